From an optimization exercise on the open Yosys and OpenROAD flow, aimed at small area, a short achievable clock period and few clock cycles per item; shortcuts taken in it are not production practice. Where RTL was checked, it was by simulation tests only, not by an equivalence proof against the original. Runs are listed by start time; runs that overlapped did not see each other's results, and the first one shown may already differ from the original design. Not every run is shown, and edits may drop behaviour that the tests do not exercise. Function not checked in run 6: the RTL went through the layout flow alone. Power and IR drop assume default switching activity.

[flow/run.sh]
#!/bin/bash
# synth_recipe.tcl (not shown) runs the flow's synth.tcl, then flattens the netlist and writes it again
# the make line also repeats each setting of config.mk as NAME=value (left out here)
make -C /OpenROAD-flow-scripts/flow DESIGN_CONFIG=/design/flow/config.mk WORK_HOME=/design/flow/orfs CLKGATE_MAP_FILE= SYNTH_SCRIPT=/design/flow/synth_recipe.tcl finish
[flow/config.mk]
export PLATFORM = sky130hd
export DESIGN_NAME = md5
export DESIGN_NICKNAME = md5
export VERILOG_FILES = /design/flow/design.v
export SDC_FILE = /design/flow/constraint.sdc
export NUM_CORES = 4
export LEC_CHECK = 0
export CAP_MARGIN = 20
export CORE_MARGIN = 2
export CORE_UTILIZATION = 40
export SLEW_MARGIN = 20
[flow/constraint.sdc]
create_clock -name core_clock -period 11.0 [get_ports {clk}]
set_input_delay 2.2000 -clock core_clock [delete_from_list [all_inputs] [get_ports {clk}]]
set_output_delay 2.2000 -clock core_clock [all_outputs]
set_load 0.01 [all_outputs]
[flow/design.v]
`timescale 1ns / 1ps
module md5(
      input clk,
      input reset_n,
      input start,
      input [63:0] password,
      output reg done,
      output reg [127:0] passwd_hash
      );
reg [31:0] w [0:15];
reg [6:0] i;
reg [31:0] h0;
reg [31:0] h1;
reg [31:0] h2;
reg [31:0] h3;
reg [31:0] a,b,c,d,f,g;
function [31:0] r_rom;
  input [5:0] idx;
  case (idx)
    6'd0: r_rom = 32'd7;
    6'd1: r_rom = 32'd12;
    6'd2: r_rom = 32'd17;
    6'd3: r_rom = 32'd22;
    6'd4: r_rom = 32'd7;
    6'd5: r_rom = 32'd12;
    6'd6: r_rom = 32'd17;
    6'd7: r_rom = 32'd22;
    6'd8: r_rom = 32'd7;
    6'd9: r_rom = 32'd12;
    6'd10: r_rom = 32'd17;
    6'd11: r_rom = 32'd22;
    6'd12: r_rom = 32'd7;
    6'd13: r_rom = 32'd12;
    6'd14: r_rom = 32'd17;
    6'd15: r_rom = 32'd22;
    6'd16: r_rom = 32'd5;
    6'd17: r_rom = 32'd9;
    6'd18: r_rom = 32'd14;
    6'd19: r_rom = 32'd20;
    6'd20: r_rom = 32'd5;
    6'd21: r_rom = 32'd9;
    6'd22: r_rom = 32'd14;
    6'd23: r_rom = 32'd20;
    6'd24: r_rom = 32'd5;
    6'd25: r_rom = 32'd9;
    6'd26: r_rom = 32'd14;
    6'd27: r_rom = 32'd20;
    6'd28: r_rom = 32'd5;
    6'd29: r_rom = 32'd9;
    6'd30: r_rom = 32'd14;
    6'd31: r_rom = 32'd20;
    6'd32: r_rom = 32'd4;
    6'd33: r_rom = 32'd11;
    6'd34: r_rom = 32'd16;
    6'd35: r_rom = 32'd23;
    6'd36: r_rom = 32'd4;
    6'd37: r_rom = 32'd11;
    6'd38: r_rom = 32'd16;
    6'd39: r_rom = 32'd23;
    6'd40: r_rom = 32'd4;
    6'd41: r_rom = 32'd11;
    6'd42: r_rom = 32'd16;
    6'd43: r_rom = 32'd23;
    6'd44: r_rom = 32'd4;
    6'd45: r_rom = 32'd11;
    6'd46: r_rom = 32'd16;
    6'd47: r_rom = 32'd23;
    6'd48: r_rom = 32'd6;
    6'd49: r_rom = 32'd10;
    6'd50: r_rom = 32'd15;
    6'd51: r_rom = 32'd21;
    6'd52: r_rom = 32'd6;
    6'd53: r_rom = 32'd10;
    6'd54: r_rom = 32'd15;
    6'd55: r_rom = 32'd21;
    6'd56: r_rom = 32'd6;
    6'd57: r_rom = 32'd10;
    6'd58: r_rom = 32'd15;
    6'd59: r_rom = 32'd21;
    6'd60: r_rom = 32'd6;
    6'd61: r_rom = 32'd10;
    6'd62: r_rom = 32'd15;
    6'd63: r_rom = 32'd21;
    default: r_rom = 32'd0;
  endcase
endfunction
function [31:0] k_rom;
  input [5:0] idx;
  case (idx)
    6'd0: k_rom = 32'hd76aa478;
    6'd1: k_rom = 32'he8c7b756;
    6'd2: k_rom = 32'h242070db;
    6'd3: k_rom = 32'hc1bdceee;
    6'd4: k_rom = 32'hf57c0faf;
    6'd5: k_rom = 32'h4787c62a;
    6'd6: k_rom = 32'ha8304613;
    6'd7: k_rom = 32'hfd469501;
    6'd8: k_rom = 32'h698098d8;
    6'd9: k_rom = 32'h8b44f7af;
    6'd10: k_rom = 32'hffff5bb1;
    6'd11: k_rom = 32'h895cd7be;
    6'd12: k_rom = 32'h6b901122;
    6'd13: k_rom = 32'hfd987193;
    6'd14: k_rom = 32'ha679438e;
    6'd15: k_rom = 32'h49b40821;
    6'd16: k_rom = 32'hf61e2562;
    6'd17: k_rom = 32'hc040b340;
    6'd18: k_rom = 32'h265e5a51;
    6'd19: k_rom = 32'he9b6c7aa;
    6'd20: k_rom = 32'hd62f105d;
    6'd21: k_rom = 32'h02441453;
    6'd22: k_rom = 32'hd8a1e681;
    6'd23: k_rom = 32'he7d3fbc8;
    6'd24: k_rom = 32'h21e1cde6;
    6'd25: k_rom = 32'hc33707d6;
    6'd26: k_rom = 32'hf4d50d87;
    6'd27: k_rom = 32'h455a14ed;
    6'd28: k_rom = 32'ha9e3e905;
    6'd29: k_rom = 32'hfcefa3f8;
    6'd30: k_rom = 32'h676f02d9;
    6'd31: k_rom = 32'h8d2a4c8a;
    6'd32: k_rom = 32'hfffa3942;
    6'd33: k_rom = 32'h8771f681;
    6'd34: k_rom = 32'h6d9d6122;
    6'd35: k_rom = 32'hfde5380c;
    6'd36: k_rom = 32'ha4beea44;
    6'd37: k_rom = 32'h4bdecfa9;
    6'd38: k_rom = 32'hf6bb4b60;
    6'd39: k_rom = 32'hbebfbc70;
    6'd40: k_rom = 32'h289b7ec6;
    6'd41: k_rom = 32'heaa127fa;
    6'd42: k_rom = 32'hd4ef3085;
    6'd43: k_rom = 32'h04881d05;
    6'd44: k_rom = 32'hd9d4d039;
    6'd45: k_rom = 32'he6db99e5;
    6'd46: k_rom = 32'h1fa27cf8;
    6'd47: k_rom = 32'hc4ac5665;
    6'd48: k_rom = 32'hf4292244;
    6'd49: k_rom = 32'h432aff97;
    6'd50: k_rom = 32'hab9423a7;
    6'd51: k_rom = 32'hfc93a039;
    6'd52: k_rom = 32'h655b59c3;
    6'd53: k_rom = 32'h8f0ccc92;
    6'd54: k_rom = 32'hffeff47d;
    6'd55: k_rom = 32'h85845dd1;
    6'd56: k_rom = 32'h6fa87e4f;
    6'd57: k_rom = 32'hfe2ce6e0;
    6'd58: k_rom = 32'ha3014314;
    6'd59: k_rom = 32'h4e0811a1;
    6'd60: k_rom = 32'hf7537e82;
    6'd61: k_rom = 32'hbd3af235;
    6'd62: k_rom = 32'h2ad7d2bb;
    6'd63: k_rom = 32'heb86d391;
    default: k_rom = 32'd0;
  endcase
endfunction
wire [31:0] r_i = r_rom(i[5:0]);
wire [31:0] k_i = k_rom(i[5:0]);
localparam [2:0] S_MAIN_INIT = 0, S_MAIN_DIVIDE = 1,
                 S_MAIN_LOOP1 = 2, S_MAIN_LOOP2 = 3,S_MAIN_HASH=4,S_MAIN_ANS=5;
reg [2:0] P, P_next;
always @(posedge clk) begin
  if (~reset_n) P <= S_MAIN_INIT;
  else P <= P_next;
end
always @(*) begin  
  case (P)
    S_MAIN_INIT:
      if (start) P_next = S_MAIN_DIVIDE;
      else P_next = S_MAIN_INIT;
    S_MAIN_DIVIDE:
       P_next = S_MAIN_LOOP1;
    S_MAIN_LOOP1:
      P_next = S_MAIN_LOOP2;
    S_MAIN_LOOP2:
      if(i==7'd63) P_next = S_MAIN_HASH;
      else P_next = S_MAIN_LOOP1;
    S_MAIN_HASH:
      P_next = S_MAIN_ANS;
    S_MAIN_ANS:
      P_next = S_MAIN_INIT;
    default:
      P_next = S_MAIN_INIT;
  endcase
end
always @(posedge clk) begin
  if (~reset_n) begin
    {w[0],w[1],w[2],w[3],w[4],w[5],w[6],w[7],
     w[8],w[9],w[10],w[11],w[12],w[13],w[14],w[15] }
    <= {32'd0,32'd0,32'h00000080,32'd0,32'd0,32'd0,32'd0,32'd0,
        32'd0,32'd0,32'd0,32'd0,32'd0,32'd0,32'h00000040,32'd0};
  end
  else if(P==S_MAIN_DIVIDE) begin
   w[0][31:24]<=password[39:32];
   w[0][23:16]<=password[47:40];
   w[0][15:8]<=password[55:48];
   w[0][7:0]<=password[63:56];
   w[1][31:24]<=password[7:0];
   w[1][23:16]<=password[15:8];
   w[1][15:8]<=password[23:16];
   w[1][7:0]<=password[31:24];
  end
  else begin
    w[0]<=w[0];
  end
end
always @(posedge clk) begin
  if (~reset_n) begin
    i<=7'd0;
  end
  else begin
    if(P==S_MAIN_INIT) i<=7'd0;
    else if(P==S_MAIN_LOOP2) i<=i+1;
    else i<=i;
  end
end
always @(posedge clk) begin
  if (~reset_n) begin
    f<=32'd0;
    g<=32'd0;
  end
  else if(P==S_MAIN_LOOP1) begin
    if(i<16) begin
      f <= (b & c) | ((~b) & d);
      g <= i;
    end
    else if(i<32) begin
      f <= (d & b) | ((~d) & c);
      g <= (5*i + 1) %16;
    end
    else if(i<48) begin
      f <= b ^ c ^ d;
      g <= (3*i + 5) %16;
    end
    else begin
      f <= c ^ (b | (~d));
      g <= (7*i) %16;
    end
  end
  else begin
    f<=f;
    g<=g;
  end
end
always @(posedge clk) begin
  if (~reset_n || P==S_MAIN_INIT) begin
    a<=32'h67452301;
    b<=32'hefcdab89;
    c<=32'h98badcfe;
    d<=32'h10325476;
  end
  else if(P==S_MAIN_LOOP2) begin
    d <= c;
    c <= b;
    b <= b +(((a + f + k_i + w[g])<<(r_i)) | ((a + f + k_i + w[g])>>(32-r_i))) ;
    a <= d;
  end
  else begin
    a<=a;
    b<=b;
    c<=c;
    d<=d;
  end
end
always @(posedge clk) begin
  if (~reset_n || P==S_MAIN_INIT) begin
    h0 <= 32'h67452301;
    h1 <= 32'hefcdab89;
    h2 <= 32'h98badcfe;
    h3 <= 32'h10325476;
  end
  else if(P==S_MAIN_HASH) begin
    h0 <= h0+a;
    h1 <= h1+b;
    h2 <= h2+c;
    h3 <= h3+d;
  end
  else begin
    h0 <= h0;
    h1 <= h1;
    h2 <= h2;
    h3 <= h3;
  end
end
always @(posedge clk) begin
  if (~reset_n) begin
    done<=1'b0;
  end
  else begin
    done<=(P==S_MAIN_ANS);
  end
end
always @(posedge clk) begin
  if (~reset_n) begin
    passwd_hash<={128{1'b0}};
  end
  else if (P==S_MAIN_ANS) begin
    passwd_hash[127:120]<=h0[7:0];
    passwd_hash[119:112]<=h0[15:8];
    passwd_hash[111:104]<=h0[23:16];
    passwd_hash[103:96]<=h0[31:24];
    passwd_hash[95:88]<=h1[7:0];
    passwd_hash[87:80]<=h1[15:8];
    passwd_hash[79:72]<=h1[23:16];
    passwd_hash[71:64]<=h1[31:24];
    passwd_hash[63:56]<=h2[7:0];
    passwd_hash[55:48]<=h2[15:8];
    passwd_hash[47:40]<=h2[23:16];
    passwd_hash[39:32]<=h2[31:24];
    passwd_hash[31:24]<=h3[7:0];
    passwd_hash[23:16]<=h3[15:8];
    passwd_hash[15:8]<=h3[23:16];
    passwd_hash[7:0]<=h3[31:24];
  end
  else begin
    passwd_hash<=passwd_hash;
  end
end
endmodule
==> qor.yml, run 1 <==
status: "finished clean"
cts_sinks: 532
start_kind: "register"
critPathSlowestCell: "and2_1"
synth_cells: 5095
fin_skew_ns: 0.0375
fmax_ghz: 0.104
cts_tree: "done"
syn_to_final_growth_pct: 13.0
regToRegSetupSlack_ns: 1.39
hp-class: "reg2reg"
critical_path_class: "reg2reg"
cts_buffers: 61
max_stage_delay_ns: 0.74
ys_ff_latch: 532
htree_levels: 2
drv_slew: 0
hpwl_um: 104000
async_flop_share: 0
ys.flop_type: "dfxtp_1"
postCtsSetupRepairBufs: 0
synth_compound_area_frac: 0.276
grt_overflow_total: 0
clkPwrFrac: 0.376
die_x_um: 311
gp_congestion: 0.956
rsz0062_at_grt: "no"
dp_slack_ns: 1.59
io_buffers: 195
core_area_um2: 93500
finalNonFillerCells: 6362
hold_viol: 0
synth_top_family_by_area: "compound AO/OA/AOI/OAI gates"
setup.worst_path.end: "b[31]"
fillers: 9498
synthXorXnorAreaFrac: 0.0396
insertion_delay_ns: 0.67
ioPinCount: 196
yosysWarnings: 2
grt_pass1_wl_um: 215000
cts_root_buf: "clkbuf_16"
clkTransAtPathRegs_ns: 0.06
grt_max_degree: 101
grt_pass1_vias: 34600
antenna_found_initial: 0
end_kind: "register"
p_int_mw: 3.84
wl_um: 142000
power_switching_mw: 1.95
n_antenna_cell: 0
swShare: 0.337
leakagePower_nw: 16.3
synthTopCellsByArea: "dfxtp_1, nand2_1, a21oi_1, ha_1, fa_1"
dp.cells: 6249
cp.arrival_ns: 10.16
reg2reg_from: "g[3]"
worst_slew_pin_slew_ns: 1.16
period_share: 0.873
required_ns: 11.55
syn_nets: 5442
drive_gt1_frac: 0.0531
synthMuxAreaShare: 0.0385
multi_input_area_um2: 25000
grt_usage: 0.281
reg2regPathDepth: 30
dieArea_um2: 96900
setup_ws_ns: 1.39
syn_area_um2: 37800
wl_per_cell_um: 22.3
die_y_um: 311
fin_nets: 5405
peakVddDrop_v: 0.000140
viasPerCell: 5.96
r2r-end: "b[31]"
seqPwrFrac: 0.345
syn_avg_cell_area_um2: 7.41
antenna_left: 0
rows: 112
synth_top_area_frac: 0.282
synth_edf_count: 0
max_cap_viol_count: 0
synth_top_area_cell: "dfxtp_1"
drcViolationCount: 0
crit_start: "g[3]"
powerDensity_nw_per_um2: 136
drt_iter0_markers: 4105
setup_viol: 0
yosysSeqAreaShare: 0.282
register_area_um2: 10700
vias: 37900
p_comb_frac: 0.279
synthAdderAreaFrac: 0.106
synth_cell_type_count: 92
initial_utilization: 0.404
synth_simple_gate_area_frac: 0.198
slew_headroom: 0.228
clockBufferDepth: 3
hold_buffers: 0
path_max_fanout: 21
cts_resized: 0
setup_tns_ns: 0
p_total_mw: 5.79
period_minus_slack_ns: 9.61
drt_pass1_iterations: 8
through the flow:
stage	area (µm²)	util	hold slack, ns
floorplan	37800	-	0.433
global route	42700	0.457	0.471
CTS	42700	0.457	0.456
finish	42700	0.457	0.451
detailed placement	40500	0.434	0.448
global placement	40500	0.434	0.443
kinds of logic (layout without fill, tap and decap cells):
kind of cell               Yosys count  in the layout
and+or+nand+nor                   1733           1733
AOI/OAI and AO/OA                 1667           1667
buffers and inverters              590            603
DFF                                532            532
adders and majority gates          280            280
xor gates and xnor gates           171            171
muxes                              122            122
cells in the mapped netlist (all sizes together), types with 11 or more instances:
master,n
a21oi,630
or2,12
o211ai,122
o21bai,18
or3,20
a22oi,107
mux2i,89
o32a,13
o21a,28
a211oi,81
nand2b,28
nor3b,11
o22ai,129
o221ai,18
fa,69
inv,226
mux4,17
dfxtp,532
buf,55
nor3,77
mux2,16
o311ai,16
nor2,356
a21o,72
and3,25
ha,211
and2,17
clkbuf,306
a311oi,11
nand3,98
xnor2,105
o21ai,238
a31oi,58
nand2,949
nor2b,75
xor2,66
nand4,14
final cells by class:
cell class | count | area share
multi-input cells | 3973 | 0.586
repair buffers | 261 | 0.0572
clock buffers | 85 | 0.0412
inverters | 229 | 0.0203
well taps | 1254 | 0.0367
clock inverters | 28 | 0.00940
flip-flops and latches | 532 | 0.250
worst min path at each step:
stage	startpoint	to	slack, ns	cells past startpoint
floorplan	w[0][7]	w[0][7]	0.43	2
global placement	passwd_hash[19]	passwd_hash[19]	0.44	2
detailed placement	passwd_hash[14]	passwd_hash[14]	0.45	2
CTS	passwd_hash[45]	passwd_hash[45]	0.46	2
global route	passwd_hash[110]	passwd_hash[110]	0.47	2
finish	passwd_hash[14]	passwd_hash[14]	0.45	2
state kept, by name, summed over array words and instances (netlist names):
register and count:
i 7, b 32, h1 32, g 4, c 32, f 32
P 3, r_i 5, h0 32, d 32, w 64, passwd_hash 128
h3 32, h2 32, k_i 32, done 1, a 32
power by group through the flow:
stage / registers [mW] / clock network (mW) / logic, mW
final: 2.00 / 2.18 / 1.62
after detailed placement: 2.04 / 0 / 1.57
after CTS: 2.00 / 2.21 / 1.58
after global placement: 2.04 / 0 / 1.58
after floorplan: 2.01 / 0 / 1.14
after global routing: 2.00 / 2.28 / 1.76
critical path: cells and delay by family, from the launching register on:
family	cells	cell delay (ns)
mux	3	0.96
compound gates	16	5.01
buf+inv	1	0.04
flops	1	0.35
fa+ha+maj	3	1.30
simple gates	7	1.84
per-layer routing:
layer	routed length, µm	global-route usage	vias to the layer above
met5	0	0	-
met4	6400	0.110	0
met3	10900	0.0363	320
met2	63700	0.448	1645
met1	60700	0.384	17900
li1	-	-	18100
cells in the final DEF (no fill, tap or decap), types with 62 or more instances in the layout:
cell,n
ha_1,210
nor2b_1,74
nor3_1,77
o22ai_1,129
xor2_1,65
o21ai_0,231
clkdlybuf4s50_1,194
mux2i_1,89
buf_4,66
a21o_1,72
o211ai_1,122
fa_1,69
dfxtp_1,528
xnor2_1,103
a211oi_1,81
nand3_1,98
nand2_1,947
clkbuf_16,62
a21oi_1,627
a22oi_1,107
inv_1,220
nor2_1,352
Testbench counts, summed over its fixed seeds: cycles 25,344, hashes 192.
==> inputs of run 2 (changes only) <==
==> flow/design.v (replaced) <==
module md5(
      input clk,
      input reset_n,
      input start,
      input [63:0] password,
      output reg done,
      output [127:0] passwd_hash
      );
reg [6:0] cnt;
reg [31:0] p, b, c, d;
wire idle = (cnt == 7'd67);
wire fin  = cnt[6] & ~idle;
wire [1:0] rnd = cnt[5:4];
wire [1:0] pos = cnt[1:0];
wire [31:0] m0 = {password[39:32], password[47:40], password[55:48], password[63:56]};
wire [31:0] m1 = {password[7:0], password[15:8], password[23:16], password[31:24]};
reg [31:0] tc;
always @(*) begin
  case (cnt)
    7'd0: tc = 32'he8c7b756;
    7'd1: tc = 32'h2420715b;
    7'd2: tc = 32'hc1bdceee;
    7'd3: tc = 32'hf57c0faf;
    7'd4: tc = 32'h4787c62a;
    7'd5: tc = 32'ha8304613;
    7'd6: tc = 32'hfd469501;
    7'd7: tc = 32'h698098d8;
    7'd8: tc = 32'h8b44f7af;
    7'd9: tc = 32'hffff5bb1;
    7'd10: tc = 32'h895cd7be;
    7'd11: tc = 32'h6b901122;
    7'd12: tc = 32'hfd987193;
    7'd13: tc = 32'ha67943ce;
    7'd14: tc = 32'h49b40821;
    7'd15: tc = 32'hf61e2562;
    7'd16: tc = 32'hc040b340;
    7'd17: tc = 32'h265e5a51;
    7'd18: tc = 32'he9b6c7aa;
    7'd19: tc = 32'hd62f105d;
    7'd20: tc = 32'h02441453;
    7'd21: tc = 32'hd8a1e681;
    7'd22: tc = 32'he7d3fbc8;
    7'd23: tc = 32'h21e1cde6;
    7'd24: tc = 32'hc3370816;
    7'd25: tc = 32'hf4d50d87;
    7'd26: tc = 32'h455a14ed;
    7'd27: tc = 32'ha9e3e905;
    7'd28: tc = 32'hfcefa478;
    7'd29: tc = 32'h676f02d9;
    7'd30: tc = 32'h8d2a4c8a;
    7'd31: tc = 32'hfffa3942;
    7'd32: tc = 32'h8771f681;
    7'd33: tc = 32'h6d9d6122;
    7'd34: tc = 32'hfde5384c;
    7'd35: tc = 32'ha4beea44;
    7'd36: tc = 32'h4bdecfa9;
    7'd37: tc = 32'hf6bb4b60;
    7'd38: tc = 32'hbebfbc70;
    7'd39: tc = 32'h289b7ec6;
    7'd40: tc = 32'heaa127fa;
    7'd41: tc = 32'hd4ef3085;
    7'd42: tc = 32'h04881d05;
    7'd43: tc = 32'hd9d4d039;
    7'd44: tc = 32'he6db99e5;
    7'd45: tc = 32'h1fa27cf8;
    7'd46: tc = 32'hc4ac56e5;
    7'd47: tc = 32'hf4292244;
    7'd48: tc = 32'h432aff97;
    7'd49: tc = 32'hab9423e7;
    7'd50: tc = 32'hfc93a039;
    7'd51: tc = 32'h655b59c3;
    7'd52: tc = 32'h8f0ccc92;
    7'd53: tc = 32'hffeff47d;
    7'd54: tc = 32'h85845dd1;
    7'd55: tc = 32'h6fa87e4f;
    7'd56: tc = 32'hfe2ce6e0;
    7'd57: tc = 32'ha3014314;
    7'd58: tc = 32'h4e0811a1;
    7'd59: tc = 32'hf7537e82;
    7'd60: tc = 32'hbd3af235;
    7'd61: tc = 32'h2ad7d33b;
    7'd62: tc = 32'heb86d391;
    7'd63: tc = 32'h67452301;
    7'd64: tc = 32'h10325476;
    7'd65: tc = 32'h98badcfe;
    7'd66: tc = 32'hefcdab89;
    7'd67: tc = 32'h3eafc779;
    default: tc = 32'h00000000;
  endcase
end
wire s0 = (cnt == 7'd18) | (cnt == 7'd40) | (cnt == 7'd47) | (cnt == 7'd67);
wire s1 = (cnt == 7'd0) | (cnt == 7'd15) | (cnt == 7'd35) | (cnt == 7'd54);
wire [31:0] msg = ({32{s0}} & m0) | ({32{s1}} & m1);
wire [31:0] dop = idle ? 32'd0 : d;
wire [31:0] p_next = dop + tc + msg;
reg [31:0] x1, x0;
always @(*) begin
  if (fin) begin x1 = 32'd0; x0 = 32'd0; end
  else case (rnd)
    2'd0: begin x1 = c;         x0 = d;          end
    2'd1: begin x1 = c | d;     x0 = c & ~d;     end
    2'd2: begin x1 = ~(c ^ d);  x0 = c ^ d;      end
    default: begin x1 = ~c;     x0 = ~(c ^ d);   end
  endcase
end
wire [31:0] f = (b & x1) | (~b & x0);
wire [31:0] t = p + f;
reg [1:0] xr;
always @(*) begin
  case ({pos, rnd})
    4'd0: xr = 2'd3;
    4'd1: xr = 2'd1;
    4'd2: xr = 2'd0;
    4'd3: xr = 2'd2;
    4'd4: xr = 2'd3;
    4'd5: xr = 2'd0;
    4'd6: xr = 2'd2;
    4'd7: xr = 2'd1;
    4'd8: xr = 2'd3;
    4'd9: xr = 2'd0;
    4'd10: xr = 2'd2;
    4'd11: xr = 2'd1;
    4'd12: xr = 2'd2;
    4'd13: xr = 2'd0;
    4'd14: xr = 2'd3;
    4'd15: xr = 2'd1;
  endcase
end
reg [31:0] t1, rot;
always @(*) begin
  case (xr)
    2'd0: t1 = t;
    2'd1: t1 = {t[30:0], t[31]};
    2'd2: t1 = {t[29:0], t[31:30]};
    default: t1 = {t[28:0], t[31:29]};
  endcase
  case (pos)
    2'd0: rot = {t1[27:0], t1[31:28]};
    2'd1: rot = {t1[22:0], t1[31:23]};
    2'd2: rot = {t1[17:0], t1[31:18]};
    default: rot = {t1[11:0], t1[31:12]};
  endcase
end
wire [31:0] bop = fin ? 32'd0 : b;
wire [31:0] sum = bop + rot;
always @(posedge clk) begin
  if (~reset_n) cnt <= 7'd67;
  else if (idle) cnt <= start ? 7'd0 : 7'd67;
  else cnt <= cnt + 7'd1;
end
always @(posedge clk) begin
  if (~reset_n) done <= 1'b0;
  else done <= (cnt == 7'd66);
end
always @(posedge clk) begin
  p <= p_next;
  if (idle) begin
    b <= 32'hefcdab89;
    c <= 32'h98badcfe;
    d <= 32'h10325476;
  end else begin
    b <= sum;
    c <= b;
    d <= c;
  end
end
wire [31:0] ha = {d[6:0], d[31:7]};
wire [31:0] hb = p;
wire [31:0] hc = {b[16:0], b[31:17]};
wire [31:0] hd = {c[11:0], c[31:12]};
function [31:0] bswap;
  input [31:0] x;
  bswap = {x[7:0], x[15:8], x[23:16], x[31:24]};
endfunction
assign passwd_hash = {bswap(ha), bswap(hb), bswap(hc), bswap(hd)};
endmodule
==> qor.yml, run 2 <==
syn_area_um2: 18400
syn_nets: 2744
reg2regPathDepth: 29
vias: 19100
fin_nets: 2820
hpwl_um: 57100
drive_gt1_frac: 0.0584
async_flop_share: 0
cp.arrival_ns: 9.10
min_path_cells: 2
gp_congestion: 0.965
setup_ws_ns: 2.24
insertion_delay_ns: 0.49
clkTransAtPathRegs_ns: 0.07
hp-class: "reg2reg"
postCtsSetupRepairBufs: 0
grt_pass1_vias: 18100
synth_cell_type_count: 98
antenna_found_initial: 0
io_buffers: 195
status: "finished clean"
rows: 78
rsz0062_at_grt: "no"
critPathSlowestCell: "dfxtp_4"
cp.depth: 29
drt_iter0_markers: 2022
start_kind: "register"
slew_headroom: 0.311
synth_edf_count: 0
yosysWarnings: 1
synthTopCellsByArea: "dfxtp_1, ha_1, nand2_1, a21oi_1, o21ai_0"
core_area_um2: 45400
ioPinCount: 196
cts_tree: "done"
die_y_um: 218
dieArea_um2: 47700
grt_max_degree: 108
synth_top_area_cell: "dfxtp_1"
dp_slack_ns: 2.27
htree_levels: 4
path_buf_inv: 1
worst_slew_pin_slew_ns: 1.03
path_max_fanout: 107
viasPerCell: 6.05
max_stage_delay_ns: 0.86
grt_overflow_total: 0
setup_tns_ns: 0
yosysSeqAreaShare: 0.185
wl_um: 74800
fmax_ghz: 0.114
hold_buffers: 0
period_minus_slack_ns: 8.76
die_x_um: 218
final_common_cell: "nand2_1"
drcViolationCount: 0
ys.flop_type: "dfxtp_1"
yosysMostFrequentCell: "nand2_1"
grt_usage: 0.311
period_share: 0.796
ys_ff_latch: 170
fillers: 4603
syn_avg_cell_area_um2: 7.46
antenna_left: 0
cts_buffers: 17
syn_to_final_growth_pct: 15.3
grt_pass1_wl_um: 112000
fin_util: 0.467
fin_skew_ns: 0.0146
clockBufferDepth: 2
required_ns: 11.34
initial_utilization: 0.405
synth_commonest_cells: "nand2_1, nor2_1, inv_1, a21oi_1, ha_1"
hold_slack_ns: 0.526
crit_family: "compound AO/OA/AOI/OAI gates"
end_kind: "register"
wl_per_cell_um: 23.7
cts_sinks: 170
drt_pass1_iterations: 6
cts_root_buf: "clkbuf_16"
cts_resized: 0
drv_slew: 0
max_cap_viol_count: 0
hold_viol: 0
layout_common_cells: "nand2_1, nor2_1, inv_1"
critical_path_class: "reg2reg"
synth_top_area_frac: 0.185
setup_viol: 0
synth_cells: 2463
n_antenna_cell: 0
[run 2: logic make-up after synthesis]
family | count (synthesis) | share of synthesized area
flops | 170 | 0.185
mux | 66 | 0.0558
xor+xnor | 89 | 0.0424
compound gates | 816 | 0.298
simple gates | 737 | 0.178
buf+inv | 371 | 0.0803
fa+ha+maj | 214 | 0.160
[run 2: area by class of cell]
type / instances / area (µm²) / share of cell area
clock buffer: 18 / 429 / 0.0203
clock inverter: 14 / 134 / 0.00632
inverter: 205 / 769 / 0.0363
multi-input combinational: 1922 / 13500 / 0.639
sequential: 170 / 3410 / 0.161
tap: 600 / 751 / 0.0354
timing repair buffer: 223 / 2160 / 0.102
[run 2: worst min-delay path, stage by stage, from the launching register on]
cell	delay (ns)
dfxtp_1	0.33
inv_1	0.10
nor2_1	0.05
[run 2: through the flow]
step                      cell area, µm²  cells
after global routing               21200   3152
final                              21200   3152
after floorplan                    18400   2463
after detailed placement           20600   3120
after CTS                          21200   3152
after global placement             20600   3120
[run 2: final timing paths]
kind / from / endpoint / slack [ns]
setup / recovery: cnt[5] / b[29] / 2.24
setup reg to reg: cnt[5] / b[29] / 2.24
hold reg to reg: b[18] / c[18] / 0.53
hold / removal: b[18] / c[18] / 0.53
[run 2: metal layers]
metal	wire (µm)	global-route usage
met2	34200	0.498
met5	0	0
met4	2960	0.130
met3	5190	0.0550
met1	32400	0.411
Testbench counts for the RTL of run 2, summed over its fixed seeds: cycles 13,056, hashes 192.
Power of run 2 is not shown: default switching activity piles up to over one toggle a cycle in this logic, so the estimate is an artifact.
==> inputs of run 3 (changes only) <==
==> flow/design.v (replaced) <==
module md5(
      input clk,
      input reset_n,
      input start,
      input [63:0] password,
      output reg done,
      output [127:0] passwd_hash
      );
reg [6:0] cnt;
reg [31:0] p, b, c, d;
reg idle;            
reg fin;             
reg [3:0] rsel;      
reg [3:0] xsel;      
reg [3:0] psel;      
wire [6:0] cnt_n = ~reset_n ? 7'd67 : idle ? (start ? 7'd0 : 7'd67) : cnt + 7'd1;
reg [3:0] xsel_n;
always @(*) begin
  case ({cnt_n[1:0], cnt_n[5:4]})
    4'd0: xsel_n = 4'b1000;
    4'd1: xsel_n = 4'b0010;
    4'd2: xsel_n = 4'b0001;
    4'd3: xsel_n = 4'b0100;
    4'd4: xsel_n = 4'b1000;
    4'd5: xsel_n = 4'b0001;
    4'd6: xsel_n = 4'b0100;
    4'd7: xsel_n = 4'b0010;
    4'd8: xsel_n = 4'b1000;
    4'd9: xsel_n = 4'b0001;
    4'd10: xsel_n = 4'b0100;
    4'd11: xsel_n = 4'b0010;
    4'd12: xsel_n = 4'b0100;
    4'd13: xsel_n = 4'b0001;
    4'd14: xsel_n = 4'b1000;
    4'd15: xsel_n = 4'b0010;
  endcase
end
always @(posedge clk) begin
  cnt <= cnt_n;
  idle <= (cnt_n == 7'd67);
  fin <= cnt_n[6] & (cnt_n != 7'd67);
  rsel <= cnt_n[6] ? 4'b0000 : (4'b0001 << cnt_n[5:4]);
  xsel <= xsel_n;
  psel <= 4'b0001 << cnt_n[1:0];
end
always @(posedge clk) begin
  if (~reset_n) done <= 1'b0;
  else done <= (cnt == 7'd66);
end
wire [31:0] m0 = {password[39:32], password[47:40], password[55:48], password[63:56]};
wire [31:0] m1 = {password[7:0], password[15:8], password[23:16], password[31:24]};
wire [31:0] tc;
assign tc[0] = (cnt == 7'd1) | (cnt == 7'd3) | (cnt == 7'd5) | (cnt == 7'd6) | (cnt == 7'd8) | (cnt == 7'd9) | (cnt == 7'd12) | (cnt == 7'd14) | (cnt == 7'd17) | (cnt == 7'd19) | (cnt == 7'd20) | (cnt == 7'd21) | (cnt == 7'd25) | (cnt == 7'd26) | (cnt == 7'd27) | (cnt == 7'd29) | (cnt == 7'd32) | (cnt == 7'd36) | (cnt == 7'd41) | (cnt == 7'd42) | (cnt == 7'd43) | (cnt == 7'd44) | (cnt == 7'd46) | (cnt == 7'd48) | (cnt == 7'd49) | (cnt == 7'd50) | (cnt == 7'd51) | (cnt == 7'd53) | (cnt == 7'd54) | (cnt == 7'd55) | (cnt == 7'd58) | (cnt == 7'd60) | (cnt == 7'd61) | (cnt == 7'd62) | (cnt == 7'd63) | (cnt == 7'd66) | (cnt == 7'd67);
assign tc[1] = (cnt == 7'd0) | (cnt == 7'd1) | (cnt == 7'd2) | (cnt == 7'd3) | (cnt == 7'd4) | (cnt == 7'd5) | (cnt == 7'd8) | (cnt == 7'd10) | (cnt == 7'd11) | (cnt == 7'd12) | (cnt == 7'd13) | (cnt == 7'd15) | (cnt == 7'd18) | (cnt == 7'd20) | (cnt == 7'd23) | (cnt == 7'd24) | (cnt == 7'd25) | (cnt == 7'd30) | (cnt == 7'd31) | (cnt == 7'd33) | (cnt == 7'd39) | (cnt == 7'd40) | (cnt == 7'd48) | (cnt == 7'd49) | (cnt == 7'd51) | (cnt == 7'd52) | (cnt == 7'd55) | (cnt == 7'd59) | (cnt == 7'd61) | (cnt == 7'd64) | (cnt == 7'd65);
assign tc[2] = (cnt == 7'd0) | (cnt == 7'd2) | (cnt == 7'd3) | (cnt == 7'd8) | (cnt == 7'd10) | (cnt == 7'd13) | (cnt == 7'd19) | (cnt == 7'd23) | (cnt == 7'd24) | (cnt == 7'd25) | (cnt == 7'd26) | (cnt == 7'd27) | (cnt == 7'd34) | (cnt == 7'd35) | (cnt == 7'd39) | (cnt == 7'd41) | (cnt == 7'd42) | (cnt == 7'd44) | (cnt == 7'd46) | (cnt == 7'd47) | (cnt == 7'd48) | (cnt == 7'd49) | (cnt == 7'd53) | (cnt == 7'd55) | (cnt == 7'd57) | (cnt == 7'd60) | (cnt == 7'd64) | (cnt == 7'd65);
assign tc[3] = (cnt == 7'd1) | (cnt == 7'd2) | (cnt == 7'd3) | (cnt == 7'd4) | (cnt == 7'd7) | (cnt == 7'd8) | (cnt == 7'd10) | (cnt == 7'd13) | (cnt == 7'd18) | (cnt == 7'd19) | (cnt == 7'd22) | (cnt == 7'd26) | (cnt == 7'd28) | (cnt == 7'd29) | (cnt == 7'd30) | (cnt == 7'd34) | (cnt == 7'd36) | (cnt == 7'd40) | (cnt == 7'd43) | (cnt == 7'd45) | (cnt == 7'd50) | (cnt == 7'd53) | (cnt == 7'd55) | (cnt == 7'd61) | (cnt == 7'd65) | (cnt == 7'd66) | (cnt == 7'd67);
assign tc[4] = (cnt == 7'd0) | (cnt == 7'd1) | (cnt == 7'd5) | (cnt == 7'd7) | (cnt == 7'd9) | (cnt == 7'd10) | (cnt == 7'd12) | (cnt == 7'd17) | (cnt == 7'd19) | (cnt == 7'd20) | (cnt == 7'd24) | (cnt == 7'd28) | (cnt == 7'd29) | (cnt == 7'd38) | (cnt == 7'd40) | (cnt == 7'd43) | (cnt == 7'd45) | (cnt == 7'd48) | (cnt == 7'd50) | (cnt == 7'd52) | (cnt == 7'd53) | (cnt == 7'd54) | (cnt == 7'd57) | (cnt == 7'd60) | (cnt == 7'd61) | (cnt == 7'd62) | (cnt == 7'd64) | (cnt == 7'd65) | (cnt == 7'd67);
assign tc[5] = (cnt == 7'd2) | (cnt == 7'd3) | (cnt == 7'd4) | (cnt == 7'd8) | (cnt == 7'd9) | (cnt == 7'd10) | (cnt == 7'd11) | (cnt == 7'd14) | (cnt == 7'd15) | (cnt == 7'd18) | (cnt == 7'd23) | (cnt == 7'd26) | (cnt == 7'd28) | (cnt == 7'd33) | (cnt == 7'd36) | (cnt == 7'd37) | (cnt == 7'd38) | (cnt == 7'd40) | (cnt == 7'd43) | (cnt == 7'd44) | (cnt == 7'd45) | (cnt == 7'd46) | (cnt == 7'd49) | (cnt == 7'd50) | (cnt == 7'd53) | (cnt == 7'd56) | (cnt == 7'd58) | (cnt == 7'd60) | (cnt == 7'd61) | (cnt == 7'd64) | (cnt == 7'd65) | (cnt == 7'd67);
assign tc[6] = (cnt == 7'd0) | (cnt == 7'd1) | (cnt == 7'd2) | (cnt == 7'd7) | (cnt == 7'd13) | (cnt == 7'd15) | (cnt == 7'd16) | (cnt == 7'd17) | (cnt == 7'd19) | (cnt == 7'd20) | (cnt == 7'd22) | (cnt == 7'd23) | (cnt == 7'd26) | (cnt == 7'd28) | (cnt == 7'd29) | (cnt == 7'd31) | (cnt == 7'd34) | (cnt == 7'd35) | (cnt == 7'd37) | (cnt == 7'd38) | (cnt == 7'd39) | (cnt == 7'd40) | (cnt == 7'd44) | (cnt == 7'd45) | (cnt == 7'd46) | (cnt == 7'd47) | (cnt == 7'd49) | (cnt == 7'd51) | (cnt == 7'd53) | (cnt == 7'd54) | (cnt == 7'd55) | (cnt == 7'd56) | (cnt == 7'd64) | (cnt == 7'd65) | (cnt == 7'd67);
assign tc[7] = (cnt == 7'd2) | (cnt == 7'd3) | (cnt == 7'd7) | (cnt == 7'd8) | (cnt == 7'd9) | (cnt == 7'd10) | (cnt == 7'd12) | (cnt == 7'd13) | (cnt == 7'd18) | (cnt == 7'd21) | (cnt == 7'd22) | (cnt == 7'd23) | (cnt == 7'd25) | (cnt == 7'd26) | (cnt == 7'd29) | (cnt == 7'd30) | (cnt == 7'd32) | (cnt == 7'd36) | (cnt == 7'd39) | (cnt == 7'd40) | (cnt == 7'd41) | (cnt == 7'd44) | (cnt == 7'd45) | (cnt == 7'd46) | (cnt == 7'd48) | (cnt == 7'd49) | (cnt == 7'd51) | (cnt == 7'd52) | (cnt == 7'd54) | (cnt == 7'd56) | (cnt == 7'd58) | (cnt == 7'd59) | (cnt == 7'd62) | (cnt == 7'd65) | (cnt == 7'd66);
assign tc[8] = (cnt == 7'd0) | (cnt == 7'd1) | (cnt == 7'd3) | (cnt == 7'd6) | (cnt == 7'd8) | (cnt == 7'd9) | (cnt == 7'd10) | (cnt == 7'd11) | (cnt == 7'd12) | (cnt == 7'd13) | (cnt == 7'd15) | (cnt == 7'd16) | (cnt == 7'd18) | (cnt == 7'd22) | (cnt == 7'd23) | (cnt == 7'd25) | (cnt == 7'd27) | (cnt == 7'd31) | (cnt == 7'd33) | (cnt == 7'd36) | (cnt == 7'd37) | (cnt == 7'd40) | (cnt == 7'd42) | (cnt == 7'd44) | (cnt == 7'd48) | (cnt == 7'd49) | (cnt == 7'd51) | (cnt == 7'd54) | (cnt == 7'd57) | (cnt == 7'd58) | (cnt == 7'd61) | (cnt == 7'd62) | (cnt == 7'd63) | (cnt == 7'd66) | (cnt == 7'd67);
assign tc[9] = (cnt == 7'd0) | (cnt == 7'd2) | (cnt == 7'd3) | (cnt == 7'd4) | (cnt == 7'd5) | (cnt == 7'd8) | (cnt == 7'd9) | (cnt == 7'd10) | (cnt == 7'd13) | (cnt == 7'd16) | (cnt == 7'd17) | (cnt == 7'd18) | (cnt == 7'd21) | (cnt == 7'd22) | (cnt == 7'd29) | (cnt == 7'd32) | (cnt == 7'd35) | (cnt == 7'd36) | (cnt == 7'd37) | (cnt == 7'd39) | (cnt == 7'd40) | (cnt == 7'd46) | (cnt == 7'd47) | (cnt == 7'd48) | (cnt == 7'd49) | (cnt == 7'd55) | (cnt == 7'd56) | (cnt == 7'd57) | (cnt == 7'd59) | (cnt == 7'd60) | (cnt == 7'd61) | (cnt == 7'd62) | (cnt == 7'd63) | (cnt == 7'd66) | (cnt == 7'd67);
assign tc[10] = (cnt == 7'd0) | (cnt == 7'd2) | (cnt == 7'd3) | (cnt == 7'd4) | (cnt == 7'd5) | (cnt == 7'd6) | (cnt == 7'd8) | (cnt == 7'd10) | (cnt == 7'd15) | (cnt == 7'd18) | (cnt == 7'd20) | (cnt == 7'd21) | (cnt == 7'd23) | (cnt == 7'd25) | (cnt == 7'd26) | (cnt == 7'd28) | (cnt == 7'd30) | (cnt == 7'd32) | (cnt == 7'd36) | (cnt == 7'd38) | (cnt == 7'd39) | (cnt == 7'd40) | (cnt == 7'd42) | (cnt == 7'd45) | (cnt == 7'd46) | (cnt == 7'd48) | (cnt == 7'd52) | (cnt == 7'd53) | (cnt == 7'd54) | (cnt == 7'd55) | (cnt == 7'd56) | (cnt == 7'd59) | (cnt == 7'd64) | (cnt == 7'd65) | (cnt == 7'd67);
assign tc[11] = (cnt == 7'd2) | (cnt == 7'd3) | (cnt == 7'd7) | (cnt == 7'd9) | (cnt == 7'd14) | (cnt == 7'd17) | (cnt == 7'd22) | (cnt == 7'd23) | (cnt == 7'd24) | (cnt == 7'd25) | (cnt == 7'd27) | (cnt == 7'd30) | (cnt == 7'd31) | (cnt == 7'd34) | (cnt == 7'd35) | (cnt == 7'd36) | (cnt == 7'd37) | (cnt == 7'd38) | (cnt == 7'd39) | (cnt == 7'd42) | (cnt == 7'd44) | (cnt == 7'd45) | (cnt == 7'd48) | (cnt == 7'd51) | (cnt == 7'd52) | (cnt == 7'd54) | (cnt == 7'd55) | (cnt == 7'd59) | (cnt == 7'd65) | (cnt == 7'd66);
assign tc[12] = (cnt == 7'd0) | (cnt == 7'd1) | (cnt == 7'd6) | (cnt == 7'd7) | (cnt == 7'd8) | (cnt == 7'd9) | (cnt == 7'd10) | (cnt == 7'd11) | (cnt == 7'd12) | (cnt == 7'd16) | (cnt == 7'd17) | (cnt == 7'd19) | (cnt == 7'd20) | (cnt == 7'd22) | (cnt == 7'd26) | (cnt == 7'd31) | (cnt == 7'd32) | (cnt == 7'd34) | (cnt == 7'd38) | (cnt == 7'd39) | (cnt == 7'd41) | (cnt == 7'd42) | (cnt == 7'd43) | (cnt == 7'd44) | (cnt == 7'd45) | (cnt == 7'd46) | (cnt == 7'd48) | (cnt == 7'd51) | (cnt == 7'd53) | (cnt == 7'd54) | (cnt == 7'd55) | (cnt == 7'd58) | (cnt == 7'd59) | (cnt == 7'd60) | (cnt == 7'd61) | (cnt == 7'd62) | (cnt == 7'd64) | (cnt == 7'd65);
assign tc[13] = (cnt == 7'd0) | (cnt == 7'd1) | (cnt == 7'd8) | (cnt == 7'd12) | (cnt == 7'd15) | (cnt == 7'd16) | (cnt == 7'd21) | (cnt == 7'd22) | (cnt == 7'd27) | (cnt == 7'd28) | (cnt == 7'd31) | (cnt == 7'd32) | (cnt == 7'd33) | (cnt == 7'd34) | (cnt == 7'd35) | (cnt == 7'd38) | (cnt == 7'd39) | (cnt == 7'd40) | (cnt == 7'd41) | (cnt == 7'd45) | (cnt == 7'd47) | (cnt == 7'd48) | (cnt == 7'd49) | (cnt == 7'd50) | (cnt == 7'd53) | (cnt == 7'd55) | (cnt == 7'd56) | (cnt == 7'd59) | (cnt == 7'd60) | (cnt == 7'd63) | (cnt == 7'd66);
assign tc[14] = (cnt == 7'd1) | (cnt == 7'd2) | (cnt == 7'd4) | (cnt == 7'd5) | (cnt == 7'd8) | (cnt == 7'd9) | (cnt == 7'd10) | (cnt == 7'd12) | (cnt == 7'd13) | (cnt == 7'd17) | (cnt == 7'd18) | (cnt == 7'd21) | (cnt == 7'd22) | (cnt == 7'd23) | (cnt == 7'd27) | (cnt == 7'd30) | (cnt == 7'd32) | (cnt == 7'd33) | (cnt == 7'd35) | (cnt == 7'd36) | (cnt == 7'd37) | (cnt == 7'd39) | (cnt == 7'd43) | (cnt == 7'd45) | (cnt == 7'd46) | (cnt == 7'd48) | (cnt == 7'd51) | (cnt == 7'd52) | (cnt == 7'd53) | (cnt == 7'd54) | (cnt == 7'd55) | (cnt == 7'd56) | (cnt == 7'd57) | (cnt == 7'd59) | (cnt == 7'd60) | (cnt == 7'd61) | (cnt == 7'd62) | (cnt == 7'd64) | (cnt == 7'd65) | (cnt == 7'd67);
assign tc[15] = (cnt == 7'd0) | (cnt == 7'd2) | (cnt == 7'd4) | (cnt == 7'd6) | (cnt == 7'd7) | (cnt == 7'd8) | (cnt == 7'd10) | (cnt == 7'd16) | (cnt == 7'd18) | (cnt == 7'd21) | (cnt == 7'd22) | (cnt == 7'd23) | (cnt == 7'd27) | (cnt == 7'd28) | (cnt == 7'd32) | (cnt == 7'd35) | (cnt == 7'd36) | (cnt == 7'd38) | (cnt == 7'd43) | (cnt == 7'd44) | (cnt == 7'd48) | (cnt == 7'd50) | (cnt == 7'd52) | (cnt == 7'd53) | (cnt == 7'd56) | (cnt == 7'd60) | (cnt == 7'd61) | (cnt == 7'd62) | (cnt == 7'd65) | (cnt == 7'd66) | (cnt == 7'd67);
assign tc[16] = (cnt == 7'd0) | (cnt == 7'd2) | (cnt == 7'd4) | (cnt == 7'd9) | (cnt == 7'd13) | (cnt == 7'd19) | (cnt == 7'd21) | (cnt == 7'd22) | (cnt == 7'd23) | (cnt == 7'd24) | (cnt == 7'd25) | (cnt == 7'd27) | (cnt == 7'd28) | (cnt == 7'd29) | (cnt == 7'd32) | (cnt == 7'd33) | (cnt == 7'd34) | (cnt == 7'd37) | (cnt == 7'd38) | (cnt == 7'd39) | (cnt == 7'd40) | (cnt == 7'd41) | (cnt == 7'd44) | (cnt == 7'd47) | (cnt == 7'd50) | (cnt == 7'd51) | (cnt == 7'd53) | (cnt == 7'd57) | (cnt == 7'd59) | (cnt == 7'd61) | (cnt == 7'd63) | (cnt == 7'd66) | (cnt == 7'd67);
assign tc[17] = (cnt == 7'd0) | (cnt == 7'd4) | (cnt == 7'd6) | (cnt == 7'd9) | (cnt == 7'd15) | (cnt == 7'd17) | (cnt == 7'd18) | (cnt == 7'd19) | (cnt == 7'd22) | (cnt == 7'd24) | (cnt == 7'd26) | (cnt == 7'd27) | (cnt == 7'd28) | (cnt == 7'd29) | (cnt == 7'd30) | (cnt == 7'd31) | (cnt == 7'd35) | (cnt == 7'd36) | (cnt == 7'd37) | (cnt == 7'd38) | (cnt == 7'd39) | (cnt == 7'd41) | (cnt == 7'd44) | (cnt == 7'd45) | (cnt == 7'd48) | (cnt == 7'd50) | (cnt == 7'd51) | (cnt == 7'd53) | (cnt == 7'd59) | (cnt == 7'd60) | (cnt == 7'd61) | (cnt == 7'd62) | (cnt == 7'd64) | (cnt == 7'd65) | (cnt == 7'd67);
assign tc[18] = (cnt == 7'd0) | (cnt == 7'd2) | (cnt == 7'd3) | (cnt == 7'd4) | (cnt == 7'd6) | (cnt == 7'd8) | (cnt == 7'd9) | (cnt == 7'd10) | (cnt == 7'd14) | (cnt == 7'd15) | (cnt == 7'd17) | (cnt == 7'd18) | (cnt == 7'd19) | (cnt == 7'd20) | (cnt == 7'd24) | (cnt == 7'd25) | (cnt == 7'd28) | (cnt == 7'd29) | (cnt == 7'd33) | (cnt == 7'd34) | (cnt == 7'd35) | (cnt == 7'd36) | (cnt == 7'd38) | (cnt == 7'd41) | (cnt == 7'd43) | (cnt == 7'd46) | (cnt == 7'd49) | (cnt == 7'd52) | (cnt == 7'd53) | (cnt == 7'd54) | (cnt == 7'd56) | (cnt == 7'd61) | (cnt == 7'd62) | (cnt == 7'd63) | (cnt == 7'd66) | (cnt == 7'd67);
assign tc[19] = (cnt == 7'd2) | (cnt == 7'd3) | (cnt == 7'd9) | (cnt == 7'd10) | (cnt == 7'd12) | (cnt == 7'd13) | (cnt == 7'd15) | (cnt == 7'd17) | (cnt == 7'd19) | (cnt == 7'd26) | (cnt == 7'd28) | (cnt == 7'd29) | (cnt == 7'd30) | (cnt == 7'd31) | (cnt == 7'd33) | (cnt == 7'd35) | (cnt == 7'd36) | (cnt == 7'd37) | (cnt == 7'd38) | (cnt == 7'd39) | (cnt == 7'd41) | (cnt == 7'd42) | (cnt == 7'd44) | (cnt == 7'd46) | (cnt == 7'd47) | (cnt == 7'd48) | (cnt == 7'd51) | (cnt == 7'd52) | (cnt == 7'd53) | (cnt == 7'd55) | (cnt == 7'd56) | (cnt == 7'd58) | (cnt == 7'd60) | (cnt == 7'd65) | (cnt == 7'd66) | (cnt == 7'd67);
assign tc[20] = (cnt == 7'd2) | (cnt == 7'd3) | (cnt == 7'd5) | (cnt == 7'd9) | (cnt == 7'd10) | (cnt == 7'd11) | (cnt == 7'd12) | (cnt == 7'd13) | (cnt == 7'd14) | (cnt == 7'd15) | (cnt == 7'd17) | (cnt == 7'd18) | (cnt == 7'd22) | (cnt == 7'd24) | (cnt == 7'd25) | (cnt == 7'd26) | (cnt == 7'd31) | (cnt == 7'd32) | (cnt == 7'd33) | (cnt == 7'd35) | (cnt == 7'd36) | (cnt == 7'd37) | (cnt == 7'd38) | (cnt == 7'd39) | (cnt == 7'd43) | (cnt == 7'd44) | (cnt == 7'd49) | (cnt == 7'd50) | (cnt == 7'd51) | (cnt == 7'd59) | (cnt == 7'd60) | (cnt == 7'd61) | (cnt == 7'd64) | (cnt == 7'd65);
assign tc[21] = (cnt == 7'd1) | (cnt == 7'd2) | (cnt == 7'd3) | (cnt == 7'd5) | (cnt == 7'd9) | (cnt == 7'd13) | (cnt == 7'd14) | (cnt == 7'd18) | (cnt == 7'd19) | (cnt == 7'd21) | (cnt == 7'd23) | (cnt == 7'd24) | (cnt == 7'd27) | (cnt == 7'd28) | (cnt == 7'd29) | (cnt == 7'd30) | (cnt == 7'd31) | (cnt == 7'd32) | (cnt == 7'd34) | (cnt == 7'd35) | (cnt == 7'd37) | (cnt == 7'd38) | (cnt == 7'd40) | (cnt == 7'd41) | (cnt == 7'd45) | (cnt == 7'd46) | (cnt == 7'd47) | (cnt == 7'd48) | (cnt == 7'd53) | (cnt == 7'd55) | (cnt == 7'd56) | (cnt == 7'd60) | (cnt == 7'd64) | (cnt == 7'd65) | (cnt == 7'd67);
assign tc[22] = (cnt == 7'd0) | (cnt == 7'd3) | (cnt == 7'd6) | (cnt == 7'd8) | (cnt == 7'd9) | (cnt == 7'd10) | (cnt == 7'd13) | (cnt == 7'd16) | (cnt == 7'd17) | (cnt == 7'd20) | (cnt == 7'd22) | (cnt == 7'd23) | (cnt == 7'd25) | (cnt == 7'd26) | (cnt == 7'd27) | (cnt == 7'd28) | (cnt == 7'd29) | (cnt == 7'd31) | (cnt == 7'd32) | (cnt == 7'd34) | (cnt == 7'd36) | (cnt == 7'd41) | (cnt == 7'd43) | (cnt == 7'd44) | (cnt == 7'd51) | (cnt == 7'd53) | (cnt == 7'd59) | (cnt == 7'd61) | (cnt == 7'd63) | (cnt == 7'd66);
assign tc[23] = (cnt == 7'd0) | (cnt == 7'd2) | (cnt == 7'd4) | (cnt == 7'd7) | (cnt == 7'd9) | (cnt == 7'd11) | (cnt == 7'd12) | (cnt == 7'd14) | (cnt == 7'd18) | (cnt == 7'd21) | (cnt == 7'd22) | (cnt == 7'd23) | (cnt == 7'd25) | (cnt == 7'd27) | (cnt == 7'd28) | (cnt == 7'd31) | (cnt == 7'd33) | (cnt == 7'd34) | (cnt == 7'd35) | (cnt == 7'd36) | (cnt == 7'd37) | (cnt == 7'd38) | (cnt == 7'd39) | (cnt == 7'd40) | (cnt == 7'd41) | (cnt == 7'd42) | (cnt == 7'd43) | (cnt == 7'd44) | (cnt == 7'd45) | (cnt == 7'd46) | (cnt == 7'd49) | (cnt == 7'd50) | (cnt == 7'd53) | (cnt == 7'd54) | (cnt == 7'd55) | (cnt == 7'd61) | (cnt == 7'd62) | (cnt == 7'd65) | (cnt == 7'd66) | (cnt == 7'd67);
assign tc[24] = (cnt == 7'd2) | (cnt == 7'd3) | (cnt == 7'd4) | (cnt == 7'd6) | (cnt == 7'd7) | (cnt == 7'd8) | (cnt == 7'd9) | (cnt == 7'd10) | (cnt == 7'd11) | (cnt == 7'd12) | (cnt == 7'd14) | (cnt == 7'd18) | (cnt == 7'd22) | (cnt == 7'd23) | (cnt == 7'd24) | (cnt == 7'd26) | (cnt == 7'd27) | (cnt == 7'd29) | (cnt == 7'd30) | (cnt == 7'd31) | (cnt == 7'd32) | (cnt == 7'd33) | (cnt == 7'd34) | (cnt == 7'd36) | (cnt == 7'd43) | (cnt == 7'd45) | (cnt == 7'd48) | (cnt == 7'd49) | (cnt == 7'd51) | (cnt == 7'd52) | (cnt == 7'd53) | (cnt == 7'd54) | (cnt == 7'd55) | (cnt == 7'd57) | (cnt == 7'd59) | (cnt == 7'd60) | (cnt == 7'd62) | (cnt == 7'd63) | (cnt == 7'd66);
assign tc[25] = (cnt == 7'd4) | (cnt == 7'd8) | (cnt == 7'd9) | (cnt == 7'd11) | (cnt == 7'd13) | (cnt == 7'd15) | (cnt == 7'd17) | (cnt == 7'd19) | (cnt == 7'd20) | (cnt == 7'd22) | (cnt == 7'd24) | (cnt == 7'd29) | (cnt == 7'd31) | (cnt == 7'd32) | (cnt == 7'd36) | (cnt == 7'd37) | (cnt == 7'd38) | (cnt == 7'd40) | (cnt == 7'd44) | (cnt == 7'd45) | (cnt == 7'd48) | (cnt == 7'd49) | (cnt == 7'd52) | (cnt == 7'd53) | (cnt == 7'd55) | (cnt == 7'd56) | (cnt == 7'd57) | (cnt == 7'd58) | (cnt == 7'd59) | (cnt == 7'd61) | (cnt == 7'd62) | (cnt == 7'd63) | (cnt == 7'd66) | (cnt == 7'd67);
assign tc[26] = (cnt == 7'd1) | (cnt == 7'd3) | (cnt == 7'd4) | (cnt == 7'd6) | (cnt == 7'd9) | (cnt == 7'd12) | (cnt == 7'd13) | (cnt == 7'd15) | (cnt == 7'd17) | (cnt == 7'd19) | (cnt == 7'd22) | (cnt == 7'd25) | (cnt == 7'd26) | (cnt == 7'd28) | (cnt == 7'd29) | (cnt == 7'd30) | (cnt == 7'd31) | (cnt == 7'd32) | (cnt == 7'd33) | (cnt == 7'd34) | (cnt == 7'd35) | (cnt == 7'd37) | (cnt == 7'd38) | (cnt == 7'd41) | (cnt == 7'd42) | (cnt == 7'd44) | (cnt == 7'd45) | (cnt == 7'd46) | (cnt == 7'd47) | (cnt == 7'd50) | (cnt == 7'd51) | (cnt == 7'd52) | (cnt == 7'd53) | (cnt == 7'd54) | (cnt == 7'd55) | (cnt == 7'd56) | (cnt == 7'd58) | (cnt == 7'd59) | (cnt == 7'd60) | (cnt == 7'd63) | (cnt == 7'd66) | (cnt == 7'd67);
assign tc[27] = (cnt == 7'd0) | (cnt == 7'd5) | (cnt == 7'd6) | (cnt == 7'd7) | (cnt == 7'd8) | (cnt == 7'd9) | (cnt == 7'd10) | (cnt == 7'd11) | (cnt == 7'd12) | (cnt == 7'd14) | (cnt == 7'd18) | (cnt == 7'd21) | (cnt == 7'd27) | (cnt == 7'd28) | (cnt == 7'd30) | (cnt == 7'd31) | (cnt == 7'd33) | (cnt == 7'd34) | (cnt == 7'd36) | (cnt == 7'd38) | (cnt == 7'd39) | (cnt == 7'd40) | (cnt == 7'd43) | (cnt == 7'd45) | (cnt == 7'd49) | (cnt == 7'd50) | (cnt == 7'd52) | (cnt == 7'd53) | (cnt == 7'd55) | (cnt == 7'd56) | (cnt == 7'd58) | (cnt == 7'd60) | (cnt == 7'd61) | (cnt == 7'd62) | (cnt == 7'd65) | (cnt == 7'd66) | (cnt == 7'd67);
assign tc[28] = (cnt == 7'd3) | (cnt == 7'd6) | (cnt == 7'd9) | (cnt == 7'd12) | (cnt == 7'd15) | (cnt == 7'd19) | (cnt == 7'd21) | (cnt == 7'd25) | (cnt == 7'd28) | (cnt == 7'd31) | (cnt == 7'd34) | (cnt == 7'd37) | (cnt == 7'd38) | (cnt == 7'd41) | (cnt == 7'd43) | (cnt == 7'd45) | (cnt == 7'd47) | (cnt == 7'd50) | (cnt == 7'd53) | (cnt == 7'd56) | (cnt == 7'd59) | (cnt == 7'd60) | (cnt == 7'd64) | (cnt == 7'd65) | (cnt == 7'd67);
assign tc[29] = (cnt == 7'd0) | (cnt == 7'd1) | (cnt == 7'd3) | (cnt == 7'd5) | (cnt == 7'd6) | (cnt == 7'd7) | (cnt == 7'd9) | (cnt == 7'd11) | (cnt == 7'd12) | (cnt == 7'd13) | (cnt == 7'd15) | (cnt == 7'd17) | (cnt == 7'd18) | (cnt == 7'd22) | (cnt == 7'd23) | (cnt == 7'd25) | (cnt == 7'd27) | (cnt == 7'd28) | (cnt == 7'd29) | (cnt == 7'd31) | (cnt == 7'd33) | (cnt == 7'd34) | (cnt == 7'd35) | (cnt == 7'd37) | (cnt == 7'd38) | (cnt == 7'd39) | (cnt == 7'd40) | (cnt == 7'd44) | (cnt == 7'd47) | (cnt == 7'd49) | (cnt == 7'd50) | (cnt == 7'd51) | (cnt == 7'd53) | (cnt == 7'd55) | (cnt == 7'd56) | (cnt == 7'd57) | (cnt == 7'd59) | (cnt == 7'd60) | (cnt == 7'd61) | (cnt == 7'd62) | (cnt == 7'd63) | (cnt == 7'd66) | (cnt == 7'd67);
assign tc[30] = (cnt == 7'd0) | (cnt == 7'd2) | (cnt == 7'd3) | (cnt == 7'd4) | (cnt == 7'd6) | (cnt == 7'd7) | (cnt == 7'd9) | (cnt == 7'd11) | (cnt == 7'd12) | (cnt == 7'd14) | (cnt == 7'd15) | (cnt == 7'd16) | (cnt == 7'd18) | (cnt == 7'd19) | (cnt == 7'd21) | (cnt == 7'd22) | (cnt == 7'd24) | (cnt == 7'd25) | (cnt == 7'd26) | (cnt == 7'd28) | (cnt == 7'd29) | (cnt == 7'd31) | (cnt == 7'd33) | (cnt == 7'd34) | (cnt == 7'd36) | (cnt == 7'd37) | (cnt == 7'd40) | (cnt == 7'd41) | (cnt == 7'd43) | (cnt == 7'd44) | (cnt == 7'd46) | (cnt == 7'd47) | (cnt == 7'd48) | (cnt == 7'd50) | (cnt == 7'd51) | (cnt == 7'd53) | (cnt == 7'd55) | (cnt == 7'd56) | (cnt == 7'd58) | (cnt == 7'd59) | (cnt == 7'd62) | (cnt == 7'd63) | (cnt == 7'd66);
assign tc[31] = (cnt == 7'd0) | (cnt == 7'd2) | (cnt == 7'd3) | (cnt == 7'd5) | (cnt == 7'd6) | (cnt == 7'd8) | (cnt == 7'd9) | (cnt == 7'd10) | (cnt == 7'd12) | (cnt == 7'd13) | (cnt == 7'd15) | (cnt == 7'd16) | (cnt == 7'd18) | (cnt == 7'd19) | (cnt == 7'd21) | (cnt == 7'd22) | (cnt == 7'd24) | (cnt == 7'd25) | (cnt == 7'd27) | (cnt == 7'd28) | (cnt == 7'd30) | (cnt == 7'd31) | (cnt == 7'd32) | (cnt == 7'd34) | (cnt == 7'd35) | (cnt == 7'd37) | (cnt == 7'd38) | (cnt == 7'd40) | (cnt == 7'd41) | (cnt == 7'd43) | (cnt == 7'd44) | (cnt == 7'd46) | (cnt == 7'd47) | (cnt == 7'd49) | (cnt == 7'd50) | (cnt == 7'd52) | (cnt == 7'd53) | (cnt == 7'd54) | (cnt == 7'd56) | (cnt == 7'd57) | (cnt == 7'd59) | (cnt == 7'd60) | (cnt == 7'd62) | (cnt == 7'd65) | (cnt == 7'd66);
wire s0 = (cnt == 7'd18) | (cnt == 7'd40) | (cnt == 7'd47) | (cnt == 7'd67);
wire s1 = (cnt == 7'd0) | (cnt == 7'd15) | (cnt == 7'd35) | (cnt == 7'd54);
wire [31:0] msg = ({32{s0}} & m0) | ({32{s1}} & m1);
wire [31:0] dop = {32{~idle}} & d;
wire [31:0] p_next = dop + tc + msg;
wire [31:0] x1 = ({32{rsel[0]}} & c) | ({32{rsel[1]}} & (c | d)) | ({32{rsel[2]}} & ~(c ^ d)) | ({32{rsel[3]}} & ~c);
wire [31:0] x0 = ({32{rsel[0]}} & d) | ({32{rsel[1]}} & (c & ~d)) | ({32{rsel[2]}} & (c ^ d)) | ({32{rsel[3]}} & ~(c ^ d));
wire [31:0] f = (b & x1) | (~b & x0);
wire [31:0] t = p + f;
wire [31:0] t1 = ({32{xsel[0]}} & t) | ({32{xsel[1]}} & {t[30:0], t[31]}) |
                 ({32{xsel[2]}} & {t[29:0], t[31:30]}) | ({32{xsel[3]}} & {t[28:0], t[31:29]});
wire [31:0] rot = ({32{psel[0]}} & {t1[27:0], t1[31:28]}) | ({32{psel[1]}} & {t1[22:0], t1[31:23]}) |
                  ({32{psel[2]}} & {t1[17:0], t1[31:18]}) | ({32{psel[3]}} & {t1[11:0], t1[31:12]});
wire [31:0] bop = {32{~fin}} & b;
wire [31:0] sum = bop + rot;
always @(posedge clk) begin
  p <= p_next;
  if (idle) begin
    b <= 32'hefcdab89;
    c <= 32'h98badcfe;
    d <= 32'h10325476;
  end else begin
    b <= sum;
    c <= b;
    d <= c;
  end
end
wire [31:0] ha = {d[6:0], d[31:7]};
wire [31:0] hb = p;
wire [31:0] hc = {b[16:0], b[31:17]};
wire [31:0] hd = {c[11:0], c[31:12]};
function [31:0] bswap;
  input [31:0] x;
  bswap = {x[7:0], x[15:8], x[23:16], x[31:24]};
endfunction
assign passwd_hash = {bswap(ha), bswap(hb), bswap(hc), bswap(hd)};
endmodule
--- a/flow/config.mk
+++ b/flow/config.mk
@@ -6,4 +6,5 @@
 export NUM_CORES = 4
 export LEC_CHECK = 0
+export ABC_AREA = 1
 export CAP_MARGIN = 20
 export CORE_MARGIN = 2
==> qor.yml, run 3 <==
rows: 76
period_share: 0.642
reg2regPathDepth: 29
initial_utilization: 0.408
synth_top_area_frac: 0.170
cp.depth: 29
dieArea_um2: 45800
async_flop_share: 0
synth_commonest_cells: "nand2_1, inv_1, nor2_1, a21oi_1, nand3_1"
cts_sinks: 150
wl_um: 99500
cp.arrival_ns: 7.42
drt_pass1_iterations: 9
fmax_ghz: 0.142
rsz0062_at_grt: "no"
synth_cell_type_count: 57
crit_path_frequent_cell: "nand2_1"
start_kind: "register"
required_ns: 11.36
cts_tree: "done"
ioPinCount: 196
fin_skew_ns: 0.0185
grt_usage: 0.420
io_buffers: 195
antenna_found_initial: 10
postCtsSetupRepairBufs: 0
yosysWarnings: 1
synth_edf_count: 0
hp-class: "reg2reg"
min_path_cells: 2
insertion_delay_ns: 0.47
ys.flop_type: "dfxtp_1"
syn_avg_cell_area_um2: 6.02
synth_cells: 2930
fin_nets: 3347
finalNonFillerCells: 3685
yosysSeqAreaShare: 0.170
end_kind: "register"
drcViolationCount: 0
synth_top_area_cell: "dfxtp_1"
hpwl_um: 83100
htree_levels: 4
cts_resized: 0
path_max_fanout: 33
syn_area_um2: 17600
wl_per_cell_um: 27.0
grt_pass1_vias: 20900
syn_nets: 3191
period_minus_slack_ns: 7.06
vias: 22700
critical_path_class: "reg2reg"
max_stage_delay_ns: 0.67
ys_ff_latch: 150
clkTransAtPathRegs_ns: 0.07
critPathSlowestCell: "a21oi_1"
yosysMostFrequentCell: "nand2_1"
grt_pass1_wl_um: 141000
drt_iter0_markers: 3412
path_buf_inv: 5
gp_congestion: 1.17
die_y_um: 214
setup_viol: 0
drv_slew: 0
slew_headroom: 0.214
layout_common_cells: "nand2_1, inv_1, nor2_1"
dp.cells: 3650
hold_buffers: 0
final_common_cell: "nand2_1"
viasPerCell: 6.16
grt_overflow_total: 0
status: "finished clean"
syn_to_final_growth_pct: 17.7
cts_root_buf: "clkbuf_16"
worst_slew_pin_slew_ns: 1.18
core_area_um2: 43300
crit_family: "compound AO/OA/AOI/OAI gates"
drive_gt1_frac: 0.0423
hold_viol: 0
regToRegSetupSlack_ns: 3.94
clockBufferDepth: 2
synthTopCellsByArea: "dfxtp_1, nand2_1, ha_1, inv_1, nor2_1"
max_cap_viol_count: 0
die_x_um: 214
cts_buffers: 17
antenna_left: 0
grt_max_degree: 76
setup_tns_ns: 0
[run 3: path summary, 6_finish.rpt]
path / from / to
worst max-delay path: rsel[2] / b[13]
worst min-delay path: b[25] / c[25]
worst max register to register: rsel[2] / b[13]
worst min register to register: b[25] / c[25]
[run 3: tightest hold or removal path: stages, from the launching register on]
cell     delay, ns
dfxtp_1       0.33
inv_1         0.10
nor2_1        0.05
[run 3: metal layers]
layer  track usage  wire (µm)  part of all wire
met5        0.0125        183            0.0018
met4         0.178       5040             0.051
met3         0.163      14700              0.15
met2         0.615      40500              0.41
met1         0.545      39100              0.39
[run 3: final cells by class]
type / count / area, µm²
diodes: 2 / 5.00
clock inverters: 13 / 115
clock buffers: 18 / 429
multi-input cells: 2250 / 12600
inverters: 448 / 1690
well taps: 585 / 732
flip-flops and latches: 150 / 3000
repair buffers: 219 / 2160
fillers: 4515 / 22500
[run 3: metrics by stage]
stage	hold slack [ns]	util	worst slack [ns]	cell area, µm²
floorplan	0.490	-	6.10	17600
global route	0.530	0.480	3.44	20800
detailed placement	0.501	0.466	4.03	20200
finish	0.523	0.480	3.94	20800
global placement	0.504	0.466	3.96	20200
CTS	0.515	0.478	4.00	20700
[run 3: logic make-up (layout without fill, tap and decap cells)]
kind of cell,after synthesis,in the layout,synth area share
xor+xnor,44,44,0.0223
buf+inv,530,698,0.115
simple gates,1510,1510,0.373
fa+ha+maj,194,194,0.152
other cells,0,2,0
compound gates,502,502,0.167
flops,150,150,0.170
Testbench counts for the RTL of run 3, summed over its fixed seeds: cycles 13,056, hashes 192.
Power of run 3 is left out for the same reason.
==> inputs of run 4 (changes only) <==
==> flow/flow/run.sh (new file) <==
#!/bin/bash
set -euo pipefail
bash standard.sh \
  "BUFFER_PORTS_ARGS=-buffer_cell sky130_fd_sc_hd__buf_1" \
  SETUP_SLACK_MARGIN=5 \
  finish > make_finish.log 2>&1
==> flow/standard.sh (new file) <==
#!/bin/bash
# synth_recipe.tcl (not shown) runs the flow's synth.tcl, then flattens the netlist and writes it again
# the make line also repeats each setting of config.mk as NAME=value (left out here)
make -C /OpenROAD-flow-scripts/flow DESIGN_CONFIG=/design/flow/config.mk WORK_HOME=/design/flow/orfs CLKGATE_MAP_FILE= SYNTH_SCRIPT=/design/flow/synth_recipe.tcl "${@:-finish}"
--- a/flow/config.mk
+++ b/flow/config.mk
@@ -9,4 +9,4 @@
 export CAP_MARGIN = 20
 export CORE_MARGIN = 2
-export CORE_UTILIZATION = 40
+export CORE_UTILIZATION = 45
 export SLEW_MARGIN = 20
removed: flow/run.sh
==> qor.yml, run 4 <==
worst_slew_pin_slew_ns: 1.35
final_common_cell: "nand2_1"
dieArea_um2: 40800
wl_um: 97300
synth_cells: 2930
yosysMostFrequentCell: "nand2_1"
rows: 72
max_stage_delay_ns: 0.43
grt_max_degree: 56
setup_viol: 0
period_share: 0.533
die_x_um: 202
hpwl_um: 78100
syn_area_um2: 17600
status: "finished clean"
initial_utilization: 0.456
wl_per_cell_um: 26.6
max_cap_viol_count: 0
clockBufferDepth: 2
required_ns: 11.31
cts_root_buf: "clkbuf_16"
layout_common_cells: "nand2_1, inv_1, nor2_1"
drt_pass1_iterations: 10
synth_commonest_cells: "nand2_1, inv_1, nor2_1, a21oi_1, nand3_1"
reg2regPathDepth: 33
hold_viol: 0
syn_nets: 3191
syn_to_final_growth_pct: 15.3
drv_slew: 0
use_met1: 0.579
fin_util: 0.526
path_max_fanout: 17
insertion_delay_ns: 0.47
ioPinCount: 196
die_y_um: 202
min_path_cells: 2
fmax_ghz: 0.171
antenna_left: 0
cts_buffers: 17
clkTransAtPathRegs_ns: 0.07
grt_pass1_wl_um: 137000
crit_path_frequent_cell: "nand2_1"
fillers: 3913
synth_edf_count: 0
synth_top_area_cell: "dfxtp_1"
hp-class: "reg2reg"
viasPerCell: 6.39
period_minus_slack_ns: 5.86
grt_overflow_total: 0
ys.flop_type: "dfxtp_1"
rsz0062_at_grt: "yes"
io_buffers: 195
htree_levels: 4
gp_congestion: 1.18
vias: 23400
cts_tree: "done"
fin_nets: 3385
drcViolationCount: 0
synth_cell_type_count: 57
critPathSlowestCell: "ha_1"
async_flop_share: 0
yosysWarnings: 1
synth_top_area_frac: 0.170
critical_path_class: "reg2reg"
end_kind: "register"
synthTopCellsByArea: "dfxtp_1, nand2_1, ha_1, inv_1, nor2_1"
antenna_found_initial: 5
ys_ff_latch: 150
use_met3: 0.173
drive_gt1_frac: 0.0822
slew_headroom: 0.0948
grt.met2_usage: 0.674
top_usage_layer: "met2"
hold_buffers: 0
syn_avg_cell_area_um2: 6.02
setup_tns_ns: 0
grt_pass1_vias: 21000
yosysSeqAreaShare: 0.170
core_area_um2: 38600
cts_sinks: 150
cp.arrival_ns: 6.17
start_kind: "register"
drt_iter0_markers: 3821
grt_usage: 0.456
fin_skew_ns: 0.0179
==> run 4: cell types whose count changed in the layout (fill, tap and decap cells not counted), moves of 13 or more <==
cell,change
buf_1,+195
a21oi_2,+13
clkdlybuf4s50_1,-195
a21oi_1,-16
dfxtp_1,-16
ha_1,-13
dfxtp_2,+15
buf_4,+26
==> run 4: per-stage QoR <==
step / hold WS, ns / worst slack [ns] / area (µm²) / instances
CTS: 0.517 / 5.00 / 19700 / 3628
finish: 0.523 / 5.14 / 20300 / 3658
global placement: 0.496 / 4.32 / 18800 / 3580
floorplan: 0.490 / 6.10 / 17600 / 2930
global route: 0.553 / 4.83 / 20300 / 3655
detailed placement: 0.507 / 4.24 / 18800 / 3581
==> run 4: cell families (layout without fill, tap and decap cells) <==
logic type	Yosys count	count (layout)	synth area share
AO/OA/AOI/OAI	502	502	0.167
flip-flops	150	150	0.170
XOR/XNOR	44	44	0.0223
AND/OR/NAND/NOR	1510	1510	0.373
adder cells (fa/ha/maj)	194	194	0.152
buffers and inverters	530	737	0.115
other	0	3	0
==> run 4: layout make-up <==
type | instances | area, µm² | share of cell area
Clock inverter | 12 | 168 | 0.00824
Inverter | 448 | 1700 | 0.0837
Tap cell | 518 | 648 | 0.0319
Antenna cell | 3 | 7.51 | 0.000369
Multi-Input combinational cell | 2250 | 13000 | 0.641
Timing Repair Buffer | 254 | 1280 | 0.0628
Sequential cell | 150 | 3030 | 0.149
Clock buffer | 20 | 457 | 0.0225
Timing Repair inverter | 3 | 22.5 | 0.00111
==> run 4: final timing paths <==
kind | from | slack [ns] | end
max | rsel[2] | 5.14 | b[27]
min | b[29] | 0.52 | c[29]
max reg2reg | rsel[2] | 5.14 | b[27]
min reg2reg | b[29] | 0.52 | c[29]
==> run 4: critical path, delay by kind of cell (launching register included) <==
family | cells | cell delay, ns
buf+inv | 7 | 0.89
fa+ha+maj | 2 | 0.79
compound gates | 8 | 1.59
flops | 1 | 0.39
simple gates | 16 | 2.03
==> run 4: what timing repair did <==
action                                  4_1_cts  5_1_grt
gates cloned                                  3        2
gates resized for setup                      28       91
endpoints found under the setup margin       26       26
buffers inserted                             12       25
pin swaps                                     0       14
==> run 4: routing by layer <==
layer | wire [µm] | part of all wire
met1 | 35900 | 0.37
met2 | 39500 | 0.41
met3 | 15400 | 0.16
met4 | 6440 | 0.066
met5 | 38 | 0.00039
Power of run 4 is left out for the same reason.
==> inputs of run 5 (changes only) <==
==> flow/run.sh (new file) <==
#!/bin/bash
# synth_recipe.tcl (not shown) runs the flow's synth.tcl, then flattens the netlist and writes it again
# the make line also repeats each setting of config.mk as NAME=value (left out here)
make -C /OpenROAD-flow-scripts/flow DESIGN_CONFIG=/design/flow/config.mk WORK_HOME=/design/flow/orfs CLKGATE_MAP_FILE= SYNTH_SCRIPT=/design/flow/synth_recipe.tcl finish
--- a/flow/config.mk
+++ b/flow/config.mk
@@ -10,3 +10,4 @@
 export CORE_MARGIN = 2
 export CORE_UTILIZATION = 45
+export SETUP_SLACK_MARGIN = 5
 export SLEW_MARGIN = 20
removed: flow/flow/run.sh
removed: flow/standard.sh
==> qor.yml, run 5 <==
status: "finished clean"
insertion_delay_ns: 0.46
crit_path_frequent_cell: "nand2_1"
crit_family: "simple AND/OR/NAND/NOR gates"
layout_common_cells: "nand2_1, inv_1, nor2_1"
synth_commonest_cells: "nand2_1, inv_1, nor2_1, a21oi_1, nand3_1"
drcViolationCount: 0
hold_viol: 0
fmax_ghz: 0.172
ys_ff_latch: 150
syn_nets: 3191
antenna_found_initial: 4
cts_root_buf: "clkbuf_16"
fin_skew_ns: 0.0177
syn_area_um2: 17600
synthMuxAreaShare: 0
path_buf_inv: 4
gp_congestion: 1.14
synthXorXnorAreaFrac: 0.0223
synth_cells: 2930
reg2reg_from: "c[10]"
die_y_um: 202
period_minus_slack_ns: 5.82
yosysWarnings: 1
grt_pass1_vias: 21400
wl_um: 97000
clkTransAtPathRegs_ns: 0.08
clockBufferDepth: 2
syn_avg_cell_area_um2: 6.02
wl_per_cell_um: 26.7
rsz0062_at_grt: "yes"
path_max_fanout: 5
grt_overflow_total: 0
synth_top_family_by_area: "simple AND/OR/NAND/NOR gates"
drv_slew: 0
synthTopCellsByArea: "dfxtp_1, nand2_1, ha_1, inv_1, nor2_1"
hp-start: "b[23]"
period_share: 0.529
crit_start: "c[10]"
ioPinCount: 196
drt_pass1_iterations: 10
yosysSeqAreaShare: 0.170
grt_max_degree: 55
core_area_um2: 38600
grt_pass1_wl_um: 138000
io_buffers: 195
hpwl_um: 78500
synthAdderAreaFrac: 0.152
synth_top_area_frac: 0.170
vias: 23000
max_stage_delay_ns: 0.50
worst_slew_pin_slew_ns: 1.25
rows: 72
syn_to_final_growth_pct: 20.2
ys.flop_type: "dfxtp_1"
synth_compound_area_frac: 0.167
drt_iter0_markers: 3994
critPathSlowestCell: "dfxtp_1"
start_kind: "register"
max_cap_viol_count: 0
die_x_um: 202
cts_buffers: 17
dieArea_um2: 40800
setup_tns_ns: 0
htree_levels: 4
grt_usage: 0.459
synth_cell_type_count: 57
setup_viol: 0
end_kind: "register"
synth_edf_count: 0
cp.arrival_ns: 6.16
yosysMostFrequentCell: "nand2_1"
critical_path_class: "reg2reg"
final_common_cell: "nand2_1"
drive_gt1_frac: 0.0744
initial_utilization: 0.456
hold_buffers: 0
hp-class: "reg2reg"
cts_sinks: 150
synth_simple_gate_area_frac: 0.373
cts_tree: "done"
fin_nets: 3365
viasPerCell: 6.33
required_ns: 11.34
slew_headroom: 0.164
antenna_left: 0
synth_top_area_cell: "dfxtp_1"
async_flop_share: 0
==> run 5: changes by cell type in the layout (fill, tap and decap cells not counted), sizes merged <==
cell           before  now
clkinv              5    7
buf               251   40
clkdlybuf4s50       0  195
clkinvlp            8    5
bufinv              3    0
inv               447  453
clkbuf             23   17
diode               3    2
==> run 5: stage by stage <==
stage	instance area, µm²	utilization	setup slack (ns)	hold slack (ns)	instances
final	21200	0.549	5.18	0.542	3637
after floorplan	17600	-	6.10	0.490	2930
after detailed placement	20000	0.519	4.17	0.515	3579
after global placement	20000	0.518	4.31	0.502	3579
after CTS	20700	0.537	5.04	0.537	3618
after global routing	21200	0.549	4.87	0.563	3635
==> run 5: final cells by class <==
class                           count  area (µm²)
Multi-Input combinational cell   2250       13000
Fill cell                        3816       17400
Clock buffer                       17         425
Timing Repair inverter              2        15.0
Sequential cell                   150        3030
Antenna cell                        2        5.00
Tap cell                          518         648
Inverter                          448        1700
Clock inverter                     15         156
Timing Repair Buffer              235        2270
==> run 5: layer usage <==
metal / wire (µm) / part of all wire / global-route usage / vias to the layer above
li1: - / - / - / 10100
met1: 36600 / 0.38 / 0.590 / 10600
met2: 39400 / 0.41 / 0.675 / 1923
met3: 14700 / 0.15 / 0.165 / 428
met4: 6090 / 0.063 / 0.227 / 10
met5: 214 / 0.0022 / 0.00833 / -
==> run 5: worst min-delay path: stages (launching register included) <==
cell,delay [ns]
dfxtp_1,0.34
inv_1,0.11
nand2_1,0.05
==> run 5: worst paths after layout <==
check / end / slack [ns] / cells after the start
setup reg to reg: b[30] / 5.18 / 35
setup / recovery: b[30] / 5.18 / 35
hold / removal: c[23] / 0.54 / 2
hold reg to reg: c[23] / 0.54 / 2
==> run 5: cell families after synthesis <==
group / after synthesis
AOI/OAI and AO/OA: 502
xor gates and xnor gates: 44
adders and majority gates: 194
buffers and inverters: 530
DFF: 150
and+or+nand+nor: 1510
==> run 5: repair_timing <==
| item | 4_1_cts | 5_1_grt |
|---|---|---|
| pin swaps | 0 | 8 |
| setup buffers | 5 | 17 |
| resized for setup | 14 | 82 |
| gates cloned | 2 | 0 |
| endpoints found under the setup margin | 26 | 25 |
Power of run 5 is left out for the same reason.
==> inputs of run 6 (changes only) <==
--- a/flow/design.v
+++ b/flow/design.v
@@ -88,6 +88,17 @@
 wire [31:0] dop = {32{~idle}} & d;
 wire [31:0] p_next = dop + tc + msg;
-wire [31:0] x1 = ({32{rsel[0]}} & c) | ({32{rsel[1]}} & (c | d)) | ({32{rsel[2]}} & ~(c ^ d)) | ({32{rsel[3]}} & ~c);
-wire [31:0] x0 = ({32{rsel[0]}} & d) | ({32{rsel[1]}} & (c & ~d)) | ({32{rsel[2]}} & (c ^ d)) | ({32{rsel[3]}} & ~(c ^ d));
+wire [3:0] rn = cnt_n[6] ? 4'b0000 : (4'b0001 << cnt_n[5:4]);
+reg [3:0] rs1, rs2n, rs3n;
+always @(posedge clk) begin
+  if (~reset_n) rs1 <= 4'b1111; else rs1 <= rn;
+  rs2n <= ~rn;
+  if (~reset_n) rs3n <= 4'b0000; else rs3n <= ~rn;
+end
+wire [31:0] r0 = {{8{~rs3n[0]}}, {8{~rs2n[0]}}, {8{rs1[0]}}, {8{rsel[0]}}};
+wire [31:0] r1 = {{8{~rs3n[1]}}, {8{~rs2n[1]}}, {8{rs1[1]}}, {8{rsel[1]}}};
+wire [31:0] r2 = {{8{~rs3n[2]}}, {8{~rs2n[2]}}, {8{rs1[2]}}, {8{rsel[2]}}};
+wire [31:0] r3 = {{8{~rs3n[3]}}, {8{~rs2n[3]}}, {8{rs1[3]}}, {8{rsel[3]}}};
+wire [31:0] x1 = (r0 & c) | (r1 & (c | d)) | (r2 & ~(c ^ d)) | (r3 & ~c);
+wire [31:0] x0 = (r0 & d) | (r1 & (c & ~d)) | (r2 & (c ^ d)) | (r3 & ~(c ^ d));
 wire [31:0] f = (b & x1) | (~b & x0);
 wire [31:0] t = p + f;
==> flow/flow/run.sh (new file) <==
#!/bin/bash
set -euo pipefail
bash standard.sh \
  "BUFFER_PORTS_ARGS=-buffer_cell sky130_fd_sc_hd__buf_1" \
  SETUP_SLACK_MARGIN=6 \
  finish > make_finish.log 2>&1
==> flow/standard.sh (new file) <==
#!/bin/bash
# synth_recipe.tcl (not shown) runs the flow's synth.tcl, then flattens the netlist and writes it again
# the make line also repeats each setting of config.mk as NAME=value (left out here)
make -C /OpenROAD-flow-scripts/flow DESIGN_CONFIG=/design/flow/config.mk WORK_HOME=/design/flow/orfs CLKGATE_MAP_FILE= SYNTH_SCRIPT=/design/flow/synth_recipe.tcl "${@:-finish}"
--- a/flow/config.mk
+++ b/flow/config.mk
@@ -10,4 +10,3 @@
 export CORE_MARGIN = 2
 export CORE_UTILIZATION = 45
-export SETUP_SLACK_MARGIN = 5
 export SLEW_MARGIN = 20
removed: flow/run.sh
==> qor.yml, run 6 <==
cts_tree: "done"
cts_buffers: 17
grt_max_degree: 54
hpwl_um: 77300
hp-start: "c[0]"
end_kind: "register"
hold_buffers: 0
slew_headroom: 0.101
drcViolationCount: 0
yosysMostFrequentCell: "nand2_1"
syn_area_um2: 17800
vias: 24900
grt_pass1_wl_um: 143000
worst_slew_pin_slew_ns: 1.34
grt_pass1_vias: 22700
gp_congestion: 1.17
required_ns: 11.31
period_share: 0.480
clkTransAtPathRegs_ns: 0.09
max_cap_viol_count: 0
crit_path_frequent_cell: "nand2_2"
reg2reg_from: "rs2n[1]"
hold_slack_ns: 0.478
viasPerCell: 6.62
yosysWarnings: 1
dp.cells: 3585
grt_usage: 0.465
cp.arrival_ns: 5.59
status: "finished clean"
synth_edf_count: 0
fin_skew_ns: 0.0196
cts_sinks: 162
synth_commonest_cells: "nand2_1, nor2_1, inv_1, nand3_1, a21oi_1"
synth_cell_type_count: 51
async_flop_share: 0
final_common_cell: "nand2_1"
drive_gt1_frac: 0.266
drv_slew: 0
synth_cells: 2934
critPathSlowestCell: "dfxtp_4"
syn_to_final_growth_pct: 35.7
wl_um: 105000
start_kind: "register"
path_max_fanout: 8
die_x_um: 203
antenna_found_initial: 4
cts_root_buf: "clkbuf_16"
syn_nets: 3195
fin_nets: 3492
drt_iter0_markers: 4303
synthTopCellsByArea: "dfxtp_1, nand2_1, ha_1, nor2_1, inv_1"
setup_viol: 0
path_buf_inv: 4
initial_utilization: 0.458
critical_path_class: "reg2reg"
rows: 72
crit_start: "rs2n[1]"
syn_avg_cell_area_um2: 6.06
drt_pass1_iterations: 13
max_stage_delay_ns: 0.39
ioPinCount: 196
wl_per_cell_um: 27.8
fin_util: 0.621
yosysSeqAreaShare: 0.182
setup_tns_ns: 0
synth_top_area_cell: "dfxtp_1"
layout_common_cells: "nand2_1, inv_1, nor2_1"
fillers: 3391
regToRegSetupSlack_ns: 5.72
insertion_delay_ns: 0.47
crit_family: "simple AND/OR/NAND/NOR gates"
hold_viol: 0
synth_top_area_frac: 0.182
die_y_um: 203
ys_ff_latch: 162
core_area_um2: 38800
ys.flop_type: "dfxtp_1"
finalNonFillerCells: 3765
fmax_ghz: 0.189
clockBufferDepth: 2
rsz0062_at_grt: "yes"
dieArea_um2: 41100
htree_levels: 4
antenna_left: 0
period_minus_slack_ns: 5.28
hp-class: "reg2reg"
grt_overflow_total: 0
io_buffers: 195
-- run 6: changes by cell type after synthesis, sizes merged, moves of 5 or more --
cell | previous run | this run
buf | 13 | 8
nand2 | 667 | 652
dfxtp | 150 | 162
nor2 | 424 | 445
inv | 446 | 434
a31oi | 13 | 28
a21oi | 219 | 204
nand4 | 88 | 99
nor4 | 47 | 41
a221oi | 17 | 7
o22ai | 16 | 22
clkbuf | 69 | 64
o21ai | 131 | 122
nand3 | 201 | 210
-- run 6: final cells by class --
type                       instances  area, µm²  share of cell area
antenna                            3       7.51            0.000311
clock buffer                      18        439              0.0182
clock inverter                    14        159             0.00659
inverter                         436       1680              0.0694
multi-input combinational       2264      15900               0.658
sequential                       162       3410               0.141
tap                              518        648              0.0269
timing repair buffer             350       1920              0.0797
-- run 6: tightest hold or removal path, stage by stage, from the launching register on --
cell	delay (ns)
dfxtp_2	0.33
inv_4	0.07
nor2_1	0.04
-- run 6: cells by family (layout without fill, tap and decap cells) --
kind of cell / Yosys count / count (layout) / share of synthesized area
xor gates and xnor gates: 43 / 43 / 0.0216
other: 0 / 3 / 0
AOI/OAI and AO/OA: 488 / 488 / 0.161
and+or+nand+nor: 1539 / 1539 / 0.376
adders and majority gates: 194 / 194 / 0.151
buffers and inverters: 508 / 818 / 0.109
DFF: 162 / 162 / 0.182
-- run 6: path summary, 6_finish.rpt --
check             endpoint  cells after the start
setup reg to reg     b[31]                     30
hold / removal        d[0]                      2
hold reg to reg       d[0]                      2
setup / recovery     b[31]                     30
-- run 6: through the flow --
step	area [µm²]	setup WS (ns)
after floorplan	17800	6.23
after detailed placement	18900	4.80
after global placement	18900	4.85
final	24100	5.72
after global routing	24100	5.67
after CTS	21400	6.00
-- run 6: per-layer routing --
metal	global-route usage	vias to the layer above	share of wire	routed length, µm
li1	-	10400	-	-
met1	0.565	11400	0.34	35800
met2	0.713	2328	0.41	43300
met3	0.133	825	0.14	14700
met4	0.313	4	0.10	10600
met5	0	-	0.00047	49
-- run 6: what timing repair did --
| item | 4_1_cts | 5_1_grt |
|---|---|---|
| endpoints found under the setup margin | 49 | 40 |
| resized for setup | 334 | 507 |
| setup buffers | 61 | 84 |
| pin swaps | 83 | 183 |
Power of run 6 is left out for the same reason.
==> inputs of run 7 (changes only) <==
--- a/flow/design.v
+++ b/flow/design.v
@@ -88,17 +88,12 @@
 wire [31:0] dop = {32{~idle}} & d;
 wire [31:0] p_next = dop + tc + msg;
+wire [31:0] cn = idle ? 32'h98badcfe : b;
+wire [31:0] dn = idle ? 32'h10325476 : c;
 wire [3:0] rn = cnt_n[6] ? 4'b0000 : (4'b0001 << cnt_n[5:4]);
-reg [3:0] rs1, rs2n, rs3n;
+reg [31:0] x1, x0;
 always @(posedge clk) begin
-  if (~reset_n) rs1 <= 4'b1111; else rs1 <= rn;
-  rs2n <= ~rn;
-  if (~reset_n) rs3n <= 4'b0000; else rs3n <= ~rn;
+  x1 <= ({32{rn[0]}} & cn) | ({32{rn[1]}} & (cn | dn)) | ({32{rn[2]}} & ~(cn ^ dn)) | ({32{rn[3]}} & ~cn);
+  x0 <= ({32{rn[0]}} & dn) | ({32{rn[1]}} & (cn & ~dn)) | ({32{rn[2]}} & (cn ^ dn)) | ({32{rn[3]}} & ~(cn ^ dn));
 end
-wire [31:0] r0 = {{8{~rs3n[0]}}, {8{~rs2n[0]}}, {8{rs1[0]}}, {8{rsel[0]}}};
-wire [31:0] r1 = {{8{~rs3n[1]}}, {8{~rs2n[1]}}, {8{rs1[1]}}, {8{rsel[1]}}};
-wire [31:0] r2 = {{8{~rs3n[2]}}, {8{~rs2n[2]}}, {8{rs1[2]}}, {8{rsel[2]}}};
-wire [31:0] r3 = {{8{~rs3n[3]}}, {8{~rs2n[3]}}, {8{rs1[3]}}, {8{rsel[3]}}};
-wire [31:0] x1 = (r0 & c) | (r1 & (c | d)) | (r2 & ~(c ^ d)) | (r3 & ~c);
-wire [31:0] x0 = (r0 & d) | (r1 & (c & ~d)) | (r2 & (c ^ d)) | (r3 & ~(c ^ d));
 wire [31:0] f = (b & x1) | (~b & x0);
 wire [31:0] t = p + f;
==> qor.yml, run 7 <==
status: "finished clean"
setup_viol: 0
clkTransAtPathRegs_ns: 0.07
drv_slew: 0
synth_edf_count: 0
drcViolationCount: 0
yosysWarnings: 1
grt_pass1_vias: 23400
crit_path_frequent_cell: "nand2_1"
ys.flop_type: "dfxtp_1"
final_common_cell: "nand2_1"
drive_gt1_frac: 0.119
synthXorXnorAreaFrac: 0.0217
fmax_ghz: 0.198
crit_family: "compound AO/OA/AOI/OAI gates"
synth_commonest_cells: "nand2_1, inv_1, nor2_1, dfxtp_1, nand3_1"
fin_skew_ns: 0.0527
synth_compound_area_frac: 0.137
drt_iter0_markers: 4067
required_ns: 11.42
cts_buffers: 24
yosysMostFrequentCell: "nand2_1"
grt_overflow_total: 0
syn_nets: 3381
rows: 75
period_share: 0.460
die_x_um: 211
synth_top_family_by_area: "simple AND/OR/NAND/NOR gates"
hold_buffers: 0
critPathSlowestCell: "fa_1"
reg2reg_from: "b[18]"
gp_congestion: 1.17
antenna_found_initial: 9
slew_headroom: 0.248
wl_um: 111000
syn_to_final_growth_pct: 18.3
synth_top_area_cell: "dfxtp_1"
hold_viol: 0
insertion_delay_ns: 0.57
synth_cells: 3120
layout_common_cells: "nand2_1, inv_1, nor2_1"
grt_pass1_wl_um: 155000
end_kind: "register"
synthMuxAreaShare: 0
drt_pass1_iterations: 10
worst_slew_pin_slew_ns: 1.12
synth_cell_type_count: 52
synthTopCellsByArea: "dfxtp_1, nand2_1, ha_1, inv_1, nor2_1"
wl_per_cell_um: 28.4
hp-start: "c[16]"
start_kind: "register"
core_area_um2: 42100
viasPerCell: 6.35
die_y_um: 211
grt_max_degree: 59
setup_ws_ns: 5.94
cp.arrival_ns: 5.48
syn_avg_cell_area_um2: 6.20
fin_nets: 3593
ys_ff_latch: 210
max_stage_delay_ns: 0.48
yosysSeqAreaShare: 0.217
max_cap_viol_count: 0
clockBufferDepth: 3
cts_sinks: 210
synth_simple_gate_area_frac: 0.370
initial_utilization: 0.459
crit_start: "b[18]"
cts_root_buf: "clkbuf_16"
hpwl_um: 85900
period_minus_slack_ns: 5.06
dieArea_um2: 44600
hp-class: "reg2reg"
path_buf_inv: 4
htree_levels: 1
grt_usage: 0.479
critical_path_class: "reg2reg"
synth_top_area_frac: 0.217
path_max_fanout: 5
syn_area_um2: 19300
hold_slack_ns: 0.452
async_flop_share: 0
dp_slack_ns: 5.35
io_buffers: 195
synthAdderAreaFrac: 0.139
setup_tns_ns: 0
ioPinCount: 196
vias: 24800
cts_tree: "done"
rsz0062_at_grt: "yes"
antenna_left: 0
-- run 7: changes by cell type after synthesis, moves of 30 or more --
cell / previous run / this run
a21oi_1: 204 / 133
dfxtp_1: 162 / 210
inv_1: 424 / 475
nand2_1: 648 / 759
nor2_1: 429 / 459
o2111ai_1: 10 / 60
-- run 7: routing by layer --
layer,wire (µm),vias up,track usage
li1,-,10600,-
met4,12100,6,0.413
met1,37500,11400,0.527
met5,43,-,0
met2,46700,2066,0.732
met3,14500,656,0.172
-- run 7: path summary, 6_finish.rpt --
kind	endpoint	slack (ns)	depth (start not counted)
min	d[16]	0.45	2
min reg2reg	d[16]	0.45	2
max reg2reg	b[10]	5.94	25
max	b[10]	5.94	25
-- run 7: what timing repair did --
action                     4_1_cts  5_1_grt
setup endpoints to repair       39       38
pin swaps                        8       30
gates cloned                     0        0
gates resized for setup         93      199
buffers inserted                12       27
-- run 7: area by class of cell --
type                       instances  area [µm²]
multi-input combinational       2337       14000
tap                              539         674
timing repair buffer             266        1270
clock inverter                     8        82.6
clock buffer                      36         716
fill                            4041       19300
sequential                       210        4230
antenna                            8        20.0
inverter                         493        1860
-- run 7: cells by family after synthesis --
| kind of cell | after synthesis |
|---|---|
| buf+inv | 573 |
| flops | 210 |
| xor+xnor | 48 |
| fa+ha+maj | 194 |
| compound gates | 435 |
| simple gates | 1660 |
-- run 7: stage by stage --
step,cell area (µm²),std cells,util
after floorplan,19300,3120,-
after global placement,20600,3805,0.489
after detailed placement,20600,3806,0.489
after CTS,21900,3862,0.519
after global routing,22900,3890,0.542
final,22900,3897,0.543
-- run 7: worst reg2reg max path: cells and delay by family, from the launching register on --
family	cells	cell delay, ns
AOI/OAI and AO/OA	7	1.74
and+or+nand+nor	11	1.31
adders and majority gates	3	1.01
DFF	1	0.44
buffers and inverters	4	0.43
Testbench counts for the RTL of run 7, summed over its fixed seeds: cycles 13,056, hashes 192.
Power of run 7 is not shown: the default activity estimate is doubtful for this run.
==> inputs of run 8 (changes only) <==
--- a/flow/design.v
+++ b/flow/design.v
@@ -87,5 +87,170 @@
 wire [31:0] msg = ({32{s0}} & m0) | ({32{s1}} & m1);
 wire [31:0] dop = {32{~idle}} & d;
-wire [31:0] p_next = dop + tc + msg;
+wire [31:0] ps = dop ^ tc ^ msg;
+wire [31:0] pc = (dop & tc) | (dop & msg) | (tc & msg);
+wire [31:0] pc1 = {pc[30:0], 1'b0};
+wire [31:0] p_next_g0 = ps & pc1;
+wire [31:0] p_next_p0 = ps ^ pc1;
+wire p_next_g_0 = p_next_g0[1] | (p_next_p0[1] & p_next_g0[0]);
+wire p_next_p_0 = p_next_p0[1] & p_next_p0[0];
+wire p_next_g_1 = p_next_g0[3] | (p_next_p0[3] & p_next_g0[2]);
+wire p_next_p_1 = p_next_p0[3] & p_next_p0[2];
+wire p_next_g_2 = p_next_g0[5] | (p_next_p0[5] & p_next_g0[4]);
+wire p_next_p_2 = p_next_p0[5] & p_next_p0[4];
+wire p_next_g_3 = p_next_g0[7] | (p_next_p0[7] & p_next_g0[6]);
+wire p_next_p_3 = p_next_p0[7] & p_next_p0[6];
+wire p_next_g_4 = p_next_g0[9] | (p_next_p0[9] & p_next_g0[8]);
+wire p_next_p_4 = p_next_p0[9] & p_next_p0[8];
+wire p_next_g_5 = p_next_g0[11] | (p_next_p0[11] & p_next_g0[10]);
+wire p_next_p_5 = p_next_p0[11] & p_next_p0[10];
+wire p_next_g_6 = p_next_g0[13] | (p_next_p0[13] & p_next_g0[12]);
+wire p_next_p_6 = p_next_p0[13] & p_next_p0[12];
+wire p_next_g_7 = p_next_g0[15] | (p_next_p0[15] & p_next_g0[14]);
+wire p_next_p_7 = p_next_p0[15] & p_next_p0[14];
+wire p_next_g_8 = p_next_g0[17] | (p_next_p0[17] & p_next_g0[16]);
+wire p_next_p_8 = p_next_p0[17] & p_next_p0[16];
+wire p_next_g_9 = p_next_g0[19] | (p_next_p0[19] & p_next_g0[18]);
+wire p_next_p_9 = p_next_p0[19] & p_next_p0[18];
+wire p_next_g_10 = p_next_g0[21] | (p_next_p0[21] & p_next_g0[20]);
+wire p_next_p_10 = p_next_p0[21] & p_next_p0[20];
+wire p_next_g_11 = p_next_g0[23] | (p_next_p0[23] & p_next_g0[22]);
+wire p_next_p_11 = p_next_p0[23] & p_next_p0[22];
+wire p_next_g_12 = p_next_g0[25] | (p_next_p0[25] & p_next_g0[24]);
+wire p_next_p_12 = p_next_p0[25] & p_next_p0[24];
+wire p_next_g_13 = p_next_g0[27] | (p_next_p0[27] & p_next_g0[26]);
+wire p_next_p_13 = p_next_p0[27] & p_next_p0[26];
+wire p_next_g_14 = p_next_g0[29] | (p_next_p0[29] & p_next_g0[28]);
+wire p_next_p_14 = p_next_p0[29] & p_next_p0[28];
+wire p_next_g_15 = p_next_g0[31] | (p_next_p0[31] & p_next_g0[30]);
+wire p_next_p_15 = p_next_p0[31] & p_next_p0[30];
+wire p_next_g_16 = p_next_g0[2] | (p_next_p0[2] & p_next_g_0);
+wire p_next_p_16 = p_next_p0[2] & p_next_p_0;
+wire p_next_g_17 = p_next_g_1 | (p_next_p_1 & p_next_g_0);
+wire p_next_p_17 = p_next_p_1 & p_next_p_0;
+wire p_next_g_18 = p_next_g0[6] | (p_next_p0[6] & p_next_g_2);
+wire p_next_p_18 = p_next_p0[6] & p_next_p_2;
+wire p_next_g_19 = p_next_g_3 | (p_next_p_3 & p_next_g_2);
+wire p_next_p_19 = p_next_p_3 & p_next_p_2;
+wire p_next_g_20 = p_next_g0[10] | (p_next_p0[10] & p_next_g_4);
+wire p_next_p_20 = p_next_p0[10] & p_next_p_4;
+wire p_next_g_21 = p_next_g_5 | (p_next_p_5 & p_next_g_4);
+wire p_next_p_21 = p_next_p_5 & p_next_p_4;
+wire p_next_g_22 = p_next_g0[14] | (p_next_p0[14] & p_next_g_6);
+wire p_next_p_22 = p_next_p0[14] & p_next_p_6;
+wire p_next_g_23 = p_next_g_7 | (p_next_p_7 & p_next_g_6);
+wire p_next_p_23 = p_next_p_7 & p_next_p_6;
+wire p_next_g_24 = p_next_g0[18] | (p_next_p0[18] & p_next_g_8);
+wire p_next_p_24 = p_next_p0[18] & p_next_p_8;
+wire p_next_g_25 = p_next_g_9 | (p_next_p_9 & p_next_g_8);
+wire p_next_p_25 = p_next_p_9 & p_next_p_8;
+wire p_next_g_26 = p_next_g0[22] | (p_next_p0[22] & p_next_g_10);
+wire p_next_p_26 = p_next_p0[22] & p_next_p_10;
+wire p_next_g_27 = p_next_g_11 | (p_next_p_11 & p_next_g_10);
+wire p_next_p_27 = p_next_p_11 & p_next_p_10;
+wire p_next_g_28 = p_next_g0[26] | (p_next_p0[26] & p_next_g_12);
+wire p_next_p_28 = p_next_p0[26] & p_next_p_12;
+wire p_next_g_29 = p_next_g_13 | (p_next_p_13 & p_next_g_12);
+wire p_next_p_29 = p_next_p_13 & p_next_p_12;
+wire p_next_g_30 = p_next_g0[30] | (p_next_p0[30] & p_next_g_14);
+wire p_next_p_30 = p_next_p0[30] & p_next_p_14;
+wire p_next_g_31 = p_next_g_15 | (p_next_p_15 & p_next_g_14);
+wire p_next_p_31 = p_next_p_15 & p_next_p_14;
+wire p_next_g_32 = p_next_g0[4] | (p_next_p0[4] & p_next_g_17);
+wire p_next_p_32 = p_next_p0[4] & p_next_p_17;
+wire p_next_g_33 = p_next_g_2 | (p_next_p_2 & p_next_g_17);
+wire p_next_p_33 = p_next_p_2 & p_next_p_17;
+wire p_next_g_34 = p_next_g_18 | (p_next_p_18 & p_next_g_17);
+wire p_next_p_34 = p_next_p_18 & p_next_p_17;
+wire p_next_g_35 = p_next_g_19 | (p_next_p_19 & p_next_g_17);
+wire p_next_p_35 = p_next_p_19 & p_next_p_17;
+wire p_next_g_36 = p_next_g0[12] | (p_next_p0[12] & p_next_g_21);
+wire p_next_p_36 = p_next_p0[12] & p_next_p_21;
+wire p_next_g_37 = p_next_g_6 | (p_next_p_6 & p_next_g_21);
+wire p_next_p_37 = p_next_p_6 & p_next_p_21;
+wire p_next_g_38 = p_next_g_22 | (p_next_p_22 & p_next_g_21);
+wire p_next_p_38 = p_next_p_22 & p_next_p_21;
+wire p_next_g_39 = p_next_g_23 | (p_next_p_23 & p_next_g_21);
+wire p_next_p_39 = p_next_p_23 & p_next_p_21;
+wire p_next_g_40 = p_next_g0[20] | (p_next_p0[20] & p_next_g_25);
+wire p_next_p_40 = p_next_p0[20] & p_next_p_25;
+wire p_next_g_41 = p_next_g_10 | (p_next_p_10 & p_next_g_25);
+wire p_next_p_41 = p_next_p_10 & p_next_p_25;
+wire p_next_g_42 = p_next_g_26 | (p_next_p_26 & p_next_g_25);
+wire p_next_p_42 = p_next_p_26 & p_next_p_25;
+wire p_next_g_43 = p_next_g_27 | (p_next_p_27 & p_next_g_25);
+wire p_next_p_43 = p_next_p_27 & p_next_p_25;
+wire p_next_g_44 = p_next_g0[28] | (p_next_p0[28] & p_next_g_29);
+wire p_next_p_44 = p_next_p0[28] & p_next_p_29;
+wire p_next_g_45 = p_next_g_14 | (p_next_p_14 & p_next_g_29);
+wire p_next_p_45 = p_next_p_14 & p_next_p_29;
+wire p_next_g_46 = p_next_g_30 | (p_next_p_30 & p_next_g_29);
+wire p_next_p_46 = p_next_p_30 & p_next_p_29;
+wire p_next_g_47 = p_next_g_31 | (p_next_p_31 & p_next_g_29);
+wire p_next_p_47 = p_next_p_31 & p_next_p_29;
+wire p_next_g_48 = p_next_g0[8] | (p_next_p0[8] & p_next_g_35);
+wire p_next_p_48 = p_next_p0[8] & p_next_p_35;
+wire p_next_g_49 = p_next_g_4 | (p_next_p_4 & p_next_g_35);
+wire p_next_p_49 = p_next_p_4 & p_next_p_35;
+wire p_next_g_50 = p_next_g_20 | (p_next_p_20 & p_next_g_35);
+wire p_next_p_50 = p_next_p_20 & p_next_p_35;
+wire p_next_g_51 = p_next_g_21 | (p_next_p_21 & p_next_g_35);
+wire p_next_p_51 = p_next_p_21 & p_next_p_35;
+wire p_next_g_52 = p_next_g_36 | (p_next_p_36 & p_next_g_35);
+wire p_next_p_52 = p_next_p_36 & p_next_p_35;
+wire p_next_g_53 = p_next_g_37 | (p_next_p_37 & p_next_g_35);
+wire p_next_p_53 = p_next_p_37 & p_next_p_35;
+wire p_next_g_54 = p_next_g_38 | (p_next_p_38 & p_next_g_35);
+wire p_next_p_54 = p_next_p_38 & p_next_p_35;
+wire p_next_g_55 = p_next_g_39 | (p_next_p_39 & p_next_g_35);
+wire p_next_p_55 = p_next_p_39 & p_next_p_35;
+wire p_next_g_56 = p_next_g0[24] | (p_next_p0[24] & p_next_g_43);
+wire p_next_p_56 = p_next_p0[24] & p_next_p_43;
+wire p_next_g_57 = p_next_g_12 | (p_next_p_12 & p_next_g_43);
+wire p_next_p_57 = p_next_p_12 & p_next_p_43;
+wire p_next_g_58 = p_next_g_28 | (p_next_p_28 & p_next_g_43);
+wire p_next_p_58 = p_next_p_28 & p_next_p_43;
+wire p_next_g_59 = p_next_g_29 | (p_next_p_29 & p_next_g_43);
+wire p_next_p_59 = p_next_p_29 & p_next_p_43;
+wire p_next_g_60 = p_next_g_44 | (p_next_p_44 & p_next_g_43);
+wire p_next_p_60 = p_next_p_44 & p_next_p_43;
+wire p_next_g_61 = p_next_g_45 | (p_next_p_45 & p_next_g_43);
+wire p_next_p_61 = p_next_p_45 & p_next_p_43;
+wire p_next_g_62 = p_next_g_46 | (p_next_p_46 & p_next_g_43);
+wire p_next_p_62 = p_next_p_46 & p_next_p_43;
+wire p_next_g_63 = p_next_g_47 | (p_next_p_47 & p_next_g_43);
+wire p_next_p_63 = p_next_p_47 & p_next_p_43;
+wire p_next_g_64 = p_next_g0[16] | (p_next_p0[16] & p_next_g_55);
+wire p_next_p_64 = p_next_p0[16] & p_next_p_55;
+wire p_next_g_65 = p_next_g_8 | (p_next_p_8 & p_next_g_55);
+wire p_next_p_65 = p_next_p_8 & p_next_p_55;
+wire p_next_g_66 = p_next_g_24 | (p_next_p_24 & p_next_g_55);
+wire p_next_p_66 = p_next_p_24 & p_next_p_55;
+wire p_next_g_67 = p_next_g_25 | (p_next_p_25 & p_next_g_55);
+wire p_next_p_67 = p_next_p_25 & p_next_p_55;
+wire p_next_g_68 = p_next_g_40 | (p_next_p_40 & p_next_g_55);
+wire p_next_p_68 = p_next_p_40 & p_next_p_55;
+wire p_next_g_69 = p_next_g_41 | (p_next_p_41 & p_next_g_55);
+wire p_next_p_69 = p_next_p_41 & p_next_p_55;
+wire p_next_g_70 = p_next_g_42 | (p_next_p_42 & p_next_g_55);
+wire p_next_p_70 = p_next_p_42 & p_next_p_55;
+wire p_next_g_71 = p_next_g_43 | (p_next_p_43 & p_next_g_55);
+wire p_next_p_71 = p_next_p_43 & p_next_p_55;
+wire p_next_g_72 = p_next_g_56 | (p_next_p_56 & p_next_g_55);
+wire p_next_p_72 = p_next_p_56 & p_next_p_55;
+wire p_next_g_73 = p_next_g_57 | (p_next_p_57 & p_next_g_55);
+wire p_next_p_73 = p_next_p_57 & p_next_p_55;
+wire p_next_g_74 = p_next_g_58 | (p_next_p_58 & p_next_g_55);
+wire p_next_p_74 = p_next_p_58 & p_next_p_55;
+wire p_next_g_75 = p_next_g_59 | (p_next_p_59 & p_next_g_55);
+wire p_next_p_75 = p_next_p_59 & p_next_p_55;
+wire p_next_g_76 = p_next_g_60 | (p_next_p_60 & p_next_g_55);
+wire p_next_p_76 = p_next_p_60 & p_next_p_55;
+wire p_next_g_77 = p_next_g_61 | (p_next_p_61 & p_next_g_55);
+wire p_next_p_77 = p_next_p_61 & p_next_p_55;
+wire p_next_g_78 = p_next_g_62 | (p_next_p_62 & p_next_g_55);
+wire p_next_p_78 = p_next_p_62 & p_next_p_55;
+wire p_next_g_79 = p_next_g_63 | (p_next_p_63 & p_next_g_55);
+wire p_next_p_79 = p_next_p_63 & p_next_p_55;
+wire [31:0] p_next = p_next_p0 ^ {p_next_g_78, p_next_g_77, p_next_g_76, p_next_g_75, p_next_g_74, p_next_g_73, p_next_g_72, p_next_g_71, p_next_g_70, p_next_g_69, p_next_g_68, p_next_g_67, p_next_g_66, p_next_g_65, p_next_g_64, p_next_g_55, p_next_g_54, p_next_g_53, p_next_g_52, p_next_g_51, p_next_g_50, p_next_g_49, p_next_g_48, p_next_g_35, p_next_g_34, p_next_g_33, p_next_g_32, p_next_g_17, p_next_g_16, p_next_g_0, p_next_g0[0], 1'b0};
 wire [31:0] cn = idle ? 32'h98badcfe : b;
 wire [31:0] dn = idle ? 32'h10325476 : c;
@@ -96,6 +261,121 @@
   x0 <= ({32{rn[0]}} & dn) | ({32{rn[1]}} & (cn & ~dn)) | ({32{rn[2]}} & (cn ^ dn)) | ({32{rn[3]}} & ~(cn ^ dn));
 end
-wire [31:0] f = (b & x1) | (~b & x0);
-wire [31:0] t = p + f;
+wire [31:0] t_g0 = (b & p & x1) | (~b & p & x0);
+wire [31:0] t_p0 = (b & (p ^ x1)) | (~b & (p ^ x0));
+wire t_g_0 = t_g0[1] | (t_p0[1] & t_g0[0]);
+wire t_p_0 = t_p0[1] & t_p0[0];
+wire t_g_1 = t_g0[3] | (t_p0[3] & t_g0[2]);
+wire t_p_1 = t_p0[3] & t_p0[2];
+wire t_g_2 = t_g0[5] | (t_p0[5] & t_g0[4]);
+wire t_p_2 = t_p0[5] & t_p0[4];
+wire t_g_3 = t_g0[7] | (t_p0[7] & t_g0[6]);
+wire t_p_3 = t_p0[7] & t_p0[6];
+wire t_g_4 = t_g0[9] | (t_p0[9] & t_g0[8]);
+wire t_p_4 = t_p0[9] & t_p0[8];
+wire t_g_5 = t_g0[11] | (t_p0[11] & t_g0[10]);
+wire t_p_5 = t_p0[11] & t_p0[10];
+wire t_g_6 = t_g0[13] | (t_p0[13] & t_g0[12]);
+wire t_p_6 = t_p0[13] & t_p0[12];
+wire t_g_7 = t_g0[15] | (t_p0[15] & t_g0[14]);
+wire t_p_7 = t_p0[15] & t_p0[14];
+wire t_g_8 = t_g0[17] | (t_p0[17] & t_g0[16]);
+wire t_p_8 = t_p0[17] & t_p0[16];
+wire t_g_9 = t_g0[19] | (t_p0[19] & t_g0[18]);
+wire t_p_9 = t_p0[19] & t_p0[18];
+wire t_g_10 = t_g0[21] | (t_p0[21] & t_g0[20]);
+wire t_p_10 = t_p0[21] & t_p0[20];
+wire t_g_11 = t_g0[23] | (t_p0[23] & t_g0[22]);
+wire t_p_11 = t_p0[23] & t_p0[22];
+wire t_g_12 = t_g0[25] | (t_p0[25] & t_g0[24]);
+wire t_p_12 = t_p0[25] & t_p0[24];
+wire t_g_13 = t_g0[27] | (t_p0[27] & t_g0[26]);
+wire t_p_13 = t_p0[27] & t_p0[26];
+wire t_g_14 = t_g0[29] | (t_p0[29] & t_g0[28]);
+wire t_p_14 = t_p0[29] & t_p0[28];
+wire t_g_15 = t_g0[31] | (t_p0[31] & t_g0[30]);
+wire t_p_15 = t_p0[31] & t_p0[30];
+wire t_g_16 = t_g_1 | (t_p_1 & t_g_0);
+wire t_p_16 = t_p_1 & t_p_0;
+wire t_g_17 = t_g_3 | (t_p_3 & t_g_2);
+wire t_p_17 = t_p_3 & t_p_2;
+wire t_g_18 = t_g_5 | (t_p_5 & t_g_4);
+wire t_p_18 = t_p_5 & t_p_4;
+wire t_g_19 = t_g_7 | (t_p_7 & t_g_6);
+wire t_p_19 = t_p_7 & t_p_6;
+wire t_g_20 = t_g_9 | (t_p_9 & t_g_8);
+wire t_p_20 = t_p_9 & t_p_8;
+wire t_g_21 = t_g_11 | (t_p_11 & t_g_10);
+wire t_p_21 = t_p_11 & t_p_10;
+wire t_g_22 = t_g_13 | (t_p_13 & t_g_12);
+wire t_p_22 = t_p_13 & t_p_12;
+wire t_g_23 = t_g_15 | (t_p_15 & t_g_14);
+wire t_p_23 = t_p_15 & t_p_14;
+wire t_g_24 = t_g_17 | (t_p_17 & t_g_16);
+wire t_p_24 = t_p_17 & t_p_16;
+wire t_g_25 = t_g_19 | (t_p_19 & t_g_18);
+wire t_p_25 = t_p_19 & t_p_18;
+wire t_g_26 = t_g_21 | (t_p_21 & t_g_20);
+wire t_p_26 = t_p_21 & t_p_20;
+wire t_g_27 = t_g_23 | (t_p_23 & t_g_22);
+wire t_p_27 = t_p_23 & t_p_22;
+wire t_g_28 = t_g_25 | (t_p_25 & t_g_24);
+wire t_p_28 = t_p_25 & t_p_24;
+wire t_g_29 = t_g_27 | (t_p_27 & t_g_26);
+wire t_p_29 = t_p_27 & t_p_26;
+wire t_g_30 = t_g_29 | (t_p_29 & t_g_28);
+wire t_p_30 = t_p_29 & t_p_28;
+wire t_g_31 = t_g_26 | (t_p_26 & t_g_28);
+wire t_p_31 = t_p_26 & t_p_28;
+wire t_g_32 = t_g_18 | (t_p_18 & t_g_24);
+wire t_p_32 = t_p_18 & t_p_24;
+wire t_g_33 = t_g_20 | (t_p_20 & t_g_28);
+wire t_p_33 = t_p_20 & t_p_28;
+wire t_g_34 = t_g_22 | (t_p_22 & t_g_31);
+wire t_p_34 = t_p_22 & t_p_31;
+wire t_g_35 = t_g_2 | (t_p_2 & t_g_16);
+wire t_p_35 = t_p_2 & t_p_16;
+wire t_g_36 = t_g_4 | (t_p_4 & t_g_24);
+wire t_p_36 = t_p_4 & t_p_24;
+wire t_g_37 = t_g_6 | (t_p_6 & t_g_32);
+wire t_p_37 = t_p_6 & t_p_32;
+wire t_g_38 = t_g_8 | (t_p_8 & t_g_28);
+wire t_p_38 = t_p_8 & t_p_28;
+wire t_g_39 = t_g_10 | (t_p_10 & t_g_33);
+wire t_p_39 = t_p_10 & t_p_33;
+wire t_g_40 = t_g_12 | (t_p_12 & t_g_31);
+wire t_p_40 = t_p_12 & t_p_31;
+wire t_g_41 = t_g_14 | (t_p_14 & t_g_34);
+wire t_p_41 = t_p_14 & t_p_34;
+wire t_g_42 = t_g0[2] | (t_p0[2] & t_g_0);
+wire t_p_42 = t_p0[2] & t_p_0;
+wire t_g_43 = t_g0[4] | (t_p0[4] & t_g_16);
+wire t_p_43 = t_p0[4] & t_p_16;
+wire t_g_44 = t_g0[6] | (t_p0[6] & t_g_35);
+wire t_p_44 = t_p0[6] & t_p_35;
+wire t_g_45 = t_g0[8] | (t_p0[8] & t_g_24);
+wire t_p_45 = t_p0[8] & t_p_24;
+wire t_g_46 = t_g0[10] | (t_p0[10] & t_g_36);
+wire t_p_46 = t_p0[10] & t_p_36;
+wire t_g_47 = t_g0[12] | (t_p0[12] & t_g_32);
+wire t_p_47 = t_p0[12] & t_p_32;
+wire t_g_48 = t_g0[14] | (t_p0[14] & t_g_37);
+wire t_p_48 = t_p0[14] & t_p_37;
+wire t_g_49 = t_g0[16] | (t_p0[16] & t_g_28);
+wire t_p_49 = t_p0[16] & t_p_28;
+wire t_g_50 = t_g0[18] | (t_p0[18] & t_g_38);
+wire t_p_50 = t_p0[18] & t_p_38;
+wire t_g_51 = t_g0[20] | (t_p0[20] & t_g_33);
+wire t_p_51 = t_p0[20] & t_p_33;
+wire t_g_52 = t_g0[22] | (t_p0[22] & t_g_39);
+wire t_p_52 = t_p0[22] & t_p_39;
+wire t_g_53 = t_g0[24] | (t_p0[24] & t_g_31);
+wire t_p_53 = t_p0[24] & t_p_31;
+wire t_g_54 = t_g0[26] | (t_p0[26] & t_g_40);
+wire t_p_54 = t_p0[26] & t_p_40;
+wire t_g_55 = t_g0[28] | (t_p0[28] & t_g_34);
+wire t_p_55 = t_p0[28] & t_p_34;
+wire t_g_56 = t_g0[30] | (t_p0[30] & t_g_41);
+wire t_p_56 = t_p0[30] & t_p_41;
+wire [31:0] t = t_p0 ^ {t_g_56, t_g_41, t_g_55, t_g_34, t_g_54, t_g_40, t_g_53, t_g_31, t_g_52, t_g_39, t_g_51, t_g_33, t_g_50, t_g_38, t_g_49, t_g_28, t_g_48, t_g_37, t_g_47, t_g_32, t_g_46, t_g_36, t_g_45, t_g_24, t_g_44, t_g_35, t_g_43, t_g_16, t_g_42, t_g_0, t_g0[0], 1'b0};
 wire [31:0] t1 = ({32{xsel[0]}} & t) | ({32{xsel[1]}} & {t[30:0], t[31]}) |
                  ({32{xsel[2]}} & {t[29:0], t[31:30]}) | ({32{xsel[3]}} & {t[28:0], t[31:29]});
==> qor.yml, run 8 <==
placed_area_um2: 19300
drcViolationCount: 0
path_max_fanout: 11
io_buffers: 195
setup_tns_ns: 0
regToRegSetupSlack_ns: 6.06
crit_family: "simple AND/OR/NAND/NOR gates"
yosysWarnings: 1
hp-class: "reg2reg"
crit_path_frequent_cell: "nand2_1"
drt_iter0_markers: 2729
synth_top_area_frac: 0.232
period_minus_slack_ns: 4.94
synth_commonest_cells: "nand2_1, inv_1, nor2_1, dfxtp_1, nand3_1"
max_stage_delay_ns: 0.57
syn_to_final_growth_pct: 16.6
wl_um: 89200
fin_nets: 3290
grt_max_degree: 65
die_x_um: 205
cts_sinks: 210
syn_nets: 3100
htree_levels: 1
max_cap_viol_count: 0
status: "finished clean"
critical_path_class: "reg2reg"
syn_area_um2: 18100
wl_per_cell_um: 24.9
final_common_cell: "nand2_1"
grt_pass1_vias: 20200
drive_gt1_frac: 0.0912
vias: 21600
required_ns: 11.44
clkTransAtPathRegs_ns: 0.06
antenna_found_initial: 2
period_share: 0.449
fmax_ghz: 0.202
synthTopCellsByArea: "dfxtp_1, nand2_1, ha_1, inv_1, nor2_1"
setup_viol: 0
synth_edf_count: 0
fin_util: 0.532
async_flop_share: 0
insertion_delay_ns: 0.55
yosysMostFrequentCell: "nand2_1"
cts_buffers: 25
antenna_left: 0
grt_pass1_wl_um: 128000
n_antenna_cell: 0
slew_headroom: 0.224
end_kind: "register"
clockBufferDepth: 3
drt_pass1_iterations: 7
rows: 73
hpwl_um: 70100
gp_congestion: 1.07
cts_tree: "done"
hold_buffers: 0
cp_cell_sequence: "ha_1 -> nand2_1 -> nor2_1 -> buf_4 -> a21oi_1 -> nand2_1 -> nor4_1 -> nand4_1 -> fa_1 -> ha_1 -> nand2_1 -> inv_1 -> nand4_1 -> nand3_4 -> nand3_1 -> nand2_4 -> inv_1 -> fa_1 -> xnor2_1"
rsz0062_at_grt: "no"
postLayoutCellArea_um2: 21100
grt_overflow_total: 0
syn_avg_cell_area_um2: 6.35
synth_cell_type_count: 49
yosysSeqAreaShare: 0.232
fillers: 3957
grt_usage: 0.411
ys_ff_latch: 210
ys.flop_type: "dfxtp_1"
worst_slew_pin_slew_ns: 1.16
layout_common_cells: "nand2_1, inv_1, nor2_1"
hold_slack_ns: 0.501
synth_cells: 2852
dieArea_um2: 41900
cp.arrival_ns: 5.38
synth_top_area_cell: "dfxtp_1"
die_y_um: 205
hold_viol: 0
core_area_um2: 39700
critPathSlowestCell: "nor4_1"
initial_utilization: 0.456
viasPerCell: 6.02
drv_slew: 0
path_buf_inv: 3
start_kind: "register"
fin_skew_ns: 0.0283
cts_root_buf: "clkbuf_16"
ioPinCount: 196
==> run 8: cell type report <==
| type | count | area [µm²] | area share |
|---|---|---|---|
| clock buffer | 31 | 688 | 0.0326 |
| clock inverter | 14 | 161 | 0.00764 |
| inverter | 414 | 1560 | 0.0740 |
| multi-input combinational | 2155 | 12800 | 0.605 |
| sequential | 210 | 4230 | 0.200 |
| tap | 525 | 657 | 0.0311 |
| timing repair buffer | 235 | 1030 | 0.0489 |
| timing repair inverter | 1 | 7.51 | 0.000355 |
==> run 8: routing by layer <==
metal | vias up | wire (µm) | track usage
met4 | 2 | 5250 | 0.198
met5 | - | 9 | 0
met3 | 286 | 8820 | 0.0681
met2 | 1338 | 38900 | 0.647
met1 | 10200 | 36200 | 0.546
li1 | 9736 | - | -
==> run 8: final timing paths <==
kind / startpoint / end / cells past startpoint
setup / recovery: cnt[0] / p[17] / 19
setup reg to reg: cnt[0] / p[17] / 19
hold / removal: c[2] / d[2] / 2
hold reg to reg: c[2] / d[2] / 2
==> run 8: cell families (layout without fill, tap and decap cells) <==
group,count (synthesis),in the layout,synth area share
and+or+nand+nor,1608,1609,0.380
buffers and inverters,488,695,0.105
AOI/OAI and AO/OA,328,328,0.124
DFF,210,210,0.232
adders and majority gates,181,181,0.140
xor gates and xnor gates,34,34,0.0164
muxes,3,3,0.00166
==> run 8: timing repair <==
item / 4_1_cts / 5_1_grt
hold endpoints to repair: 0 / 0
resized for setup: 55 / 151
endpoints found under the setup margin: 48 / 41
cloned: 1 / 1
pin swaps: 7 / 31
buffers inserted: 7 / 17
==> run 8: stage by stage <==
stage	instances	setup WS [ns]
2_1_floorplan	2852	6.19
6_report	3585	6.06
3_5_place_dp	3514	4.91
3_3_place_gp	3514	5.06
5_1_grt	3585	5.94
4_1_cts	3567	6.00
==> run 8: worst min-delay path, stage by stage (launching register included) <==
cell	delay [ns]
dfxtp_1	0.33
nor2_1	0.07
inv_1	0.07
Testbench counts for the RTL of run 8, summed over its fixed seeds: cycles 13,056, hashes 192.
Power of run 8 is not shown: the default activity estimate is doubtful for this run.
==> inputs of run 9 (changes only) <==
==> flow/flow/run.sh (replaced) <==
#!/bin/bash
set -euo pipefail
bash standard.sh \
  "BUFFER_PORTS_ARGS=-buffer_cell sky130_fd_sc_hd__buf_1" \
  SETUP_SLACK_MARGIN=6.5 \
  finish > make_finish.log 2>&1
==> qor.yml, run 9 <==
grt_usage: 0.436
drcViolationCount: 0
die_x_um: 205
synth_commonest_cells: "nand2_1, inv_1, nor2_1, dfxtp_1, nand3_1"
synth_edf_count: 0
max_stage_delay_ns: 0.39
ioPinCount: 196
insertion_delay_ns: 0.56
postLayoutCellArea_um2: 23000
viasPerCell: 6.15
rsz0062_at_grt: "yes"
drive_gt1_frac: 0.189
placed_area_um2: 19300
max_cap_viol_count: 0
drt_pass1_iterations: 7
slew_headroom: 0.345
end_kind: "register"
fin_skew_ns: 0.0205
n_antenna_cell: 0
syn_nets: 3100
ys.flop_type: "dfxtp_1"
worst_slew_pin_slew_ns: 0.980
path_max_fanout: 4
vias: 22500
syn_area_um2: 18100
required_ns: 11.44
synth_cells: 2852
cts_sinks: 210
grt_pass1_wl_um: 134000
critPathSlowestCell: "dfxtp_4"
clkTransAtPathRegs_ns: 0.06
die_y_um: 205
reg2regPathDepth: 33
period_share: 0.427
setup_tns_ns: 0
cts_tree: "done"
setup_viol: 0
clockBufferDepth: 3
layout_common_cells: "nand2_1, inv_1, nor2_1"
hpwl_um: 72100
syn_to_final_growth_pct: 26.7
grt_pass1_vias: 20700
cts_buffers: 25
hp-class: "reg2reg"
fmax_ghz: 0.213
period_minus_slack_ns: 4.70
synthTopCellsByArea: "dfxtp_1, nand2_1, ha_1, inv_1, nor2_1"
dieArea_um2: 41900
wl_um: 95200
htree_levels: 1
gp_congestion: 1.11
rows: 73
crit_path_frequent_cell: "buf_4"
status: "finished clean"
fillers: 3675
grt_max_degree: 65
min_path_cells: 2
synth_cell_type_count: 49
final_common_cell: "nand2_1"
io_buffers: 195
synth_top_area_cell: "dfxtp_1"
critical_path_class: "reg2reg"
yosysWarnings: 1
drv_slew: 0
hold_viol: 0
cp.arrival_ns: 5.13
yosysMostFrequentCell: "nand2_1"
start_kind: "register"
fin_util: 0.578
cts_root_buf: "clkbuf_16"
grt_overflow_total: 0
initial_utilization: 0.456
wl_per_cell_um: 26.0
core_area_um2: 39700
antenna_found_initial: 0
yosysSeqAreaShare: 0.232
drt_iter0_markers: 3123
ys_ff_latch: 210
syn_avg_cell_area_um2: 6.35
async_flop_share: 0
fin_nets: 3368
synth_top_area_frac: 0.232
antenna_left: 0
hold_slack_ns: 0.507
==> run 9: cell types whose count changed in the layout (fill, tap and decap cells not counted), sizes merged <==
cell,delta
bufinv,-3
nor2,+1
clkinv,-5
clkinvlp,+5
buf,+77
inv,-2
clkbuf,+4
==> run 9: path summary, 6_finish.rpt <==
path	startpoint	end	slack, ns
setup / recovery	b[1]	b[23]	6.30
hold / removal	c[2]	d[2]	0.51
setup reg to reg	b[1]	b[23]	6.30
hold reg to reg	c[2]	d[2]	0.51
==> run 9: logic make-up (layout without fill, tap and decap cells) <==
kind of cell               after synthesis  in the layout  synth area share
muxes                                    3              3           0.00166
adders and majority gates              181            181             0.140
AOI/OAI and AO/OA                      328            328             0.124
and+or+nand+nor                       1608           1610             0.380
DFF                                    210            210             0.232
buffers and inverters                  488            771             0.105
xor gates and xnor gates                34             34            0.0164
==> run 9: stage by stage <==
step	instances	setup slack [ns]
after CTS	3608	6.39
after global placement	3513	5.34
final	3662	6.30
after detailed placement	3513	5.28
after floorplan	2852	6.47
after global routing	3662	6.13
==> run 9: what timing repair did <==
| item | in CTS | in global routing |
|---|---|---|
| setup buffers | 49 | 53 |
| resized for setup | 257 | 271 |
| gates cloned | 2 | 1 |
| hold buffers | 0 | 0 |
| endpoints found under the setup margin | 54 | 79 |
| hold endpoints to repair | 0 | 0 |
| pin swaps | 55 | 94 |
==> run 9: cell type report <==
cell class | instances | area, µm² | area share
Clock buffer | 35 | 754 | 0.0329
Clock inverter | 9 | 78.8 | 0.00343
Timing Repair inverter | 1 | 7.51 | 0.000327
Inverter | 414 | 1590 | 0.0692
Sequential cell | 210 | 4260 | 0.186
Multi-Input combinational cell | 2156 | 13900 | 0.607
Tap cell | 525 | 657 | 0.0286
Timing Repair Buffer | 312 | 1670 | 0.0728
==> run 9: layer usage <==
layer	GRT usage	wire length (µm)	up-vias
met5	0	0	-
met1	0.569	37400	10600
met4	0.241	6920	0
met2	0.662	39800	1636
met3	0.0994	11100	385
li1	-	-	9888
==> run 9: critical path: cells and delay by family (launching register included) <==
kind	cells	cell delay (ns)
AO/OA/AOI/OAI	5	0.62
adder cells (fa/ha/maj)	1	0.29
buffers and inverters	23	2.91
AND/OR/NAND/NOR	4	0.37
flip-flops	1	0.39
Power of run 9 is not shown: the default activity estimate is doubtful for this run.
==> inputs of run 10 (changes only) <==
--- a/flow/design.v
+++ b/flow/design.v
@@ -87,170 +87,5 @@
 wire [31:0] msg = ({32{s0}} & m0) | ({32{s1}} & m1);
 wire [31:0] dop = {32{~idle}} & d;
-wire [31:0] ps = dop ^ tc ^ msg;
-wire [31:0] pc = (dop & tc) | (dop & msg) | (tc & msg);
-wire [31:0] pc1 = {pc[30:0], 1'b0};
-wire [31:0] p_next_g0 = ps & pc1;
-wire [31:0] p_next_p0 = ps ^ pc1;
-wire p_next_g_0 = p_next_g0[1] | (p_next_p0[1] & p_next_g0[0]);
-wire p_next_p_0 = p_next_p0[1] & p_next_p0[0];
-wire p_next_g_1 = p_next_g0[3] | (p_next_p0[3] & p_next_g0[2]);
-wire p_next_p_1 = p_next_p0[3] & p_next_p0[2];
-wire p_next_g_2 = p_next_g0[5] | (p_next_p0[5] & p_next_g0[4]);
-wire p_next_p_2 = p_next_p0[5] & p_next_p0[4];
-wire p_next_g_3 = p_next_g0[7] | (p_next_p0[7] & p_next_g0[6]);
-wire p_next_p_3 = p_next_p0[7] & p_next_p0[6];
-wire p_next_g_4 = p_next_g0[9] | (p_next_p0[9] & p_next_g0[8]);
-wire p_next_p_4 = p_next_p0[9] & p_next_p0[8];
-wire p_next_g_5 = p_next_g0[11] | (p_next_p0[11] & p_next_g0[10]);
-wire p_next_p_5 = p_next_p0[11] & p_next_p0[10];
-wire p_next_g_6 = p_next_g0[13] | (p_next_p0[13] & p_next_g0[12]);
-wire p_next_p_6 = p_next_p0[13] & p_next_p0[12];
-wire p_next_g_7 = p_next_g0[15] | (p_next_p0[15] & p_next_g0[14]);
-wire p_next_p_7 = p_next_p0[15] & p_next_p0[14];
-wire p_next_g_8 = p_next_g0[17] | (p_next_p0[17] & p_next_g0[16]);
-wire p_next_p_8 = p_next_p0[17] & p_next_p0[16];
-wire p_next_g_9 = p_next_g0[19] | (p_next_p0[19] & p_next_g0[18]);
-wire p_next_p_9 = p_next_p0[19] & p_next_p0[18];
-wire p_next_g_10 = p_next_g0[21] | (p_next_p0[21] & p_next_g0[20]);
-wire p_next_p_10 = p_next_p0[21] & p_next_p0[20];
-wire p_next_g_11 = p_next_g0[23] | (p_next_p0[23] & p_next_g0[22]);
-wire p_next_p_11 = p_next_p0[23] & p_next_p0[22];
-wire p_next_g_12 = p_next_g0[25] | (p_next_p0[25] & p_next_g0[24]);
-wire p_next_p_12 = p_next_p0[25] & p_next_p0[24];
-wire p_next_g_13 = p_next_g0[27] | (p_next_p0[27] & p_next_g0[26]);
-wire p_next_p_13 = p_next_p0[27] & p_next_p0[26];
-wire p_next_g_14 = p_next_g0[29] | (p_next_p0[29] & p_next_g0[28]);
-wire p_next_p_14 = p_next_p0[29] & p_next_p0[28];
-wire p_next_g_15 = p_next_g0[31] | (p_next_p0[31] & p_next_g0[30]);
-wire p_next_p_15 = p_next_p0[31] & p_next_p0[30];
-wire p_next_g_16 = p_next_g0[2] | (p_next_p0[2] & p_next_g_0);
-wire p_next_p_16 = p_next_p0[2] & p_next_p_0;
-wire p_next_g_17 = p_next_g_1 | (p_next_p_1 & p_next_g_0);
-wire p_next_p_17 = p_next_p_1 & p_next_p_0;
-wire p_next_g_18 = p_next_g0[6] | (p_next_p0[6] & p_next_g_2);
-wire p_next_p_18 = p_next_p0[6] & p_next_p_2;
-wire p_next_g_19 = p_next_g_3 | (p_next_p_3 & p_next_g_2);
-wire p_next_p_19 = p_next_p_3 & p_next_p_2;
-wire p_next_g_20 = p_next_g0[10] | (p_next_p0[10] & p_next_g_4);
-wire p_next_p_20 = p_next_p0[10] & p_next_p_4;
-wire p_next_g_21 = p_next_g_5 | (p_next_p_5 & p_next_g_4);
-wire p_next_p_21 = p_next_p_5 & p_next_p_4;
-wire p_next_g_22 = p_next_g0[14] | (p_next_p0[14] & p_next_g_6);
-wire p_next_p_22 = p_next_p0[14] & p_next_p_6;
-wire p_next_g_23 = p_next_g_7 | (p_next_p_7 & p_next_g_6);
-wire p_next_p_23 = p_next_p_7 & p_next_p_6;
-wire p_next_g_24 = p_next_g0[18] | (p_next_p0[18] & p_next_g_8);
-wire p_next_p_24 = p_next_p0[18] & p_next_p_8;
-wire p_next_g_25 = p_next_g_9 | (p_next_p_9 & p_next_g_8);
-wire p_next_p_25 = p_next_p_9 & p_next_p_8;
-wire p_next_g_26 = p_next_g0[22] | (p_next_p0[22] & p_next_g_10);
-wire p_next_p_26 = p_next_p0[22] & p_next_p_10;
-wire p_next_g_27 = p_next_g_11 | (p_next_p_11 & p_next_g_10);
-wire p_next_p_27 = p_next_p_11 & p_next_p_10;
-wire p_next_g_28 = p_next_g0[26] | (p_next_p0[26] & p_next_g_12);
-wire p_next_p_28 = p_next_p0[26] & p_next_p_12;
-wire p_next_g_29 = p_next_g_13 | (p_next_p_13 & p_next_g_12);
-wire p_next_p_29 = p_next_p_13 & p_next_p_12;
-wire p_next_g_30 = p_next_g0[30] | (p_next_p0[30] & p_next_g_14);
-wire p_next_p_30 = p_next_p0[30] & p_next_p_14;
-wire p_next_g_31 = p_next_g_15 | (p_next_p_15 & p_next_g_14);
-wire p_next_p_31 = p_next_p_15 & p_next_p_14;
-wire p_next_g_32 = p_next_g0[4] | (p_next_p0[4] & p_next_g_17);
-wire p_next_p_32 = p_next_p0[4] & p_next_p_17;
-wire p_next_g_33 = p_next_g_2 | (p_next_p_2 & p_next_g_17);
-wire p_next_p_33 = p_next_p_2 & p_next_p_17;
-wire p_next_g_34 = p_next_g_18 | (p_next_p_18 & p_next_g_17);
-wire p_next_p_34 = p_next_p_18 & p_next_p_17;
-wire p_next_g_35 = p_next_g_19 | (p_next_p_19 & p_next_g_17);
-wire p_next_p_35 = p_next_p_19 & p_next_p_17;
-wire p_next_g_36 = p_next_g0[12] | (p_next_p0[12] & p_next_g_21);
-wire p_next_p_36 = p_next_p0[12] & p_next_p_21;
-wire p_next_g_37 = p_next_g_6 | (p_next_p_6 & p_next_g_21);
-wire p_next_p_37 = p_next_p_6 & p_next_p_21;
-wire p_next_g_38 = p_next_g_22 | (p_next_p_22 & p_next_g_21);
-wire p_next_p_38 = p_next_p_22 & p_next_p_21;
-wire p_next_g_39 = p_next_g_23 | (p_next_p_23 & p_next_g_21);
-wire p_next_p_39 = p_next_p_23 & p_next_p_21;
-wire p_next_g_40 = p_next_g0[20] | (p_next_p0[20] & p_next_g_25);
-wire p_next_p_40 = p_next_p0[20] & p_next_p_25;
-wire p_next_g_41 = p_next_g_10 | (p_next_p_10 & p_next_g_25);
-wire p_next_p_41 = p_next_p_10 & p_next_p_25;
-wire p_next_g_42 = p_next_g_26 | (p_next_p_26 & p_next_g_25);
-wire p_next_p_42 = p_next_p_26 & p_next_p_25;
-wire p_next_g_43 = p_next_g_27 | (p_next_p_27 & p_next_g_25);
-wire p_next_p_43 = p_next_p_27 & p_next_p_25;
-wire p_next_g_44 = p_next_g0[28] | (p_next_p0[28] & p_next_g_29);
-wire p_next_p_44 = p_next_p0[28] & p_next_p_29;
-wire p_next_g_45 = p_next_g_14 | (p_next_p_14 & p_next_g_29);
-wire p_next_p_45 = p_next_p_14 & p_next_p_29;
-wire p_next_g_46 = p_next_g_30 | (p_next_p_30 & p_next_g_29);
-wire p_next_p_46 = p_next_p_30 & p_next_p_29;
-wire p_next_g_47 = p_next_g_31 | (p_next_p_31 & p_next_g_29);
-wire p_next_p_47 = p_next_p_31 & p_next_p_29;
-wire p_next_g_48 = p_next_g0[8] | (p_next_p0[8] & p_next_g_35);
-wire p_next_p_48 = p_next_p0[8] & p_next_p_35;
-wire p_next_g_49 = p_next_g_4 | (p_next_p_4 & p_next_g_35);
-wire p_next_p_49 = p_next_p_4 & p_next_p_35;
-wire p_next_g_50 = p_next_g_20 | (p_next_p_20 & p_next_g_35);
-wire p_next_p_50 = p_next_p_20 & p_next_p_35;
-wire p_next_g_51 = p_next_g_21 | (p_next_p_21 & p_next_g_35);
-wire p_next_p_51 = p_next_p_21 & p_next_p_35;
-wire p_next_g_52 = p_next_g_36 | (p_next_p_36 & p_next_g_35);
-wire p_next_p_52 = p_next_p_36 & p_next_p_35;
-wire p_next_g_53 = p_next_g_37 | (p_next_p_37 & p_next_g_35);
-wire p_next_p_53 = p_next_p_37 & p_next_p_35;
-wire p_next_g_54 = p_next_g_38 | (p_next_p_38 & p_next_g_35);
-wire p_next_p_54 = p_next_p_38 & p_next_p_35;
-wire p_next_g_55 = p_next_g_39 | (p_next_p_39 & p_next_g_35);
-wire p_next_p_55 = p_next_p_39 & p_next_p_35;
-wire p_next_g_56 = p_next_g0[24] | (p_next_p0[24] & p_next_g_43);
-wire p_next_p_56 = p_next_p0[24] & p_next_p_43;
-wire p_next_g_57 = p_next_g_12 | (p_next_p_12 & p_next_g_43);
-wire p_next_p_57 = p_next_p_12 & p_next_p_43;
-wire p_next_g_58 = p_next_g_28 | (p_next_p_28 & p_next_g_43);
-wire p_next_p_58 = p_next_p_28 & p_next_p_43;
-wire p_next_g_59 = p_next_g_29 | (p_next_p_29 & p_next_g_43);
-wire p_next_p_59 = p_next_p_29 & p_next_p_43;
-wire p_next_g_60 = p_next_g_44 | (p_next_p_44 & p_next_g_43);
-wire p_next_p_60 = p_next_p_44 & p_next_p_43;
-wire p_next_g_61 = p_next_g_45 | (p_next_p_45 & p_next_g_43);
-wire p_next_p_61 = p_next_p_45 & p_next_p_43;
-wire p_next_g_62 = p_next_g_46 | (p_next_p_46 & p_next_g_43);
-wire p_next_p_62 = p_next_p_46 & p_next_p_43;
-wire p_next_g_63 = p_next_g_47 | (p_next_p_47 & p_next_g_43);
-wire p_next_p_63 = p_next_p_47 & p_next_p_43;
-wire p_next_g_64 = p_next_g0[16] | (p_next_p0[16] & p_next_g_55);
-wire p_next_p_64 = p_next_p0[16] & p_next_p_55;
-wire p_next_g_65 = p_next_g_8 | (p_next_p_8 & p_next_g_55);
-wire p_next_p_65 = p_next_p_8 & p_next_p_55;
-wire p_next_g_66 = p_next_g_24 | (p_next_p_24 & p_next_g_55);
-wire p_next_p_66 = p_next_p_24 & p_next_p_55;
-wire p_next_g_67 = p_next_g_25 | (p_next_p_25 & p_next_g_55);
-wire p_next_p_67 = p_next_p_25 & p_next_p_55;
-wire p_next_g_68 = p_next_g_40 | (p_next_p_40 & p_next_g_55);
-wire p_next_p_68 = p_next_p_40 & p_next_p_55;
-wire p_next_g_69 = p_next_g_41 | (p_next_p_41 & p_next_g_55);
-wire p_next_p_69 = p_next_p_41 & p_next_p_55;
-wire p_next_g_70 = p_next_g_42 | (p_next_p_42 & p_next_g_55);
-wire p_next_p_70 = p_next_p_42 & p_next_p_55;
-wire p_next_g_71 = p_next_g_43 | (p_next_p_43 & p_next_g_55);
-wire p_next_p_71 = p_next_p_43 & p_next_p_55;
-wire p_next_g_72 = p_next_g_56 | (p_next_p_56 & p_next_g_55);
-wire p_next_p_72 = p_next_p_56 & p_next_p_55;
-wire p_next_g_73 = p_next_g_57 | (p_next_p_57 & p_next_g_55);
-wire p_next_p_73 = p_next_p_57 & p_next_p_55;
-wire p_next_g_74 = p_next_g_58 | (p_next_p_58 & p_next_g_55);
-wire p_next_p_74 = p_next_p_58 & p_next_p_55;
-wire p_next_g_75 = p_next_g_59 | (p_next_p_59 & p_next_g_55);
-wire p_next_p_75 = p_next_p_59 & p_next_p_55;
-wire p_next_g_76 = p_next_g_60 | (p_next_p_60 & p_next_g_55);
-wire p_next_p_76 = p_next_p_60 & p_next_p_55;
-wire p_next_g_77 = p_next_g_61 | (p_next_p_61 & p_next_g_55);
-wire p_next_p_77 = p_next_p_61 & p_next_p_55;
-wire p_next_g_78 = p_next_g_62 | (p_next_p_62 & p_next_g_55);
-wire p_next_p_78 = p_next_p_62 & p_next_p_55;
-wire p_next_g_79 = p_next_g_63 | (p_next_p_63 & p_next_g_55);
-wire p_next_p_79 = p_next_p_63 & p_next_p_55;
-wire [31:0] p_next = p_next_p0 ^ {p_next_g_78, p_next_g_77, p_next_g_76, p_next_g_75, p_next_g_74, p_next_g_73, p_next_g_72, p_next_g_71, p_next_g_70, p_next_g_69, p_next_g_68, p_next_g_67, p_next_g_66, p_next_g_65, p_next_g_64, p_next_g_55, p_next_g_54, p_next_g_53, p_next_g_52, p_next_g_51, p_next_g_50, p_next_g_49, p_next_g_48, p_next_g_35, p_next_g_34, p_next_g_33, p_next_g_32, p_next_g_17, p_next_g_16, p_next_g_0, p_next_g0[0], 1'b0};
+wire [31:0] p_next = dop + tc + msg;
 wire [31:0] cn = idle ? 32'h98badcfe : b;
 wire [31:0] dn = idle ? 32'h10325476 : c;
@@ -383,5 +218,265 @@
                   ({32{psel[2]}} & {t1[17:0], t1[31:18]}) | ({32{psel[3]}} & {t1[11:0], t1[31:12]});
 wire [31:0] bop = {32{~fin}} & b;
-wire [31:0] sum = bop + rot;
+wire [31:0] sum_g0 = bop & rot;
+wire [31:0] sum_p0 = bop ^ rot;
+wire sum_g_0 = sum_g0[1] | (sum_p0[1] & sum_g0[0]);
+wire sum_p_0 = sum_p0[1] & sum_p0[0];
+wire sum_g_1 = sum_g0[2] | (sum_p0[2] & sum_g0[1]);
+wire sum_p_1 = sum_p0[2] & sum_p0[1];
+wire sum_g_2 = sum_g0[3] | (sum_p0[3] & sum_g0[2]);
+wire sum_p_2 = sum_p0[3] & sum_p0[2];
+wire sum_g_3 = sum_g0[4] | (sum_p0[4] & sum_g0[3]);
+wire sum_p_3 = sum_p0[4] & sum_p0[3];
+wire sum_g_4 = sum_g0[5] | (sum_p0[5] & sum_g0[4]);
+wire sum_p_4 = sum_p0[5] & sum_p0[4];
+wire sum_g_5 = sum_g0[6] | (sum_p0[6] & sum_g0[5]);
+wire sum_p_5 = sum_p0[6] & sum_p0[5];
+wire sum_g_6 = sum_g0[7] | (sum_p0[7] & sum_g0[6]);
+wire sum_p_6 = sum_p0[7] & sum_p0[6];
+wire sum_g_7 = sum_g0[8] | (sum_p0[8] & sum_g0[7]);
+wire sum_p_7 = sum_p0[8] & sum_p0[7];
+wire sum_g_8 = sum_g0[9] | (sum_p0[9] & sum_g0[8]);
+wire sum_p_8 = sum_p0[9] & sum_p0[8];
+wire sum_g_9 = sum_g0[10] | (sum_p0[10] & sum_g0[9]);
+wire sum_p_9 = sum_p0[10] & sum_p0[9];
+wire sum_g_10 = sum_g0[11] | (sum_p0[11] & sum_g0[10]);
+wire sum_p_10 = sum_p0[11] & sum_p0[10];
+wire sum_g_11 = sum_g0[12] | (sum_p0[12] & sum_g0[11]);
+wire sum_p_11 = sum_p0[12] & sum_p0[11];
+wire sum_g_12 = sum_g0[13] | (sum_p0[13] & sum_g0[12]);
+wire sum_p_12 = sum_p0[13] & sum_p0[12];
+wire sum_g_13 = sum_g0[14] | (sum_p0[14] & sum_g0[13]);
+wire sum_p_13 = sum_p0[14] & sum_p0[13];
+wire sum_g_14 = sum_g0[15] | (sum_p0[15] & sum_g0[14]);
+wire sum_p_14 = sum_p0[15] & sum_p0[14];
+wire sum_g_15 = sum_g0[16] | (sum_p0[16] & sum_g0[15]);
+wire sum_p_15 = sum_p0[16] & sum_p0[15];
+wire sum_g_16 = sum_g0[17] | (sum_p0[17] & sum_g0[16]);
+wire sum_p_16 = sum_p0[17] & sum_p0[16];
+wire sum_g_17 = sum_g0[18] | (sum_p0[18] & sum_g0[17]);
+wire sum_p_17 = sum_p0[18] & sum_p0[17];
+wire sum_g_18 = sum_g0[19] | (sum_p0[19] & sum_g0[18]);
+wire sum_p_18 = sum_p0[19] & sum_p0[18];
+wire sum_g_19 = sum_g0[20] | (sum_p0[20] & sum_g0[19]);
+wire sum_p_19 = sum_p0[20] & sum_p0[19];
+wire sum_g_20 = sum_g0[21] | (sum_p0[21] & sum_g0[20]);
+wire sum_p_20 = sum_p0[21] & sum_p0[20];
+wire sum_g_21 = sum_g0[22] | (sum_p0[22] & sum_g0[21]);
+wire sum_p_21 = sum_p0[22] & sum_p0[21];
+wire sum_g_22 = sum_g0[23] | (sum_p0[23] & sum_g0[22]);
+wire sum_p_22 = sum_p0[23] & sum_p0[22];
+wire sum_g_23 = sum_g0[24] | (sum_p0[24] & sum_g0[23]);
+wire sum_p_23 = sum_p0[24] & sum_p0[23];
+wire sum_g_24 = sum_g0[25] | (sum_p0[25] & sum_g0[24]);
+wire sum_p_24 = sum_p0[25] & sum_p0[24];
+wire sum_g_25 = sum_g0[26] | (sum_p0[26] & sum_g0[25]);
+wire sum_p_25 = sum_p0[26] & sum_p0[25];
+wire sum_g_26 = sum_g0[27] | (sum_p0[27] & sum_g0[26]);
+wire sum_p_26 = sum_p0[27] & sum_p0[26];
+wire sum_g_27 = sum_g0[28] | (sum_p0[28] & sum_g0[27]);
+wire sum_p_27 = sum_p0[28] & sum_p0[27];
+wire sum_g_28 = sum_g0[29] | (sum_p0[29] & sum_g0[28]);
+wire sum_p_28 = sum_p0[29] & sum_p0[28];
+wire sum_g_29 = sum_g0[30] | (sum_p0[30] & sum_g0[29]);
+wire sum_p_29 = sum_p0[30] & sum_p0[29];
+wire sum_g_30 = sum_g0[31] | (sum_p0[31] & sum_g0[30]);
+wire sum_p_30 = sum_p0[31] & sum_p0[30];
+wire sum_g_31 = sum_g_1 | (sum_p_1 & sum_g0[0]);
+wire sum_p_31 = sum_p_1 & sum_p0[0];
+wire sum_g_32 = sum_g_2 | (sum_p_2 & sum_g_0);
+wire sum_p_32 = sum_p_2 & sum_p_0;
+wire sum_g_33 = sum_g_3 | (sum_p_3 & sum_g_1);
+wire sum_p_33 = sum_p_3 & sum_p_1;
+wire sum_g_34 = sum_g_4 | (sum_p_4 & sum_g_2);
+wire sum_p_34 = sum_p_4 & sum_p_2;
+wire sum_g_35 = sum_g_5 | (sum_p_5 & sum_g_3);
+wire sum_p_35 = sum_p_5 & sum_p_3;
+wire sum_g_36 = sum_g_6 | (sum_p_6 & sum_g_4);
+wire sum_p_36 = sum_p_6 & sum_p_4;
+wire sum_g_37 = sum_g_7 | (sum_p_7 & sum_g_5);
+wire sum_p_37 = sum_p_7 & sum_p_5;
+wire sum_g_38 = sum_g_8 | (sum_p_8 & sum_g_6);
+wire sum_p_38 = sum_p_8 & sum_p_6;
+wire sum_g_39 = sum_g_9 | (sum_p_9 & sum_g_7);
+wire sum_p_39 = sum_p_9 & sum_p_7;
+wire sum_g_40 = sum_g_10 | (sum_p_10 & sum_g_8);
+wire sum_p_40 = sum_p_10 & sum_p_8;
+wire sum_g_41 = sum_g_11 | (sum_p_11 & sum_g_9);
+wire sum_p_41 = sum_p_11 & sum_p_9;
+wire sum_g_42 = sum_g_12 | (sum_p_12 & sum_g_10);
+wire sum_p_42 = sum_p_12 & sum_p_10;
+wire sum_g_43 = sum_g_13 | (sum_p_13 & sum_g_11);
+wire sum_p_43 = sum_p_13 & sum_p_11;
+wire sum_g_44 = sum_g_14 | (sum_p_14 & sum_g_12);
+wire sum_p_44 = sum_p_14 & sum_p_12;
+wire sum_g_45 = sum_g_15 | (sum_p_15 & sum_g_13);
+wire sum_p_45 = sum_p_15 & sum_p_13;
+wire sum_g_46 = sum_g_16 | (sum_p_16 & sum_g_14);
+wire sum_p_46 = sum_p_16 & sum_p_14;
+wire sum_g_47 = sum_g_17 | (sum_p_17 & sum_g_15);
+wire sum_p_47 = sum_p_17 & sum_p_15;
+wire sum_g_48 = sum_g_18 | (sum_p_18 & sum_g_16);
+wire sum_p_48 = sum_p_18 & sum_p_16;
+wire sum_g_49 = sum_g_19 | (sum_p_19 & sum_g_17);
+wire sum_p_49 = sum_p_19 & sum_p_17;
+wire sum_g_50 = sum_g_20 | (sum_p_20 & sum_g_18);
+wire sum_p_50 = sum_p_20 & sum_p_18;
+wire sum_g_51 = sum_g_21 | (sum_p_21 & sum_g_19);
+wire sum_p_51 = sum_p_21 & sum_p_19;
+wire sum_g_52 = sum_g_22 | (sum_p_22 & sum_g_20);
+wire sum_p_52 = sum_p_22 & sum_p_20;
+wire sum_g_53 = sum_g_23 | (sum_p_23 & sum_g_21);
+wire sum_p_53 = sum_p_23 & sum_p_21;
+wire sum_g_54 = sum_g_24 | (sum_p_24 & sum_g_22);
+wire sum_p_54 = sum_p_24 & sum_p_22;
+wire sum_g_55 = sum_g_25 | (sum_p_25 & sum_g_23);
+wire sum_p_55 = sum_p_25 & sum_p_23;
+wire sum_g_56 = sum_g_26 | (sum_p_26 & sum_g_24);
+wire sum_p_56 = sum_p_26 & sum_p_24;
+wire sum_g_57 = sum_g_27 | (sum_p_27 & sum_g_25);
+wire sum_p_57 = sum_p_27 & sum_p_25;
+wire sum_g_58 = sum_g_28 | (sum_p_28 & sum_g_26);
+wire sum_p_58 = sum_p_28 & sum_p_26;
+wire sum_g_59 = sum_g_29 | (sum_p_29 & sum_g_27);
+wire sum_p_59 = sum_p_29 & sum_p_27;
+wire sum_g_60 = sum_g_30 | (sum_p_30 & sum_g_28);
+wire sum_p_60 = sum_p_30 & sum_p_28;
+wire sum_g_61 = sum_g_33 | (sum_p_33 & sum_g0[0]);
+wire sum_p_61 = sum_p_33 & sum_p0[0];
+wire sum_g_62 = sum_g_34 | (sum_p_34 & sum_g_0);
+wire sum_p_62 = sum_p_34 & sum_p_0;
+wire sum_g_63 = sum_g_35 | (sum_p_35 & sum_g_31);
+wire sum_p_63 = sum_p_35 & sum_p_31;
+wire sum_g_64 = sum_g_36 | (sum_p_36 & sum_g_32);
+wire sum_p_64 = sum_p_36 & sum_p_32;
+wire sum_g_65 = sum_g_37 | (sum_p_37 & sum_g_33);
+wire sum_p_65 = sum_p_37 & sum_p_33;
+wire sum_g_66 = sum_g_38 | (sum_p_38 & sum_g_34);
+wire sum_p_66 = sum_p_38 & sum_p_34;
+wire sum_g_67 = sum_g_39 | (sum_p_39 & sum_g_35);
+wire sum_p_67 = sum_p_39 & sum_p_35;
+wire sum_g_68 = sum_g_40 | (sum_p_40 & sum_g_36);
+wire sum_p_68 = sum_p_40 & sum_p_36;
+wire sum_g_69 = sum_g_41 | (sum_p_41 & sum_g_37);
+wire sum_p_69 = sum_p_41 & sum_p_37;
+wire sum_g_70 = sum_g_42 | (sum_p_42 & sum_g_38);
+wire sum_p_70 = sum_p_42 & sum_p_38;
+wire sum_g_71 = sum_g_43 | (sum_p_43 & sum_g_39);
+wire sum_p_71 = sum_p_43 & sum_p_39;
+wire sum_g_72 = sum_g_44 | (sum_p_44 & sum_g_40);
+wire sum_p_72 = sum_p_44 & sum_p_40;
+wire sum_g_73 = sum_g_45 | (sum_p_45 & sum_g_41);
+wire sum_p_73 = sum_p_45 & sum_p_41;
+wire sum_g_74 = sum_g_46 | (sum_p_46 & sum_g_42);
+wire sum_p_74 = sum_p_46 & sum_p_42;
+wire sum_g_75 = sum_g_47 | (sum_p_47 & sum_g_43);
+wire sum_p_75 = sum_p_47 & sum_p_43;
+wire sum_g_76 = sum_g_48 | (sum_p_48 & sum_g_44);
+wire sum_p_76 = sum_p_48 & sum_p_44;
+wire sum_g_77 = sum_g_49 | (sum_p_49 & sum_g_45);
+wire sum_p_77 = sum_p_49 & sum_p_45;
+wire sum_g_78 = sum_g_50 | (sum_p_50 & sum_g_46);
+wire sum_p_78 = sum_p_50 & sum_p_46;
+wire sum_g_79 = sum_g_51 | (sum_p_51 & sum_g_47);
+wire sum_p_79 = sum_p_51 & sum_p_47;
+wire sum_g_80 = sum_g_52 | (sum_p_52 & sum_g_48);
+wire sum_p_80 = sum_p_52 & sum_p_48;
+wire sum_g_81 = sum_g_53 | (sum_p_53 & sum_g_49);
+wire sum_p_81 = sum_p_53 & sum_p_49;
+wire sum_g_82 = sum_g_54 | (sum_p_54 & sum_g_50);
+wire sum_p_82 = sum_p_54 & sum_p_50;
+wire sum_g_83 = sum_g_55 | (sum_p_55 & sum_g_51);
+wire sum_p_83 = sum_p_55 & sum_p_51;
+wire sum_g_84 = sum_g_56 | (sum_p_56 & sum_g_52);
+wire sum_p_84 = sum_p_56 & sum_p_52;
+wire sum_g_85 = sum_g_57 | (sum_p_57 & sum_g_53);
+wire sum_p_85 = sum_p_57 & sum_p_53;
+wire sum_g_86 = sum_g_58 | (sum_p_58 & sum_g_54);
+wire sum_p_86 = sum_p_58 & sum_p_54;
+wire sum_g_87 = sum_g_59 | (sum_p_59 & sum_g_55);
+wire sum_p_87 = sum_p_59 & sum_p_55;
+wire sum_g_88 = sum_g_60 | (sum_p_60 & sum_g_56);
+wire sum_p_88 = sum_p_60 & sum_p_56;
+wire sum_g_89 = sum_g_65 | (sum_p_65 & sum_g0[0]);
+wire sum_p_89 = sum_p_65 & sum_p0[0];
+wire sum_g_90 = sum_g_66 | (sum_p_66 & sum_g_0);
+wire sum_p_90 = sum_p_66 & sum_p_0;
+wire sum_g_91 = sum_g_67 | (sum_p_67 & sum_g_31);
+wire sum_p_91 = sum_p_67 & sum_p_31;
+wire sum_g_92 = sum_g_68 | (sum_p_68 & sum_g_32);
+wire sum_p_92 = sum_p_68 & sum_p_32;
+wire sum_g_93 = sum_g_69 | (sum_p_69 & sum_g_61);
+wire sum_p_93 = sum_p_69 & sum_p_61;
+wire sum_g_94 = sum_g_70 | (sum_p_70 & sum_g_62);
+wire sum_p_94 = sum_p_70 & sum_p_62;
+wire sum_g_95 = sum_g_71 | (sum_p_71 & sum_g_63);
+wire sum_p_95 = sum_p_71 & sum_p_63;
+wire sum_g_96 = sum_g_72 | (sum_p_72 & sum_g_64);
+wire sum_p_96 = sum_p_72 & sum_p_64;
+wire sum_g_97 = sum_g_73 | (sum_p_73 & sum_g_65);
+wire sum_p_97 = sum_p_73 & sum_p_65;
+wire sum_g_98 = sum_g_74 | (sum_p_74 & sum_g_66);
+wire sum_p_98 = sum_p_74 & sum_p_66;
+wire sum_g_99 = sum_g_75 | (sum_p_75 & sum_g_67);
+wire sum_p_99 = sum_p_75 & sum_p_67;
+wire sum_g_100 = sum_g_76 | (sum_p_76 & sum_g_68);
+wire sum_p_100 = sum_p_76 & sum_p_68;
+wire sum_g_101 = sum_g_77 | (sum_p_77 & sum_g_69);
+wire sum_p_101 = sum_p_77 & sum_p_69;
+wire sum_g_102 = sum_g_78 | (sum_p_78 & sum_g_70);
+wire sum_p_102 = sum_p_78 & sum_p_70;
+wire sum_g_103 = sum_g_79 | (sum_p_79 & sum_g_71);
+wire sum_p_103 = sum_p_79 & sum_p_71;
+wire sum_g_104 = sum_g_80 | (sum_p_80 & sum_g_72);
+wire sum_p_104 = sum_p_80 & sum_p_72;
+wire sum_g_105 = sum_g_81 | (sum_p_81 & sum_g_73);
+wire sum_p_105 = sum_p_81 & sum_p_73;
+wire sum_g_106 = sum_g_82 | (sum_p_82 & sum_g_74);
+wire sum_p_106 = sum_p_82 & sum_p_74;
+wire sum_g_107 = sum_g_83 | (sum_p_83 & sum_g_75);
+wire sum_p_107 = sum_p_83 & sum_p_75;
+wire sum_g_108 = sum_g_84 | (sum_p_84 & sum_g_76);
+wire sum_p_108 = sum_p_84 & sum_p_76;
+wire sum_g_109 = sum_g_85 | (sum_p_85 & sum_g_77);
+wire sum_p_109 = sum_p_85 & sum_p_77;
+wire sum_g_110 = sum_g_86 | (sum_p_86 & sum_g_78);
+wire sum_p_110 = sum_p_86 & sum_p_78;
+wire sum_g_111 = sum_g_87 | (sum_p_87 & sum_g_79);
+wire sum_p_111 = sum_p_87 & sum_p_79;
+wire sum_g_112 = sum_g_88 | (sum_p_88 & sum_g_80);
+wire sum_p_112 = sum_p_88 & sum_p_80;
+wire sum_g_113 = sum_g_97 | (sum_p_97 & sum_g0[0]);
+wire sum_p_113 = sum_p_97 & sum_p0[0];
+wire sum_g_114 = sum_g_98 | (sum_p_98 & sum_g_0);
+wire sum_p_114 = sum_p_98 & sum_p_0;
+wire sum_g_115 = sum_g_99 | (sum_p_99 & sum_g_31);
+wire sum_p_115 = sum_p_99 & sum_p_31;
+wire sum_g_116 = sum_g_100 | (sum_p_100 & sum_g_32);
+wire sum_p_116 = sum_p_100 & sum_p_32;
+wire sum_g_117 = sum_g_101 | (sum_p_101 & sum_g_61);
+wire sum_p_117 = sum_p_101 & sum_p_61;
+wire sum_g_118 = sum_g_102 | (sum_p_102 & sum_g_62);
+wire sum_p_118 = sum_p_102 & sum_p_62;
+wire sum_g_119 = sum_g_103 | (sum_p_103 & sum_g_63);
+wire sum_p_119 = sum_p_103 & sum_p_63;
+wire sum_g_120 = sum_g_104 | (sum_p_104 & sum_g_64);
+wire sum_p_120 = sum_p_104 & sum_p_64;
+wire sum_g_121 = sum_g_105 | (sum_p_105 & sum_g_89);
+wire sum_p_121 = sum_p_105 & sum_p_89;
+wire sum_g_122 = sum_g_106 | (sum_p_106 & sum_g_90);
+wire sum_p_122 = sum_p_106 & sum_p_90;
+wire sum_g_123 = sum_g_107 | (sum_p_107 & sum_g_91);
+wire sum_p_123 = sum_p_107 & sum_p_91;
+wire sum_g_124 = sum_g_108 | (sum_p_108 & sum_g_92);
+wire sum_p_124 = sum_p_108 & sum_p_92;
+wire sum_g_125 = sum_g_109 | (sum_p_109 & sum_g_93);
+wire sum_p_125 = sum_p_109 & sum_p_93;
+wire sum_g_126 = sum_g_110 | (sum_p_110 & sum_g_94);
+wire sum_p_126 = sum_p_110 & sum_p_94;
+wire sum_g_127 = sum_g_111 | (sum_p_111 & sum_g_95);
+wire sum_p_127 = sum_p_111 & sum_p_95;
+wire sum_g_128 = sum_g_112 | (sum_p_112 & sum_g_96);
+wire sum_p_128 = sum_p_112 & sum_p_96;
+wire [31:0] sum = sum_p0 ^ {sum_g_127, sum_g_126, sum_g_125, sum_g_124, sum_g_123, sum_g_122, sum_g_121, sum_g_120, sum_g_119, sum_g_118, sum_g_117, sum_g_116, sum_g_115, sum_g_114, sum_g_113, sum_g_96, sum_g_95, sum_g_94, sum_g_93, sum_g_92, sum_g_91, sum_g_90, sum_g_89, sum_g_64, sum_g_63, sum_g_62, sum_g_61, sum_g_32, sum_g_31, sum_g_0, sum_g0[0], 1'b0};
 always @(posedge clk) begin
   p <= p_next;
==> flow/flow/run.sh (replaced) <==
#!/bin/bash
set -euo pipefail
bash standard.sh \
  "BUFFER_PORTS_ARGS=-buffer_cell sky130_fd_sc_hd__buf_1" \
  SETUP_SLACK_MARGIN=6 \
  finish > make_finish.log 2>&1
==> qor.yml, run 10 <==
core_area_um2: 40900
crit_start: "b[1]"
grt_max_degree: 65
antenna_found_initial: 4
yosysMostFrequentCell: "nand2_1"
cts_sinks: 210
reg2reg_from: "b[1]"
syn_area_um2: 18700
cp.arrival_ns: 5.52
syn_avg_cell_area_um2: 6.14
hpwl_um: 79000
insertion_delay_ns: 0.58
worst_slew_pin_slew_ns: 1.17
grt_pass1_vias: 22200
die_x_um: 208
yosysSeqAreaShare: 0.224
max_cap_viol_count: 0
die_y_um: 208
period_minus_slack_ns: 5.06
drt_iter0_markers: 3602
slew_headroom: 0.218
critical_path_class: "reg2reg"
viasPerCell: 6.25
antenna_left: 0
synth_top_area_frac: 0.224
postLayoutCellArea_um2: 22200
synth_cell_type_count: 50
clkTransAtPathRegs_ns: 0.07
syn_nets: 3298
wl_um: 101000
async_flop_share: 0
synthTopCellsByArea: "dfxtp_1, nand2_1, ha_1, inv_1, nor2_1"
clockBufferDepth: 3
n_antenna_cell: 0
setup_tns_ns: 0
fillers: 3884
ys.flop_type: "dfxtp_1"
synth_edf_count: 0
final_common_cell: "nand2_1"
cts_tree: "done"
drive_gt1_frac: 0.106
io_buffers: 195
yosysWarnings: 1
synth_commonest_cells: "nand2_1, inv_1, nor2_1, dfxtp_1, nand3_1"
dieArea_um2: 43300
synth_cells: 3053
critPathSlowestCell: "dfxtp_4"
drt_pass1_iterations: 9
gp_congestion: 1.12
hold_buffers: 0
setup_viol: 0
grt_pass1_wl_um: 142000
syn_to_final_growth_pct: 18.5
rows: 74
regToRegSetupSlack_ns: 5.94
placed_area_um2: 19900
rsz0062_at_grt: "yes"
grt_overflow_total: 0
max_stage_delay_ns: 0.40
initial_utilization: 0.458
fin_skew_ns: 0.0385
status: "finished clean"
vias: 23700
fin_nets: 3486
hp-start: "c[2]"
hold_viol: 0
cts_root_buf: "clkbuf_16"
layout_common_cells: "nand2_1, inv_1, nor2_1"
drcViolationCount: 0
drv_slew: 0
start_kind: "register"
period_share: 0.460
fmax_ghz: 0.198
path_max_fanout: 4
end_kind: "register"
grt_usage: 0.439
hp-class: "reg2reg"
required_ns: 11.46
wl_per_cell_um: 26.6
htree_levels: 1
cts_buffers: 26
synth_top_area_cell: "dfxtp_1"
ys_ff_latch: 210
ioPinCount: 196
run 10: cell types whose count changed in the layout (fill, tap and decap cells not counted), moves of 14 or more:
| cell | previous run | this run |
|---|---|---|
| o21ai_0 | 25 | 86 |
| nor2_2 | 60 | 34 |
| nor4_1 | 14 | 36 |
| nor4_2 | 16 | 2 |
| a21oi_1 | 61 | 77 |
| nor2_4 | 45 | 11 |
| nor2_1 | 271 | 333 |
| inv_1 | 375 | 434 |
| buf_4 | 110 | 42 |
| a22o_1 | 31 | 0 |
| nand2_1 | 773 | 898 |
| nand2_2 | 55 | 30 |
| nor3_1 | 35 | 55 |
run 10: worst paths after layout:
| kind | endpoint | cells after the start |
|---|---|---|
| max | b[21] | 37 |
| min | d[2] | 2 |
| max reg2reg | b[21] | 37 |
| min reg2reg | d[2] | 2 |
run 10: stage by stage:
step / hold slack (ns) / util / setup WS (ns) / instances
after floorplan: 0.526 / - / 6.41 / 3053
after global placement: 0.470 / 0.486 / 4.93 / 3715
after detailed placement: 0.485 / 0.486 / 5.14 / 3715
after CTS: 0.499 / 0.521 / 6.00 / 3772
after global routing: 0.534 / 0.542 / 5.78 / 3793
final: 0.507 / 0.542 / 5.94 / 3793
run 10: critical path, delay by kind of cell (launching register included):
kind | cells | cell delay [ns]
AND/OR/NAND/NOR | 25 | 2.58
AO/OA/AOI/OAI | 5 | 0.79
adder cells (fa/ha/maj) | 3 | 0.77
flip-flops | 1 | 0.40
XOR/XNOR | 2 | 0.25
buffers and inverters | 2 | 0.11
run 10: cells by family (layout without fill, tap and decap cells):
kind of cell | count (synthesis) | after routing | synth area share
DFF | 210 | 210 | 0.224
adders and majority gates | 178 | 178 | 0.132
and+or+nand+nor | 1723 | 1723 | 0.390
AOI/OAI and AO/OA | 368 | 368 | 0.125
buffers and inverters | 535 | 743 | 0.110
xor gates and xnor gates | 39 | 39 | 0.0182
run 10: timing repair:
| item | CTS | global route |
|---|---|---|
| setup buffers | 9 | 21 |
| resized for setup | 104 | 205 |
| endpoints found under the setup margin | 52 | 45 |
| pin swaps | 17 | 61 |
run 10: layer usage:
metal,GRT usage,wire length (µm)
met1,0.530,36400
met2,0.689,43300
met3,0.120,12600
met4,0.278,8410
met5,0,31
run 10: layout make-up:
cell class	instances	area, µm²	share of cell area
Clock buffer	29	672	0.0303
Clock inverter	19	234	0.0105
Inverter	456	1720	0.0775
Multi-Input combinational cell	2308	13600	0.613
Sequential cell	210	4240	0.191
Tap cell	532	666	0.0300
Timing Repair Buffer	239	1070	0.0482
Testbench counts for the RTL of run 10, summed over its fixed seeds: cycles 13,056, hashes 192.
Power of run 10 is not shown: the default activity estimate is doubtful for this run.
==> inputs of run 11 (changes only) <==
==> flow/design.v: back to that of run 8 <==
--- a/flow/config.mk
+++ b/flow/config.mk
@@ -10,3 +10,5 @@
 export CORE_MARGIN = 2
 export CORE_UTILIZATION = 45
+export CTS_BUF_LIST = sky130_fd_sc_hd__clkbuf_8
+export CTS_CLUSTER_SIZE = 25
 export SLEW_MARGIN = 20
==> qor.yml, run 11 <==
r2r-end: "p[17]"
end_kind: "register"
rows: 73
core_area_um2: 39700
drt_pass1_iterations: 5
synth_top_area_cell: "dfxtp_1"
setup_tns_ns: 0
drv_slew: 0
cp.arrival_ns: 5.42
status: "finished clean"
io_buffers: 195
drive_gt1_frac: 0.0906
hold_buffers: 0
fillers: 3960
fin_util: 0.529
cts_buffers: 40
fmax_ghz: 0.203
htree_levels: 2
synth_top_area_frac: 0.232
viasPerCell: 5.99
multi_input_area_um2: 12700
die_y_um: 205
synthTopCellsByArea: "dfxtp_1, nand2_1, ha_1, inv_1, nor2_1"
drt_iter0_markers: 2756
wl_per_cell_um: 24.9
grt_usage: 0.413
hold_viol: 0
period_share: 0.447
hold_slack_ns: 0.503
placed_area_um2: 19300
postLayoutCellArea_um2: 21000
critical_path_class: "reg2reg"
start_kind: "register"
antenna_left: 0
initial_utilization: 0.456
hpwl_um: 70100
yosysSeqAreaShare: 0.232
clkTransAtPathRegs_ns: 0.06
gp_congestion: 1.07
cts_root_buf: "clkbuf_8"
register_area_um2: 4220
clockBufferDepth: 3
ys_ff_latch: 210
grt_overflow_total: 0
synth_commonest_cells: "nand2_1, inv_1, nor2_1, dfxtp_1, nand3_1"
ys.flop_type: "dfxtp_1"
grt_max_degree: 65
syn_to_final_growth_pct: 16.1
ioPinCount: 196
yosysWarnings: 1
grt_pass1_vias: 20200
hp-start: "c[2]"
fin_nets: 3301
slew_headroom: 0.231
antenna_found_initial: 3
path_max_fanout: 11
reg2regPathDepth: 19
die_x_um: 205
drcViolationCount: 0
fin_skew_ns: 0.0480
synth_cell_type_count: 49
dieArea_um2: 41900
syn_nets: 3100
worstHoldEndpoint: "d[2]"
synth_edf_count: 0
regToRegSetupSlack_ns: 6.08
insertion_delay_ns: 0.63
wl_um: 89700
period_minus_slack_ns: 4.92
yosysMostFrequentCell: "nand2_1"
min_path_cells: 2
max_cap_viol_count: 0
rsz0062_at_grt: "yes"
final_common_cell: "nand2_1"
setup_viol: 0
grt_pass1_wl_um: 128000
worst_slew_pin_slew_ns: 1.15
cts_tree: "done"
layout_common_cells: "nand2_1, inv_1, nor2_1"
syn_avg_cell_area_um2: 6.35
required_ns: 11.51
vias: 21600
hp-class: "reg2reg"
async_flop_share: 0
reg2reg_from: "cnt[0]"
synth_cells: 2852
cts_sinks: 210
syn_area_um2: 18100
-- run 11: cell types whose count changed after synthesis, sizes merged, moves of 8 or more --
cell,previous run,this run
nor3,66,49
inv,455,413
xor2,33,22
clkbuf,52,41
o21ai,108,56
a21oi,100,92
a22o,0,31
nand2,946,848
-- run 11: layout make-up --
cell class | count | share of cell area
Sequential cell | 210 | 0.201
Clock buffer | 47 | 0.0308
Timing Repair inverter | 1 | 0.000357
Timing Repair Buffer | 231 | 0.0477
Tap cell | 525 | 0.0312
Inverter | 414 | 0.0742
Clock inverter | 21 | 0.00821
Antenna cell | 1 | 0.000119
Multi-Input combinational cell | 2155 | 0.606
-- run 11: worst max-delay path by stage --
stage | start | endpoint | slack [ns] | cells after the start
after global routing | b[1] | b[31] | 5.76 | 35
final | cnt[0] | p[17] | 6.08 | 19
after CTS | b[1] | b[22] | 5.99 | 36
after global placement | b[1] | b[22] | 5.06 | 36
after detailed placement | b[1] | b[22] | 4.91 | 36
after floorplan | password[27] | p[17] | 6.19 | 13
-- run 11: logic make-up (layout without fill, tap and decap cells) --
group                    count (synthesis)  in the layout  synth area share
AND/OR/NAND/NOR                       1608           1609             0.380
buffers and inverters                  488            714             0.105
AO/OA/AOI/OAI                          328            328             0.124
flip-flops                             210            210             0.232
adder cells (fa/ha/maj)                181            181             0.140
XOR/XNOR                                34             34            0.0164
multiplexers                             3              3           0.00166
other                                    0              1                 0
-- run 11: stage by stage --
stage,setup WS [ns],instances
after floorplan,6.19,2852
after global placement,5.06,3514
after detailed placement,4.91,3514
after CTS,5.99,3590
after global routing,5.76,3604
final,6.08,3605
-- run 11: metal layers --
| layer | GRT usage | share of wire | vias to the layer above |
|---|---|---|---|
| li1 | - | - | 9735 |
| met2 | 0.629 | 0.42 | 1337 |
| met4 | 0.225 | 0.067 | 6 |
| met3 | 0.0768 | 0.10 | 300 |
| met1 | 0.550 | 0.41 | 10200 |
| met5 | 0 | 0.00057 | - |
-- run 11: worst max-delay path, stage by stage (launching register included) --
cell,delay (ns)
dfxtp_1,0.35
inv_1,0.11
ha_1,0.29
nand2_1,0.18
nor2_1,0.74
nor2_1,0.39
nand4_1,0.22
nor4_1,0.06
nand2_1,0.17
fa_1,0.49
ha_1,0.30
nand3_1,0.07
nand2_1,0.15
nand4_1,0.15
nand3_4,0.18
nand3_1,0.15
nand2_4,0.16
inv_1,0.08
fa_1,0.44
xnor2_1,0.13
-- run 11: repair_timing --
action / in CTS / in global routing
gates resized for setup: 56 / 139
buffers inserted: 7 / 13
cloned: 1 / 1
pin swaps: 7 / 34
endpoints found under the setup margin: 48 / 41
Testbench counts for the RTL of run 11, summed over its fixed seeds: cycles 13,056, hashes 192.
Power of run 11 is not shown: the default activity estimate is doubtful for this run.
==> inputs of run 12 (changes only) <==
--- a/flow/design.v
+++ b/flow/design.v
@@ -383,5 +383,121 @@
                   ({32{psel[2]}} & {t1[17:0], t1[31:18]}) | ({32{psel[3]}} & {t1[11:0], t1[31:12]});
 wire [31:0] bop = {32{~fin}} & b;
-wire [31:0] sum = bop + rot;
+wire [31:0] sum_g0 = bop & rot;
+wire [31:0] sum_p0 = bop ^ rot;
+wire sum_g_0 = sum_g0[1] | (sum_p0[1] & sum_g0[0]);
+wire sum_p_0 = sum_p0[1] & sum_p0[0];
+wire sum_g_1 = sum_g0[3] | (sum_p0[3] & sum_g0[2]);
+wire sum_p_1 = sum_p0[3] & sum_p0[2];
+wire sum_g_2 = sum_g0[5] | (sum_p0[5] & sum_g0[4]);
+wire sum_p_2 = sum_p0[5] & sum_p0[4];
+wire sum_g_3 = sum_g0[7] | (sum_p0[7] & sum_g0[6]);
+wire sum_p_3 = sum_p0[7] & sum_p0[6];
+wire sum_g_4 = sum_g0[9] | (sum_p0[9] & sum_g0[8]);
+wire sum_p_4 = sum_p0[9] & sum_p0[8];
+wire sum_g_5 = sum_g0[11] | (sum_p0[11] & sum_g0[10]);
+wire sum_p_5 = sum_p0[11] & sum_p0[10];
+wire sum_g_6 = sum_g0[13] | (sum_p0[13] & sum_g0[12]);
+wire sum_p_6 = sum_p0[13] & sum_p0[12];
+wire sum_g_7 = sum_g0[15] | (sum_p0[15] & sum_g0[14]);
+wire sum_p_7 = sum_p0[15] & sum_p0[14];
+wire sum_g_8 = sum_g0[17] | (sum_p0[17] & sum_g0[16]);
+wire sum_p_8 = sum_p0[17] & sum_p0[16];
+wire sum_g_9 = sum_g0[19] | (sum_p0[19] & sum_g0[18]);
+wire sum_p_9 = sum_p0[19] & sum_p0[18];
+wire sum_g_10 = sum_g0[21] | (sum_p0[21] & sum_g0[20]);
+wire sum_p_10 = sum_p0[21] & sum_p0[20];
+wire sum_g_11 = sum_g0[23] | (sum_p0[23] & sum_g0[22]);
+wire sum_p_11 = sum_p0[23] & sum_p0[22];
+wire sum_g_12 = sum_g0[25] | (sum_p0[25] & sum_g0[24]);
+wire sum_p_12 = sum_p0[25] & sum_p0[24];
+wire sum_g_13 = sum_g0[27] | (sum_p0[27] & sum_g0[26]);
+wire sum_p_13 = sum_p0[27] & sum_p0[26];
+wire sum_g_14 = sum_g0[29] | (sum_p0[29] & sum_g0[28]);
+wire sum_p_14 = sum_p0[29] & sum_p0[28];
+wire sum_g_15 = sum_g0[31] | (sum_p0[31] & sum_g0[30]);
+wire sum_p_15 = sum_p0[31] & sum_p0[30];
+wire sum_g_16 = sum_g_1 | (sum_p_1 & sum_g_0);
+wire sum_p_16 = sum_p_1 & sum_p_0;
+wire sum_g_17 = sum_g_3 | (sum_p_3 & sum_g_2);
+wire sum_p_17 = sum_p_3 & sum_p_2;
+wire sum_g_18 = sum_g_5 | (sum_p_5 & sum_g_4);
+wire sum_p_18 = sum_p_5 & sum_p_4;
+wire sum_g_19 = sum_g_7 | (sum_p_7 & sum_g_6);
+wire sum_p_19 = sum_p_7 & sum_p_6;
+wire sum_g_20 = sum_g_9 | (sum_p_9 & sum_g_8);
+wire sum_p_20 = sum_p_9 & sum_p_8;
+wire sum_g_21 = sum_g_11 | (sum_p_11 & sum_g_10);
+wire sum_p_21 = sum_p_11 & sum_p_10;
+wire sum_g_22 = sum_g_13 | (sum_p_13 & sum_g_12);
+wire sum_p_22 = sum_p_13 & sum_p_12;
+wire sum_g_23 = sum_g_15 | (sum_p_15 & sum_g_14);
+wire sum_p_23 = sum_p_15 & sum_p_14;
+wire sum_g_24 = sum_g_17 | (sum_p_17 & sum_g_16);
+wire sum_p_24 = sum_p_17 & sum_p_16;
+wire sum_g_25 = sum_g_19 | (sum_p_19 & sum_g_18);
+wire sum_p_25 = sum_p_19 & sum_p_18;
+wire sum_g_26 = sum_g_21 | (sum_p_21 & sum_g_20);
+wire sum_p_26 = sum_p_21 & sum_p_20;
+wire sum_g_27 = sum_g_23 | (sum_p_23 & sum_g_22);
+wire sum_p_27 = sum_p_23 & sum_p_22;
+wire sum_g_28 = sum_g_25 | (sum_p_25 & sum_g_24);
+wire sum_p_28 = sum_p_25 & sum_p_24;
+wire sum_g_29 = sum_g_27 | (sum_p_27 & sum_g_26);
+wire sum_p_29 = sum_p_27 & sum_p_26;
+wire sum_g_30 = sum_g_29 | (sum_p_29 & sum_g_28);
+wire sum_p_30 = sum_p_29 & sum_p_28;
+wire sum_g_31 = sum_g_26 | (sum_p_26 & sum_g_28);
+wire sum_p_31 = sum_p_26 & sum_p_28;
+wire sum_g_32 = sum_g_18 | (sum_p_18 & sum_g_24);
+wire sum_p_32 = sum_p_18 & sum_p_24;
+wire sum_g_33 = sum_g_20 | (sum_p_20 & sum_g_28);
+wire sum_p_33 = sum_p_20 & sum_p_28;
+wire sum_g_34 = sum_g_22 | (sum_p_22 & sum_g_31);
+wire sum_p_34 = sum_p_22 & sum_p_31;
+wire sum_g_35 = sum_g_2 | (sum_p_2 & sum_g_16);
+wire sum_p_35 = sum_p_2 & sum_p_16;
+wire sum_g_36 = sum_g_4 | (sum_p_4 & sum_g_24);
+wire sum_p_36 = sum_p_4 & sum_p_24;
+wire sum_g_37 = sum_g_6 | (sum_p_6 & sum_g_32);
+wire sum_p_37 = sum_p_6 & sum_p_32;
+wire sum_g_38 = sum_g_8 | (sum_p_8 & sum_g_28);
+wire sum_p_38 = sum_p_8 & sum_p_28;
+wire sum_g_39 = sum_g_10 | (sum_p_10 & sum_g_33);
+wire sum_p_39 = sum_p_10 & sum_p_33;
+wire sum_g_40 = sum_g_12 | (sum_p_12 & sum_g_31);
+wire sum_p_40 = sum_p_12 & sum_p_31;
+wire sum_g_41 = sum_g_14 | (sum_p_14 & sum_g_34);
+wire sum_p_41 = sum_p_14 & sum_p_34;
+wire sum_g_42 = sum_g0[2] | (sum_p0[2] & sum_g_0);
+wire sum_p_42 = sum_p0[2] & sum_p_0;
+wire sum_g_43 = sum_g0[4] | (sum_p0[4] & sum_g_16);
+wire sum_p_43 = sum_p0[4] & sum_p_16;
+wire sum_g_44 = sum_g0[6] | (sum_p0[6] & sum_g_35);
+wire sum_p_44 = sum_p0[6] & sum_p_35;
+wire sum_g_45 = sum_g0[8] | (sum_p0[8] & sum_g_24);
+wire sum_p_45 = sum_p0[8] & sum_p_24;
+wire sum_g_46 = sum_g0[10] | (sum_p0[10] & sum_g_36);
+wire sum_p_46 = sum_p0[10] & sum_p_36;
+wire sum_g_47 = sum_g0[12] | (sum_p0[12] & sum_g_32);
+wire sum_p_47 = sum_p0[12] & sum_p_32;
+wire sum_g_48 = sum_g0[14] | (sum_p0[14] & sum_g_37);
+wire sum_p_48 = sum_p0[14] & sum_p_37;
+wire sum_g_49 = sum_g0[16] | (sum_p0[16] & sum_g_28);
+wire sum_p_49 = sum_p0[16] & sum_p_28;
+wire sum_g_50 = sum_g0[18] | (sum_p0[18] & sum_g_38);
+wire sum_p_50 = sum_p0[18] & sum_p_38;
+wire sum_g_51 = sum_g0[20] | (sum_p0[20] & sum_g_33);
+wire sum_p_51 = sum_p0[20] & sum_p_33;
+wire sum_g_52 = sum_g0[22] | (sum_p0[22] & sum_g_39);
+wire sum_p_52 = sum_p0[22] & sum_p_39;
+wire sum_g_53 = sum_g0[24] | (sum_p0[24] & sum_g_31);
+wire sum_p_53 = sum_p0[24] & sum_p_31;
+wire sum_g_54 = sum_g0[26] | (sum_p0[26] & sum_g_40);
+wire sum_p_54 = sum_p0[26] & sum_p_40;
+wire sum_g_55 = sum_g0[28] | (sum_p0[28] & sum_g_34);
+wire sum_p_55 = sum_p0[28] & sum_p_34;
+wire sum_g_56 = sum_g0[30] | (sum_p0[30] & sum_g_41);
+wire sum_p_56 = sum_p0[30] & sum_p_41;
+wire [31:0] sum = sum_p0 ^ {sum_g_56, sum_g_41, sum_g_55, sum_g_34, sum_g_54, sum_g_40, sum_g_53, sum_g_31, sum_g_52, sum_g_39, sum_g_51, sum_g_33, sum_g_50, sum_g_38, sum_g_49, sum_g_28, sum_g_48, sum_g_37, sum_g_47, sum_g_32, sum_g_46, sum_g_36, sum_g_45, sum_g_24, sum_g_44, sum_g_35, sum_g_43, sum_g_16, sum_g_42, sum_g_0, sum_g0[0], 1'b0};
 always @(posedge clk) begin
   p <= p_next;
==> qor.yml, run 12 <==
final_common_cell: "nand2_1"
syn_to_final_growth_pct: 19.6
insertion_delay_ns: 0.62
synth_cells: 2794
drive_gt1_frac: 0.121
grt_max_degree: 48
fmax_ghz: 0.189
cp.arrival_ns: 5.75
die_x_um: 203
path_max_fanout: 4
viasPerCell: 6.01
drt_iter0_markers: 2867
synthXorXnorAreaFrac: 0.0158
yosysWarnings: 1
die_y_um: 203
hold_buffers: 0
async_flop_share: 0
drv_slew: 0
synthMuxAreaShare: 0
clockBufferDepth: 3
setup_viol: 0
max_cap_viol_count: 0
grt_pass1_wl_um: 129000
grt_pass1_vias: 20400
grt_usage: 0.424
period_minus_slack_ns: 5.28
synthTopCellsByArea: "dfxtp_1, nand2_1, ha_1, inv_1, nor2_1"
cts_root_buf: "clkbuf_8"
hpwl_um: 69000
cts_buffers: 38
yosysMostFrequentCell: "nand2_1"
worst_slew_pin_slew_ns: 1.15
end_kind: "register"
gp_congestion: 1.16
hold_viol: 0
synthAdderAreaFrac: 0.158
antenna_left: 0
syn_nets: 3055
dieArea_um2: 41000
fin_skew_ns: 0.0524
drcViolationCount: 0
ys.flop_type: "dfxtp_1"
fin_util: 0.548
dp_slack_ns: 4.98
finalNonFillerCells: 3564
htree_levels: 2
setup_ws_ns: 5.72
vias: 21400
core_area_um2: 38700
grt_overflow_total: 0
cts_sinks: 210
dp.cells: 3456
fin_nets: 3278
rsz0062_at_grt: "yes"
synth_top_area_cell: "dfxtp_1"
synth_top_area_frac: 0.237
critPathSlowestCell: "dfxtp_4"
synth_cell_type_count: 44
synth_simple_gate_area_frac: 0.377
hp-class: "reg2reg"
start_kind: "register"
drt_pass1_iterations: 9
status: "finished clean"
antenna_found_initial: 4
synth_top_family_by_area: "simple AND/OR/NAND/NOR gates"
syn_avg_cell_area_um2: 6.35
period_share: 0.480
setup_tns_ns: 0
ioPinCount: 196
synth_edf_count: 0
required_ns: 11.47
wl_per_cell_um: 25.0
clkTransAtPathRegs_ns: 0.07
initial_utilization: 0.458
synth_commonest_cells: "nand2_1, inv_1, nor2_1, dfxtp_1, ha_1"
max_stage_delay_ns: 0.38
syn_area_um2: 17700
slew_headroom: 0.228
rows: 72
wl_um: 89100
yosysSeqAreaShare: 0.237
io_buffers: 195
crit_path_frequent_cell: "nand2_2"
critical_path_class: "reg2reg"
cts_tree: "done"
ys_ff_latch: 210
synth_compound_area_frac: 0.103
layout_common_cells: "nand2_1, inv_1, nor2_1"
-- run 12: cell count changes after synthesis, sizes merged, moves of 8 or more --
cell	previous run	this run
a21o	19	11
inv	413	431
fa	36	51
nand3	162	128
nand2	848	886
nor2	375	363
nand3b	28	18
o21ai	56	38
a21oi	92	60
-- run 12: per-layer routing --
metal | up-vias | routed length [µm] | global-route usage
li1 | 9465 | - | -
met1 | 10100 | 33700 | 0.531
met2 | 1480 | 38800 | 0.666
met3 | 390 | 9650 | 0.0981
met4 | 2 | 6920 | 0.253
met5 | - | 13 | 0
-- run 12: timing repair --
| item | 4_1_cts | 5_1_grt |
|---|---|---|
| gates resized for setup | 127 | 155 |
| cloned | 0 | 0 |
| buffers inserted | 14 | 25 |
| pin swaps | 36 | 41 |
| setup endpoints to repair | 44 | 45 |
-- run 12: final timing paths --
check,from,endpoint,slack [ns],depth (start not counted)
worst max-delay path,b[1],b[23],5.72,40
worst max register to register,b[1],b[23],5.72,40
worst min register to register,c[4],d[4],0.51,2
worst min-delay path,c[4],d[4],0.51,2
-- run 12: through the flow --
step,hold slack [ns],instance area (µm²)
6_report,0.513,21200
5_1_grt,0.540,21200
4_1_cts,0.511,20400
3_5_place_dp,0.492,19000
3_3_place_gp,0.475,19000
2_1_floorplan,0.517,17800
-- run 12: final cells by class --
type                            instances  area (µm²)
Fill cell                            3741       17500
Multi-Input combinational cell       2076       12700
Sequential cell                       210        4230
Inverter                              433        1640
Timing Repair Buffer                  258        1220
Tap cell                              518         648
Clock buffer                           44         606
Clock inverter                         24         209
Antenna cell                            1        2.50
-- run 12: worst max-delay path, delay by kind of cell (launching register included) --
| family | cells | cell delay (ns) |
|---|---|---|
| buf+inv | 6 | 0.54 |
| simple gates | 22 | 2.12 |
| xor+xnor | 2 | 0.27 |
| compound gates | 6 | 0.77 |
| fa+ha+maj | 4 | 1.06 |
| flops | 1 | 0.38 |
-- run 12: cell families (layout without fill, tap and decap cells) --
| group | Yosys count | in the layout |
|---|---|---|
| compound gates | 257 | 257 |
| xor+xnor | 32 | 32 |
| other cells | 0 | 1 |
| simple gates | 1593 | 1593 |
| fa+ha+maj | 194 | 194 |
| flops | 210 | 210 |
| buf+inv | 508 | 759 |
Testbench counts for the RTL of run 12, summed over its fixed seeds: cycles 13,056, hashes 192.
Power of run 12 is not shown: the default activity estimate is doubtful for this run.
==> inputs of run 13 (changes only) <==
==> flow/design.v: back to that of run 8 <==
--- a/flow/config.mk
+++ b/flow/config.mk
@@ -9,5 +9,5 @@
 export CAP_MARGIN = 20
 export CORE_MARGIN = 2
-export CORE_UTILIZATION = 45
+export CORE_UTILIZATION = 55
 export CTS_BUF_LIST = sky130_fd_sc_hd__clkbuf_8
 export CTS_CLUSTER_SIZE = 25
==> qor.yml, run 13 <==
synth_cell_type_count: 49
r2r-end: "b[24]"
gp_congestion: 1.15
dieArea_um2: 34400
drt_iter0_markers: 5002
start_kind: "register"
yosysWarnings: 1
cts_tree: "done"
ioPinCount: 196
period_minus_slack_ns: 5.66
hpwl_um: 68000
fmax_ghz: 0.177
setup.worst_path.end: "b[24]"
fin_skew_ns: 0.0329
reg2reg_from: "b[2]"
cts_root_buf: "clkbuf_8"
wl_um: 98800
clockBufferDepth: 3
worst_slew_pin_slew_ns: 1.15
syn_to_final_growth_pct: 17.2
fillers: 2658
cts_sinks: 210
path_max_fanout: 5
register_area_um2: 4230
die_y_um: 185
insertion_delay_ns: 0.58
drv_slew: 0
hold_viol: 0
setup_tns_ns: 0
cts_buffers: 36
grt_usage: 0.527
reg2regPathDepth: 27
drcViolationCount: 0
initial_utilization: 0.558
yosysSeqAreaShare: 0.232
antenna_left: 0
synth_cells: 2852
syn_nets: 3100
period_share: 0.514
status: "finished clean"
clkTransAtPathRegs_ns: 0.08
grt_overflow_total: 0
grt_max_degree: 71
cp.arrival_ns: 6.09
async_flop_share: 0
vias: 23900
critical_path_class: "reg2reg"
rows: 66
grt_pass1_wl_um: 133000
multi_input_area_um2: 12900
fin_nets: 3320
synthTopCellsByArea: "dfxtp_1, nand2_1, ha_1, inv_1, nor2_1"
regToRegSetupSlack_ns: 5.34
wl_per_cell_um: 27.9
hold_slack_ns: 0.526
drive_gt1_frac: 0.115
hp-class: "reg2reg"
synth_commonest_cells: "nand2_1, inv_1, nor2_1, dfxtp_1, nand3_1"
htree_levels: 2
yosysMostFrequentCell: "nand2_1"
end_kind: "register"
drt_pass1_iterations: 12
layout_common_cells: "nand2_1, inv_1, nor2_1"
ys_ff_latch: 210
die_x_um: 185
max_cap_viol_count: 0
viasPerCell: 6.76
setup_viol: 0
antenna_found_initial: 5
rsz0062_at_grt: "yes"
grt_pass1_vias: 22000
crit_start: "b[2]"
io_buffers: 195
final_common_cell: "nand2_1"
synth_edf_count: 0
ys.flop_type: "dfxtp_1"
syn_avg_cell_area_um2: 6.35
slew_headroom: 0.232
core_area_um2: 32500
synth_top_area_cell: "dfxtp_1"
syn_area_um2: 18100
synth_top_area_frac: 0.232
required_ns: 11.43
## run 13: cell types whose count changed after synthesis, sizes merged, moves of 8 or more
cell | previous run | this run
nand3 | 128 | 162
inv | 431 | 413
nand2 | 886 | 848
nand3b | 18 | 28
a21o | 11 | 19
a21oi | 60 | 92
nor2 | 363 | 375
o21ai | 38 | 56
fa | 51 | 36
## run 13: cell families (layout without fill, tap and decap cells)
| group | after synthesis | after routing | synth area share |
|---|---|---|---|
| and+or+nand+nor | 1608 | 1609 | 0.380 |
| xor gates and xnor gates | 34 | 34 | 0.0164 |
| adders and majority gates | 181 | 181 | 0.140 |
| DFF | 210 | 210 | 0.232 |
| muxes | 3 | 3 | 0.00166 |
| other | 0 | 6 | 0 |
| AOI/OAI and AO/OA | 328 | 328 | 0.124 |
| buffers and inverters | 488 | 730 | 0.105 |
## run 13: what timing repair did
item,4_1_cts,5_1_grt
setup endpoints to repair,43,52
pin swaps,20,48
hold buffers,0,0
setup buffers,17,22
gates cloned,1,1
resized for setup,79,197
## run 13: stage by stage
step	instances	utilization	setup slack, ns	cell area, µm²
final	3543	0.654	5.34	21200
after global routing	3540	0.654	5.06	21200
after CTS	3513	0.627	6.00	20400
after detailed placement	3434	0.591	5.03	19200
after global placement	3434	0.591	5.13	19200
after floorplan	2852	-	6.19	18100
## run 13: per-layer routing
layer,global-route usage,up-vias,routed length [µm]
met4,0.381,2,10500
met2,0.776,2464,38800
met5,0.00593,-,17
met1,0.612,10700,32300
li1,-,9813,-
met3,0.222,934,17000
## run 13: how the worst min path moves through the flow
| stage | slack (ns) | startpoint | endpoint | cells past startpoint |
|---|---|---|---|---|
| 6_report | 0.53 | c[2] | d[2] | 2 |
| 5_1_grt | 0.54 | c[2] | d[2] | 2 |
| 4_1_cts | 0.50 | c[4] | d[4] | 2 |
| 3_5_place_dp | 0.49 | c[4] | d[4] | 2 |
| 3_3_place_gp | 0.46 | c[4] | d[4] | 2 |
| 2_1_floorplan | 0.53 | c[10] | d[10] | 2 |
## run 13: final cells by class
type | count | area share
Antenna cell | 6 | 0.000708
Tap cell | 442 | 0.0261
Inverter | 414 | 0.0739
Multi-Input combinational cell | 2155 | 0.609
Timing Repair inverter | 1 | 0.000354
Timing Repair Buffer | 254 | 0.0565
Clock inverter | 15 | 0.00407
Clock buffer | 46 | 0.0298
Sequential cell | 210 | 0.200
## run 13: worst max-delay path, cell delays in order (launching register included)
cell       delay (ns)
dfxtp_2          0.38
inv_1            0.23
nand2_1          0.20
nand2_1          0.13
nand2_1          0.30
nand3_2          0.15
nand2_2          0.12
nand2_4          0.07
buf_4            0.14
a31o_2           0.19
ha_1             0.20
a21oi_1          0.62
xor2_1           0.28
nand2_1          0.13
o2111ai_1        0.27
nand2_1          0.14
nand4_1          0.15
ha_1             0.37
a21oi_1          0.27
o21ai_1          0.22
a21oi_2          0.19
o21ai_4          0.11
nand2_1          0.09
nand2_2          0.07
nand2_2          0.12
nor2_2           0.05
o21ai_0          0.22
nand3_2          0.10
Testbench counts for the RTL of run 13, summed over its fixed seeds: cycles 13,056, hashes 192.
Power of run 13 is not shown: the default activity estimate is doubtful for this run.
==> inputs of run 14 (changes only) <==
--- a/flow/config.mk
+++ b/flow/config.mk
@@ -9,6 +9,4 @@
 export CAP_MARGIN = 20
 export CORE_MARGIN = 2
-export CORE_UTILIZATION = 55
-export CTS_BUF_LIST = sky130_fd_sc_hd__clkbuf_8
-export CTS_CLUSTER_SIZE = 25
+export CORE_UTILIZATION = 50
 export SLEW_MARGIN = 20
==> qor.yml, run 14 <==
syn_area_um2: 18100
status: "finished clean"
grt_pass1_wl_um: 133000
max_stage_delay_ns: 0.56
clkTransAtPathRegs_ns: 0.07
reg2regPathDepth: 21
syn_avg_cell_area_um2: 6.35
htree_levels: 1
end_kind: "register"
setup.worst_path.end: "p[17]"
worst_slew_pin_slew_ns: 1.19
gp_congestion: 1.13
fmax_ghz: 0.204
insertion_delay_ns: 0.56
syn_to_final_growth_pct: 17.3
cts_buffers: 24
period_share: 0.447
ys.flop_type: "dfxtp_1"
drt_iter0_markers: 3003
drt_pass1_iterations: 23
synthTopCellsByArea: "dfxtp_1, nand2_1, ha_1, inv_1, nor2_1"
fin_nets: 3281
yosysWarnings: 1
synth_top_area_frac: 0.232
final_common_cell: "nand2_1"
drive_gt1_frac: 0.102
hp-class: "reg2reg"
required_ns: 11.45
synth_cells: 2852
layout_common_cells: "nand2_1, inv_1, nor2_1"
clockBufferDepth: 3
async_flop_share: 0
synth_cell_type_count: 49
hold_slack_ns: 0.525
register_area_um2: 4230
reg2reg_from: "cnt[0]"
crit_family: "simple AND/OR/NAND/NOR gates"
hold_viol: 0
wl_um: 91600
cp_cell_sequence: "inv_1 -> ha_1 -> nand2_1 -> inv_1 -> nand2_2 -> nand2_1 -> inv_1 -> nand2_1 -> nor4_2 -> nand4_1 -> fa_1 -> ha_1 -> nand2_1 -> inv_1 -> nand4_1 -> nand3_4 -> nand3_1 -> nand2_2 -> inv_1 -> fa_1 -> xnor2_1"
max_cap_viol_count: 0
dieArea_um2: 37800
wl_per_cell_um: 26.1
r2r-end: "p[17]"
syn_nets: 3100
yosysMostFrequentCell: "nand2_1"
antenna_found_initial: 6
setup_tns_ns: 0
drv_slew: 0
initial_utilization: 0.508
viasPerCell: 6.40
crit_start: "cnt[0]"
crit_path_frequent_cell: "inv_1"
regToRegSetupSlack_ns: 6.09
synth_top_area_cell: "dfxtp_1"
grt_pass1_vias: 21500
path_buf_inv: 5
core_area_um2: 35700
yosysSeqAreaShare: 0.232
vias: 22500
grt_usage: 0.466
io_buffers: 195
period_minus_slack_ns: 4.91
cts_sinks: 210
path_max_fanout: 11
synth_commonest_cells: "nand2_1, inv_1, nor2_1, dfxtp_1, nand3_1"
start_kind: "register"
hold_buffers: 0
cts_tree: "done"
multi_input_area_um2: 13100
critPathSlowestCell: "fa_1"
cts_root_buf: "clkbuf_16"
slew_headroom: 0.205
rows: 69
fillers: 3180
grt_max_degree: 53
hpwl_um: 70200
rsz0062_at_grt: "no"
ioPinCount: 196
die_y_um: 194
fin_skew_ns: 0.0326
critical_path_class: "reg2reg"
ys_ff_latch: 210
die_x_um: 194
cp.depth: 21
drcViolationCount: 0
cp.arrival_ns: 5.36
grt_overflow_total: 0
synth_edf_count: 0
setup_viol: 0
antenna_left: 0
[run 14: cell counts after synthesis]
No cell type changed its count.
[run 14: repair_timing]
item                       in CTS  in global routing
buffers inserted                1                 12
setup endpoints to repair      43                 47
gates resized for setup        59                212
pin swaps                       3                 36
gates cloned                    1                  0
[run 14: metal layers]
metal  global-route usage  vias up  share of wire
met4                0.305        4          0.086
li1                     -     9712              -
met5                    0        -        0.00020
met2                0.722     1800           0.42
met3                0.127      504           0.13
met1                0.569    10400           0.36
[run 14: layout make-up]
cell class                 instances  share of cell area
antenna                            1            0.000118
clock buffer                      29              0.0301
clock inverter                    15             0.00871
inverter                         414              0.0734
multi-input combinational       2155               0.615
sequential                       210               0.199
tap                              461              0.0271
timing repair buffer             228              0.0463
[run 14: kinds of logic (layout without fill, tap and decap cells)]
family                     after synthesis  count (layout)  share of synthesized area
and+or+nand+nor                       1608            1609                      0.380
buffers and inverters                  488             686                      0.105
AOI/OAI and AO/OA                      328             328                      0.124
DFF                                    210             210                      0.232
adders and majority gates              181             181                      0.140
xor gates and xnor gates                34              34                     0.0164
muxes                                    3               3                    0.00166
other                                    0               1                          0
[run 14: worst reg2reg max path, delay by kind of cell (launching register included)]
family | cells | cell delay (ns)
and+or+nand+nor | 11 | 2.11
adders and majority gates | 4 | 1.57
buffers and inverters | 5 | 0.60
DFF | 1 | 0.42
xor gates and xnor gates | 1 | 0.13
[run 14: how the worst min path moves through the flow]
stage | startpoint | to | depth (start not counted)
4_1_cts | c[17] | d[17] | 2
5_1_grt | c[17] | d[17] | 2
3_5_place_dp | c[6] | d[6] | 2
2_1_floorplan | c[10] | d[10] | 2
3_3_place_gp | c[5] | d[5] | 2
6_report | c[5] | d[5] | 2
[run 14: per-stage QoR]
step,cells,util,worst slack (ns),area [µm²]
final,3513,0.596,6.09,21300
after global routing,3512,0.596,5.87,21300
after CTS,3500,0.570,6.00,20300
after detailed placement,3454,0.539,5.18,19200
after global placement,3454,0.539,5.30,19200
after floorplan,2852,-,6.19,18100
Power of run 14 is not shown: the default activity estimate is doubtful for this run.

re-timing with driven ports:
How much do the figures lean on ideal ports? The routed layouts below were timed once more, with nothing changed but the port constraints. Step 1 (the two cells are an assumption about what drives the block):
set clk [get_ports {clk}]
set_driving_cell -lib_cell sky130_fd_sc_hd__clkbuf_16 $clk
set_driving_cell -lib_cell sky130_fd_sc_hd__buf_2 [delete_from_list [all_inputs] $clk]
Step 2 also shifts input and output timing later by t, the mid clock arrival at the registers, as if the neighbouring blocks saw the same clock. a / b / c = no drivers / after step 1 / after step 2; a / b = the first two.
run | t (ns) | setup WS [ns] | worst setup path at the end
run 1 | 0.724 | 1.393 / 1.393 / 1.393 | register to register
run 2 | 0.536 | 2.242 / 2.242 / 2.242 | register to register
run 3 | 0.526 | 3.943 / 3.943 / 3.943 | register to register
run 4 | 0.518 | 5.137 / 5.137 / 5.137 | register to register
run 5 | 0.515 | 5.178 / 5.178 / 5.108 | input to register
run 6 | 0.520 | 5.721 / 5.721 / 5.721 | register to register
run 7 | 0.611 | 5.942 / 5.942 / 5.804 | input to register
run 8 | 0.594 | 6.056 / 6.056 / 5.954 | input to register
run 9 | 0.606 | 6.305 / 6.305 / 6.018 | input to register
run 10 | 0.619 | 5.944 / 5.944 / 5.642 | input to register
run 11 | 0.670 | 6.084 / 6.084 / 5.901 | input to register
run 12 | 0.645 | 5.718 / 5.718 / 5.718 | register to register
run 13 | 0.622 | 5.342 / 5.342 / 5.342 | register to register
run 14 | 0.602 | 6.088 / 6.088 / 5.893 | input to register
After both steps every run listed still meets setup and hold. For run 10, which loses most, drivers alone change the setup slack by 0.000 ns; drivers and shift together by -0.302 ns.
